Source: an optimization exercise on an open RTL-to-GDS flow (aim: small area). Production flows keep margins and buffers that such runs may drop. RTL that was checked went through simulation tests only; none was proved equivalent to the original. The runs stand in the order in which they began. Some may have run side by side, so a run need not build on the results above it, and the first need not be the original design. Not every run is shown, and edits may drop behaviour that the tests do not exercise. Function not checked in runs 1, 5 and 16: the RTL went through the layout flow alone. No activity file was given, so power comes from the tool's default toggle rates.

<file path="config.mk">
export PLATFORM = sky130hd
export DESIGN_NAME = game
export DESIGN_NICKNAME = game
export VERILOG_FILES = /design/flow/design.v
export SDC_FILE = /design/flow/constraint.sdc
export NUM_CORES = 8
export LEC_CHECK = 0
export CAP_MARGIN = 20
export CORE_MARGIN = 2
export CORE_UTILIZATION = 25
export SLEW_MARGIN = 20
</file>
<file path="constraint.sdc">
create_clock -name core_clock -period 10.0 [get_ports {clk}]
set_input_delay 2.0000 -clock core_clock [delete_from_list [all_inputs] [get_ports {clk}]]
set_output_delay 2.0000 -clock core_clock [all_outputs]
set_load 0.01 [all_outputs]
</file>
<file path="design.v">
module game(clk, movement, row, col, state, start, reset, matrix, head_row, head_col, fout, ones, tens);
    input clk;
    input start, reset;
    input [3:0] movement;  
    output [7:0] row;
    output [7:0] col;
    output [2:0] head_row, head_col;
    output [63:0] matrix;
    output [2:0] state;
    wire [7:0] out;
    output fout;
    output [7:0] ones, tens;
    wire [3:0] bcd_ones, bcd_tens;
    wire [5:0] score;
    wire tick;
    freq_divider fd(clk, reset, out, fout, tick, score);
    move snake_move(movement, head_row, head_col, clk, matrix, state, start, reset, tick, score);
    bin2bcd b1(score, bcd_tens, bcd_ones);  
    Seg7disp TEN(bcd_tens, tens);
    Seg7disp UNIT(bcd_ones, ones);
    led_scanner led(clk, reset, matrix, row, col);
endmodule
module led_scanner(clk, reset, matrix, row, col);
    input clk, reset;
    input [63:0] matrix;  
    output reg [7:0] row;
    output reg [7:0] col;
    always @(posedge clk) begin
        if (reset) begin
            row <= 8'd1;
            col <= 8'd0;
        end else begin
            case (row)
                8'd1: col <= matrix[7:0];
                8'd2: col <= matrix[15:8];
                8'd4: col <= matrix[23:16];
                8'd8: col <= matrix[31:24];
                8'd16: col <= matrix[39:32];
                8'd32: col <= matrix[47:40];
                8'd64: col <= matrix[55:48];
                8'd128: col <= matrix[63:56];
                default: col <= col;
            endcase
            if ((row >> 1) < 8'b0000_0001)
                row <= 8'b1000_0000;
            else
                row <= row >> 1;
        end
    end
endmodule
module move(movement, head_row, head_col, clk, matrix, state, start, reset, tick, score);
    input [3:0] movement;
    input clk, tick;
    input start, reset;
    reg [2:0] apple_row;  
    reg [2:0] apple_col;
    output [2:0] state;
    reg [3:0] old_movement;
    reg over;
    reg state_start;
    output reg [63:0] matrix;
    output reg [2:0] head_row, head_col;
    reg [2:0] center_row, center_col;
    reg [2:0] tail_row, tail_col;
    reg [2:0] min_row[29:0];  
    reg [2:0] min_col[29:0];  
    output reg [5:0] score;
    parameter UP = 1, DOWN = 2, LEFT = 4, RIGHT = 8;
    reg [2:0] k;  
    reg [63:0] pic;
    reg [3:0] next_movement;
    reg step;
    integer i, j;  
    assign state = {over, ~state_start & ~over, state_start};
    always @(*) begin
        pic = 64'd0;
        pic[head_row*8 + head_col] = 1'b1;
        pic[center_row*8 + center_col] = 1'b1;
        pic[tail_row*8 + tail_col] = 1'b1;
        pic[apple_row*8 + apple_col] = 1'b1;
        for (i = 0; i < 30; i = i + 1) begin
            if (i < score)
                pic[min_row[i]*8 + min_col[i]] = 1'b1;
        end
    end
    always @(*) begin
        if (movement == 0)
            next_movement = old_movement;
        else if ((old_movement == UP && movement == DOWN) ||
                 (old_movement == DOWN && movement == UP) ||
                 (old_movement == LEFT && movement == RIGHT) ||
                 (old_movement == RIGHT && movement == LEFT))
            next_movement = old_movement;  
        else
            next_movement = movement;
    end
    always @(posedge clk) begin
        if (reset) begin
            score <= 6'd0;
            old_movement <= 4'd0;
            apple_row <= 3'd3;
            apple_col <= 3'd6;
            k <= 3'd3;  
            matrix <= 64'h0018244200666600;
        end else if (state_start == 1) begin
            matrix <= 64'h0018244200666600;
        end else if (over == 1) begin
            score <= 6'd0;
            old_movement <= 4'd0;
            matrix <= 64'h0042241800666600;
        end else begin
            old_movement <= next_movement;
            matrix <= pic;
            if ((head_row == apple_row) && (head_col == apple_col)) begin
                case (k)
                    3'd0: begin apple_row <= 3'd0; apple_col <= 3'd4; end
                    3'd1: begin apple_row <= 3'd4; apple_col <= 3'd1; end
                    3'd2: begin apple_row <= 3'd1; apple_col <= 3'd5; end
                    3'd3: begin apple_row <= 3'd5; apple_col <= 3'd2; end
                    3'd4: begin apple_row <= 3'd2; apple_col <= 3'd6; end
                    3'd5: begin apple_row <= 3'd6; apple_col <= 3'd3; end
                    default: begin apple_row <= 3'd3; apple_col <= 3'd0; end
                endcase
                k <= (k == 3'd6) ? 3'd0 : k + 3'd1;
                score <= score + 6'd1;
            end
        end
    end
    always @(*) begin
        case (old_movement)
            UP: step = (head_row > 0);
            DOWN: step = (head_row < 7);
            LEFT: step = (head_col > 0);
            RIGHT: step = (head_col < 7);
            default: step = 1'b0;
        endcase
    end
    always @(posedge clk) begin
        if (reset) begin
            state_start <= 1'b1;
            over <= 1'b0;
            head_row <= 3'd3;
            head_col <= 3'd3;
            center_row <= 3'd3;
            center_col <= 3'd2;
            tail_row <= 3'd3;
            tail_col <= 3'd1;
        end else if (tick) begin
            if (state_start == 1 || over == 1) begin
                if (start == 1) begin
                    state_start <= 1'b0;
                    over <= 1'b0;
                    head_row <= 3'd3;
                    head_col <= 3'd3;
                    center_row <= 3'd3;
                    center_col <= 3'd2;
                    tail_row <= 3'd3;
                    tail_col <= 3'd1;
                end
            end else if (old_movement == UP || old_movement == DOWN ||
                         old_movement == LEFT || old_movement == RIGHT) begin
                if (step) begin
                    case (old_movement)
                        UP: head_row <= head_row - 3'd1;
                        DOWN: head_row <= head_row + 3'd1;
                        LEFT: head_col <= head_col - 3'd1;
                        default: head_col <= head_col + 3'd1;
                    endcase
                    center_row <= head_row;
                    center_col <= head_col;
                    tail_row <= center_row;
                    tail_col <= center_col;
                end else begin
                    over <= 1'b1;
                end
            end
        end
    end
    always @(posedge clk) begin
        if (!reset && tick) begin
            if (state_start == 1 || over == 1) begin
                if (start == 1) begin
                    min_row[0] <= 3'd3;
                    min_col[0] <= 3'd0;
                end
            end else if (step) begin
                min_row[0] <= tail_row;
                min_col[0] <= tail_col;
                for (j = 1; j < 30; j = j + 1) begin
                    min_row[j] <= min_row[j-1];
                    min_col[j] <= min_col[j-1];
                end
            end
        end
    end
endmodule
module freq_divider(clk, reset, out, fout, tick, score);
    input clk, reset;
    input [5:0] score;
    output reg fout;
    output reg [7:0] out;
    output tick;  
    assign tick = (out == 8'd1) && !fout;
    always @(posedge clk) begin
        if (reset) begin
            fout <= 1'b0;
            out <= 8'b1000_0000;
        end else if (out == 8'd1) begin
            fout <= !fout;
            out <= 8'b1000_0000 - (score * 5);
        end else
            out <= out - 8'd1;
    end
endmodule
module bin2bcd(in, tens, units);
    input [5:0] in;
    output reg [3:0] tens, units;
    reg [5:0] value;
    always @(in) begin
        value = in;
        units = value % 10;
        value = value / 10;
        tens = value % 10;
        value = value / 10;
    end
endmodule
module Seg7disp(bcd_nums, display_num);
    input [3:0] bcd_nums;
    output reg [7:0] display_num;
    parameter BLANK = 8'b11111111;
    parameter ZERO  = 8'b11000000;
    parameter ONE   = 8'b11111001;
    parameter TWO   = 8'b10100100;
    parameter THREE = 8'b10110000;
    parameter FOUR  = 8'b10011001;
    parameter FIVE  = 8'b10010010;
    parameter SIX   = 8'b10000010;
    parameter SEVEN = 8'b11111000;
    parameter EIGHT = 8'b10000000;
    parameter NINE  = 8'b10010000;
    always @(bcd_nums) begin
        case (bcd_nums)
            0: display_num = ZERO;
            1: display_num = ONE;
            2: display_num = TWO;
            3: display_num = THREE;
            4: display_num = FOUR;
            5: display_num = FIVE;
            6: display_num = SIX;
            7: display_num = SEVEN;
            8: display_num = EIGHT;
            9: display_num = NINE;
            default: display_num = BLANK;
        endcase
    end
endmodule
</file>
<file path="run.sh">
#!/bin/bash
# synth_recipe.tcl (not shown) runs the flow's synth.tcl, then flattens the netlist and writes it again
# the make line also repeats each setting of config.mk as NAME=value (left out here)
make -C /OpenROAD-flow-scripts/flow DESIGN_CONFIG=/design/flow/config.mk WORK_HOME=/design/flow/orfs CLKGATE_MAP_FILE= SYNTH_SCRIPT=/design/flow/synth_recipe.tcl finish
</file>
==> flow_summary.yaml, run 1 <==
run_status:
  status: "no timing/DRC/antenna violations"
clock_tree:
  clkTransAtPathRegs_ns: 0.06
  root_buffer: "clkbuf_16"
  post_cts_buffers: 0
  clk_latency_ns: 0.74
  ctsLongestPathBuffers: 3
  cts_hold_buf: 0
  ctsResizeCount: 0
  htree_levels: 2
  cts_tree: "yes"
  numCtsBuffers: 44
  cts_sinks: 308
worst_hold_path:
  hp-class: "flip-flop to flip-flop"
  worstHoldEndpoint: "snake_move.k[1]$_SDFFE_PP1P_"
  min_from: "snake_move.k[1]$_SDFFE_PP1P_"
  min_path_cells: 2
setup_path:
  r2r_cells: 10
  crit_fanout: 44
  crit_type: "flip-flop to output pin"
  critPathTopFamily: "buffers and inverters"
  path_buf_inv: 3
  cp-end-kind: "output pin"
  startpoint: "snake_move.score[5]$_SDFFE_PP0P_"
  worstPathRequired_ns: 8.00
  start_kind: "flip-flop"
  reg2reg_from: "snake_move.score[5]$_SDFFE_PP0P_"
  path_cells: "buf_4, ha_1, nand2b_1, o31ai_1, nand3_1, inv_2, a21oi_1, ha_1, nand2b_1, xnor2_2, nor2_1, a21oi_1, clkdlybuf4s50_1"
  r2r-end: "snake_move.matrix[16]$_SDFF_PP0_"
  crit_arrival_ns: 5.16
  slowest_delay_ns: 0.65
  r2r_setup_slack_ns: 3.88
  slowest_stage: "buf_4"
sta:
  tns_ns: 0
  hold_viol: 0
  tightest_slew_ns: 1.427
  min_period_ns: 7.164
  drv_slew: 0
  period_share_pct: 71.64
  maxSlewHeadroom_pct: 4.062
  rsz0062_at_grt: "false"
  final-setup-viol-count: 0
  skew_ns: 0.1270
  fmax_mhz: 139.6
die:
  io_pins: 113
  dieArea_sq_mm: 0.1467
  fp.dieH_um: 383.0
  initial_utilization_pct: 25.08
  dieWidth_um: 383.0
  rows: 139
  core_sq_mm: 0.1431
grt:
  grt_pass1_vias: 48320
  track_usage_pct: 59.41
  antenna_found_initial: 127
  grt_max_degree: 92
  grt_pass1_wl_um: 558200
  grt_remaining_overflow: 0
placed_design:
  dpl.hpwl_um: 361500
  place_congestion: 1.325
  port_buffers: 110
drt:
  drtIter0Drc: 12110
  drc: 0
  wl_um: 455700
  vias: 56690
  routedWlPerCell_um: 63.54
  vias_per_cell: 7.904
  antenna_left: 0
  dr.pass1.iters: 21
logic_synthesis:
  netlist_instances: 4929
  synth_edf_count: 180
  synth_area_per_cell_sq_um: 7.284
  syn-cell-area_sq_mm: 0.03590
  synth_area_leaders: "edfxtp_1 15%, o22ai_1 7.5%, dfxtp_1 7.1%"
  ys_ff_latch: 308
  ys.flop_type: "edfxtp_1"
  yosys.area.top_type: "edfxtp_1"
  synth_cell_types: 115
  async_reset_ff_share_pct: 0
  yosysWarningCount: 7
  yosysSeqAreaShare_pct: 22.19
  netlist.area_leader.share_pct: 15.05
finish:
  area_growth_syn_to_layout_pct: 20.61
  final.fill_count: 15460
  nets: 5243
  drive_gt1_share_pct: 13.59
flow_run:
  max_cap_violations: 0
-- kinds of logic after synthesis --
kind of cell               count (synthesis)  synth area share [%]
AOI/OAI and AO/OA                       1555                 30.78
other                                      1               0.01044
and+or+nand+nor                         2321                 33.50
DFF                                      308                 22.19
buffers and inverters                    468                 5.377
xor gates and xnor gates                 122                 3.018
adders and majority gates                106                 3.736
muxes                                     48                 1.390
-- how the worst max path moves through the flow --
stage,endpoint,slack [ns],cells past startpoint
3_3_place_gp,ones[6],3.56,13
5_1_grt,ones[6],2.63,13
3_5_place_dp,ones[6],3.60,13
6_report,ones[6],2.84,13
4_1_cts,ones[6],2.84,13
2_1_floorplan,snake_move.min_col[10][0]$_DFFE_PP_,2.59,3
-- cells in the final DEF (no fill, tap or decap), types with 26 or more instances in the layout --
cell type,synthesis,final
o2111ai_1,35,34
nor2_1,575,553
ha_1,104,104
nor3b_1,43,38
and2_1,74,74
buf_4,13,331
nor2b_1,73,71
nand3b_1,32,32
a211o_1,29,29
diode_2,0,104
edfxtp_1,180,180
nand2b_1,106,99
nand3_1,208,202
clkbuf_16,0,45
a22oi_1,90,90
a21oi_1,159,156
nor3_1,177,155
a221oi_1,66,66
or4_1,35,35
nand2_1,466,460
a211oi_1,90,86
o22ai_1,430,427
o21ai_0,130,124
dfxtp_1,128,124
and3_1,68,68
clkdlybuf4s50_1,0,109
xnor2_1,72,72
o32ai_1,45,43
o221ai_1,65,64
nor4_2,4,26
o211ai_1,32,32
inv_1,168,168
or3_1,64,64
a2111oi_0,52,33
or2_2,58,58
nor4_1,123,99
a31oi_1,75,73
nand4_1,82,82
mux2i_1,33,33
xor2_1,48,48
-- Yosys cell counts, types with 74 or more instances --
cell type and number:
dfxtp_1 128, nand2_1 466, a211oi_1 90, nand4_1 82, nor2_1 575, o22ai_1 430, a22oi_1 90, ha_1 104
and2_1 74, nand2b_1 106, o21ai_0 130, a21oi_1 159, a31oi_1 75, nand3_1 208, clkbuf_1 194, nor3_1 177
nor4_1 123, edfxtp_1 180, inv_1 168, buf_2 76
-- routing by layer --
metal	part of all wire, %	track usage, %
met5	0.47	10.55
met1	35	64.21
met3	17	41.52
met2	35	74.08
met4	12	54.89
-- final cells by class --
class	instances	area, sq um	area share [%]
repair buffers	450	3715	8.578
clock inverters	30	444.2	1.026
clock buffers	51	1169	2.699
multi-input cells	4154	26720	61.70
well taps	1903	2381	5.498
inverters	172	645.6	1.491
diodes	104	260.3	0.6010
flip-flops and latches	308	7973	18.41
-- sequential cells by signal (all words and copies together), names as in the netlist --
name                     count
snake_move.min_row          90
snake_move.apple_col         3
fd.fout                      1
snake_move.state_start       1
snake_move.matrix           64
snake_move.center_row        3
snake_move.head_row          3
snake_move.tail_col          3
snake_move.old_movement      4
snake_move.apple_row         3
snake_move.over              1
snake_move.min_col          90
fd.out                       8
snake_move.tail_row          3
snake_move.center_col        3
snake_move.score             6
led.col                      8
snake_move.k                 3
snake_move.head_col          3
led.row                      8
-- metrics by stage --
step | cells | setup slack [ns] | area, sq um | hold slack [ns] | util, %
global placement | 6977 | 3.555 | 41170 | 0.4723 | 28.76
global route | 7095 | 2.631 | 43110 | 0.5144 | 30.12
CTS | 7058 | 2.840 | 42820 | 0.5093 | 29.92
detailed placement | 6977 | 3.597 | 41210 | 0.4946 | 28.79
finish | 7172 | 2.836 | 43310 | 0.5126 | 30.26
floorplan | 4930 | 2.595 | 35910 | 0.4206 | -
-- worst reg2reg max path, delay by kind of cell (launching register included) --
family	cells	cell delay [ns]
AO/OA/AOI/OAI	3	1.71
flip-flops	1	0.31
buffers and inverters	3	1.33
AND/OR/NAND/NOR	4	2.51
Power of run 1 is not shown: the default activity estimate is doubtful for this run.
==> inputs of run 2 (changes only) <==
==> design.v (replaced) <==
module game(clk, movement, row, col, state, start, reset, matrix, head_row, head_col, fout, ones, tens);
    input clk;
    input start, reset;
    input [3:0] movement;
    output reg [7:0] row;
    output reg [7:0] col;
    output reg [2:0] head_row, head_col;
    output reg [63:0] matrix;
    output [2:0] state;
    output reg fout;
    output reg [7:0] ones, tens;
    reg run, over;              
    reg [7:0] cnt;
    reg [5:0] score;
    reg [2:0] dir;              
    reg [2:0] ai;               
    reg [2:0] cr, cc, tr, tc;
    reg [2:0] mr [0:29];
    reg [2:0] mc [0:29];
    integer i, n;
    assign state = {over, run, ~run & ~over};
    wire tick = (cnt == 8'd1) & ~fout;
    reg [2:0] ar, ac;
    always @(*) begin
        case (ai)
            3'd0: begin ar = 3'd0; ac = 3'd4; end
            3'd1: begin ar = 3'd4; ac = 3'd1; end
            3'd2: begin ar = 3'd1; ac = 3'd5; end
            3'd3: begin ar = 3'd5; ac = 3'd2; end
            3'd4: begin ar = 3'd2; ac = 3'd6; end
            3'd5: begin ar = 3'd6; ac = 3'd3; end
            3'd6: begin ar = 3'd3; ac = 3'd0; end
            default: begin ar = 3'd3; ac = 3'd6; end
        endcase
    end
    reg [63:0] pic;
    reg [7:0] rh, ch;
    always @(*) begin
        pic = 64'd0;
        rh = 8'd1 << head_row; ch = 8'd1 << head_col;
        for (i = 0; i < 64; i = i + 1) pic[i] = pic[i] | (rh[i/8] & ch[i%8]);
        rh = 8'd1 << cr; ch = 8'd1 << cc;
        for (i = 0; i < 64; i = i + 1) pic[i] = pic[i] | (rh[i/8] & ch[i%8]);
        rh = 8'd1 << tr; ch = 8'd1 << tc;
        for (i = 0; i < 64; i = i + 1) pic[i] = pic[i] | (rh[i/8] & ch[i%8]);
        rh = 8'd1 << ar; ch = 8'd1 << ac;
        for (i = 0; i < 64; i = i + 1) pic[i] = pic[i] | (rh[i/8] & ch[i%8]);
    end
    reg [63:0] hpic;
    reg [7:0] hr8, hc8;
    integer j, k;
    always @(*) begin
        hpic = 64'd0;
        for (j = 0; j < 30; j = j + 1) begin
            hr8 = (score > j) ? (8'd1 << mr[j]) : 8'd0;
            hc8 = 8'd1 << mc[j];
            for (k = 0; k < 64; k = k + 1) hpic[k] = hpic[k] | (hr8[k/8] & hc8[k%8]);
        end
    end
    wire eat = run & (head_row == ar) & (head_col == ac);
    reg can;
    always @(*) begin
        case (dir)
            3'd1: can = (head_row != 3'd0);
            3'd2: can = (head_row != 3'd7);
            3'd3: can = (head_col != 3'd0);
            3'd4: can = (head_col != 3'd7);
            default: can = 1'b0;
        endcase
    end
    wire move = run & tick & can;
    reg [2:0] mdir;
    always @(*) begin
        case (movement)
            4'd1: mdir = 3'd1;
            4'd2: mdir = 3'd2;
            4'd4: mdir = 3'd3;
            4'd8: mdir = 3'd4;
            default: mdir = 3'd0;
        endcase
    end
    wire rev = (dir == 3'd1 && movement == 4'd2) || (dir == 3'd2 && movement == 4'd1) ||
               (dir == 3'd3 && movement == 4'd8) || (dir == 3'd4 && movement == 4'd4);
    always @(posedge clk) begin
        if (reset) begin
            run <= 1'b0; over <= 1'b0;
            cnt <= 8'd128; fout <= 1'b0;
            score <= 6'd0; dir <= 3'd0; ai <= 3'd7;
            head_row <= 3'd3; head_col <= 3'd3;
            cr <= 3'd3; cc <= 3'd2; tr <= 3'd3; tc <= 3'd1;
            matrix <= 64'h0018244200666600;
            row <= 8'd1; col <= 8'd0;
        end else begin
            if (cnt == 8'd1) begin
                fout <= ~fout;
                cnt <= 8'd128 - {score, 2'b00} - {2'b00, score};
            end else
                cnt <= cnt - 8'd1;
            row <= {row[0], row[7:1]};
            col <= ({8{row[0]}} & matrix[7:0]) | ({8{row[1]}} & matrix[15:8]) |
                   ({8{row[2]}} & matrix[23:16]) | ({8{row[3]}} & matrix[31:24]) |
                   ({8{row[4]}} & matrix[39:32]) | ({8{row[5]}} & matrix[47:40]) |
                   ({8{row[6]}} & matrix[55:48]) | ({8{row[7]}} & matrix[63:56]);
            if (run) begin
                matrix <= pic | hpic;
                if (movement != 4'd0 && !rev) dir <= mdir;
                if (eat) begin
                    score <= score + 6'd1;
                    ai <= (ai == 3'd7) ? 3'd3 : (ai == 3'd6) ? 3'd0 : ai + 3'd1;
                end
                if (tick) begin
                    if (can) begin
                        case (dir)
                            3'd1: head_row <= head_row - 3'd1;
                            3'd2: head_row <= head_row + 3'd1;
                            3'd3: head_col <= head_col - 3'd1;
                            default: head_col <= head_col + 3'd1;
                        endcase
                        cr <= head_row; cc <= head_col;
                        tr <= cr; tc <= cc;
                    end else if (dir != 3'd0) begin
                        run <= 1'b0; over <= 1'b1;
                    end
                end
            end else begin
                matrix <= over ? 64'h0042241800666600 : 64'h0018244200666600;
                if (over) begin score <= 6'd0; dir <= 3'd0; end
                if (tick && start) begin
                    run <= 1'b1; over <= 1'b0;
                    head_row <= 3'd3; head_col <= 3'd3;
                    cr <= 3'd3; cc <= 3'd2; tr <= 3'd3; tc <= 3'd1;
                end
            end
        end
    end
    always @(posedge clk) begin
        if (!reset && tick) begin
            if (!run) begin
                if (start) begin mr[0] <= 3'd3; mc[0] <= 3'd0; end
            end else if (can) begin
                mr[0] <= tr; mc[0] <= tc;
                for (n = 1; n < 30; n = n + 1) begin mr[n] <= mr[n-1]; mc[n] <= mc[n-1]; end
            end
        end
    end
    reg [3:0] u, t;
    function [7:0] seg(input [3:0] d);
        case (d)
            4'd0: seg = 8'hC0; 4'd1: seg = 8'hF9; 4'd2: seg = 8'hA4; 4'd3: seg = 8'hB0;
            4'd4: seg = 8'h99; 4'd5: seg = 8'h92; 4'd6: seg = 8'h82; 4'd7: seg = 8'hF8;
            4'd8: seg = 8'h80; 4'd9: seg = 8'h90; default: seg = 8'hFF;
        endcase
    endfunction
    always @(*) begin
        t = score / 10;
        u = score % 10;
        ones = seg(u);
        tens = seg(t);
    end
endmodule
==> flow_summary.yaml, run 2 <==
run_status:
  status: "no timing/DRC/antenna violations"
setup_path:
  path_buf_inv: 2
  crit_fanout: 27
  path_cells: "ha_1, nor2b_1, o211a_1, nand3b_1, or2_2, inv_1, xnor2_1, ha_1, a21oi_1, o31a_1, o211a_1, nor3_2, nor3_2, a31oi_1, clkdlybuf4s50_1"
  reg2reg_from: "score[5]$_SDFFE_PP0P_"
  slowest_stage: "dfxtp_1"
  r2r_cells: 11
  critPathTopFamily: "simple AND/OR/NAND/NOR gates"
  startpoint: "score[5]$_SDFFE_PP0P_"
  start_kind: "flip-flop"
  crit_arrival_ns: 5.66
  worstPathRequired_ns: 8.00
  slowest_delay_ns: 0.92
  r2r-end: "matrix[63]$_SDFF_PP0_"
  crit_type: "flip-flop to output pin"
  cp-end-kind: "output pin"
  r2r_setup_slack_ns: 4.15
drt:
  drc: 0
  wl_um: 251600
  vias: 37810
  drtIter0Drc: 7143
  dr.pass1.iters: 7
  routedWlPerCell_um: 49.54
  vias_per_cell: 7.445
  antenna_left: 0
grt:
  antenna_found_initial: 29
  grt_max_degree: 64
  grt_pass1_wl_um: 328000
  grt_remaining_overflow: 0
  track_usage_pct: 42.69
  grt_pass1_vias: 33950
logic_synthesis:
  netlist.area_leader.share_pct: 19.47
  synth_edf_count: 180
  yosysMostFrequentCell: "o22ai_1"
  synth_common_cells: "556 x o22ai_1, 316 x nor2_1, 249 x clkbuf_1, 248 x nand2_1, 180 x edfxtp_1"
  ys_ff_latch: 301
  syn-cell-area_sq_mm: 0.02776
  netlist_instances: 3579
  async_reset_ff_share_pct: 0
  ys.flop_type: "edfxtp_1"
  synth_cell_types: 91
  synth_area_per_cell_sq_um: 7.757
  yosysWarningCount: 3
  yosys.area.top_type: "edfxtp_1"
  synth_area_leaders: "edfxtp_1 19%, o22ai_1 13%, dfxtp_1 8.7%"
  yosysSeqAreaShare_pct: 28.20
sta:
  fmax_mhz: 130.6
  final-setup-viol-count: 0
  maxSlewHeadroom_pct: 7.237
  min_period_ns: 7.655
  drv_slew: 0
  hold_ws_ns: 0.4812
  hold_viol: 0
  tns_ns: 0
  rsz0062_at_grt: "false"
  period_share_pct: 76.55
  skew_ns: 0.04797
  tightest_slew_ns: 1.385
die:
  io_pins: 113
  initial_utilization_pct: 25.15
  fp.dieH_um: 337.2
  rows: 122
  dieArea_sq_mm: 0.1137
  dieWidth_um: 337.2
  core_sq_mm: 0.1104
placed_design:
  placed_cells: 4993
  dpl_cell_area_sq_mm: 0.03073
  place_congestion: 1.164
  port_buffers: 110
  dpl.hpwl_um: 192900
clock_tree:
  root_buffer: "clkbuf_16"
  cts_tree: "yes"
  cts_hold_buf: 0
  ctsLongestPathBuffers: 3
  htree_levels: 2
  ctsResizeCount: 0
  post_cts_buffers: 0
  cts_sinks: 301
  clkTransAtPathRegs_ns: 0.06
  numCtsBuffers: 38
  clk_latency_ns: 0.64
finish:
  final_cell_mix: "554 x o22ai_1, 313 x nor2_1, 248 x nand2_1"
  nets: 3595
  drive_gt1_share_pct: 10.79
  fin_cells: 5079
  reg.largest.list: "mc: 90 flops, mr: 90 flops, matrix: 64 flops"
  finish.instance_area_sq_mm: 0.03222
  area_growth_syn_to_layout_pct: 16.07
  layout.cells.most_common: "o22ai_1"
worst_hold_path:
  worstHoldEndpoint: "mr[9][2]$_DFFE_PP_"
  min_from: "mr[8][2]$_DFFE_PP_"
  min_path_cells: 0
  hp-class: "flip-flop to flip-flop"
flow_run:
  max_cap_violations: 0
==> run 2: final cells by class <==
cell class	count	area (sq um)
multi-input cells	2884	18670
repair buffers	265	2280
clock inverters	21	242.7
inverters	62	232.7
flip-flops and latches	301	7829
fillers	11920	78140
diodes	13	32.53
well taps	1488	1862
clock buffers	45	1071
==> run 2: metrics by stage <==
step                util, %  setup slack [ns]
global placement      27.84             2.595
floorplan                 -            0.3199
CTS                   29.04             2.348
finish                29.20             2.345
global route          29.17             1.847
detailed placement    27.85             3.001
==> run 2: how the worst max path moves through the flow <==
stage | cells after the start | to | slack (ns)
global placement | 15 | ones[5] | 2.59
finish | 15 | ones[5] | 2.34
global route | 15 | ones[5] | 1.85
floorplan | 3 | mc[10][0]$_DFFE_PP_ | 0.32
CTS | 15 | ones[6] | 2.35
detailed placement | 15 | ones[6] | 3.00
==> run 2: cell families after synthesis <==
group           count (synthesis)  synth area share, %
buf+inv                       395                5.589
xor+xnor                       21               0.6625
simple gates                 1433                28.42
compound gates               1385                35.19
fa+ha+maj                      36                1.677
mux                             7               0.2569
other cells                     1              0.01351
flops                         301                28.20
==> run 2: worst register-to-register path, cell delays in order, from the launching register on <==
cell	delay, ns
dfxtp_1	0.92
inv_1	0.41
ha_1	0.55
o21ai_0	0.35
a21boi_0	0.31
nand3_1	0.54
o22ai_1	0.25
nor2_1	0.84
o2111ai_1	0.75
nor4_1	0.43
buf_4	0.22
a31oi_1	0.10
==> run 2: layer usage <==
| layer | share of wire (%) | vias to the layer above | GRT usage [%] |
|---|---|---|---|
| li1 | - | 14370 | - |
| met4 | 11 | 18 | 35.44 |
| met3 | 14 | 1216 | 17.34 |
| met1 | 36 | 18520 | 50.22 |
| met2 | 39 | 3692 | 60.40 |
| met5 | 0.049 | - | 0.2128 |
Power of run 2 is not shown: the default activity estimate is doubtful for this run.
==> inputs of run 3 (changes only) <==
==> design.v (replaced) <==
module game(clk, movement, row, col, state, start, reset, matrix, head_row, head_col, fout, ones, tens);
    input clk;
    input start, reset;
    input [3:0] movement;
    output reg [7:0] row;
    output reg [7:0] col;
    output reg [2:0] head_row, head_col;
    output reg [63:0] matrix;
    output [2:0] state;
    output reg fout;
    output reg [7:0] ones, tens;
    localparam [63:0] HAPPY = 64'h0018244200666600;
    localparam [63:0] SAD   = 64'h0042241800666600;
    localparam [63:0] FIRST = 64'h000000000E000000;  
    reg run, over;               
    reg [7:0] cnt;
    reg [5:0] score;
    reg dv, dax, dsg;            
    reg [2:0] ai;                
    reg [1:0] q [0:30];          
    reg [2:0] er, ec;            
    reg [2:0] pr, pc;            
    reg [4:0] rem;               
    reg [2:0] wc;                
    reg cov;                     
    reg stp, grw, wrp, sta;      
    integer i;
    assign state = {over, run, ~run & ~over};
    wire tick = (cnt == 8'd1) & ~fout;
    reg [2:0] ar, ac;
    always @(*) begin
        case (ai)
            3'd0: begin ar = 3'd0; ac = 3'd4; end
            3'd1: begin ar = 3'd4; ac = 3'd1; end
            3'd2: begin ar = 3'd1; ac = 3'd5; end
            3'd3: begin ar = 3'd5; ac = 3'd2; end
            3'd4: begin ar = 3'd2; ac = 3'd6; end
            3'd5: begin ar = 3'd6; ac = 3'd3; end
            3'd6: begin ar = 3'd3; ac = 3'd0; end
            default: begin ar = 3'd3; ac = 3'd6; end
        endcase
    end
    function [63:0] acell(input [2:0] a);
        begin
            acell = 64'd0;
            case (a)
                3'd0: acell[8*0+4] = 1'b1;
                3'd1: acell[8*4+1] = 1'b1;
                3'd2: acell[8*1+5] = 1'b1;
                3'd3: acell[8*5+2] = 1'b1;
                3'd4: acell[8*2+6] = 1'b1;
                3'd5: acell[8*6+3] = 1'b1;
                3'd6: acell[8*3+0] = 1'b1;
                default: acell[8*3+6] = 1'b1;
            endcase
        end
    endfunction
    wire [63:0] ap = acell(ai);
    wire [63:0] apprev = acell(ai == 3'd0 ? 3'd6 : ai - 3'd1);
    wire eat = run & (head_row == ar) & (head_col == ac);
    wire grow = eat & (score < 6'd30);
    wire wrap = eat & (score == 6'd63);
    reg can;
    always @(*) begin
        if (!dax) can = dsg ? (head_row != 3'd7) : (head_row != 3'd0);
        else      can = dsg ? (head_col != 3'd7) : (head_col != 3'd0);
    end
    wire step = run & tick & dv & can;
    wire begin_game = ~run & tick & start;
    reg [2:0] wr [0:6];
    reg [2:0] wcl [0:6];
    reg [1:0] lk;
    reg hit;
    integer k;
    always @(*) begin
        wr[0] = pr; wcl[0] = pc;
        hit = 1'b0;
        for (k = 0; k < 6; k = k + 1) begin
            lk = (6*wc + k < 31) ? q[6*wc + k] : 2'd0;
            wr[k+1] = wr[k]; wcl[k+1] = wcl[k];
            if (k < rem) begin
                if (!lk[1]) wr[k+1] = lk[0] ? wr[k] - 3'd1 : wr[k] + 3'd1;
                else        wcl[k+1] = lk[0] ? wcl[k] - 3'd1 : wcl[k] + 3'd1;
            end
            if (wr[k] == er && wcl[k] == ec) hit = 1'b1;
        end
    end
    function [63:0] onecell(input [2:0] r, input [2:0] c);
        begin
            onecell = 64'd0;
            onecell[{r, c}] = 1'b1;
        end
    endfunction
    wire [63:0] da = wrp ? onecell(wr[1], wcl[1]) : onecell(head_row, head_col);
    wire [63:0] db = wrp ? onecell(wr[2], wcl[2]) : onecell(er, ec);
    wire [5:0] snext = eat ? score + 6'd1 : score;
    wire [4:0] nlinks = ((snext > 6'd30) ? 5'd30 : snext[4:0]) + 5'd1 + {4'd0, wrap};
    wire mone = (movement == 4'd1) | (movement == 4'd2) | (movement == 4'd4) | (movement == 4'd8);
    wire max = movement[2] | movement[3];
    wire msg = movement[1] | movement[3];
    wire rev = dv & mone & (max == dax) & (msg != dsg);
    always @(posedge clk) begin
        if (reset) begin
            run <= 1'b0; over <= 1'b0;
            cnt <= 8'd128; fout <= 1'b0;
            score <= 6'd0; dv <= 1'b0; ai <= 3'd7;
            head_row <= 3'd3; head_col <= 3'd3;
            matrix <= HAPPY;
            row <= 8'd1; col <= 8'd0;
            stp <= 1'b0; grw <= 1'b0; wrp <= 1'b0; sta <= 1'b0;
        end else begin
            if (cnt == 8'd1) begin
                fout <= ~fout;
                cnt <= 8'd128 - {score, 2'b00} - {2'b00, score};
            end else
                cnt <= cnt - 8'd1;
            row <= {row[0], row[7:1]};
            col <= ({8{row[0]}} & matrix[7:0]) | ({8{row[1]}} & matrix[15:8]) |
                   ({8{row[2]}} & matrix[23:16]) | ({8{row[3]}} & matrix[31:24]) |
                   ({8{row[4]}} & matrix[39:32]) | ({8{row[5]}} & matrix[47:40]) |
                   ({8{row[6]}} & matrix[55:48]) | ({8{row[7]}} & matrix[63:56]);
            stp <= step; grw <= grow; wrp <= wrap; sta <= begin_game;
            if (!run)
                matrix <= over ? SAD : HAPPY;
            else if (sta)
                matrix <= FIRST | ap;
            else if (wrp)
                matrix <= ap | apprev | da | db;
            else
                matrix <= (matrix & ~(db & {64{stp & ~cov}})) | (da & {64{stp}}) |
                          (db & {64{grw}}) | ap;
            if (run) begin
                if (movement != 4'd0 && !rev) begin
                    dv <= mone; dax <= max; dsg <= msg;
                end
                if (eat) begin
                    score <= score + 6'd1;
                    ai <= (ai == 3'd7) ? 3'd3 : (ai == 3'd6) ? 3'd0 : ai + 3'd1;
                end
                if (tick && dv) begin
                    if (can) begin
                        if (!dax) head_row <= dsg ? head_row + 3'd1 : head_row - 3'd1;
                        else      head_col <= dsg ? head_col + 3'd1 : head_col - 3'd1;
                    end else begin
                        run <= 1'b0; over <= 1'b1;
                    end
                end
            end else begin
                if (over) begin score <= 6'd0; dv <= 1'b0; end
                if (tick && start) begin
                    run <= 1'b1; over <= 1'b0;
                    head_row <= 3'd3; head_col <= 3'd3;
                end
            end
        end
    end
    always @(posedge clk) begin
        if (step) begin
            q[0] <= {dax, dsg};
            for (i = 1; i < 31; i = i + 1) q[i] <= q[i-1];
        end else if (begin_game) begin
            q[0] <= 2'b11; q[1] <= 2'b11;    
        end
        if (begin_game) begin
            er <= 3'd3; ec <= 3'd1;
        end else if (wrp) begin
            er <= wr[2]; ec <= wcl[2];
        end else if (stp && !grow) begin
            er <= pr; ec <= pc;
        end
        if (stp || sta || wrp) begin
            pr <= head_row; pc <= head_col;
            rem <= wrp ? 5'd1 : nlinks;
            wc <= 3'd0;
        end else if (rem != 5'd0) begin
            pr <= wr[6]; pc <= wcl[6];
            rem <= (rem > 5'd6) ? rem - 5'd6 : 5'd0;
            wc <= wc + 3'd1;
            cov <= (wc == 3'd0 ? 1'b0 : cov) | hit;
        end
    end
    function [7:0] seg(input [3:0] d);
        case (d)
            4'd0: seg = 8'hC0; 4'd1: seg = 8'hF9; 4'd2: seg = 8'hA4; 4'd3: seg = 8'hB0;
            4'd4: seg = 8'h99; 4'd5: seg = 8'h92; 4'd6: seg = 8'h82; 4'd7: seg = 8'hF8;
            4'd8: seg = 8'h80; 4'd9: seg = 8'h90; default: seg = 8'hFF;
        endcase
    endfunction
    always @(*) begin
        ones = seg(score % 10);
        tens = seg(score / 10);
    end
endmodule
==> flow_summary.yaml, run 3 <==
drt:
  drc: 0
  antenna_left: 0
  wl_um: 56190
  routedWlPerCell_um: 21.05
  vias: 15330
  vias_per_cell: 5.742
  dr.pass1.iters: 9
  drtIter0Drc: 1730
sta:
  rsz0062_at_grt: "false"
  hold_viol: 0
  min_period_ns: 8.874
  tns_ns: 0
  fmax_mhz: 112.7
  period_share_pct: 88.74
  tightest_slew_ns: 1.049
  hold_ws_ns: 0.4812
  drv_slew: 0
  skew_ns: 0.02126
  final-setup-viol-count: 0
  maxSlewHeadroom_pct: 29.67
placed_design:
  port_buffers: 110
  dpl.hpwl_um: 41090
  place_congestion: 0.9713
clock_tree:
  cts_hold_buf: 0
  clkTransAtPathRegs_ns: 0.08
  cts_sinks: 196
  root_buffer: "clkbuf_16"
  cts_tree: "yes"
  numCtsBuffers: 17
  htree_levels: 4
  post_cts_buffers: 0
  ctsLongestPathBuffers: 2
  ctsResizeCount: 0
  clk_latency_ns: 0.49
setup_path:
  cp-end-kind: "flip-flop"
  crit_arrival_ns: 9.08
  crit_type: "flip-flop to flip-flop"
  start_kind: "flip-flop"
  worstPathRequired_ns: 10.21
  crit_fanout: 27
grt:
  grt_pass1_vias: 14390
  grt.met1_usage_pct: 22.76
  grtUsageMet3_pct: 3.444
  grt_max_degree: 71
  grt.busiest_layer: "met2"
  track_usage_pct: 17.17
  met2_usage_pct: 26.95
  antenna_found_initial: 0
  grt_remaining_overflow: 0
  grt_pass1_wl_um: 86660
die:
  core_sq_mm: 0.06148
  rows: 91
  fp.dieH_um: 252.9
  initial_utilization_pct: 25.19
  dieWidth_um: 252.9
  dieArea_sq_mm: 0.06395
  io_pins: 113
worst_hold_path:
  hp-class: "flip-flop to flip-flop"
finish:
  largest_reg_flops: 64
  reg.largest.list: "matrix: 64 flops, q: 62 flops"
  final_cell_mix: "189 x nand2_1, 137 x nor2_1, 119 x dfxtp_1"
  layout.cells.most_common: "nand2_1"
  top_register: "matrix"
  nets: 1945
  diodes: 0
  area_growth_syn_to_layout_pct: 15.21
  drive_gt1_share_pct: 7.717
logic_synthesis:
  async_reset_ff_share_pct: 0
  ys_ff_latch: 196
  synth_cell_types: 91
  yosys.area.top_type: "dfxtp_1"
  synth_area_per_cell_sq_um: 8.362
  yosysSeqAreaShare_pct: 30.25
  synth_area_leaders: "dfxtp_1 16%, edfxtp_1 15%, xnor2_1 5.1%"
  netlist_instances: 1852
  yosysWarningCount: 4
  ys.flop_type: "dfxtp_1"
  synth_common_cells: "189 x nand2_1, 138 x nor2_1, 120 x dfxtp_1, 112 x clkbuf_1, 104 x a21oi_1"
  syn-cell-area_sq_mm: 0.01549
  synth_edf_count: 76
  netlist.area_leader.share_pct: 15.51
  yosysMostFrequentCell: "nand2_1"
run_status:
  status: "no timing/DRC/antenna violations"
flow_run:
  max_cap_violations: 0
==> run 3: cell types whose count changed in the layout (fill, tap and decap cells not counted), moves of 43 or more <==
| cell | change |
|---|---|
| or3b_2 | -58 |
| nand3b_1 | -103 |
| nor4_1 | -47 |
| xnor2_1 | +77 |
| o22ai_1 | -540 |
| nand3_1 | -43 |
| nand2_1 | -59 |
| nor3_1 | -56 |
| o221ai_1 | -102 |
| nor2_1 | -176 |
| edfxtp_1 | -104 |
| buf_4 | -119 |
==> run 3: metal layers <==
metal,vias to the layer above,part of all wire [%]
met5,-,0
met4,0,3.8
met3,151,9.1
met2,838,45
met1,7370,42
li1,6967,-
==> run 3: cell families (layout without fill, tap and decap cells) <==
logic type	after synthesis	in the layout	share of synthesized area, %
buffers and inverters	204	230	5.252
xor gates and xnor gates	133	133	7.853
other	1	2	0.02422
muxes	63	63	4.581
AOI/OAI and AO/OA	579	579	26.81
DFF	196	196	30.25
and+or+nand+nor	604	604	18.70
adders and majority gates	72	72	6.528
==> run 3: path summary, 6_finish.rpt <==
kind | from | cells after the start | slack [ns] | end
worst max-delay path | wc[1]$_SDFFE_PN0P_ | 22 | 1.13 | pc[2]$_DFFE_PP_
worst min-delay path | matrix[8]$_SDFF_PP0_ | 2 | 0.48 | matrix[8]$_SDFF_PP0_
worst max register to register | wc[1]$_SDFFE_PN0P_ | 22 | 1.13 | pc[2]$_DFFE_PP_
worst min register to register | matrix[8]$_SDFF_PP0_ | 2 | 0.48 | matrix[8]$_SDFF_PP0_
==> run 3: critical path, cell delays in order (launching register included) <==
cell and delay (ns):
dfxtp_1 0.40, ha_1 0.28, fa_1 1.06, buf_4 0.42, mux2_2 0.38, a22oi_1 0.19, o2bb2ai_1 0.44, a21oi_1 0.39
a32oi_1 0.52, fa_1 0.55, mux2i_1 0.49, fa_1 0.49, mux2_2 0.32, fa_1 0.46, mux2_2 0.32, fa_1 0.45
mux2_2 0.31, fa_1 0.41, xnor2_1 0.16, nand2_1 0.08, xnor2_1 0.22, xnor2_1 0.14, o21ai_0 0.10
==> run 3: cell type report <==
class / instances / area (sq um)
Clock inverter: 12 / 128.9
Multi-Input combinational cell: 1453 / 10030
Clock buffer: 19 / 464.2
Tap cell: 790 / 988.4
Timing Repair Buffer: 141 / 1329
Fill cell: 6514 / 43640
Inverter: 58 / 217.7
Sequential cell: 196 / 4686
==> run 3: per-stage QoR <==
step	setup WS, ns	cell area (sq um)	std cells	util (%)
after detailed placement	1.261	17240	2638	28.04
after global placement	1.475	17240	2638	28.04
after CTS	1.240	17830	2669	29.00
after floorplan	2.330	15490	1853	-
after global routing	0.6787	17840	2669	29.02
final	1.126	17840	2669	29.02
Power of run 3 is not shown: default switching activity piles up to over one toggle a cycle in this logic, so the estimate is an artifact.
==> inputs of run 4 (changes only) <==
--- a/design.v
+++ b/design.v
@@ -68,18 +68,24 @@
     wire step = run & tick & dv & can;
     wire begin_game = ~run & tick & start;
+    function [2:0] pm1(input [2:0] v, input m);    
+        pm1 = {v[2] ^ ((v[0] ^ m) & (v[1] ^ m)), v[1] ^ (v[0] ^ m), ~v[0]};
+    endfunction
+    wire [5:0] wsel = {wc == 3'd5, wc == 3'd4, wc == 3'd3, wc == 3'd2, wc == 3'd1, wc == 3'd0};
     reg [2:0] wr [0:6];
     reg [2:0] wcl [0:6];
     reg [1:0] lk;
     reg hit;
-    integer k;
+    integer k, c;
     always @(*) begin
         wr[0] = pr; wcl[0] = pc;
         hit = 1'b0;
         for (k = 0; k < 6; k = k + 1) begin
-            lk = (6*wc + k < 31) ? q[6*wc + k] : 2'd0;
+            lk = 2'd0;
+            for (c = 0; c < 6; c = c + 1)
+                if (6*c + k < 31) lk = lk | ({2{wsel[c]}} & q[6*c + k]);
             wr[k+1] = wr[k]; wcl[k+1] = wcl[k];
-            if (k < rem) begin
-                if (!lk[1]) wr[k+1] = lk[0] ? wr[k] - 3'd1 : wr[k] + 3'd1;
-                else        wcl[k+1] = lk[0] ? wcl[k] - 3'd1 : wcl[k] + 3'd1;
+            if (rem > k) begin
+                if (!lk[1]) wr[k+1] = pm1(wr[k], lk[0]);
+                else        wcl[k+1] = pm1(wcl[k], lk[0]);
             end
             if (wr[k] == er && wcl[k] == ec) hit = 1'b1;
@@ -92,6 +98,20 @@
         end
     endfunction
-    wire [63:0] da = wrp ? onecell(wr[1], wcl[1]) : onecell(head_row, head_col);
-    wire [63:0] db = wrp ? onecell(wr[2], wcl[2]) : onecell(er, ec);
+    wire [2:0] ra = wrp ? wr[1] : head_row;
+    wire [2:0] ca = wrp ? wcl[1] : head_col;
+    wire [2:0] rb = wrp ? wr[2] : er;
+    wire [2:0] cb = wrp ? wcl[2] : ec;
+    wire [7:0] rowa = (8'd1 << ra) & {8{stp | wrp}};
+    wire [7:0] cola = 8'd1 << ca;
+    wire [7:0] rowbs = (8'd1 << rb) & {8{grw | wrp}};
+    wire [7:0] rowbc = (8'd1 << rb) & {8{stp & ~cov}};
+    wire [7:0] colb = 8'd1 << cb;
+    wire hold = ~(sta | wrp);
+    reg [63:0] mnext;
+    always @(*) begin
+        for (k = 0; k < 64; k = k + 1)
+            mnext[k] = (matrix[k] & hold & ~(rowbc[k/8] & colb[k%8])) | (rowbs[k/8] & colb[k%8]) |
+                       (rowa[k/8] & cola[k%8]);
+    end
     wire [5:0] snext = eat ? score + 6'd1 : score;
     wire [4:0] nlinks = ((snext > 6'd30) ? 5'd30 : snext[4:0]) + 5'd1 + {4'd0, wrap};
@@ -123,11 +143,6 @@
             if (!run)
                 matrix <= over ? SAD : HAPPY;
-            else if (sta)
-                matrix <= FIRST | ap;
-            else if (wrp)
-                matrix <= ap | apprev | da | db;
             else
-                matrix <= (matrix & ~(db & {64{stp & ~cov}})) | (da & {64{stp}}) |
-                          (db & {64{grw}}) | ap;
+                matrix <= mnext | ap | (apprev & {64{wrp}}) | (FIRST & {64{sta}});
             if (run) begin
                 if (movement != 4'd0 && !rev) begin
==> flow_summary.yaml, run 4 <==
drt:
  drtIter0Drc: 1243
  routedWlPerCell_um: 19.51
  vias: 11720
  vias_per_cell: 5.432
  drc: 0
  dr.pass1.iters: 6
  antenna_left: 0
  wl_um: 42070
die:
  dieArea_sq_mm: 0.05291
  io_pins: 113
  fp.dieH_um: 230.0
  rows: 82
  dieWidth_um: 230.0
  core_sq_mm: 0.05027
  initial_utilization_pct: 25.41
power_and_ir_drop:
  clock_power_share_pct: 14.4
  p_switching_uw: 2235
  leakage_uw: 0.004928
  ir_drop_mv: 0.3596
  pwr-share-comb_pct: 63.3
  swShare_pct: 46.48
  p_int_uw: 2574
  pwr_density_cell_mw_per_mm2: 320.3
  seqPwrFrac_pct: 22.3
clock_tree:
  cts_tree: "yes"
  ctsResizeCount: 0
  numCtsBuffers: 17
  ctsLongestPathBuffers: 2
  post_cts_buffers: 0
  root_buffer: "clkbuf_16"
  cts_sinks: 196
  cts_hold_buf: 0
  clk_latency_ns: 0.47
  htree_levels: 4
  clkTransAtPathRegs_ns: 0.07
finish:
  reg.largest.list: "matrix: 64 flops, q: 62 flops"
  diodes: 0
  area_growth_syn_to_layout_pct: 17.57
  nets: 1528
  layout.cells.most_common: "dfxtp_1"
  largest_reg_flops: 64
  top_register: "matrix"
  post-route-util_pct: 29.87
  final_cell_mix: "120 x dfxtp_1, 112 x nand2_1, 112 x a21oi_1"
  drive_gt1_share_pct: 6.330
logic_synthesis:
  yosysWarningCount: 4
  synth_edf_count: 76
  ys.flop_type: "dfxtp_1"
  synth_area_leaders: "dfxtp_1 19%, edfxtp_1 18%, a22oi_1 5.0%"
  synth_cell_types: 88
  synth_area_per_cell_sq_um: 8.932
  netlist.area_leader.share_pct: 18.81
  syn-cell-area_sq_mm: 0.01277
  synth_common_cells: "120 x dfxtp_1, 112 x a21oi_1, 112 x nand2_1, 108 x nor2_1, 85 x a22oi_1"
  yosysMostFrequentCell: "dfxtp_1"
  yosys.area.top_type: "dfxtp_1"
  ys_ff_latch: 196
  yosysSeqAreaShare_pct: 36.68
  async_reset_ff_share_pct: 0
  netlist_instances: 1430
sta:
  skew_ns: 0.01893
  drv_slew: 0
  fmax_mhz: 145.4
  rsz0062_at_grt: "false"
  period_share_pct: 68.78
  maxSlewHeadroom_pct: 31.59
  final-setup-viol-count: 0
  tightest_slew_ns: 1.022
  hold_viol: 0
  min_period_ns: 6.878
  tns_ns: 0
setup_path:
  crit_type: "flip-flop to output pin"
  cp-end-kind: "output pin"
  crit_fanout: 10
  worstPathRequired_ns: 8.00
  r2r_cells: 16
  crit_arrival_ns: 4.88
  start_kind: "flip-flop"
placed_design:
  place_congestion: 0.8828
  port_buffers: 110
  dpl.hpwl_um: 30530
grt:
  grt_pass1_wl_um: 64830
  antenna_found_initial: 0
  grt_max_degree: 65
  grt_pass1_vias: 11120
  grt_remaining_overflow: 0
  track_usage_pct: 15.52
run_status:
  status: "no timing/DRC/antenna violations"
worst_hold_path:
  hp-class: "flip-flop to flip-flop"
  min_path_cells: 0
flow_run:
  max_cap_violations: 0
## run 4: cell types whose count changed after synthesis, moves of 30 or more
cell      change
nor2_1       -30
clkbuf_1     -33
xnor2_1      -34
o21ai_0      -32
o211ai_1     +62
a221oi_1     -34
nand3_1      -44
nand2_1      -77
## run 4: cell type report
class | instances | area (sq um)
clock buffer | 19 | 432.9
fill | 5258 | 35260
inverter | 32 | 120.1
multi-input combinational | 1104 | 7600
timing repair buffer | 121 | 1191
clock inverter | 13 | 146.4
tap | 672 | 840.8
sequential | 196 | 4684
## run 4: worst paths after layout
| kind | from | end | slack, ns |
|---|---|---|---|
| max | score[4]$_SDFFE_PP0N_ | ones[5] | 3.12 |
| min | q[21][0]$_DFFE_PP_ | q[22][0]$_DFFE_PP_ | 0.45 |
| max reg2reg | ai[0]$_SDFFE_PP1P_ | rem[2]$_DFFE_PP_ | 4.68 |
| min reg2reg | q[21][0]$_DFFE_PP_ | q[22][0]$_DFFE_PP_ | 0.45 |
## run 4: cell families (layout without fill, tap and decap cells)
| family | count (synthesis) | after routing | share of synthesized area, % |
|---|---|---|---|
| mux | 36 | 36 | 3.105 |
| flops | 196 | 196 | 36.68 |
| simple gates | 430 | 430 | 16.80 |
| compound gates | 497 | 497 | 27.22 |
| xor+xnor | 90 | 90 | 7.171 |
| buf+inv | 131 | 185 | 4.075 |
| fa+ha+maj | 49 | 49 | 4.918 |
| other cells | 1 | 2 | 0.02936 |
## run 4: power by group through the flow
stage,combinational [uW],sequential [uW],clock (uW)
after global routing,3320,1080,742
after floorplan,2420,1010,0
final,3040,1070,693
after CTS,3000,1070,709
after global placement,2940,1080,0
after detailed placement,2970,1090,0
## run 4: through the flow
| step | instance area [sq um] | instances | hold slack, ns | setup WS [ns] | total power [uW] |
|---|---|---|---|---|---|
| floorplan | 12780 | 1431 | 0.4187 | 3.652 | 3430 |
| global placement | 14400 | 2124 | 0.4259 | 3.792 | 4021 |
| detailed placement | 14420 | 2125 | 0.4340 | 3.628 | 4060 |
| CTS | 15000 | 2157 | 0.4510 | 3.089 | 4778 |
| global route | 15020 | 2157 | 0.4586 | 2.597 | 5143 |
| finish | 15020 | 2157 | 0.4487 | 3.122 | 4809 |
## run 4: worst max-delay path, cell delays in order, from the launching register on
cell and delay (ns):
dfxtp_1 0.52, inv_1 0.21, ha_1 0.30, or2_2 0.31
o221ai_1 0.22, nand2_1 0.08, nand2_1 0.14, inv_1 0.15
o22ai_1 0.16, o21ai_0 0.10, nand2_1 0.10, nand3_1 0.22
xnor2_1 0.51, inv_1 0.20, ha_1 0.25, mux2_2 0.26
a21oi_1 0.14, clkdlybuf4s50_1 0.55
## run 4: per-layer routing
layer	wire length, um	track usage (%)
met5	0	0
met4	968	4.899
met3	3138	4.092
met2	19470	24.62
met1	18490	20.50
==> inputs of run 5 (changes only) <==
--- a/design.v
+++ b/design.v
@@ -15,5 +15,6 @@
     reg run, over;               
     reg [7:0] cnt;
-    reg [5:0] score;
+    reg [2:0] st;                
+    reg [3:0] so;                
     reg dv, dax, dsg;            
     reg [2:0] ai;                
@@ -21,5 +22,4 @@
     reg [2:0] er, ec;            
     reg [2:0] pr, pc;            
-    reg [4:0] rem;               
     reg [2:0] wc;                
     reg cov;                     
@@ -59,6 +59,6 @@
     wire [63:0] apprev = acell(ai == 3'd0 ? 3'd6 : ai - 3'd1);
     wire eat = run & (head_row == ar) & (head_col == ac);
-    wire grow = eat & (score < 6'd30);
-    wire wrap = eat & (score == 6'd63);
+    wire grow = eat & (st < 3'd3);
+    wire wrap = eat & (st == 3'd6) & (so == 4'd3);
     reg can;
     always @(*) begin
@@ -72,4 +72,13 @@
     endfunction
     wire [5:0] wsel = {wc == 3'd5, wc == 3'd4, wc == 3'd3, wc == 3'd2, wc == 3'd1, wc == 3'd0};
+    wire [4:0] smin = (st >= 3'd3) ? 5'd30 : (((st == 3'd1) ? 5'd10 : (st == 3'd2) ? 5'd20 : 5'd0) + {1'b0, so});
+    reg [5:0] base;
+    always @(*) begin
+        case (wc)
+            3'd0: base = 6'd0; 3'd1: base = 6'd6; 3'd2: base = 6'd12; 3'd3: base = 6'd18;
+            3'd4: base = 6'd24; 3'd5: base = 6'd30; default: base = 6'd36;
+        endcase
+    end
+    wire [6:0] left = {2'b0, smin} + {6'd0, wrp} + 7'd1 - {1'b0, base};
     reg [2:0] wr [0:6];
     reg [2:0] wcl [0:6];
@@ -85,5 +94,5 @@
                 if (6*c + k < 31) lk = lk | ({2{wsel[c]}} & q[6*c + k]);
             wr[k+1] = wr[k]; wcl[k+1] = wcl[k];
-            if (rem > k) begin
+            if (!left[6] && left[5:0] > k) begin
                 if (!lk[1]) wr[k+1] = pm1(wr[k], lk[0]);
                 else        wcl[k+1] = pm1(wcl[k], lk[0]);
@@ -114,6 +123,4 @@
                        (rowa[k/8] & cola[k%8]);
     end
-    wire [5:0] snext = eat ? score + 6'd1 : score;
-    wire [4:0] nlinks = ((snext > 6'd30) ? 5'd30 : snext[4:0]) + 5'd1 + {4'd0, wrap};
     wire mone = (movement == 4'd1) | (movement == 4'd2) | (movement == 4'd4) | (movement == 4'd8);
     wire max = movement[2] | movement[3];
@@ -124,5 +131,5 @@
             run <= 1'b0; over <= 1'b0;
             cnt <= 8'd128; fout <= 1'b0;
-            score <= 6'd0; dv <= 1'b0; ai <= 3'd7;
+            st <= 3'd0; so <= 4'd0; dv <= 1'b0; ai <= 3'd7;
             head_row <= 3'd3; head_col <= 3'd3;
             matrix <= HAPPY;
@@ -132,5 +139,5 @@
             if (cnt == 8'd1) begin
                 fout <= ~fout;
-                cnt <= 8'd128 - {score, 2'b00} - {2'b00, score};
+                cnt <= reload(st, so);
             end else
                 cnt <= cnt - 8'd1;
@@ -150,5 +157,10 @@
                 end
                 if (eat) begin
-                    score <= score + 6'd1;
+                    if (wrap) begin
+                        st <= 3'd0; so <= 4'd0;
+                    end else if (so == 4'd9) begin
+                        st <= st + 3'd1; so <= 4'd0;
+                    end else
+                        so <= so + 4'd1;
                     ai <= (ai == 3'd7) ? 3'd3 : (ai == 3'd6) ? 3'd0 : ai + 3'd1;
                 end
@@ -162,5 +174,5 @@
                 end
             end else begin
-                if (over) begin score <= 6'd0; dv <= 1'b0; end
+                if (over) begin st <= 3'd0; so <= 4'd0; dv <= 1'b0; end
                 if (tick && start) begin
                     run <= 1'b1; over <= 1'b0;
@@ -186,23 +198,150 @@
         if (stp || sta || wrp) begin
             pr <= head_row; pc <= head_col;
-            rem <= wrp ? 5'd1 : nlinks;
             wc <= 3'd0;
-        end else if (rem != 5'd0) begin
+        end else begin
             pr <= wr[6]; pc <= wcl[6];
-            rem <= (rem > 5'd6) ? rem - 5'd6 : 5'd0;
-            wc <= wc + 3'd1;
+            if (wc != 3'd6) wc <= wc + 3'd1;
             cov <= (wc == 3'd0 ? 1'b0 : cov) | hit;
         end
     end
+    function [7:0] reload(input [2:0] t, input [3:0] o);
+        case ({t, o})
+            7'd0: reload = 8'd128;
+            7'd1: reload = 8'd123;
+            7'd2: reload = 8'd118;
+            7'd3: reload = 8'd113;
+            7'd4: reload = 8'd108;
+            7'd5: reload = 8'd103;
+            7'd6: reload = 8'd98;
+            7'd7: reload = 8'd93;
+            7'd8: reload = 8'd88;
+            7'd9: reload = 8'd83;
+            7'd10: reload = 8'd78;
+            7'd11: reload = 8'd73;
+            7'd12: reload = 8'd68;
+            7'd13: reload = 8'd63;
+            7'd14: reload = 8'd58;
+            7'd15: reload = 8'd53;
+            7'd16: reload = 8'd78;
+            7'd17: reload = 8'd73;
+            7'd18: reload = 8'd68;
+            7'd19: reload = 8'd63;
+            7'd20: reload = 8'd58;
+            7'd21: reload = 8'd53;
+            7'd22: reload = 8'd48;
+            7'd23: reload = 8'd43;
+            7'd24: reload = 8'd38;
+            7'd25: reload = 8'd33;
+            7'd26: reload = 8'd28;
+            7'd27: reload = 8'd23;
+            7'd28: reload = 8'd18;
+            7'd29: reload = 8'd13;
+            7'd30: reload = 8'd8;
+            7'd31: reload = 8'd3;
+            7'd32: reload = 8'd28;
+            7'd33: reload = 8'd23;
+            7'd34: reload = 8'd18;
+            7'd35: reload = 8'd13;
+            7'd36: reload = 8'd8;
+            7'd37: reload = 8'd3;
+            7'd38: reload = 8'd254;
+            7'd39: reload = 8'd249;
+            7'd40: reload = 8'd244;
+            7'd41: reload = 8'd239;
+            7'd42: reload = 8'd234;
+            7'd43: reload = 8'd229;
+            7'd44: reload = 8'd224;
+            7'd45: reload = 8'd219;
+            7'd46: reload = 8'd214;
+            7'd47: reload = 8'd209;
+            7'd48: reload = 8'd234;
+            7'd49: reload = 8'd229;
+            7'd50: reload = 8'd224;
+            7'd51: reload = 8'd219;
+            7'd52: reload = 8'd214;
+            7'd53: reload = 8'd209;
+            7'd54: reload = 8'd204;
+            7'd55: reload = 8'd199;
+            7'd56: reload = 8'd194;
+            7'd57: reload = 8'd189;
+            7'd58: reload = 8'd184;
+            7'd59: reload = 8'd179;
+            7'd60: reload = 8'd174;
+            7'd61: reload = 8'd169;
+            7'd62: reload = 8'd164;
+            7'd63: reload = 8'd159;
+            7'd64: reload = 8'd184;
+            7'd65: reload = 8'd179;
+            7'd66: reload = 8'd174;
+            7'd67: reload = 8'd169;
+            7'd68: reload = 8'd164;
+            7'd69: reload = 8'd159;
+            7'd70: reload = 8'd154;
+            7'd71: reload = 8'd149;
+            7'd72: reload = 8'd144;
+            7'd73: reload = 8'd139;
+            7'd74: reload = 8'd134;
+            7'd75: reload = 8'd129;
+            7'd76: reload = 8'd124;
+            7'd77: reload = 8'd119;
+            7'd78: reload = 8'd114;
+            7'd79: reload = 8'd109;
+            7'd80: reload = 8'd134;
+            7'd81: reload = 8'd129;
+            7'd82: reload = 8'd124;
+            7'd83: reload = 8'd119;
+            7'd84: reload = 8'd114;
+            7'd85: reload = 8'd109;
+            7'd86: reload = 8'd104;
+            7'd87: reload = 8'd99;
+            7'd88: reload = 8'd94;
+            7'd89: reload = 8'd89;
+            7'd90: reload = 8'd84;
+            7'd91: reload = 8'd79;
+            7'd92: reload = 8'd74;
+            7'd93: reload = 8'd69;
+            7'd94: reload = 8'd64;
+            7'd95: reload = 8'd59;
+            7'd96: reload = 8'd84;
+            7'd97: reload = 8'd79;
+            7'd98: reload = 8'd74;
+            7'd99: reload = 8'd69;
+            7'd100: reload = 8'd64;
+            7'd101: reload = 8'd59;
+            7'd102: reload = 8'd54;
+            7'd103: reload = 8'd49;
+            7'd104: reload = 8'd44;
+            7'd105: reload = 8'd39;
+            7'd106: reload = 8'd34;
+            7'd107: reload = 8'd29;
+            7'd108: reload = 8'd24;
+            7'd109: reload = 8'd19;
+            7'd110: reload = 8'd14;
+            7'd111: reload = 8'd9;
+            7'd112: reload = 8'd34;
+            7'd113: reload = 8'd29;
+            7'd114: reload = 8'd24;
+            7'd115: reload = 8'd19;
+            7'd116: reload = 8'd14;
+            7'd117: reload = 8'd9;
+            7'd118: reload = 8'd4;
+            7'd119: reload = 8'd255;
+            7'd120: reload = 8'd250;
+            7'd121: reload = 8'd245;
+            7'd122: reload = 8'd240;
+            7'd123: reload = 8'd235;
+            7'd124: reload = 8'd230;
+            7'd125: reload = 8'd225;
+            7'd126: reload = 8'd220;
+            7'd127: reload = 8'd215;
+        endcase
+    endfunction
+    localparam [79:0] SEG = 80'h90_80_F8_82_92_99_B0_A4_F9_C0;
     function [7:0] seg(input [3:0] d);
-        case (d)
-            4'd0: seg = 8'hC0; 4'd1: seg = 8'hF9; 4'd2: seg = 8'hA4; 4'd3: seg = 8'hB0;
-            4'd4: seg = 8'h99; 4'd5: seg = 8'h92; 4'd6: seg = 8'h82; 4'd7: seg = 8'hF8;
-            4'd8: seg = 8'h80; 4'd9: seg = 8'h90; default: seg = 8'hFF;
-        endcase
-    endfunction
-    always @(*) begin
-        ones = seg(score % 10);
-        tens = seg(score / 10);
+        seg = SEG[8*d +: 8];
+    endfunction
+    always @(*) begin
+        ones = seg(so);
+        tens = seg({1'b0, st});
     end
 endmodule
--- a/config.mk
+++ b/config.mk
@@ -8,4 +8,5 @@
 export CAP_MARGIN = 20
 export CORE_MARGIN = 2
-export CORE_UTILIZATION = 25
+export CORE_UTILIZATION = 45
+export CTS_BUF_LIST = sky130_fd_sc_hd__clkbuf_8
 export SLEW_MARGIN = 20
==> flow_summary.yaml, run 5 <==
sta:
  fmax_mhz: 123.3
  hold_ws_ns: 0.4613
  period_share_pct: 81.13
  maxSlewHeadroom_pct: 25.82
  skew_ns: 0.01554
  tns_ns: 0
  rsz0062_at_grt: "false"
  tightest_slew_ns: 1.109
  hold_viol: 0
  final-setup-viol-count: 0
  min_period_ns: 8.113
  drv_slew: 0
logic_synthesis:
  synth_cell_types: 94
  synth_area_leaders: "dfxtp_1 20%, edfxtp_1 16%, a22oi_1 4.8%"
  netlist_instances: 1436
  syn-cell-area_sq_mm: 0.01254
  yosysSeqAreaShare_pct: 35.84
  synth_area_per_cell_sq_um: 8.732
  synth_common_cells: "140 x nor2_1, 127 x dfxtp_1, 116 x nand2_1, 101 x a21oi_1, 81 x a22oi_1"
  ys.flop_type: "dfxtp_1"
  async_reset_ff_share_pct: 0
  yosysWarningCount: 4
  yosys.area.top_type: "dfxtp_1"
  yosysMostFrequentCell: "nor2_1"
  synth_edf_count: 65
  ys_ff_latch: 192
  netlist.area_leader.share_pct: 20.28
drt:
  dr.pass1.iters: 6
  antenna_left: 0
  routedWlPerCell_um: 21.22
  wl_um: 39660
  drc: 0
  drtIter0Drc: 1295
  vias: 11640
  vias_per_cell: 6.230
setup_path:
  worstPathRequired_ns: 10.38
  start_kind: "flip-flop"
  slowest_stage: "dfxtp_1"
  path_buf_inv: 2
  cp-end-kind: "flip-flop"
  crit_fanout: 22
  critPathTopFamily: "simple AND/OR/NAND/NOR gates"
  slowest_delay_ns: 0.84
  crit_arrival_ns: 8.49
  crit_type: "flip-flop to flip-flop"
  path_common_cell: "ha_1"
grt:
  grt_remaining_overflow: 0
  grt_pass1_wl_um: 60580
  antenna_found_initial: 0
  grt_max_degree: 60
  track_usage_pct: 26.71
  grt_pass1_vias: 10690
clock_tree:
  ctsResizeCount: 0
  root_buffer: "clkbuf_8"
  clkTransAtPathRegs_ns: 0.10
  cts_hold_buf: 0
  cts_tree: "yes"
  cts_sinks: 192
  ctsLongestPathBuffers: 2
  htree_levels: 4
  numCtsBuffers: 17
  clk_latency_ns: 0.49
  post_cts_buffers: 0
placed_design:
  dpl.hpwl_um: 28460
  place_congestion: 0.9354
  port_buffers: 111
power_and_ir_drop:
  ir_drop_mv: 0.1097
  pwr_density_cell_mw_per_mm2: 224.5
  total_power_uw: 3195
  leakage_uw: 0.004722
run_status:
  status: "no timing/DRC/antenna violations"
finish:
  final_cell_mix: "138 x nor2_1, 127 x dfxtp_1, 115 x nand2_1"
  reg.largest.list: "matrix: 64 flops, q: 62 flops"
  area_growth_syn_to_layout_pct: 13.49
  largest_reg_flops: 64
  drive_gt1_share_pct: 6.237
  layout.cells.most_common: "nor2_1"
  diodes: 0
  nets: 1530
  top_register: "matrix"
die:
  dieArea_sq_mm: 0.02922
  fp.dieH_um: 170.9
  dieWidth_um: 170.9
  initial_utilization_pct: 45.39
  io_pins: 113
  rows: 61
  core_sq_mm: 0.02763
flow_run:
  max_cap_violations: 0
worst_hold_path:
  hp-class: "flip-flop to flip-flop"
==> run 5: cell count changes after synthesis, sizes merged, moves of 8 or more <==
cell and delta:
or2 -9, o21ai +18, nor2 +31, a211oi +9, mux2 -8, xor2 +10
a21oi -13, edfxtp -11, o211ai -8
==> run 5: final timing paths <==
path,slack [ns],start,endpoint,cells past startpoint
hold / removal,0.46,q[6][1]$_DFFE_PP_,q[7][1]$_DFFE_PP_,0
hold reg to reg,0.46,q[6][1]$_DFFE_PP_,q[7][1]$_DFFE_PP_,0
setup / recovery,1.89,st[0]$_SDFFE_PP0P_,matrix[51]$_SDFF_PP1_,25
setup reg to reg,1.89,st[0]$_SDFFE_PP0P_,matrix[51]$_SDFF_PP1_,25
==> run 5: logic make-up (layout without fill, tap and decap cells) <==
logic type      count (synthesis)  after routing  synth area share (%)
fa+ha+maj                      46             46                 4.809
other cells                     1              1               0.02991
buf+inv                       139            194                 4.341
xor+xnor                       95             95                 7.833
flops                         192            192                 35.84
compound gates                470            470                 26.16
mux                            32             32                 3.103
simple gates                  461            461                 17.88
==> run 5: layout make-up <==
cell class | count | area, sq um
fillers | 2695 | 13400
multi-input cells | 1105 | 7523
flip-flops and latches | 192 | 4494
repair buffers | 124 | 1204
well taps | 378 | 473.0
clock buffers | 18 | 247.7
clock inverters | 14 | 146.4
inverters | 38 | 142.6
==> run 5: worst reg2reg max path, delay by kind of cell (launching register included) <==
family	cells	cell delay, ns
and+or+nand+nor	6	2.10
AOI/OAI and AO/OA	10	2.06
adders and majority gates	4	1.35
DFF	1	0.84
muxes	1	0.83
buffers and inverters	2	0.55
xor gates and xnor gates	2	0.26
==> run 5: stage by stage <==
| step | utilization [%] | instance area, sq um | std cells | worst slack, ns |
|---|---|---|---|---|
| floorplan | - | 12540 | 1436 | 3.931 |
| global placement | 50.06 | 13830 | 1837 | 2.075 |
| detailed placement | 50.06 | 13830 | 1837 | 1.946 |
| CTS | 51.49 | 14230 | 1869 | 1.917 |
| global route | 51.51 | 14230 | 1869 | 1.340 |
| finish | 51.51 | 14230 | 1869 | 1.887 |
==> run 5: power by group <==
part,internal [uW],total [uW],switching [uW]
registers,854,956,103
clock network,221,527,306
logic,672,1710,1040
==> run 5: layer usage <==
| metal | wire [um] | vias to the layer above | track usage, % |
|---|---|---|---|
| met4 | 675 | 0 | 6.964 |
| met1 | 18480 | 5626 | 38.66 |
| met3 | 2871 | 51 | 4.279 |
| met2 | 17640 | 498 | 41.42 |
| li1 | - | 5468 | - |
| met5 | 0 | - | 0.3478 |
==> inputs of run 6 (changes only) <==
--- a/design.v
+++ b/design.v
@@ -98,5 +98,5 @@
                 else        wcl[k+1] = pm1(wcl[k], lk[0]);
             end
-            if (wr[k] == er && wcl[k] == ec) hit = 1'b1;
+            if (wr[k] == 3'd0 && wcl[k] == 3'd0) hit = 1'b1;
         end
     end
@@ -111,15 +111,20 @@
     wire [2:0] rb = wrp ? wr[2] : er;
     wire [2:0] cb = wrp ? wcl[2] : ec;
-    wire [7:0] rowa = (8'd1 << ra) & {8{stp | wrp}};
+    wire nr = ~reset;
+    wire hold = nr & run & ~(sta | wrp);
+    wire [7:0] rowa = (8'd1 << ra) & {8{nr & (stp | wrp)}};
     wire [7:0] cola = 8'd1 << ca;
-    wire [7:0] rowbs = (8'd1 << rb) & {8{grw | wrp}};
+    wire [7:0] rowbs = (8'd1 << rb) & {8{nr & (grw | wrp)}};
     wire [7:0] rowbc = (8'd1 << rb) & {8{stp & ~cov}};
     wire [7:0] colb = 8'd1 << cb;
-    wire hold = ~(sta | wrp);
+    wire xhappy = reset | (~run & ~over);
+    wire xsad = nr & ~run & over;
+    wire [63:0] xbits = (HAPPY & {64{xhappy}}) | (SAD & {64{xsad}}) | (FIRST & {64{nr & sta}}) |
+                        (ap & {64{nr & run}}) | (apprev & {64{nr & wrp}});
     reg [63:0] mnext;
     always @(*) begin
         for (k = 0; k < 64; k = k + 1)
             mnext[k] = (matrix[k] & hold & ~(rowbc[k/8] & colb[k%8])) | (rowbs[k/8] & colb[k%8]) |
-                       (rowa[k/8] & cola[k%8]);
+                       (rowa[k/8] & cola[k%8]) | xbits[k];
     end
     wire mone = (movement == 4'd1) | (movement == 4'd2) | (movement == 4'd4) | (movement == 4'd8);
@@ -127,4 +132,5 @@
     wire msg = movement[1] | movement[3];
     wire rev = dv & mone & (max == dax) & (msg != dsg);
+    always @(posedge clk) matrix <= mnext;
     always @(posedge clk) begin
         if (reset) begin
@@ -133,5 +139,4 @@
             st <= 3'd0; so <= 4'd0; dv <= 1'b0; ai <= 3'd7;
             head_row <= 3'd3; head_col <= 3'd3;
-            matrix <= HAPPY;
             row <= 8'd1; col <= 8'd0;
             stp <= 1'b0; grw <= 1'b0; wrp <= 1'b0; sta <= 1'b0;
@@ -148,8 +153,4 @@
                    ({8{row[6]}} & matrix[55:48]) | ({8{row[7]}} & matrix[63:56]);
             stp <= step; grw <= grow; wrp <= wrap; sta <= begin_game;
-            if (!run)
-                matrix <= over ? SAD : HAPPY;
-            else
-                matrix <= mnext | ap | (apprev & {64{wrp}}) | (FIRST & {64{sta}});
             if (run) begin
                 if (movement != 4'd0 && !rev) begin
@@ -182,4 +183,16 @@
         end
     end
+    reg [2:0] xr, xc;
+    always @(*) begin
+        if (wrp) begin
+            xr = wr[2]; xc = wcl[2];
+        end else if (stp && wrap) begin
+            xr = 3'd0; xc = 3'd0;
+        end else if (stp && !grow) begin
+            xr = er + pr; xc = ec + pc;
+        end else begin
+            xr = er; xc = ec;
+        end
+    end
     always @(posedge clk) begin
         if (step) begin
@@ -191,11 +204,9 @@
         if (begin_game) begin
             er <= 3'd3; ec <= 3'd1;
-        end else if (wrp) begin
-            er <= wr[2]; ec <= wcl[2];
-        end else if (stp && !grow) begin
-            er <= pr; ec <= pc;
+        end else if (stp || sta || wrp) begin
+            er <= xr; ec <= xc;
         end
         if (stp || sta || wrp) begin
-            pr <= head_row; pc <= head_col;
+            pr <= head_row - xr; pc <= head_col - xc;
             wc <= 3'd0;
         end else begin
@@ -206,134 +217,14 @@
     end
     function [7:0] reload(input [2:0] t, input [3:0] o);
-        case ({t, o})
-            7'd0: reload = 8'd128;
-            7'd1: reload = 8'd123;
-            7'd2: reload = 8'd118;
-            7'd3: reload = 8'd113;
-            7'd4: reload = 8'd108;
-            7'd5: reload = 8'd103;
-            7'd6: reload = 8'd98;
-            7'd7: reload = 8'd93;
-            7'd8: reload = 8'd88;
-            7'd9: reload = 8'd83;
-            7'd10: reload = 8'd78;
-            7'd11: reload = 8'd73;
-            7'd12: reload = 8'd68;
-            7'd13: reload = 8'd63;
-            7'd14: reload = 8'd58;
-            7'd15: reload = 8'd53;
-            7'd16: reload = 8'd78;
-            7'd17: reload = 8'd73;
-            7'd18: reload = 8'd68;
-            7'd19: reload = 8'd63;
-            7'd20: reload = 8'd58;
-            7'd21: reload = 8'd53;
-            7'd22: reload = 8'd48;
-            7'd23: reload = 8'd43;
-            7'd24: reload = 8'd38;
-            7'd25: reload = 8'd33;
-            7'd26: reload = 8'd28;
-            7'd27: reload = 8'd23;
-            7'd28: reload = 8'd18;
-            7'd29: reload = 8'd13;
-            7'd30: reload = 8'd8;
-            7'd31: reload = 8'd3;
-            7'd32: reload = 8'd28;
-            7'd33: reload = 8'd23;
-            7'd34: reload = 8'd18;
-            7'd35: reload = 8'd13;
-            7'd36: reload = 8'd8;
-            7'd37: reload = 8'd3;
-            7'd38: reload = 8'd254;
-            7'd39: reload = 8'd249;
-            7'd40: reload = 8'd244;
-            7'd41: reload = 8'd239;
-            7'd42: reload = 8'd234;
-            7'd43: reload = 8'd229;
-            7'd44: reload = 8'd224;
-            7'd45: reload = 8'd219;
-            7'd46: reload = 8'd214;
-            7'd47: reload = 8'd209;
-            7'd48: reload = 8'd234;
-            7'd49: reload = 8'd229;
-            7'd50: reload = 8'd224;
-            7'd51: reload = 8'd219;
-            7'd52: reload = 8'd214;
-            7'd53: reload = 8'd209;
-            7'd54: reload = 8'd204;
-            7'd55: reload = 8'd199;
-            7'd56: reload = 8'd194;
-            7'd57: reload = 8'd189;
-            7'd58: reload = 8'd184;
-            7'd59: reload = 8'd179;
-            7'd60: reload = 8'd174;
-            7'd61: reload = 8'd169;
-            7'd62: reload = 8'd164;
-            7'd63: reload = 8'd159;
-            7'd64: reload = 8'd184;
-            7'd65: reload = 8'd179;
-            7'd66: reload = 8'd174;
-            7'd67: reload = 8'd169;
-            7'd68: reload = 8'd164;
-            7'd69: reload = 8'd159;
-            7'd70: reload = 8'd154;
-            7'd71: reload = 8'd149;
-            7'd72: reload = 8'd144;
-            7'd73: reload = 8'd139;
-            7'd74: reload = 8'd134;
-            7'd75: reload = 8'd129;
-            7'd76: reload = 8'd124;
-            7'd77: reload = 8'd119;
-            7'd78: reload = 8'd114;
-            7'd79: reload = 8'd109;
-            7'd80: reload = 8'd134;
-            7'd81: reload = 8'd129;
-            7'd82: reload = 8'd124;
-            7'd83: reload = 8'd119;
-            7'd84: reload = 8'd114;
-            7'd85: reload = 8'd109;
-            7'd86: reload = 8'd104;
-            7'd87: reload = 8'd99;
-            7'd88: reload = 8'd94;
-            7'd89: reload = 8'd89;
-            7'd90: reload = 8'd84;
-            7'd91: reload = 8'd79;
-            7'd92: reload = 8'd74;
-            7'd93: reload = 8'd69;
-            7'd94: reload = 8'd64;
-            7'd95: reload = 8'd59;
-            7'd96: reload = 8'd84;
-            7'd97: reload = 8'd79;
-            7'd98: reload = 8'd74;
-            7'd99: reload = 8'd69;
-            7'd100: reload = 8'd64;
-            7'd101: reload = 8'd59;
-            7'd102: reload = 8'd54;
-            7'd103: reload = 8'd49;
-            7'd104: reload = 8'd44;
-            7'd105: reload = 8'd39;
-            7'd106: reload = 8'd34;
-            7'd107: reload = 8'd29;
-            7'd108: reload = 8'd24;
-            7'd109: reload = 8'd19;
-            7'd110: reload = 8'd14;
-            7'd111: reload = 8'd9;
-            7'd112: reload = 8'd34;
-            7'd113: reload = 8'd29;
-            7'd114: reload = 8'd24;
-            7'd115: reload = 8'd19;
-            7'd116: reload = 8'd14;
-            7'd117: reload = 8'd9;
-            7'd118: reload = 8'd4;
-            7'd119: reload = 8'd255;
-            7'd120: reload = 8'd250;
-            7'd121: reload = 8'd245;
-            7'd122: reload = 8'd240;
-            7'd123: reload = 8'd235;
-            7'd124: reload = 8'd230;
-            7'd125: reload = 8'd225;
-            7'd126: reload = 8'd220;
-            7'd127: reload = 8'd215;
-        endcase
+        reg [7:0] ta;
+        reg [5:0] ob;
+        begin
+            case (t)
+                3'd0: ta = 8'd128; 3'd1: ta = 8'd78; 3'd2: ta = 8'd28; 3'd3: ta = 8'd234;
+                3'd4: ta = 8'd184; 3'd5: ta = 8'd134; 3'd6: ta = 8'd84; default: ta = 8'd34;
+            endcase
+            ob = {o, 2'b00} + {2'b00, o};
+            reload = ta - {2'b00, ob};
+        end
     endfunction
     localparam [79:0] SEG = 80'h90_80_F8_82_92_99_B0_A4_F9_C0;
==> flow/run.sh (new file) <==
#!/bin/bash
# The standard layout, with the port buffers made from buf_1 cells.
export BUFFER_PORTS_ARGS="-buffer_cell sky130_fd_sc_hd__buf_1"
bash standard.sh > flow_standard.log 2>&1
==> standard.sh (new file) <==
#!/bin/bash
# synth_recipe.tcl (not shown) runs the flow's synth.tcl, then flattens the netlist and writes it again
# the make line also repeats each setting of config.mk as NAME=value (left out here)
make -C /OpenROAD-flow-scripts/flow DESIGN_CONFIG=/design/flow/config.mk WORK_HOME=/design/flow/orfs CLKGATE_MAP_FILE= SYNTH_SCRIPT=/design/flow/synth_recipe.tcl "${@:-finish}"
--- a/config.mk
+++ b/config.mk
@@ -10,3 +10,4 @@
 export CORE_UTILIZATION = 45
 export CTS_BUF_LIST = sky130_fd_sc_hd__clkbuf_8
+export CTS_CLUSTER_SIZE = 10
 export SLEW_MARGIN = 20
removed: run.sh
==> flow_summary.yaml, run 6 <==
placed_design:
  port_buffers: 111
  dpl_cell_area_sq_mm: 0.01234
  placed_cells: 1686
  place_congestion: 0.9142
  dpl.hpwl_um: 26320
clock_tree:
  ctsResizeCount: 0
  htree_levels: 4
  clkTransAtPathRegs_ns: 0.11
  cts_sinks: 192
  ctsLongestPathBuffers: 2
  cts_tree: "yes"
  cts_hold_buf: 0
  numCtsBuffers: 17
  clk_latency_ns: 0.49
  root_buffer: "clkbuf_8"
  post_cts_buffers: 0
drt:
  vias: 10520
  routedWlPerCell_um: 20.76
  drtIter0Drc: 988
  vias_per_cell: 6.122
  dr.pass1.iters: 5
  wl_um: 35690
  drc: 0
  antenna_left: 0
logic_synthesis:
  yosys.area_share.adder_pct: 6.618
  yosysMostFrequentCell: "dfxtp_1"
  muxShareOfSynthArea_pct: 1.590
  yosys.area.top_type: "dfxtp_1"
  synth_compound_area_share_pct: 23.84
  yosysWarningCount: 4
  synth_area_per_cell_sq_um: 8.983
  synth_edf_count: 65
  netlist.area_leader.share_pct: 21.69
  synth_area_leaders: "dfxtp_1 22%, edfxtp_1 17%, ha_1 4.9%"
  yosysSeqAreaShare_pct: 38.34
  synth_common_cells: "127 x dfxtp_1, 125 x nand2_1, 124 x nor2_1, 87 x a21oi_1, 76 x o211ai_1"
  synth_xor_area_share_pct: 7.290
  netlist_instances: 1305
  ys_ff_latch: 192
  async_reset_ff_share_pct: 0
  yosys.area_share.simple_pct: 18.41
  syn-cell-area_sq_mm: 0.01172
  ys.flop_type: "dfxtp_1"
  synth_top_family_by_area: "compound AO/OA/AOI/OAI gates"
  synth_cell_types: 80
sta:
  drv_slew: 0
  final-setup-viol-count: 0
  skew_ns: 0.02149
  tightest_slew_ns: 1.080
  period_share_pct: 64.22
  maxSlewHeadroom_pct: 27.86
  fmax_mhz: 155.7
  tns_ns: 0
  rsz0062_at_grt: "false"
  hold_viol: 0
  min_period_ns: 6.422
finish:
  fin_cells: 1719
  final.fill_count: 2518
  finish.instance_area_sq_mm: 0.01275
  reg.largest.list: "matrix: 64 flops, q: 62 flops"
  drive_gt1_share_pct: 6.363
  final_cell_mix: "127 x dfxtp_1, 125 x nand2_1, 123 x nor2_1"
  top_register: "matrix"
  nets: 1433
  layout.cells.most_common: "dfxtp_1"
  area_growth_syn_to_layout_pct: 8.731
  post-route-util_pct: 49.33
  largest_reg_flops: 64
grt:
  track_usage_pct: 26.44
  grt_pass1_wl_um: 55260
  grt_remaining_overflow: 0
  grt_max_degree: 65
  grt_pass1_vias: 9526
  antenna_found_initial: 0
setup_path:
  cp-end-kind: "flip-flop"
  slowest_delay_ns: 0.49
  slowest_stage: "ha_1"
  crit_arrival_ns: 6.80
  start_kind: "flip-flop"
  worstPathRequired_ns: 10.38
  crit_fanout: 20
  critPathTopFamily: "simple AND/OR/NAND/NOR gates"
  path_buf_inv: 3
  crit_type: "flip-flop to flip-flop"
  path_cells: "inv_1, ha_1, or2_2, nor3_1, nor2_1, ha_1, inv_1, ha_1, inv_1, fa_1, nand2b_1, a21oi_2, xor2_2, nor3_4, nor4_4, xor2_1, xnor2_1, nand2_1, o21ai_1, nand2b_1, nor2_1, a21oi_1, a221o_1"
run_status:
  status: "no timing/DRC/antenna violations"
power_and_ir_drop:
  pwr_density_cell_mw_per_mm2: 226.0
  ir_drop_mv: 0.1183
  leakage_uw: 0.004383
  total_power_uw: 2880
die:
  dieArea_sq_mm: 0.02736
  core_sq_mm: 0.02584
  dieWidth_um: 165.4
  io_pins: 113
  fp.dieH_um: 165.4
  rows: 59
  initial_utilization_pct: 45.37
worst_hold_path:
  hp-class: "flip-flop to flip-flop"
flow_run:
  max_cap_violations: 0
-- run 6: cell count changes after synthesis, sizes merged, moves of 10 or more --
cell    before  now
nor2       141  124
clkbuf      80   51
nand2b      12   22
a21oi      101   89
o21ai       69   41
a22oi       81   43
a221o        3   24
a221oi      25    5
xor2        34   22
-- run 6: final timing paths --
check	start	end	slack [ns]	cells after the start
max reg2reg	wc[0]$_SDFFE_PN0P_	matrix[6]$_DFF_P_	3.58	23
min reg2reg	q[9][0]$_DFFE_PP_	q[10][0]$_DFFE_PP_	0.46	0
max	wc[0]$_SDFFE_PN0P_	matrix[6]$_DFF_P_	3.58	23
min	q[9][0]$_DFFE_PP_	q[10][0]$_DFFE_PP_	0.46	0
-- run 6: cell type report --
type | instances | area, sq um | share of cell area, %
well taps | 335 | 419.2 | 3.288
multi-input cells | 999 | 6797 | 53.32
clock buffers | 17 | 234.0 | 1.836
clock inverters | 15 | 163.9 | 1.286
inverters | 40 | 150.1 | 1.178
repair buffers | 120 | 485.5 | 3.809
diodes | 1 | 2.502 | 0.01963
flip-flops and latches | 192 | 4494 | 35.26
-- run 6: cells by family (layout without fill, tap and decap cells) --
family                     count (synthesis)  in the layout
AOI/OAI and AO/OA                        392            392
xor gates and xnor gates                  86             86
adders and majority gates                 56             56
buffers and inverters                    114            192
DFF                                      192            192
muxes                                     17             17
other                                      1              2
and+or+nand+nor                          447            447
-- run 6: power breakdown --
| part | internal (uW) | switching (uW) |
|---|---|---|
| clock | 198 | 331 |
| combinational | 531 | 896 |
| sequential | 853 | 70.9 |
-- run 6: worst reg2reg max path, cell delays in order (launching register included) --
cell and delay (ns):
dfxtp_1 0.40, inv_1 0.08, ha_1 0.49, or2_2 0.43
nor3_1 0.30, nor2_1 0.10, ha_1 0.30, inv_1 0.06
ha_1 0.19, inv_1 0.07, fa_1 0.38, nand2b_1 0.20
a21oi_2 0.24, xor2_2 0.39, nor3_4 0.14, nor4_4 0.29
xor2_1 0.46, xnor2_1 0.25, nand2_1 0.11, o21ai_1 0.36
nand2b_1 0.21, nor2_1 0.49, a21oi_1 0.14, a221o_1 0.28
-- run 6: through the flow --
stage	hold slack, ns	setup slack (ns)
global placement	0.4306	3.803
floorplan	0.4222	4.202
CTS	0.4513	3.656
finish	0.4561	3.578
detailed placement	0.4333	3.675
global route	0.4608	3.027
-- run 6: routing by layer --
layer	wire length (um)	vias up	track usage, %	share of wire [%]
met4	624	0	7.406	1.7
met5	0	-	0	0
met3	2803	44	5.270	7.9
met2	15590	433	38.09	44
li1	-	4968	-	-
met1	16670	5079	39.95	47
==> inputs of run 7 (changes only) <==
--- a/config.mk
+++ b/config.mk
@@ -8,6 +8,5 @@
 export CAP_MARGIN = 20
 export CORE_MARGIN = 2
-export CORE_UTILIZATION = 45
+export CORE_UTILIZATION = 60
 export CTS_BUF_LIST = sky130_fd_sc_hd__clkbuf_8
-export CTS_CLUSTER_SIZE = 10
 export SLEW_MARGIN = 20
==> flow_summary.yaml, run 7 <==
sta:
  hold_viol: 0
  rsz0062_at_grt: "false"
  final-setup-viol-count: 0
  fmax_mhz: 155.4
  drv_slew: 0
  tns_ns: 0
  skew_ns: 0.02354
  tightest_slew_ns: 1.196
  period_share_pct: 64.37
  maxSlewHeadroom_pct: 19.64
  min_period_ns: 6.437
flow_run:
  max_cap_violations: 0
logic_synthesis:
  synth_xor_area_share_pct: 7.290
  yosys.area_share.adder_pct: 6.618
  yosys.area_share.simple_pct: 18.41
  synth_area_leaders: "dfxtp_1 22%, edfxtp_1 17%, ha_1 4.9%"
  synth_compound_area_share_pct: 23.84
  ys_ff_latch: 192
  yosysMostFrequentCell: "dfxtp_1"
  muxShareOfSynthArea_pct: 1.590
  yosysSeqAreaShare_pct: 38.34
  yosysWarningCount: 4
  ys.flop_type: "dfxtp_1"
  async_reset_ff_share_pct: 0
  synth_area_per_cell_sq_um: 8.983
  netlist.area_leader.share_pct: 21.69
  netlist_instances: 1305
  synth_cell_types: 80
  synth_common_cells: "127 x dfxtp_1, 125 x nand2_1, 124 x nor2_1, 87 x a21oi_1, 76 x o211ai_1"
  synth_top_family_by_area: "compound AO/OA/AOI/OAI gates"
  yosys.area.top_type: "dfxtp_1"
  syn-cell-area_sq_mm: 0.01172
  synth_edf_count: 65
clock_tree:
  root_buffer: "clkbuf_8"
  cts_tree: "yes"
  clkTransAtPathRegs_ns: 0.11
  cts_sinks: 192
  ctsResizeCount: 0
  clk_latency_ns: 0.49
  htree_levels: 4
  cts_hold_buf: 0
  numCtsBuffers: 17
  post_cts_buffers: 0
  ctsLongestPathBuffers: 2
power_and_ir_drop:
  leakage_uw: 0.004381
  ir_drop_mv: 0.1366
  total_power_uw: 2846
  pwr_density_cell_mw_per_mm2: 225.4
drt:
  dr.pass1.iters: 5
  wl_um: 34870
  drtIter0Drc: 1280
  vias_per_cell: 6.461
  antenna_left: 0
  drc: 0
  routedWlPerCell_um: 21.14
  vias: 10650
finish:
  largest_reg_flops: 64
  drive_gt1_share_pct: 6.214
  post-route-util_pct: 65.30
  final_cell_mix: "127 x dfxtp_1, 125 x nand2_1, 123 x nor2_1"
  reg.largest.list: "matrix: 64 flops, q: 62 flops"
  area_growth_syn_to_layout_pct: 7.707
  layout.cells.most_common: "dfxtp_1"
  finish.instance_area_sq_mm: 0.01263
  diodes: 0
  top_register: "matrix"
  nets: 1434
  fin_cells: 1649
placed_design:
  port_buffers: 111
  place_congestion: 0.9961
  placed_cells: 1617
  dpl_cell_area_sq_mm: 0.01226
  dpl.hpwl_um: 25210
setup_path:
  slowest_delay_ns: 0.73
  critPathCapture: "matrix[60]$_DFF_P_"
  r2r-end: "matrix[60]$_DFF_P_"
  crit_type: "flip-flop to flip-flop"
  reg2reg_from: "wc[0]$_SDFFE_PN0P_"
  slowest_stage: "nor3_1"
  r2r_setup_slack_ns: 3.56
  r2r_cells: 22
  path_cells: "inv_1, ha_1, or2_2, nor3_1, nor2_1, ha_1, inv_1, ha_1, inv_1, fa_1, nand2b_1, a21oi_2, xor2_2, nor3_4, nor4_4, xnor2_1, mux2i_1, xnor2_1, a21oi_1, nor3_1, a21oi_1, a221o_1"
  startpoint: "wc[0]$_SDFFE_PN0P_"
  worstPathRequired_ns: 10.37
  start_kind: "flip-flop"
  crit_fanout: 20
  cp-end-kind: "flip-flop"
  crit_arrival_ns: 6.81
die:
  fp.dieH_um: 143.8
  core_sq_mm: 0.01933
  io_pins: 113
  rows: 51
  dieArea_sq_mm: 0.02067
  dieWidth_um: 143.8
  initial_utilization_pct: 60.63
run_status:
  status: "no timing/DRC/antenna violations"
worst_hold_path:
  hp-class: "flip-flop to flip-flop"
grt:
  grt_pass1_vias: 9594
  track_usage_pct: 33.83
  grt_pass1_wl_um: 53870
  antenna_found_initial: 0
  grt_remaining_overflow: 0
  grt_max_degree: 65
-- run 7: cell counts after synthesis --
Identical to the previous run, type by type.
-- run 7: worst min path at each step --
| stage | from | to | cells past startpoint |
|---|---|---|---|
| 3_5_place_dp | q[27][1]$_DFFE_PP_ | q[28][1]$_DFFE_PP_ | 0 |
| 4_1_cts | q[27][1]$_DFFE_PP_ | q[28][1]$_DFFE_PP_ | 0 |
| 5_1_grt | q[21][1]$_DFFE_PP_ | q[22][1]$_DFFE_PP_ | 0 |
| 2_1_floorplan | q[6][0]$_DFFE_PP_ | q[7][0]$_DFFE_PP_ | 0 |
| 3_3_place_gp | q[26][1]$_DFFE_PP_ | q[27][1]$_DFFE_PP_ | 0 |
| 6_report | q[27][1]$_DFFE_PP_ | q[28][1]$_DFFE_PP_ | 0 |
-- run 7: routing by layer --
| layer | routed length [um] | GRT usage (%) |
|---|---|---|
| met1 | 15500 | 49.94 |
| met2 | 14950 | 48.70 |
| met3 | 3822 | 9.663 |
| met4 | 597 | 8.204 |
| met5 | 0 | 0 |
-- run 7: stage by stage --
step,hold WS [ns],worst slack (ns)
after floorplan,0.4222,4.202
after global placement,0.4314,3.887
after detailed placement,0.4333,3.635
after CTS,0.4404,3.631
after global routing,0.4501,2.994
final,0.4437,3.563
-- run 7: power breakdown --
part | internal [uW] | switching [uW]
Sequential | 853 | 67.7
Clock | 182 | 310
Combinational | 530 | 904
-- run 7: cell families after synthesis --
| logic type | Yosys count |
|---|---|
| xor+xnor | 86 |
| flops | 192 |
| fa+ha+maj | 56 |
| other cells | 1 |
| simple gates | 447 |
| mux | 17 |
| buf+inv | 114 |
| compound gates | 392 |
-- run 7: critical path: cells and delay by family, from the launching register on --
| kind | cells | cell delay [ns] |
|---|---|---|
| buffers and inverters | 3 | 0.20 |
| multiplexers | 1 | 0.14 |
| AND/OR/NAND/NOR | 7 | 2.23 |
| adder cells (fa/ha/maj) | 4 | 1.34 |
| AO/OA/AOI/OAI | 4 | 0.97 |
| flip-flops | 1 | 0.40 |
| XOR/XNOR | 3 | 1.04 |
-- run 7: final cells by class --
cell class	instances	area, sq um
repair buffers	121	493.0
flip-flops and latches	192	4494
inverters	40	150.1
clock buffers	17	234.0
fillers	1699	6709
multi-input cells	999	6792
well taps	265	331.6
clock inverters	15	131.4
==> inputs of run 8 (changes only) <==
--- a/config.mk
+++ b/config.mk
@@ -8,5 +8,5 @@
 export CAP_MARGIN = 20
 export CORE_MARGIN = 2
-export CORE_UTILIZATION = 60
-export CTS_BUF_LIST = sky130_fd_sc_hd__clkbuf_8
+export CORE_UTILIZATION = 45
+export CTS_BUF_LIST = sky130_fd_sc_hd__clkbuf_8 sky130_fd_sc_hd__clkbuf_16
 export SLEW_MARGIN = 20
==> flow_summary.yaml, run 8 <==
sta:
  min_period_ns: 6.460
  tightest_slew_ns: 1.118
  skew_ns: 0.01576
  hold_viol: 0
  period_share_pct: 64.60
  fmax_mhz: 154.8
  setup_slack_ns: 3.540
  drv_slew: 0
  final-setup-viol-count: 0
  tns_ns: 0
  maxSlewHeadroom_pct: 25.31
  rsz0062_at_grt: "false"
power_and_ir_drop:
  leakage_uw: 0.004470
  pwr_density_cell_mw_per_mm2: 236.1
  ir_drop_mv: 0.1680
logic_synthesis:
  ys_ff_latch: 192
  netlist_instances: 1305
  synth_area_per_cell_sq_um: 8.983
  ys.flop_type: "dfxtp_1"
  yosysSeqAreaShare_pct: 38.34
  netlist.area_leader.share_pct: 21.69
  yosysMostFrequentCell: "dfxtp_1"
  synth_common_cells: "127 x dfxtp_1, 125 x nand2_1, 124 x nor2_1, 87 x a21oi_1, 76 x o211ai_1"
  yosysWarningCount: 4
  yosys.area.top_type: "dfxtp_1"
  synth_area_leaders: "dfxtp_1 22%, edfxtp_1 17%, ha_1 4.9%"
  synth_edf_count: 65
  async_reset_ff_share_pct: 0
  synth_cell_types: 80
  syn-cell-area_sq_mm: 0.01172
clock_tree:
  clk_latency_ns: 0.45
  ctsResizeCount: 0
  numCtsBuffers: 17
  post_cts_buffers: 0
  cts_hold_buf: 0
  ctsLongestPathBuffers: 2
  clkTransAtPathRegs_ns: 0.08
  htree_levels: 4
  cts_tree: "yes"
  cts_sinks: 192
  root_buffer: "clkbuf_16"
die:
  core_sq_mm: 0.02584
  rows: 59
  initial_utilization_pct: 45.37
  dieArea_sq_mm: 0.02736
  io_pins: 113
  dieWidth_um: 165.4
  fp.dieH_um: 165.4
finish:
  largest_reg_flops: 64
  layout.cells.most_common: "dfxtp_1"
  reg.largest.list: "matrix: 64 flops, q: 62 flops"
  final_cell_mix: "127 x dfxtp_1, 125 x nand2_1, 123 x nor2_1"
  final.fill_count: 2508
  area_growth_syn_to_layout_pct: 10.36
  top_register: "matrix"
  nets: 1433
  drive_gt1_share_pct: 6.363
setup_path:
  crit_fanout: 20
  worstPathRequired_ns: 10.34
  crit_arrival_ns: 6.79
  start_kind: "flip-flop"
  cp-end-kind: "flip-flop"
  crit_type: "flip-flop to flip-flop"
drt:
  vias: 10580
  vias_per_cell: 6.152
  drtIter0Drc: 1219
  wl_um: 35790
  antenna_left: 0
  drc: 0
  routedWlPerCell_um: 20.82
  dr.pass1.iters: 6
grt:
  grt_pass1_vias: 9536
  grt_pass1_wl_um: 55480
  track_usage_pct: 26.46
  grt_max_degree: 65
  antenna_found_initial: 0
  grt_remaining_overflow: 0
run_status:
  status: "no timing/DRC/antenna violations"
placed_design:
  place_congestion: 0.9142
  port_buffers: 111
  dpl.hpwl_um: 26320
  place_ws_ns: 3.675
worst_hold_path:
  hp-class: "flip-flop to flip-flop"
flow_run:
  max_cap_violations: 0
==> run 8: routing by layer <==
metal  up-vias  track usage, %  part of all wire [%]
met4         0           6.583                   1.6
li1       4963               -                     -
met2       455           38.47                    44
met3        44           4.870                   7.9
met1      5114           40.28                    47
met5         -               0                     0
==> run 8: path summary, 6_finish.rpt <==
kind,endpoint,startpoint,cells past startpoint,slack [ns]
max,matrix[6]$_DFF_P_,wc[0]$_SDFFE_PN0P_,23,3.54
min,q[11][0]$_DFFE_PP_,q[10][0]$_DFFE_PP_,0,0.45
max reg2reg,matrix[6]$_DFF_P_,wc[0]$_SDFFE_PN0P_,23,3.54
min reg2reg,q[11][0]$_DFFE_PP_,q[10][0]$_DFFE_PP_,0,0.45
==> run 8: layout make-up <==
class | instances | area (sq um) | share of cell area, %
multi-input cells | 999 | 6797 | 52.53
flip-flops and latches | 192 | 4494 | 34.74
repair buffers | 120 | 485.5 | 3.752
clock buffers | 17 | 425.4 | 3.288
well taps | 335 | 419.2 | 3.240
clock inverters | 15 | 163.9 | 1.267
inverters | 40 | 150.1 | 1.161
diodes | 1 | 2.502 | 0.01934
==> run 8: cells by family (layout without fill, tap and decap cells) <==
family                   Yosys count  after routing  share of synthesized area [%]
flip-flops                       192            192                          38.34
multiplexers                      17             17                          1.590
buffers and inverters            114            192                          3.874
AO/OA/AOI/OAI                    392            392                          23.84
XOR/XNOR                          86             86                          7.290
AND/OR/NAND/NOR                  447            447                          18.41
other                              1              2                        0.03199
adder cells (fa/ha/maj)           56             56                          6.618
==> run 8: through the flow <==
| stage | power, uW | hold WS (ns) | area [sq um] | cells | utilization (%) |
|---|---|---|---|---|---|
| CTS | 3049 | 0.4484 | 12920 | 1718 | 50.02 |
| global placement | 2338 | 0.4306 | 12340 | 1686 | 47.74 |
| detailed placement | 2346 | 0.4333 | 12340 | 1686 | 47.74 |
| global route | 3246 | 0.4509 | 12930 | 1718 | 50.06 |
| floorplan | 2052 | 0.4222 | 11720 | 1305 | - |
| finish | 3055 | 0.4466 | 12940 | 1719 | 50.07 |
==> run 8: critical path: stages (launching register included) <==
cell	delay [ns]
dfxtp_1	0.40
inv_1	0.08
ha_1	0.49
or2_2	0.43
nor3_1	0.30
nor2_1	0.10
ha_1	0.30
inv_1	0.06
ha_1	0.21
inv_1	0.07
fa_1	0.39
nand2b_1	0.20
a21oi_2	0.24
xor2_2	0.39
nor3_4	0.14
nor4_4	0.29
xor2_1	0.45
xnor2_1	0.25
nand2_1	0.11
o21ai_1	0.35
nand2b_1	0.20
nor2_1	0.48
a21oi_1	0.14
a221o_1	0.27
==> run 8: where the power goes <==
group	internal [uW]	total, uW	switching (uW)
clock	346	699	353
sequential	853	924	71.2
combinational	532	1430	900
total	1730	3050	1320
==> inputs of run 9 (changes only) <==
==> flow/run.sh (replaced) <==
#!/bin/bash
# Layout flow: the standard flow (standard.sh) with two changes.
#  1. Synthesis maps the combinational logic for area (flow/synth_area.tcl):
#     the registers are those of the standard synthesis, which runs first and
#     is compared with; if they differ, the standard netlist is used.
#  2. The port buffers are buf_1 cells.
# Each step writes its full output to a log file here.
set -u
W=$(pwd)
R=$W/orfs/results/sky130hd/game/base

bash standard.sh synth > log_synth_standard.log 2>&1 || exit 1
cp "$R/1_2_yosys.v" "$W/netlist_standard.v"

MAKECMD=$(grep '^make ' standard.sh | sed "s|SYNTH_SCRIPT=[^ ]*|SYNTH_SCRIPT=$W/flow/synth_area.tcl|; s|\"\${@:-finish}\"||")
rm -f "$R/1_2_yosys.v" "$R/1_synth.odb" "$R/1_synth.sdc"
if eval "$MAKECMD synth" > log_synth_area.log 2>&1; then
  regs() { grep -oE '^ *sky130_fd_sc_hd__[a-z]*df[a-z]*_[0-9]+ +[^ ]+' "$1" | sed 's/_[0-9]* / /' | sort; }
  if [[ "$(regs "$W/netlist_standard.v")" == "$(regs "$R/1_2_yosys.v")" ]]; then
    echo "area synthesis: registers match the standard synthesis" > log_synth_check.log
  else
    echo "area synthesis: registers differ; using the standard netlist" > log_synth_check.log
    rm -f "$R/1_synth.odb" "$R/1_synth.sdc"
    cp "$W/netlist_standard.v" "$R/1_2_yosys.v"
    eval "$MAKECMD synth" >> log_synth_check.log 2>&1 || exit 1
  fi
else
  echo "area synthesis failed; using the standard netlist" > log_synth_check.log
  rm -f "$R/1_synth.odb" "$R/1_synth.sdc"
  cp "$W/netlist_standard.v" "$R/1_2_yosys.v"
  eval "$MAKECMD synth" >> log_synth_check.log 2>&1 || exit 1
fi

export BUFFER_PORTS_ARGS="-buffer_cell sky130_fd_sc_hd__buf_1"
bash standard.sh > log_layout.log 2>&1
==> flow/area.abc (new file) <==
strash
ifraig
dc2
dch -f
amap
==> flow/synth_area.tcl (new file) <==
# synth_recipe.tcl (the standard synthesis) with two changes that only touch the
# combinational logic: no full-adder extraction, and ABC maps with the
# area-oriented script in area.abc instead of ORFS's speed script.
proc synth {args} { yosys synth -nofsm -noshare {*}$args }
proc extract_fa {args} {}
set ::area_abc_script [file join [file dirname [file normalize [info script]]] area.abc]
proc abc {args} {
  set i [lsearch -exact $args -script]
  if {$i >= 0} { set args [lreplace $args [expr {$i + 1}] [expr {$i + 1}] $::area_abc_script] }
  yosys abc {*}$args
}
source $::env(SCRIPTS_DIR)/synth.tcl
# left out here: clear keep_hierarchy, flatten, clean up, hide names made inside functions, write 1_2_yosys.v
--- a/config.mk
+++ b/config.mk
@@ -8,5 +8,5 @@
 export CAP_MARGIN = 20
 export CORE_MARGIN = 2
-export CORE_UTILIZATION = 45
-export CTS_BUF_LIST = sky130_fd_sc_hd__clkbuf_8 sky130_fd_sc_hd__clkbuf_16
+export CORE_UTILIZATION = 60
+export CTS_BUF_LIST = sky130_fd_sc_hd__clkbuf_8
 export SLEW_MARGIN = 20
==> flow_summary.yaml, run 9 <==
sta:
  tns_ns: 0
  skew_ns: 0.01726
  hold_viol: 0
  tightest_slew_ns: 0.8937
  rsz0062_at_grt: "false"
  min_period_ns: 7.826
  fmax_mhz: 127.8
  drv_slew: 0
  maxSlewHeadroom_pct: 39.79
  period_share_pct: 78.26
  final-setup-viol-count: 0
die:
  rows: 46
  core_sq_mm: 0.01594
  dieWidth_um: 131.9
  fp.dieH_um: 131.9
  initial_utilization_pct: 61.58
  io_pins: 113
  dieArea_sq_mm: 0.01740
worst_hold_path:
  hp-class: "flip-flop to flip-flop"
  min_path_cells: 0
grt:
  track_usage_pct: 34.39
  antenna_found_initial: 0
  grt_pass1_vias: 8993
  grt_remaining_overflow: 0
  grt_pass1_wl_um: 47960
  grt_max_degree: 65
finish:
  finish.instance_area_sq_mm: 0.01101
  nets: 1312
  diodes: 0
  largest_reg_flops: 64
  reg.largest.list: "matrix: 64 flops, q: 62 flops"
  area_growth_syn_to_layout_pct: 12.09
  drive_gt1_share_pct: 3.566
  top_register: "matrix"
  final_cell_mix: "233 x nor2_1, 127 x dfxtp_1, 110 x buf_1"
  layout.cells.most_common: "nor2_1"
  post-route-util_pct: 69.03
drt:
  wl_um: 30720
  highest_layer: "met4"
  vias: 10040
  met1_length_um: 13220
  dr.pass1.iters: 6
  antenna_left: 0
  dr_wl_met3_um: 3470
  vias_per_cell: 6.544
  dr_wl_met2_um: 13380
  routedWlPerCell_um: 20.02
  drtIter0Drc: 1141
  drc: 0
logic_synthesis:
  synth_area_per_cell_sq_um: 8.420
  ys_ff_latch: 192
  yosys.area.top_type: "dfxtp_1"
  synth_common_cells: "234 x nor2_1, 127 x dfxtp_1, 105 x clkinv_1, 82 x nand2_1, 70 x a21oi_1"
  synth_area_leaders: "dfxtp_1 26%, edfxtp_1 20%, nor2_1 8.9%"
  async_reset_ff_share_pct: 0
  netlist_instances: 1166
  yosysMostFrequentCell: "nor2_1"
  yosysSeqAreaShare_pct: 45.78
  synth_edf_count: 65
  yosysWarningCount: 4
  synth_cell_types: 47
  ys.flop_type: "dfxtp_1"
  syn-cell-area_sq_mm: 0.009818
  netlist.area_leader.share_pct: 25.90
placed_design:
  port_buffers: 111
  dpl.hpwl_um: 21970
  dpl_cell_area_sq_mm: 0.01059
  place_congestion: 0.9448
setup_path:
  slowest_stage: "o21ai_0"
  r2r_cells: 35
  crit_type: "flip-flop to flip-flop"
  crit_arrival_ns: 8.25
  worstPathRequired_ns: 10.42
  cp-end-kind: "flip-flop"
  start_kind: "flip-flop"
  slowest_delay_ns: 0.73
  crit_fanout: 7
flow_run:
  max_cap_violations: 0
clock_tree:
  root_buffer: "clkbuf_8"
  clkTransAtPathRegs_ns: 0.11
  ctsResizeCount: 0
  post_cts_buffers: 0
  htree_levels: 4
  cts_sinks: 192
  cts_hold_buf: 0
  ctsLongestPathBuffers: 2
  cts_tree: "yes"
  numCtsBuffers: 17
  clk_latency_ns: 0.48
run_status:
  status: "no timing/DRC/antenna violations"
power_and_ir_drop:
  total_power_uw: 2385
  leakage_uw: 0.003415
  pwr_density_cell_mw_per_mm2: 216.7
  ir_drop_mv: 0.2247
## run 9: cell type report
class	instances	area, sq um
inverters	105	394.1
multi-input cells	866	4920
flip-flops and latches	192	4494
clock inverters	15	185.2
well taps	216	270.3
fillers	1363	4937
clock buffers	17	234.0
repair buffers	123	508.0
## run 9: critical path: cells and delay by family (launching register included)
family / cells / cell delay (ns)
DFF: 1 / 0.46
buffers and inverters: 7 / 1.22
and+or+nand+nor: 10 / 1.21
AOI/OAI and AO/OA: 18 / 4.88
## run 9: cells by family after synthesis
group / synth area share (%)
and+or+nand+nor: 19.97
AOI/OAI and AO/OA: 29.71
DFF: 45.78
buffers and inverters: 4.244
xor gates and xnor gates: 0.2677
other: 0.03819
## run 9: final timing paths
check	start	end	slack, ns
worst min register to register	q[22][0]$_DFFE_PP_	q[23][0]$_DFFE_PP_	0.46
worst max-delay path	st[0]$_SDFFE_PP0P_	pr[2]$_DFF_P_	2.17
worst max register to register	st[0]$_SDFFE_PP0P_	pr[2]$_DFF_P_	2.17
worst min-delay path	q[22][0]$_DFFE_PP_	q[23][0]$_DFFE_PP_	0.46
## run 9: per-stage QoR
stage               setup slack [ns]  hold slack, ns  instances
floorplan                      3.653          0.4252       1166
finish                         2.174          0.4582       1534
CTS                            2.325          0.4588       1534
global route                   1.261          0.4612       1534
global placement               2.785          0.4272       1502
detailed placement             2.418          0.4356       1502
## run 9: metal layers
metal,vias to the layer above,GRT usage (%)
met4,0,9.239
met3,63,8.920
met1,4633,48.41
li1,4778,-
met2,565,52.84
met5,-,0
## run 9: report_power, final
part / switching (uW) / total (uW) / internal, uW
combinational: 651 / 946 / 295
sequential: 44.5 / 887 / 842
clock: 308 / 552 / 244
==> inputs of run 10 (changes only) <==
--- a/design.v
+++ b/design.v
@@ -3,5 +3,5 @@
     input start, reset;
     input [3:0] movement;
-    output reg [7:0] row;
+    output [7:0] row;
     output reg [7:0] col;
     output reg [2:0] head_row, head_col;
@@ -14,4 +14,5 @@
     localparam [63:0] FIRST = 64'h000000000E000000;  
     reg run, over;               
+    reg [2:0] rc;                
     reg [7:0] cnt;
     reg [2:0] st;                
@@ -27,4 +28,5 @@
     integer i;
     assign state = {over, run, ~run & ~over};
+    assign row = 8'd1 << rc;
     wire tick = (cnt == 8'd1) & ~fout;
     reg [2:0] ar, ac;
@@ -139,5 +141,5 @@
             st <= 3'd0; so <= 4'd0; dv <= 1'b0; ai <= 3'd7;
             head_row <= 3'd3; head_col <= 3'd3;
-            row <= 8'd1; col <= 8'd0;
+            rc <= 3'd0; col <= 8'd0;
             stp <= 1'b0; grw <= 1'b0; wrp <= 1'b0; sta <= 1'b0;
         end else begin
@@ -147,5 +149,5 @@
             end else
                 cnt <= cnt - 8'd1;
-            row <= {row[0], row[7:1]};
+            rc <= rc - 3'd1;
             col <= ({8{row[0]}} & matrix[7:0]) | ({8{row[1]}} & matrix[15:8]) |
                    ({8{row[2]}} & matrix[23:16]) | ({8{row[3]}} & matrix[31:24]) |
==> flow_summary.yaml, run 10 <==
power_and_ir_drop:
  leakage_uw: 0.003413
  pwr_density_cell_mw_per_mm2: 223.1
  total_power_uw: 2438
  ir_drop_mv: 0.2379
setup_path:
  crit_arrival_ns: 8.32
  crit_type: "flip-flop to flip-flop"
  start_kind: "flip-flop"
  path_common_cell: "o21ai_0"
  slowest_stage: "or3_1"
  crit_fanout: 9
  slowest_delay_ns: 0.56
  cp-end-kind: "flip-flop"
  startpoint: "st[1]$_SDFFE_PP0P_"
  reg2reg_from: "st[1]$_SDFFE_PP0P_"
  worstPathRequired_ns: 10.40
sta:
  min_period_ns: 7.924
  maxSlewHeadroom_pct: 38.39
  hold_viol: 0
  fmax_mhz: 126.2
  tns_ns: 0
  rsz0062_at_grt: "false"
  period_share_pct: 79.24
  tightest_slew_ns: 0.9208
  final-setup-viol-count: 0
  skew_ns: 0.01442
  drv_slew: 0
grt:
  grt.busiest_layer: "met2"
  grt_pass1_wl_um: 47880
  met2_usage_pct: 53.84
  grt.met1_usage_pct: 48.16
  antenna_found_initial: 0
  track_usage_pct: 34.74
  grt_remaining_overflow: 0
  grt_max_degree: 65
  grtUsageMet3_pct: 7.832
  grt_pass1_vias: 9108
logic_synthesis:
  synth_edf_count: 65
  syn-cell-area_sq_mm: 0.009744
  netlist_instances: 1160
  async_reset_ff_share_pct: 0
  synth_cell_types: 46
  yosysMostFrequentCell: "nor2_1"
  yosys.area.top_type: "dfxtp_1"
  synth_common_cells: "208 x nor2_1, 122 x dfxtp_1, 120 x clkinv_1, 87 x nand2_1, 71 x a21oi_1"
  ys.flop_type: "dfxtp_1"
  synth_area_leaders: "dfxtp_1 25%, edfxtp_1 20%, nor2_1 8.0%"
  yosysSeqAreaShare_pct: 45.10
  synth_area_per_cell_sq_um: 8.400
  yosysWarningCount: 4
  ys_ff_latch: 187
  netlist.area_leader.share_pct: 25.06
drt:
  vias: 10100
  vias_per_cell: 6.608
  antenna_left: 0
  wl_um: 30310
  drc: 0
  routedWlPerCell_um: 19.82
  drtIter0Drc: 1190
  dr.pass1.iters: 6
worst_hold_path:
  hp-class: "flip-flop to flip-flop"
  min_from: "q[9][0]$_DFFE_PP_"
clock_tree:
  ctsResizeCount: 0
  htree_levels: 4
  cts_tree: "yes"
  numCtsBuffers: 17
  post_cts_buffers: 0
  cts_sinks: 187
  ctsLongestPathBuffers: 2
  root_buffer: "clkbuf_8"
  cts_hold_buf: 0
  clk_latency_ns: 0.49
  clkTransAtPathRegs_ns: 0.11
finish:
  largest_reg_flops: 64
  area_growth_syn_to_layout_pct: 12.17
  diodes: 0
  nets: 1307
  top_register: "matrix"
  drive_gt1_share_pct: 3.732
  reg.largest.list: "matrix: 64 flops, q: 62 flops"
  layout.cells.most_common: "nor2_1"
  final_cell_mix: "207 x nor2_1, 122 x dfxtp_1, 120 x clkinv_1"
placed_design:
  port_buffers: 111
  dpl.hpwl_um: 21820
  place_congestion: 1.049
die:
  io_pins: 113
  core_sq_mm: 0.01589
  fp.dieH_um: 131.4
  dieArea_sq_mm: 0.01728
  initial_utilization_pct: 61.34
  dieWidth_um: 131.4
  rows: 46
run_status:
  status: "no timing/DRC/antenna violations"
flow_run:
  max_cap_violations: 0
## run 10: cell count changes in the layout (fill, tap and decap cells not counted), sizes merged, moves of 4 or more
cell    before  now
a311o        0    7
clkinv     106  126
dfxtp      127  122
nand2       82   87
nand3       19   12
nor2       234  208
nor2b       18   10
o211ai      63   54
o21ai       68   64
o22ai       24   43
or2         14   22
or4          4    0
## run 10: kinds of logic after synthesis
logic type | Yosys count | synth area share [%]
compound gates | 425 | 30.77
simple gates | 422 | 19.07
flops | 187 | 45.09
buf+inv | 123 | 4.854
xor+xnor | 2 | 0.1798
other cells | 1 | 0.03848
## run 10: final timing paths
path / end / slack (ns) / cells past startpoint
max: matrix[45]$_DFF_P_ / 2.08 / 34
min: q[10][0]$_DFFE_PP_ / 0.45 / 0
max reg2reg: matrix[45]$_DFF_P_ / 2.08 / 34
min reg2reg: q[10][0]$_DFFE_PP_ / 0.45 / 0
## run 10: worst max-delay path, delay by kind of cell (launching register included)
| kind | cells | cell delay (ns) |
|---|---|---|
| flops | 1 | 0.48 |
| buf+inv | 7 | 1.17 |
| simple gates | 11 | 2.13 |
| compound gates | 16 | 4.03 |
## run 10: stage by stage
stage | area, sq um | setup WS, ns | hold slack (ns) | cells | util (%)
after floorplan | 9744 | 3.388 | 0.4173 | 1160 | -
after global placement | 10530 | 2.593 | 0.4286 | 1497 | 66.26
after detailed placement | 10530 | 2.334 | 0.4366 | 1497 | 66.26
after CTS | 10930 | 2.315 | 0.4486 | 1529 | 68.81
after global routing | 10930 | 1.039 | 0.4552 | 1529 | 68.81
final | 10930 | 2.076 | 0.4494 | 1529 | 68.81
## run 10: cell type report
class	instances	area, sq um
clock inverters	15	171.4
fillers	1350	4955
repair buffers	124	515.5
flip-flops and latches	187	4394
multi-input cells	850	4895
well taps	216	270.3
clock buffers	17	234.0
inverters	120	450.4
## run 10: report_power, final
part           internal (uW)  switching [uW]
clock                    211             308
combinational            327             728
sequential               826            37.5
## run 10: metal layers
metal  vias to the layer above  part of all wire [%]
met5                         -                     0
met3                        77                    11
met4                         0                   2.7
met1                      4678                    42
li1                       4769                     -
met2                       580                    44
==> inputs of run 11 (changes only) <==
--- a/config.mk
+++ b/config.mk
@@ -8,5 +8,5 @@
 export CAP_MARGIN = 20
 export CORE_MARGIN = 2
-export CORE_UTILIZATION = 60
+export CORE_UTILIZATION = 70
 export CTS_BUF_LIST = sky130_fd_sc_hd__clkbuf_8
 export SLEW_MARGIN = 20
==> flow_summary.yaml, run 11 <==
finish:
  final.fill_count: 968
  top_register: "matrix"
  area_growth_syn_to_layout_pct: 11.49
  final_cell_mix: "207 x nor2_1, 122 x dfxtp_1, 120 x clkinv_1"
  reg.largest.list: "matrix: 64 flops, q: 62 flops"
  diodes: 0
  layout.cells.most_common: "nor2_1"
  largest_reg_flops: 64
  drive_gt1_share_pct: 3.659
  nets: 1306
clock_tree:
  clkTransAtPathRegs_ns: 0.10
  cts_tree: "yes"
  numCtsBuffers: 17
  htree_levels: 4
  root_buffer: "clkbuf_8"
  cts_sinks: 187
  ctsLongestPathBuffers: 2
  cts_hold_buf: 0
  clk_latency_ns: 0.48
  post_cts_buffers: 0
  ctsResizeCount: 0
die:
  dieArea_sq_mm: 0.01488
  dieWidth_um: 122.0
  io_pins: 113
  fp.dieH_um: 122.0
  rows: 43
  core_sq_mm: 0.01372
  initial_utilization_pct: 71.03
grt:
  grt_max_degree: 65
  grt_pass1_wl_um: 47830
  grt_remaining_overflow: 0
  grt_pass1_vias: 9143
  antenna_found_initial: 0
  track_usage_pct: 41.58
sta:
  period_share_pct: 83.08
  drv_slew: 0
  tns_ns: 0
  hold_ws_ns: 0.4559
  hold_viol: 0
  rsz0062_at_grt: "false"
  skew_ns: 0.01744
  final-setup-viol-count: 0
  min_period_ns: 8.308
  fmax_mhz: 120.4
  tightest_slew_ns: 1.167
  maxSlewHeadroom_pct: 21.94
worst_hold_path:
  min_from: "q[3][0]$_DFFE_PP_"
  worstHoldEndpoint: "q[4][0]$_DFFE_PP_"
  hp-class: "flip-flop to flip-flop"
  min_path_cells: 0
logic_synthesis:
  ys_ff_latch: 187
  netlist.area_leader.share_pct: 25.06
  synth_edf_count: 65
  syn-cell-area_sq_mm: 0.009744
  synth_cell_types: 46
  synth_area_leaders: "dfxtp_1 25%, edfxtp_1 20%, nor2_1 8.0%"
  synth_common_cells: "208 x nor2_1, 122 x dfxtp_1, 120 x clkinv_1, 87 x nand2_1, 71 x a21oi_1"
  yosysWarningCount: 4
  async_reset_ff_share_pct: 0
  yosys.area.top_type: "dfxtp_1"
  ys.flop_type: "dfxtp_1"
  yosysMostFrequentCell: "nor2_1"
  synth_area_per_cell_sq_um: 8.400
  yosysSeqAreaShare_pct: 45.10
  netlist_instances: 1160
drt:
  drc: 0
  routedWlPerCell_um: 20.95
  dr.pass1.iters: 14
  wl_um: 31260
  drtIter0Drc: 1698
  antenna_left: 0
  vias_per_cell: 7.050
  vias: 10520
setup_path:
  path_common_cell: "o21ai_0"
  r2r_cells: 34
  slowest_stage: "o21ai_0"
  slowest_delay_ns: 0.64
  path_buf_inv: 7
  critPathTopFamily: "compound AO/OA/AOI/OAI gates"
  crit_arrival_ns: 8.68
  reg2reg_from: "st[1]$_SDFFE_PP0P_"
  crit_type: "flip-flop to flip-flop"
  r2r_setup_slack_ns: 1.69
  crit_fanout: 9
  start_kind: "flip-flop"
  r2r-end: "matrix[45]$_DFF_P_"
  cp-end-kind: "flip-flop"
  worstPathRequired_ns: 10.37
power_and_ir_drop:
  ir_drop_mv: 0.2335
  leakage_uw: 0.003382
  pwr_density_cell_mw_per_mm2: 224.9
placed_design:
  place_congestion: 1.061
  dpl.hpwl_um: 21970
  port_buffers: 111
run_status:
  status: "no timing/DRC/antenna violations"
flow_run:
  max_cap_violations: 0
## run 11: cell counts after synthesis
No cell type changed its count.
## run 11: worst max path at each step
stage / startpoint / cells past startpoint / end / slack (ns)
6_report: st[1]$_SDFFE_PP0P_ / 34 / matrix[45]$_DFF_P_ / 1.69
5_1_grt: st[1]$_SDFFE_PP0P_ / 34 / matrix[63]$_DFF_P_ / 0.85
4_1_cts: st[1]$_SDFFE_PP0P_ / 34 / matrix[45]$_DFF_P_ / 2.01
3_5_place_dp: st[1]$_SDFFE_PP0P_ / 34 / matrix[45]$_DFF_P_ / 2.10
3_3_place_gp: st[1]$_SDFFE_PP0P_ / 34 / matrix[45]$_DFF_P_ / 2.30
2_1_floorplan: st[1]$_SDFFE_PP0P_ / 34 / matrix[45]$_DFF_P_ / 3.39
## run 11: logic make-up (layout without fill, tap and decap cells)
logic type                Yosys count  in the layout  share of synthesized area (%)
xor gates and xnor gates            2              2                         0.1798
DFF                               187            187                          45.09
and+or+nand+nor                   422            422                          19.07
buffers and inverters             123            275                          4.854
AOI/OAI and AO/OA                 425            425                          30.77
other                               1              1                        0.03848
## run 11: metrics by stage
stage,total power [uW],setup WS (ns),util (%),instances,area (sq um)
5_1_grt,2594,0.8452,79.19,1492,10860
4_1_cts,2406,2.007,79.19,1492,10860
6_report,2444,1.692,79.19,1492,10860
3_3_place_gp,1880,2.296,76.33,1460,10470
2_1_floorplan,1653,3.388,-,1160,9744
3_5_place_dp,1916,2.097,76.33,1460,10470
## run 11: area by class of cell
| type | instances | area [sq um] | area share, % |
|---|---|---|---|
| clock buffer | 17 | 234.0 | 2.154 |
| multi-input combinational | 850 | 4895 | 45.05 |
| sequential | 187 | 4394 | 40.45 |
| tap | 180 | 225.2 | 2.073 |
| timing repair buffer | 123 | 508.0 | 4.676 |
| inverter | 120 | 450.4 | 4.146 |
| clock inverter | 15 | 157.7 | 1.451 |
## run 11: layer usage
layer	up-vias	share of wire, %	GRT usage (%)
li1	4758	-	-
met1	4836	39	57.13
met2	796	44	62.47
met3	128	13	10.72
met4	0	4.0	17.74
met5	-	0	0
## run 11: worst reg2reg max path, delay by kind of cell, from the launching register on
kind                   cells  cell delay [ns]
AOI/OAI and AO/OA         16             4.30
and+or+nand+nor           11             2.20
buffers and inverters      7             1.26
DFF                        1             0.47
## run 11: report_power, final
group	total, uW	switching (uW)	internal [uW]
Combinational	1080	752	326
Sequential	864	38.0	826
Clock	502	297	205
Total	2440	1090	1360
==> inputs of run 12 (changes only) <==
--- a/config.mk
+++ b/config.mk
@@ -6,7 +6,7 @@
 export NUM_CORES = 8
 export LEC_CHECK = 0
-export CAP_MARGIN = 20
+export CAP_MARGIN = 0
 export CORE_MARGIN = 2
-export CORE_UTILIZATION = 70
+export CORE_UTILIZATION = 60
 export CTS_BUF_LIST = sky130_fd_sc_hd__clkbuf_8
-export SLEW_MARGIN = 20
+export SLEW_MARGIN = 0
==> flow_summary.yaml, run 12 <==
clock_tree:
  clkTransAtPathRegs_ns: 0.11
  numCtsBuffers: 17
  cts_sinks: 187
  cts_hold_buf: 0
  post_cts_buffers: 0
  ctsResizeCount: 0
  clk_latency_ns: 0.49
  cts_tree: "yes"
  htree_levels: 4
  ctsLongestPathBuffers: 2
  root_buffer: "clkbuf_8"
power_and_ir_drop:
  pwr_density_cell_mw_per_mm2: 223.1
  ir_drop_mv: 0.2379
  leakage_uw: 0.003413
sta:
  final-setup-viol-count: 0
  tightest_slew_ns: 1.293
  tns_ns: 0
  min_period_ns: 7.906
  maxSlewHeadroom_pct: 12.89
  skew_ns: 0.01465
  fmax_mhz: 126.5
  rsz0062_at_grt: "false"
  hold_ws_ns: 0.4494
  hold_viol: 0
  drv_slew: 0
  period_share_pct: 79.06
grt:
  grt_remaining_overflow: 0
  track_usage_pct: 34.74
  grt_max_degree: 65
  grt_pass1_wl_um: 47880
  antenna_found_initial: 0
  grt_pass1_vias: 9108
finish:
  finish.instance_area_sq_mm: 0.01093
  drive_gt1_share_pct: 3.732
  largest_reg_flops: 64
  nets: 1307
  top_register: "matrix"
  final_cell_mix: "207 x nor2_1, 122 x dfxtp_1, 120 x clkinv_1"
  reg.largest.list: "matrix: 64 flops, q: 62 flops"
  post-route-util_pct: 68.81
  area_growth_syn_to_layout_pct: 12.17
  fin_cells: 1529
  diodes: 0
  final.fill_count: 1350
  layout.cells.most_common: "nor2_1"
die:
  io_pins: 113
  core_sq_mm: 0.01589
  fp.dieH_um: 131.4
  initial_utilization_pct: 61.34
  dieWidth_um: 131.4
  dieArea_sq_mm: 0.01728
  rows: 46
logic_synthesis:
  synth_edf_count: 65
  yosysWarningCount: 4
  yosys.area_share.simple_pct: 19.07
  synth_area_per_cell_sq_um: 8.400
  netlist_instances: 1160
  synth_common_cells: "208 x nor2_1, 122 x dfxtp_1, 120 x clkinv_1, 87 x nand2_1, 71 x a21oi_1"
  ys_ff_latch: 187
  yosys.area_share.adder_pct: 0
  ys.flop_type: "dfxtp_1"
  syn-cell-area_sq_mm: 0.009744
  synth_compound_area_share_pct: 30.77
  muxShareOfSynthArea_pct: 0
  synth_cell_types: 46
  synth_xor_area_share_pct: 0.1798
  synth_top_family_by_area: "compound AO/OA/AOI/OAI gates"
  yosys.area.top_type: "dfxtp_1"
  async_reset_ff_share_pct: 0
  netlist.area_leader.share_pct: 25.06
  yosysMostFrequentCell: "nor2_1"
  synth_area_leaders: "dfxtp_1 25%, edfxtp_1 20%, nor2_1 8.0%"
  yosysSeqAreaShare_pct: 45.10
flow_run:
  max_cap_violations: 0
setup_path:
  slowest_delay_ns: 0.56
  path_common_cell: "o21ai_0"
  r2r_cells: 34
  worstPathRequired_ns: 10.39
  crit_arrival_ns: 8.30
  cp-end-kind: "flip-flop"
  slowest_stage: "or3_1"
  critPathTopFamily: "compound AO/OA/AOI/OAI gates"
  path_buf_inv: 7
  worst-path-stages: 34
  crit_fanout: 9
  crit_type: "flip-flop to flip-flop"
  start_kind: "flip-flop"
drt:
  routedWlPerCell_um: 19.84
  vias_per_cell: 6.585
  drc: 0
  wl_um: 30330
  antenna_left: 0
  drtIter0Drc: 1189
  vias: 10070
  dr.pass1.iters: 10
worst_hold_path:
  hp-class: "flip-flop to flip-flop"
  min_path_cells: 0
placed_design:
  place_congestion: 1.049
  dpl_cell_area_sq_mm: 0.01053
  placed_cells: 1497
  port_buffers: 111
  dpl.hpwl_um: 21820
run_status:
  status: "no timing/DRC/antenna violations"
[run 12: power by group]
part / leakage (uW) / switching (uW) / total (uW) / internal (uW)
clock network: 0.000209 / 308 / 520 / 211
logic: 0.00162 / 728 / 1050 / 327
registers: 0.00159 / 37.4 / 864 / 826
[run 12: logic make-up after synthesis]
logic type                Yosys count
AOI/OAI and AO/OA                 425
and+or+nand+nor                   422
DFF                               187
buffers and inverters             123
xor gates and xnor gates            2
other                               1
[run 12: final timing paths]
path	from	endpoint	slack (ns)
max	st[1]$_SDFFE_PP0P_	matrix[45]$_DFF_P_	2.09
min	q[9][0]$_DFFE_PP_	q[10][0]$_DFFE_PP_	0.45
max reg2reg	st[1]$_SDFFE_PP0P_	matrix[45]$_DFF_P_	2.09
min reg2reg	q[9][0]$_DFFE_PP_	q[10][0]$_DFFE_PP_	0.45
[run 12: layout make-up]
type                       instances  area (sq um)  share of cell area (%)
clock buffer                      17         234.0                   2.141
clock inverter                    15         171.4                   1.568
inverter                         120         450.4                   4.121
multi-input combinational        850          4895                   44.78
sequential                       187          4394                   40.20
tap                              216         270.3                   2.473
timing repair buffer             124         515.5                   4.716
[run 12: worst reg2reg max path: cells and delay by family, from the launching register on]
family	cells	cell delay, ns
simple gates	11	2.14
buf+inv	7	1.17
compound gates	16	4.03
flops	1	0.48
[run 12: per-layer routing]
metal  GRT usage, %  wire length (um)  up-vias
li1               -                 -     4766
met1          48.16             12580     4632
met2          53.84             13450      596
met3          7.832              3423       75
met4          11.96               882        0
met5              0                 0        -
[run 12: stage by stage]
step           total power [uW]  setup slack, ns
6_report                   2438            2.094
5_1_grt                    2616            1.039
4_1_cts                    2413            2.315
3_5_place_dp               1904            2.334
3_3_place_gp               1881            2.593
2_1_floorplan              1653            3.388
==> inputs of run 13 (changes only) <==
--- a/flow/run.sh
+++ b/flow/run.sh
@@ -5,4 +5,5 @@
 #     is compared with; if they differ, the standard netlist is used.
 #  2. The port buffers are buf_1 cells.
+#  3. Clock tree synthesis adds no dummy loads.
 # Each step writes its full output to a log file here.
 set -u
@@ -33,3 +34,4 @@
 
 export BUFFER_PORTS_ARGS="-buffer_cell sky130_fd_sc_hd__buf_1"
+export CTS_ARGS="-sink_clustering_enable -repair_clock_nets -buf_list {sky130_fd_sc_hd__clkbuf_4 sky130_fd_sc_hd__clkbuf_8} -sink_clustering_size 8 -sink_clustering_max_diameter 40 -dont_use_dummy_load"
 bash standard.sh > log_layout.log 2>&1
--- a/config.mk
+++ b/config.mk
@@ -6,7 +6,7 @@
 export NUM_CORES = 8
 export LEC_CHECK = 0
-export CAP_MARGIN = 0
+export CAP_MARGIN = 20
 export CORE_MARGIN = 2
 export CORE_UTILIZATION = 60
 export CTS_BUF_LIST = sky130_fd_sc_hd__clkbuf_8
-export SLEW_MARGIN = 0
+export SLEW_MARGIN = 20
==> flow_summary.yaml, run 13 <==
run_status:
  status: "no timing/DRC/antenna violations"
setup_path:
  path_buf_inv: 7
  start_kind: "flip-flop"
  slowest_stage: "or3_1"
  slowest_delay_ns: 0.56
  path_common_cell: "o21ai_0"
  worstPathRequired_ns: 10.36
  crit_fanout: 9
  crit_arrival_ns: 8.32
  cp-end-kind: "flip-flop"
  crit_type: "flip-flop to flip-flop"
  critPathTopFamily: "compound AO/OA/AOI/OAI gates"
clock_tree:
  htree_levels: 4
  numCtsBuffers: 17
  clkTransAtPathRegs_ns: 0.10
  cts_tree: "yes"
  clk_latency_ns: 0.47
  ctsLongestPathBuffers: 2
  ctsResizeCount: 0
  post_cts_buffers: 0
  root_buffer: "clkbuf_8"
  cts_hold_buf: 0
  cts_sinks: 187
die:
  initial_utilization_pct: 61.34
  core_sq_mm: 0.01589
  dieArea_sq_mm: 0.01728
  io_pins: 113
  rows: 46
  fp.dieH_um: 131.4
  dieWidth_um: 131.4
drt:
  routedWlPerCell_um: 19.93
  drtIter0Drc: 1184
  dr.pass1.iters: 8
  antenna_left: 0
  drc: 0
  vias_per_cell: 6.631
  vias: 10040
  wl_um: 30170
sta:
  fmax_mhz: 125.6
  tns_ns: 0
  skew_ns: 0.03648
  hold_ws_ns: 0.4302
  setup_slack_ns: 2.036
  hold_viol: 0
  rsz0062_at_grt: "false"
  final-setup-viol-count: 0
  period_share_pct: 79.64
  drv_slew: 0
  tightest_slew_ns: 0.9507
  min_period_ns: 7.964
  maxSlewHeadroom_pct: 36.39
finish:
  reg.largest.list: "matrix: 64 flops, q: 62 flops"
  diodes: 0
  layout.cells.most_common: "nor2_1"
  drive_gt1_share_pct: 2.619
  nets: 1307
  final.fill_count: 1368
  final_cell_mix: "207 x nor2_1, 122 x dfxtp_1, 120 x clkinv_1"
  top_register: "matrix"
  largest_reg_flops: 64
  fin_cells: 1514
  area_growth_syn_to_layout_pct: 10.41
  post-route-util_pct: 67.73
grt:
  grt_max_degree: 65
  antenna_found_initial: 0
  grt_pass1_vias: 9034
  grt_remaining_overflow: 0
  grt_pass1_wl_um: 47690
  track_usage_pct: 34.43
power_and_ir_drop:
  ir_drop_mv: 0.2755
  leakage_uw: 0.003326
  pwr_density_cell_mw_per_mm2: 214.2
logic_synthesis:
  synth_common_cells: "208 x nor2_1, 122 x dfxtp_1, 120 x clkinv_1, 87 x nand2_1, 71 x a21oi_1"
  synth_cell_types: 46
  synth_edf_count: 65
  synth_area_per_cell_sq_um: 8.400
  yosysMostFrequentCell: "nor2_1"
  yosys.area.top_type: "dfxtp_1"
  ys.flop_type: "dfxtp_1"
  netlist_instances: 1160
  syn-cell-area_sq_mm: 0.009744
  synth_area_leaders: "dfxtp_1 25%, edfxtp_1 20%, nor2_1 8.0%"
  ys_ff_latch: 187
  netlist.area_leader.share_pct: 25.06
  yosysWarningCount: 4
  async_reset_ff_share_pct: 0
  yosysSeqAreaShare_pct: 45.10
flow_run:
  max_cap_violations: 0
placed_design:
  place_congestion: 1.049
  dpl.hpwl_um: 21820
  place_ws_ns: 2.334
  port_buffers: 111
  placed_cells: 1497
worst_hold_path:
  hp-class: "flip-flop to flip-flop"
[run 13: per-stage QoR]
step	instance area (sq um)	power, uW
after floorplan	9744	1653
after global placement	10530	1881
after detailed placement	10530	1904
after CTS	10760	2278
after global routing	10760	2482
final	10760	2304
[run 13: final cells by class]
cell class | instances | area (sq um) | area share [%]
Tap cell | 216 | 270.3 | 2.512
Inverter | 120 | 450.4 | 4.187
Multi-Input combinational cell | 850 | 4895 | 45.49
Clock buffer | 17 | 234.0 | 2.175
Timing Repair Buffer | 124 | 515.5 | 4.791
Sequential cell | 187 | 4394 | 40.84
[run 13: worst paths after layout]
check	depth (start not counted)	end	start	slack, ns
worst max-delay path	34	matrix[45]$_DFF_P_	st[1]$_SDFFE_PP0P_	2.04
worst min-delay path	0	q[10][0]$_DFFE_PP_	q[9][0]$_DFFE_PP_	0.43
worst max register to register	34	matrix[45]$_DFF_P_	st[1]$_SDFFE_PP0P_	2.04
worst min register to register	0	q[10][0]$_DFFE_PP_	q[9][0]$_DFFE_PP_	0.43
[run 13: cells by family after synthesis]
group | synth area share [%]
AO/OA/AOI/OAI | 30.77
XOR/XNOR | 0.1798
buffers and inverters | 4.854
flip-flops | 45.09
other | 0.03848
AND/OR/NAND/NOR | 19.07
[run 13: where the power goes]
group / switching, uW / total [uW] / internal [uW]
Sequential: 37.7 / 864 / 827
Clock: 233 / 384 / 151
Combinational: 729 / 1060 / 327
Total: 1000 / 2300 / 1300
[run 13: routing by layer]
| layer | global-route usage [%] | share of wire [%] | vias to the layer above |
|---|---|---|---|
| met5 | 0 | 0 | - |
| met4 | 10.81 | 2.2 | 0 |
| met3 | 7.485 | 11 | 56 |
| met2 | 53.43 | 45 | 556 |
| met1 | 48.28 | 43 | 4693 |
| li1 | - | - | 4734 |
==> inputs of run 14 (changes only) <==
--- a/flow/run.sh
+++ b/flow/run.sh
@@ -34,4 +34,4 @@
 
 export BUFFER_PORTS_ARGS="-buffer_cell sky130_fd_sc_hd__buf_1"
-export CTS_ARGS="-sink_clustering_enable -repair_clock_nets -buf_list {sky130_fd_sc_hd__clkbuf_4 sky130_fd_sc_hd__clkbuf_8} -sink_clustering_size 8 -sink_clustering_max_diameter 40 -dont_use_dummy_load"
+export CTS_ARGS="-sink_clustering_enable -repair_clock_nets -buf_list sky130_fd_sc_hd__clkbuf_8 -dont_use_dummy_load"
 bash standard.sh > log_layout.log 2>&1
--- a/config.mk
+++ b/config.mk
@@ -10,3 +10,4 @@
 export CORE_UTILIZATION = 60
 export CTS_BUF_LIST = sky130_fd_sc_hd__clkbuf_8
+export GPL_TIMING_DRIVEN = 0
 export SLEW_MARGIN = 20
==> flow_summary.yaml, run 14 <==
setup_path:
  start_kind: "flip-flop"
  crit_arrival_ns: 9.14
  cp-end-kind: "flip-flop"
  r2r_setup_slack_ns: 1.22
  slowest_delay_ns: 0.65
  path_common_cell: "o21ai_0"
  slowest_stage: "or3_1"
  crit_fanout: 9
  crit_type: "flip-flop to flip-flop"
  worstPathRequired_ns: 10.36
  critPathTopFamily: "compound AO/OA/AOI/OAI gates"
  path_buf_inv: 7
power_and_ir_drop:
  p_switching_uw: 999.8
  p_int_uw: 1303
  ir_drop_mv: 0.2041
  seqPwrFrac_pct: 37.5
  pwr_density_cell_mw_per_mm2: 212.0
  swShare_pct: 43.41
  pwr-share-comb_pct: 45.6
  leakage_uw: 0.003357
  clock_power_share_pct: 16.8
logic_synthesis:
  netlist.area_leader.share_pct: 25.06
  synth_common_cells: "208 x nor2_1, 122 x dfxtp_1, 120 x clkinv_1, 87 x nand2_1, 71 x a21oi_1"
  synth_area_per_cell_sq_um: 8.400
  ys_ff_latch: 187
  yosysMostFrequentCell: "nor2_1"
  netlist_instances: 1160
  ys.flop_type: "dfxtp_1"
  yosys.area.top_type: "dfxtp_1"
  synth_edf_count: 65
  synth_cell_types: 46
  yosysSeqAreaShare_pct: 45.10
  yosysWarningCount: 4
  async_reset_ff_share_pct: 0
  synth_area_leaders: "dfxtp_1 25%, edfxtp_1 20%, nor2_1 8.0%"
  syn-cell-area_sq_mm: 0.009744
sta:
  period_share_pct: 87.83
  setup_slack_ns: 1.217
  hold_ws_ns: 0.4415
  tns_ns: 0
  hold_viol: 0
  skew_ns: 0.03966
  fmax_mhz: 113.9
  maxSlewHeadroom_pct: 27.14
  min_period_ns: 8.783
  tightest_slew_ns: 1.089
  drv_slew: 0
  rsz0062_at_grt: "false"
  final-setup-viol-count: 0
run_status:
  status: "no timing/DRC/antenna violations"
flow_run:
  max_cap_violations: 0
clock_tree:
  post_cts_buffers: 0
  ctsResizeCount: 0
  htree_levels: 4
  numCtsBuffers: 17
  cts_sinks: 187
  cts_hold_buf: 0
  root_buffer: "clkbuf_8"
  ctsLongestPathBuffers: 2
  clkTransAtPathRegs_ns: 0.09
  cts_tree: "yes"
  clk_latency_ns: 0.49
drt:
  vias: 10030
  antenna_left: 0
  wl_um: 29650
  vias_per_cell: 6.613
  drtIter0Drc: 1308
  routedWlPerCell_um: 19.56
  dr.pass1.iters: 6
  drc: 0
grt:
  grt_pass1_wl_um: 46750
  grt_remaining_overflow: 0
  grt_max_degree: 32
  grt_pass1_vias: 8778
  antenna_found_initial: 0
  track_usage_pct: 33.82
finish:
  largest_reg_flops: 64
  reg.largest.list: "matrix: 64 flops, q: 62 flops"
  diodes: 0
  drive_gt1_share_pct: 3.231
  fin_cells: 1516
  top_register: "matrix"
  nets: 1309
  area_growth_syn_to_layout_pct: 11.52
  final_cell_mix: "206 x nor2_1, 122 x dfxtp_1, 120 x clkinv_1"
  post-route-util_pct: 68.41
  layout.cells.most_common: "nor2_1"
placed_design:
  place_ws_ns: 1.532
  place_congestion: 0.9338
  placed_cells: 1499
  port_buffers: 111
  dpl.hpwl_um: 21820
die:
  core_sq_mm: 0.01589
  dieWidth_um: 131.4
  initial_utilization_pct: 61.34
  fp.dieH_um: 131.4
  io_pins: 113
  dieArea_sq_mm: 0.01728
  rows: 46
worst_hold_path:
  hp-class: "flip-flop to flip-flop"
## run 14: per-stage QoR
stage,cell area [sq um],total power (uW)
2_1_floorplan,9744,1653
3_3_place_gp,10430,1869
3_5_place_dp,10620,1902
4_1_cts,10850,2280
5_1_grt,10870,2472
6_report,10870,2303
## run 14: worst paths after layout
check                          start            endpoint  depth (start not counted)
setup reg to reg  st[1]$_SDFFE_PP0P_  matrix[45]$_DFF_P_                         34
hold reg to reg    q[6][0]$_DFFE_PP_   q[7][0]$_DFFE_PP_                          0
hold / removal     q[6][0]$_DFFE_PP_   q[7][0]$_DFFE_PP_                          0
setup / recovery  st[1]$_SDFFE_PP0P_  matrix[45]$_DFF_P_                         34
## run 14: final cells by class
type	count	area, sq um
Timing Repair Buffer	123	571.8
Clock buffer	17	234.0
Tap cell	216	270.3
Multi-Input combinational cell	850	4923
Buffer	3	22.52
Inverter	120	450.4
Sequential cell	187	4394
Fill cell	1384	5019
## run 14: kinds of logic after synthesis
logic type             synth area share [%]
buffers and inverters                 4.854
other                               0.03848
flip-flops                            45.09
AND/OR/NAND/NOR                       19.07
AO/OA/AOI/OAI                         30.77
XOR/XNOR                             0.1798
## run 14: routing by layer
metal / vias up / part of all wire [%] / global-route usage (%)
li1: 4756 / - / -
met1: 4613 / 43 / 48.52
met2: 587 / 44 / 50.81
met3: 70 / 11 / 6.752
met4: 0 / 2.4 / 12.38
met5: - / 0 / 0
## run 14: power groups by stage
| stage | Sequential (uW) | Clock, uW | Combinational (uW) |
|---|---|---|---|
| floorplan | 871 | 0 | 783 |
| global placement | 878 | 0 | 992 |
| detailed placement | 881 | 0 | 1020 |
| global route | 868 | 419 | 1190 |
| CTS | 863 | 391 | 1030 |
| finish | 865 | 388 | 1050 |
==> inputs of run 15 (changes only) <==
--- a/config.mk
+++ b/config.mk
@@ -10,4 +10,3 @@
 export CORE_UTILIZATION = 60
 export CTS_BUF_LIST = sky130_fd_sc_hd__clkbuf_8
-export GPL_TIMING_DRIVEN = 0
 export SLEW_MARGIN = 20
==> flow_summary.yaml, run 15 <==
finish:
  top_register: "matrix"
  fin_cells: 1514
  final_cell_mix: "207 x nor2_1, 122 x dfxtp_1, 120 x clkinv_1"
  layout.cells.most_common: "nor2_1"
  area_growth_syn_to_layout_pct: 10.41
  largest_reg_flops: 64
  finish.instance_area_sq_mm: 0.01076
  nets: 1307
  diodes: 0
  drive_gt1_share_pct: 2.619
  reg.largest.list: "matrix: 64 flops, q: 62 flops"
logic_synthesis:
  yosysSeqAreaShare_pct: 45.10
  yosys.area_share.simple_pct: 19.07
  synth_compound_area_share_pct: 30.77
  synth_edf_count: 65
  synth_cell_types: 46
  synth_area_leaders: "dfxtp_1 25%, edfxtp_1 20%, nor2_1 8.0%"
  async_reset_ff_share_pct: 0
  synth_top_family_by_area: "compound AO/OA/AOI/OAI gates"
  yosysMostFrequentCell: "nor2_1"
  yosys.area.top_type: "dfxtp_1"
  netlist.area_leader.share_pct: 25.06
  synth_xor_area_share_pct: 0.1798
  yosysWarningCount: 4
  ys.flop_type: "dfxtp_1"
  muxShareOfSynthArea_pct: 0
  synth_common_cells: "208 x nor2_1, 122 x dfxtp_1, 120 x clkinv_1, 87 x nand2_1, 71 x a21oi_1"
  ys_ff_latch: 187
  yosys.area_share.adder_pct: 0
  netlist_instances: 1160
  synth_area_per_cell_sq_um: 8.400
  syn-cell-area_sq_mm: 0.009744
die:
  rows: 46
  core_sq_mm: 0.01589
  fp.dieH_um: 131.4
  initial_utilization_pct: 61.34
  dieWidth_um: 131.4
  dieArea_sq_mm: 0.01728
  io_pins: 113
sta:
  final-setup-viol-count: 0
  period_share_pct: 79.64
  skew_ns: 0.03648
  maxSlewHeadroom_pct: 36.39
  rsz0062_at_grt: "false"
  fmax_mhz: 125.6
  min_period_ns: 7.964
  tightest_slew_ns: 0.9507
  setup_slack_ns: 2.036
  drv_slew: 0
  hold_viol: 0
  tns_ns: 0
drt:
  vias: 10040
  wl_um: 30170
  dr.pass1.iters: 8
  routedWlPerCell_um: 19.93
  dr_wl_met3_um: 3203
  antenna_left: 0
  highest_layer: "met4"
  vias_per_cell: 6.631
  drtIter0Drc: 1184
  dr_wl_met2_um: 13450
  drc: 0
  met1_length_um: 12850
setup_path:
  r2r_setup_slack_ns: 2.04
  start_kind: "flip-flop"
  slowest_stage: "or3_1"
  cp-end-kind: "flip-flop"
  crit_type: "flip-flop to flip-flop"
  crit_arrival_ns: 8.32
  slowest_delay_ns: 0.56
  crit_fanout: 9
  path_common_cell: "o21ai_0"
  worstPathRequired_ns: 10.36
placed_design:
  place_ws_ns: 2.334
  placed_cells: 1497
  port_buffers: 111
  dpl_cell_area_sq_mm: 0.01053
  dpl.hpwl_um: 21820
  place_congestion: 1.049
clock_tree:
  ctsResizeCount: 0
  cts_sinks: 187
  post_cts_buffers: 0
  cts_tree: "yes"
  clk_latency_ns: 0.47
  ctsLongestPathBuffers: 2
  root_buffer: "clkbuf_8"
  clkTransAtPathRegs_ns: 0.10
  numCtsBuffers: 17
  htree_levels: 4
  cts_hold_buf: 0
grt:
  grt_pass1_vias: 9034
  grt_remaining_overflow: 0
  antenna_found_initial: 0
  grt_max_degree: 65
  grt_pass1_wl_um: 47690
  track_usage_pct: 34.43
flow_run:
  max_cap_violations: 0
power_and_ir_drop:
  pwr_density_cell_mw_per_mm2: 214.2
  leakage_uw: 0.003326
  ir_drop_mv: 0.2755
run_status:
  status: "no timing/DRC/antenna violations"
worst_hold_path:
  hp-class: "flip-flop to flip-flop"
==> run 15: per-stage QoR <==
| stage | total power [uW] | hold WS [ns] | util (%) |
|---|---|---|---|
| floorplan | 1653 | 0.4173 | - |
| global placement | 1881 | 0.4286 | 66.26 |
| detailed placement | 1904 | 0.4366 | 66.26 |
| CTS | 2278 | 0.4278 | 67.73 |
| global route | 2482 | 0.4337 | 67.73 |
| finish | 2304 | 0.4302 | 67.73 |
==> run 15: area by class of cell <==
class	count	area [sq um]
Clock buffer	17	234.0
Fill cell	1368	5126
Inverter	120	450.4
Multi-Input combinational cell	850	4895
Sequential cell	187	4394
Tap cell	216	270.3
Timing Repair Buffer	124	515.5
==> run 15: final timing paths <==
check | from | end | cells past startpoint
worst max-delay path | st[1]$_SDFFE_PP0P_ | matrix[45]$_DFF_P_ | 34
worst min-delay path | q[9][0]$_DFFE_PP_ | q[10][0]$_DFFE_PP_ | 0
worst max register to register | st[1]$_SDFFE_PP0P_ | matrix[45]$_DFF_P_ | 34
worst min register to register | q[9][0]$_DFFE_PP_ | q[10][0]$_DFFE_PP_ | 0
==> run 15: power breakdown <==
| part | switching [uW] | internal [uW] |
|---|---|---|
| clock network | 233 | 151 |
| logic | 729 | 327 |
| registers | 37.7 | 827 |
| total | 1000 | 1300 |
==> run 15: kinds of logic (layout without fill, tap and decap cells) <==
group | count (synthesis) | after routing
DFF | 187 | 187
buffers and inverters | 123 | 261
AOI/OAI and AO/OA | 425 | 425
xor gates and xnor gates | 2 | 2
other | 1 | 1
and+or+nand+nor | 422 | 422
==> run 15: routing by layer <==
layer | up-vias | global-route usage, %
met5 | - | 0
met4 | 0 | 10.81
met3 | 56 | 7.485
met2 | 556 | 53.43
met1 | 4693 | 48.28
li1 | 4734 | -
==> run 15: worst max-delay path: cells and delay by family (launching register included) <==
family	cells	cell delay, ns
AO/OA/AOI/OAI	16	4.09
AND/OR/NAND/NOR	11	2.17
buffers and inverters	7	1.17
flip-flops	1	0.46
==> inputs of run 16 (changes only) <==
--- a/design.v
+++ b/design.v
@@ -16,6 +16,5 @@
     reg [2:0] rc;                
     reg [7:0] cnt;
-    reg [2:0] st;                
-    reg [3:0] so;                
+    reg [5:0] score;
     reg dv, dax, dsg;            
     reg [2:0] ai;                
@@ -61,6 +60,6 @@
     wire [63:0] apprev = acell(ai == 3'd0 ? 3'd6 : ai - 3'd1);
     wire eat = run & (head_row == ar) & (head_col == ac);
-    wire grow = eat & (st < 3'd3);
-    wire wrap = eat & (st == 3'd6) & (so == 4'd3);
+    wire grow = eat & (score < 6'd30);
+    wire wrap = eat & (score == 6'd63);
     reg can;
     always @(*) begin
@@ -74,5 +73,5 @@
     endfunction
     wire [5:0] wsel = {wc == 3'd5, wc == 3'd4, wc == 3'd3, wc == 3'd2, wc == 3'd1, wc == 3'd0};
-    wire [4:0] smin = (st >= 3'd3) ? 5'd30 : (((st == 3'd1) ? 5'd10 : (st == 3'd2) ? 5'd20 : 5'd0) + {1'b0, so});
+    wire [4:0] smin = (score >= 6'd30) ? 5'd30 : score[4:0];
     reg [5:0] base;
     always @(*) begin
@@ -139,5 +138,5 @@
             run <= 1'b0; over <= 1'b0;
             cnt <= 8'd128; fout <= 1'b0;
-            st <= 3'd0; so <= 4'd0; dv <= 1'b0; ai <= 3'd7;
+            score <= 6'd0; dv <= 1'b0; ai <= 3'd7;
             head_row <= 3'd3; head_col <= 3'd3;
             rc <= 3'd0; col <= 8'd0;
@@ -146,5 +145,5 @@
             if (cnt == 8'd1) begin
                 fout <= ~fout;
-                cnt <= reload(st, so);
+                cnt <= 8'd128 - {score, 2'b00} - {2'b00, score};
             end else
                 cnt <= cnt - 8'd1;
@@ -160,10 +159,5 @@
                 end
                 if (eat) begin
-                    if (wrap) begin
-                        st <= 3'd0; so <= 4'd0;
-                    end else if (so == 4'd9) begin
-                        st <= st + 3'd1; so <= 4'd0;
-                    end else
-                        so <= so + 4'd1;
+                    score <= score + 6'd1;
                     ai <= (ai == 3'd7) ? 3'd3 : (ai == 3'd6) ? 3'd0 : ai + 3'd1;
                 end
@@ -177,5 +171,5 @@
                 end
             end else begin
-                if (over) begin st <= 3'd0; so <= 4'd0; dv <= 1'b0; end
+                if (over) begin score <= 6'd0; dv <= 1'b0; end
                 if (tick && start) begin
                     run <= 1'b1; over <= 1'b0;
@@ -202,5 +196,5 @@
             for (i = 1; i < 31; i = i + 1) q[i] <= q[i-1];
         end else if (begin_game) begin
-            q[0] <= 2'b11; q[1] <= 2'b11;    
+            q[0] <= 2'b11;                   
         end
         if (begin_game) begin
@@ -235,6 +229,6 @@
     endfunction
     always @(*) begin
-        ones = seg(so);
-        tens = seg({1'b0, st});
+        ones = seg(score % 10);
+        tens = seg(score / 10);
     end
 endmodule
==> flow_summary.yaml, run 16 <==
run_status:
  status: "no timing/DRC/antenna violations"
finish:
  drive_gt1_share_pct: 3.023
  diodes: 0
  reg.largest.list: "matrix: 64 flops, q: 62 flops"
  nets: 1299
  layout.cells.most_common: "nor2_1"
  fin_cells: 1506
  top_register: "matrix"
  finish.instance_area_sq_mm: 0.01067
  final_cell_mix: "223 x nor2_1, 122 x clkinv_1, 121 x dfxtp_1"
  area_growth_syn_to_layout_pct: 10.78
  largest_reg_flops: 64
sta:
  fmax_mhz: 139.4
  hold_viol: 0
  drv_slew: 0
  rsz0062_at_grt: "false"
  tightest_slew_ns: 0.9612
  skew_ns: 0.03379
  min_period_ns: 7.175
  tns_ns: 0
  final-setup-viol-count: 0
  period_share_pct: 71.75
  maxSlewHeadroom_pct: 35.43
setup_path:
  slowest_stage: "dfxtp_1"
  crit_arrival_ns: 7.56
  start_kind: "flip-flop"
  slowest_delay_ns: 0.45
  cp-end-kind: "flip-flop"
  path_buf_inv: 7
  crit_fanout: 7
  worstPathRequired_ns: 10.39
  startpoint: "score[1]$_SDFFE_PP0P_"
  critPathTopFamily: "compound AO/OA/AOI/OAI gates"
  reg2reg_from: "score[1]$_SDFFE_PP0P_"
  crit_type: "flip-flop to flip-flop"
logic_synthesis:
  syn-cell-area_sq_mm: 0.009629
  ys_ff_latch: 186
  yosys.area.top_type: "dfxtp_1"
  async_reset_ff_share_pct: 0
  synth_common_cells: "223 x nor2_1, 122 x clkinv_1, 121 x dfxtp_1, 79 x nand2_1, 69 x o21ai_0"
  synth_area_leaders: "dfxtp_1 25%, edfxtp_1 20%, nor2_1 8.7%"
  yosysMostFrequentCell: "nor2_1"
  ys.flop_type: "dfxtp_1"
  yosysWarningCount: 4
  yosysSeqAreaShare_pct: 45.43
  synth_area_per_cell_sq_um: 8.381
  netlist.area_leader.share_pct: 25.16
  synth_cell_types: 45
  synth_edf_count: 65
  netlist_instances: 1149
grt:
  antenna_found_initial: 0
  track_usage_pct: 36.16
  grt_pass1_wl_um: 46980
  grt_max_degree: 65
  grt_pass1_vias: 8526
  grt_remaining_overflow: 0
drt:
  drtIter0Drc: 1443
  vias: 10040
  routedWlPerCell_um: 20.42
  vias_per_cell: 6.669
  drc: 0
  antenna_left: 0
  wl_um: 30750
  dr.pass1.iters: 8
die:
  initial_utilization_pct: 61.06
  io_pins: 113
  rows: 46
  fp.dieH_um: 130.7
  core_sq_mm: 0.01577
  dieArea_sq_mm: 0.01708
  dieWidth_um: 130.7
power_and_ir_drop:
  pwr_density_cell_mw_per_mm2: 210.2
  ir_drop_mv: 0.2209
  leakage_uw: 0.003329
worst_hold_path:
  min_from: "q[27][0]$_DFFE_PP_"
  hp-class: "flip-flop to flip-flop"
clock_tree:
  clkTransAtPathRegs_ns: 0.10
  numCtsBuffers: 17
  cts_sinks: 186
  ctsLongestPathBuffers: 2
  cts_hold_buf: 0
  cts_tree: "yes"
  htree_levels: 4
  root_buffer: "clkbuf_8"
  post_cts_buffers: 0
  clk_latency_ns: 0.47
  ctsResizeCount: 0
placed_design:
  dpl.hpwl_um: 22120
  placed_cells: 1489
  port_buffers: 110
  dpl_cell_area_sq_mm: 0.01043
  place_congestion: 0.9433
flow_run:
  max_cap_violations: 0
## run 16: through the flow
| step | util (%) | total power [uW] | setup slack, ns | hold WS [ns] |
|---|---|---|---|---|
| after floorplan | - | 1604 | 2.298 | 0.4170 |
| after global placement | 66.13 | 1823 | 3.286 | 0.4279 |
| after detailed placement | 66.13 | 1845 | 3.015 | 0.4325 |
| after CTS | 67.61 | 2223 | 2.981 | 0.4296 |
| after global routing | 67.65 | 2411 | 1.883 | 0.4362 |
| final | 67.65 | 2242 | 2.825 | 0.4332 |
## run 16: layer usage
metal	part of all wire [%]	track usage (%)	vias to the layer above
met5	0	0	-
met3	11	8.225	75
li1	-	-	4674
met4	3.3	13.77	0
met1	42	53.20	4655
met2	43	51.99	639
## run 16: layout make-up
| class | instances | area (sq um) |
|---|---|---|
| Clock buffer | 17 | 234.0 |
| Fill cell | 1366 | 5102 |
| Inverter | 122 | 457.9 |
| Multi-Input combinational cell | 837 | 4782 |
| Sequential cell | 186 | 4374 |
| Tap cell | 216 | 270.3 |
| Timing Repair Buffer | 128 | 549.3 |
## run 16: path summary, 6_finish.rpt
check                        to  slack, ns  cells past startpoint
min reg2reg  q[28][0]$_DFFE_PP_       0.43                      0
min          q[28][0]$_DFFE_PP_       0.43                      0
max reg2reg       pc[2]$_DFF_P_       2.82                     37
max               pc[2]$_DFF_P_       2.82                     37
## run 16: power by group
part	total, uW	internal, uW	switching [uW]
logic	998	310	689
registers	857	821	36.3
clock network	387	151	236
total	2240	1280	961
## run 16: worst reg2reg max path: cells and delay by family (launching register included)
| kind | cells | cell delay (ns) |
|---|---|---|
| compound gates | 15 | 3.25 |
| buf+inv | 7 | 1.23 |
| flops | 1 | 0.45 |
| simple gates | 15 | 2.20 |
## run 16: logic make-up after synthesis
family	after synthesis	synth area share, %
AOI/OAI and AO/OA	406	29.98
xor gates and xnor gates	2	0.1819
buffers and inverters	127	5.107
DFF	186	45.43
other	1	0.03894
and+or+nand+nor	427	19.27
==> inputs of run 17 (changes only) <==
--- a/design.v
+++ b/design.v
@@ -15,5 +15,5 @@
     reg run, over;               
     reg [2:0] rc;                
-    reg [7:0] cnt;
+    reg [7:0] cnt;               
     reg [5:0] score;
     reg dv, dax, dsg;            
@@ -28,5 +28,5 @@
     assign state = {over, run, ~run & ~over};
     assign row = 8'd1 << rc;
-    wire tick = (cnt == 8'd1) & ~fout;
+    wire tick = (cnt == 8'd127) & ~fout;
     reg [2:0] ar, ac;
     always @(*) begin
@@ -137,5 +137,5 @@
         if (reset) begin
             run <= 1'b0; over <= 1'b0;
-            cnt <= 8'd128; fout <= 1'b0;
+            cnt <= 8'd0; fout <= 1'b0;
             score <= 6'd0; dv <= 1'b0; ai <= 3'd7;
             head_row <= 3'd3; head_col <= 3'd3;
@@ -143,9 +143,9 @@
             stp <= 1'b0; grw <= 1'b0; wrp <= 1'b0; sta <= 1'b0;
         end else begin
-            if (cnt == 8'd1) begin
+            if (cnt == 8'd127) begin
                 fout <= ~fout;
-                cnt <= 8'd128 - {score, 2'b00} - {2'b00, score};
+                cnt <= {score, 2'b00} + {2'b00, score};
             end else
-                cnt <= cnt - 8'd1;
+                cnt <= cnt + 8'd1;
             rc <= rc - 3'd1;
             col <= ({8{row[0]}} & matrix[7:0]) | ({8{row[1]}} & matrix[15:8]) |
@@ -212,16 +212,4 @@
         end
     end
-    function [7:0] reload(input [2:0] t, input [3:0] o);
-        reg [7:0] ta;
-        reg [5:0] ob;
-        begin
-            case (t)
-                3'd0: ta = 8'd128; 3'd1: ta = 8'd78; 3'd2: ta = 8'd28; 3'd3: ta = 8'd234;
-                3'd4: ta = 8'd184; 3'd5: ta = 8'd134; 3'd6: ta = 8'd84; default: ta = 8'd34;
-            endcase
-            ob = {o, 2'b00} + {2'b00, o};
-            reload = ta - {2'b00, ob};
-        end
-    endfunction
     localparam [79:0] SEG = 80'h90_80_F8_82_92_99_B0_A4_F9_C0;
     function [7:0] seg(input [3:0] d);
==> flow/area.abc (replaced) <==
strash
ifraig
dc2
dch -f
amap -F 20 -A 40 -m
==> flow_summary.yaml, run 17 <==
run_status:
  status: "no timing/DRC/antenna violations"
placed_design:
  place_congestion: 1.003
  place_ws_ns: 2.539
  dpl.hpwl_um: 21320
  port_buffers: 110
clock_tree:
  post_cts_buffers: 0
  cts_hold_buf: 0
  cts_sinks: 186
  clkTransAtPathRegs_ns: 0.11
  ctsLongestPathBuffers: 2
  ctsResizeCount: 0
  clk_latency_ns: 0.49
  htree_levels: 4
  cts_tree: "yes"
  numCtsBuffers: 17
  root_buffer: "clkbuf_8"
power_and_ir_drop:
  pwr-share-comb_pct: 39.4
  clock_power_share_pct: 18.8
  leakage_uw: 0.003348
  p_switching_uw: 819.1
  pwr_density_cell_mw_per_mm2: 191.1
  swShare_pct: 40.60
  seqPwrFrac_pct: 41.8
  ir_drop_mv: 0.1235
  p_int_uw: 1199
worst_hold_path:
  worstHoldEndpoint: "q[29][1]$_DFFE_PP_"
  min_from: "q[28][1]$_DFFE_PP_"
  min_path_cells: 0
  hp-class: "flip-flop to flip-flop"
finish:
  top_register: "matrix"
  area_growth_syn_to_layout_pct: 10.94
  drive_gt1_share_pct: 3.113
  layout.cells.most_common: "nor2_1"
  final.fill_count: 1343
  final_cell_mix: "172 x nor2_1, 121 x dfxtp_1, 113 x clkinv_1"
  nets: 1262
  diodes: 0
  reg.largest.list: "matrix: 64 flops, q: 62 flops"
  largest_reg_flops: 64
  post-route-util_pct: 67.18
grt:
  grt_remaining_overflow: 0
  grt_pass1_wl_um: 44990
  grt_pass1_vias: 8177
  grt_max_degree: 63
  antenna_found_initial: 0
  track_usage_pct: 34.74
logic_synthesis:
  netlist_instances: 1112
  yosysMostFrequentCell: "nor2_1"
  syn-cell-area_sq_mm: 0.009515
  ys.flop_type: "dfxtp_1"
  synth_edf_count: 65
  async_reset_ff_share_pct: 0
  synth_common_cells: "173 x nor2_1, 121 x dfxtp_1, 113 x clkinv_1, 79 x o21ai_0, 75 x a21oi_1"
  netlist.area_leader.share_pct: 25.46
  ys_ff_latch: 186
  synth_area_per_cell_sq_um: 8.557
  yosysWarningCount: 4
  yosysSeqAreaShare_pct: 45.97
  synth_cell_types: 50
  synth_area_leaders: "dfxtp_1 25%, edfxtp_1 21%, nor2_1 6.8%"
  yosys.area.top_type: "dfxtp_1"
sta:
  period_share_pct: 76.42
  drv_slew: 0
  setup_slack_ns: 2.358
  final-setup-viol-count: 0
  hold_viol: 0
  tightest_slew_ns: 0.9736
  rsz0062_at_grt: "false"
  skew_ns: 0.05166
  tns_ns: 0
  fmax_mhz: 130.9
  hold_ws_ns: 0.4382
  maxSlewHeadroom_pct: 34.74
  min_period_ns: 7.642
drt:
  drc: 0
  wl_um: 29700
  vias: 9746
  dr.pass1.iters: 8
  vias_per_cell: 6.634
  antenna_left: 0
  routedWlPerCell_um: 20.22
  drtIter0Drc: 1451
setup_path:
  r2r_setup_slack_ns: 2.36
  crit_fanout: 9
  worstPathRequired_ns: 10.35
  cp-end-kind: "flip-flop"
  crit_arrival_ns: 7.99
  reg2reg_from: "score[1]$_SDFFE_PP0P_"
  path_common_cell: "nor2_1"
  start_kind: "flip-flop"
  slowest_delay_ns: 0.59
  crit_type: "flip-flop to flip-flop"
  slowest_stage: "or3_1"
  r2r_cells: 34
  r2r-end: "matrix[25]$_DFF_P_"
die:
  fp.dieH_um: 129.9
  initial_utilization_pct: 60.56
  io_pins: 113
  dieWidth_um: 129.9
  rows: 46
  core_sq_mm: 0.01571
  dieArea_sq_mm: 0.01688
flow_run:
  max_cap_violations: 0
[run 17: worst max-delay path by stage]
stage,startpoint,end,slack [ns],depth (start not counted)
detailed placement,score[1]$_SDFFE_PP0P_,matrix[25]$_DFF_P_,2.54,34
finish,score[1]$_SDFFE_PP0P_,matrix[25]$_DFF_P_,2.36,34
global placement,score[1]$_SDFFE_PP0P_,matrix[25]$_DFF_P_,2.75,34
global route,score[1]$_SDFFE_PP0P_,matrix[20]$_DFF_P_,1.35,34
CTS,score[1]$_SDFFE_PP0P_,matrix[25]$_DFF_P_,2.49,34
floorplan,reset,matrix[25]$_DFF_P_,3.26,6
[run 17: area by class of cell]
type                       instances  area [sq um]  area share (%)
multi-input combinational        809          4705           44.57
sequential                       186          4374           41.44
timing repair buffer             128         549.3           5.203
inverter                         113         424.2           4.018
tap                              216         270.3           2.560
clock buffer                      17         234.0           2.216
[run 17: through the flow]
step                      cells  area [sq um]  power, uW
final                      1469         10560       2018
after global routing       1469         10560       2144
after global placement     1452         10320       1626
after detailed placement   1452         10320       1631
after floorplan            1113          9519       1425
after CTS                  1469         10560       2002
[run 17: cell families (layout without fill, tap and decap cells)]
kind of cell,after synthesis,count (layout),synth area share (%)
simple gates,361,361,16.73
buf+inv,118,258,4.813
compound gates,445,445,32.36
other cells,1,2,0.03941
xor+xnor,1,1,0.09206
flops,186,186,45.97
[run 17: power by group through the flow]
| stage | Combinational (uW) | Clock (uW) | Sequential [uW] |
|---|---|---|---|
| 6_report | 794 | 380 | 844 |
| 5_1_grt | 890 | 407 | 847 |
| 4_1_cts | 778 | 384 | 841 |
| 3_5_place_dp | 774 | 0 | 858 |
| 3_3_place_gp | 768 | 0 | 858 |
| 2_1_floorplan | 575 | 0 | 850 |
[run 17: critical path, delay by kind of cell (launching register included)]
kind                   cells  cell delay, ns
DFF                        1            0.48
buffers and inverters      4            0.84
and+or+nand+nor           18            2.94
AOI/OAI and AO/OA         12            3.25
[run 17: per-layer routing]
metal  GRT usage [%]  routed length [um]  vias up  part of all wire [%]
met4           11.89                 738        0                   2.5
li1                -                   -     4593                     -
met1           51.96               13050     4529                    44
met5               0                   0        -                     0
met3           8.733                3325       58                    11
met2           48.85               12590      566                    42

## separate check: timing with driven ports
The flow's constraints put no driver on any port. The routed layouts listed below were extracted and timed again, unchanged, in two steps.
Step 1: set_driving_cell puts a clkbuf_16 on clk and a buf_2 on each other input, an assumption about the parent block.
Step 2 moves the port delays by t, midway between the first and last clock arrival at a register: inputs arrive t later, outputs are due t later. That takes back most of the time a late clock gives input paths.
a / b / c = ideal ports / drivers / drivers and shift; a / b = the first two.
run	t, ns	setup WS [ns]	worst hold slack (ns)	worst register clock-pin slew, ns
run 1	0.762	2.836 / 2.749 / 3.511	0.513 / 0.513 / 0.513	0.09 / 0.09
run 2	0.684	2.345 / 2.277 / 2.961	0.481 / 0.481 / 0.481	0.09 / 0.09
run 3	0.532	1.126 / 1.126 / 1.126	0.481 / 0.481 / 0.481	0.09 / 0.09
run 4	0.512	3.122 / 3.071 / 3.584	0.449 / 0.449 / 0.449	0.08 / 0.08
run 5	0.533	1.887 / 1.887 / 1.887	0.461 / 0.461 / 0.461	0.11 / 0.11
run 6	0.528	3.578 / 3.578 / 3.578	0.456 / 0.456 / 0.456	0.12 / 0.12
run 7	0.520	3.563 / 3.563 / 3.563	0.444 / 0.444 / 0.444	0.12 / 0.12
run 8	0.493	3.540 / 3.540 / 3.540	0.447 / 0.447 / 0.447	0.08 / 0.08
run 9	0.512	2.174 / 2.174 / 2.174	0.458 / 0.458 / 0.458	0.11 / 0.11
run 10	0.528	2.076 / 2.076 / 2.076	0.449 / 0.449 / 0.449	0.11 / 0.11
run 11	0.516	1.692 / 1.692 / 1.692	0.456 / 0.456 / 0.456	0.11 / 0.11
run 12	0.526	2.094 / 2.094 / 2.094	0.449 / 0.449 / 0.449	0.11 / 0.11
run 13	0.494	2.036 / 2.036 / 2.036	0.430 / 0.430 / 0.430	0.11 / 0.11
run 14	0.508	1.217 / 1.217 / 1.217	0.441 / 0.441 / 0.441	0.11 / 0.11
run 15	0.494	2.036 / 2.036 / 2.036	0.430 / 0.430 / 0.430	0.11 / 0.11
run 16	0.495	2.825 / 2.825 / 2.825	0.433 / 0.433 / 0.433	0.10 / 0.10
run 17	0.501	2.358 / 2.358 / 2.358	0.438 / 0.438 / 0.438	0.11 / 0.11
After both steps every run listed still meets setup and hold.
